Background: an optimization exercise with open tools, aiming at small area. Do not read the settings as production practice. Where RTL was checked, it was by simulation tests only, not by an equivalence proof against the original. The runs stand in the order in which they began. Some may have run side by side, so a run need not build on the results above it, and the first need not be the original design. Not every run is shown, and edits may drop behaviour that the tests do not exercise. The RTL of runs 2 and 3 was laid out without a check of its function. The clock cells of runs 4 to 9 and 11 to 22 come from the design's own scripts or RTL, not from TritonCTS. No driver is modelled on the clock port, so clock power and skew are understated where the tree is cut down; a real chip needs a root buffer or a tree.

[design/flow/config.mk]
export PLATFORM = sky130hd
export DESIGN_NAME = APB
export DESIGN_NICKNAME = APB
export VERILOG_FILES = /design/flow/design.v
export SDC_FILE = /design/flow/constraint.sdc
export NUM_CORES = 4
export LEC_CHECK = 0
export CAP_MARGIN = 20
export CORE_MARGIN = 2
export CORE_UTILIZATION = 40
export PLACE_DENSITY = 0.6
export SLEW_MARGIN = 20
[design/flow/constraint.sdc]
create_clock -name core_clock -period 10.0 [get_ports {PCLK}]
set_input_delay 2.0000 -clock core_clock [delete_from_list [all_inputs] [get_ports {PCLK}]]
set_output_delay 2.0000 -clock core_clock [all_outputs]
set_load 0.01 [all_outputs]
[design/flow/design.v]
module transmitter
(
    input tx_en,
    input [7:0] data,
    input arst_n,
    input rst,
    input clk,
    output reg TX,
    output reg busy,
    output reg done
);
parameter IDLE = 2'b00;
parameter DATA = 2'b01;
parameter ERR = 2'b10;
parameter DONE = 2'b11;
reg [1:0] cs,ns;
reg [13:0] baud_counter;
reg load_baud_transmitter;
wire zero_flag;
reg [3:0] counter;
reg [9:0] frame_shift;
reg en_PISO;
always @(posedge clk or negedge arst_n) begin
    if(~arst_n)
        baud_counter <= 14'b0;
    else if(rst)
        baud_counter <= 14'b0;
    else if(load_baud_transmitter)
        baud_counter <= 14'd10416;  
    else if(baud_counter != 14'b0)
        baud_counter <= baud_counter - 1'b1;
end
assign zero_flag = (baud_counter == 14'b0)? 1:0;
always @(posedge clk or negedge arst_n) begin
    if(~arst_n) begin
        frame_shift <= 10'b0;
        counter <= 4'b0;
    end
    else if(rst) begin 
        frame_shift <= 10'b0;
        counter <= 4'b0;
    end
    else if(cs ==IDLE && tx_en) begin
            frame_shift <= {1'b1,data[7:0],1'b0};
            counter <= 4'b0;  
    end
    else if(en_PISO && zero_flag) begin
        frame_shift <= (frame_shift >> 1);
        counter <= counter + 1'b1;
    end
end
always @(posedge clk or negedge arst_n) begin
    if (~arst_n) begin
        done <= 1'b0;
    end
    else if (rst) begin
        done <= 1'b0;
    end
    else begin
        if (cs == DONE)
            done <= 1'b1;
    end
end
always @(posedge clk or negedge arst_n) begin
    if(~arst_n)
        cs <= IDLE;
    else if(rst)
        cs <= IDLE;
    else
        cs <= ns;
end
always @(*) begin
    ns = cs;
    load_baud_transmitter = 1'b0;
    en_PISO = 1'b0;
    busy = 1'b0;
    TX = 1'b1;
    case(cs)
    IDLE : begin
        if(tx_en) begin
            ns = DATA;
            load_baud_transmitter = 1'b1;
            busy = 1'b1;
        end
    end
    DATA : begin
        TX = frame_shift[0];
        en_PISO = 1'b1;
        busy = 1'b1;
        if(zero_flag) begin
            load_baud_transmitter = 1'b1;  
            if(counter == 4'd9) begin
                if(TX == 1'b1)
                    ns = DONE;
                else
                    ns = ERR;
            end
        end
    end
    DONE : ns = IDLE;
    ERR : ns = IDLE;
    default : ns = IDLE;
endcase
end
endmodule
module receiver
(
    input clk,
    input rst,
    input arst_n,
    input rx_en,
    input RX,
    output reg busy,
    output reg done,
    output reg err,
    output [7:0] data  
);
parameter IDLE = 3'b000;
parameter START = 3'b001;
parameter DATA = 3'b010;
parameter ERR = 3'b011;
parameter DONE = 3'b100;
reg [2:0] cs,ns;
reg [13:0] baud_counter;  
reg load_baud_start;  
reg load_baud_data;  
wire zero_flag;  
reg [3:0] bit_counter;   
reg en_SIPO;  
reg [9:0] SIPO_reg;  
wire edge_detect;
reg RX_reg;
reg RX_temp;
always @(posedge clk or negedge arst_n) begin
    if(~arst_n) begin 
        RX_reg <= 1'b1;
        RX_temp <= 1'b1;
    end
    else if(rst) begin 
        RX_reg <= 1'b1;
        RX_temp <= 1'b1;
    end
    else begin
        RX_temp <= RX_reg;
        RX_reg <= RX;
    end
end
assign edge_detect = (RX_temp == 1 && RX_reg == 0)? 1 : 0;
always @(posedge clk or negedge arst_n) begin
    if(~arst_n)
        baud_counter <= 14'b0;
    else if(rst)
        baud_counter <= 14'b0;
    else if(load_baud_start)
        baud_counter <= 14'd5207;  
    else if(load_baud_data)
        baud_counter <= 14'd10416;  
    else if(baud_counter != 14'b0)
        baud_counter <= baud_counter - 1'b1;  
end
assign zero_flag = (baud_counter == 0)? 1 : 0;
always @(posedge clk or negedge arst_n) begin
    if(~arst_n)
        bit_counter <= 4'b0;
    else if(rst)
        bit_counter <= 4'b0;
    else if(cs == IDLE)
        bit_counter <= 4'b0;
    else if(cs == DATA && zero_flag) 
        bit_counter <= bit_counter + 1'b1;
end
always @(posedge clk or negedge arst_n) begin
    if(~arst_n)
        SIPO_reg <= 10'b0;
    else if(rst)
        SIPO_reg <= 10'b0;    
    else if(en_SIPO && zero_flag) 
        SIPO_reg <= {RX,SIPO_reg[9:1]};
end
assign data = SIPO_reg [7:0];
always @(posedge clk or negedge arst_n) begin
    if (~arst_n) begin
        done <= 1'b0;
        err <= 1'b0;
    end
    else if (rst) begin
        done <= 1'b0;
        err <= 1'b0;
    end
    else begin
        if (cs == DONE)
            done <= 1'b1;
        if (cs == ERR)
            err <= 1'b1;
    end
end
always @(posedge clk or negedge arst_n) begin
    if(~arst_n)
        cs <= IDLE;
    else if(rst)
        cs <= IDLE;
    else
        cs <= ns;
end
always @(*) begin
        ns = cs;
        busy = 1'b0;
        load_baud_start = 1'b0;
        load_baud_data  = 1'b0;
        en_SIPO         = 1'b0;
    case(cs)
    IDLE : begin
        busy = 1'b0;
        load_baud_start = 1'b0;
        load_baud_data  = 1'b0;
        en_SIPO         = 1'b0;
        if(edge_detect && rx_en) begin
            ns = START;
            load_baud_start = 1;
            busy = 1'b1;
        end
        end
    START : begin
        busy = 1'b1;
        if(zero_flag) begin
            ns = DATA;
            load_baud_start = 1'b1;
        end
        end
    DATA : begin
        busy = 1'b1;
        en_SIPO = 1'b1;
        if(zero_flag) begin
            load_baud_data = 1'b1;
            if(bit_counter == 4'd9) begin
                if(RX == 1'b1)
                    ns = DONE;
                else
                    ns = ERR;
            end
        end
        end
    ERR : ns = IDLE;
    DONE : ns = IDLE;
    default : ns = IDLE;
    endcase
end
endmodule 
module APB
(
    input PCLK,
    input PRESETn,
    input [31:0] PADDR,
    input PSEL,
    input PENABLE,
    input PWRITE,
    input [31:0] PWDATA,
    output reg [31:0] PRDATA,
    output reg PREADY
);
reg [31:0] CTRL_REG;  
reg [31:0] TX_DATA;
wire [31:0] RX_DATA;
wire [31:0] STATS_REG;
parameter IDLE = 2'b00;
parameter WRITE = 2'b01;
parameter READ = 2'b10;
reg [1:0] cs,ns;
wire tx;
wire tx_busy,tx_done;
transmitter transmitter_UART
(
    .tx_en(CTRL_REG[0]),
    .data(TX_DATA[7:0]),
    .arst_n(PRESETn),
    .rst(CTRL_REG[1]),
    .clk(PCLK),
    .TX(tx),
    .busy(tx_busy),
    .done(tx_done)
);
wire rx_busy,rx_done,rx_err;
wire [7:0] rx_data_wire;
receiver receiver_UART
(
    .clk(PCLK),
    .rst(CTRL_REG[3]),
    .arst_n(PRESETn),
    .rx_en(CTRL_REG[2]),
    .RX(tx),
    .busy(rx_busy),
    .done(rx_done),
    .err(rx_err),
    .data(rx_data_wire)
);
assign STATS_REG = {27'b0,rx_err,rx_done,rx_busy,tx_done,tx_busy};
assign RX_DATA = {24'b0, rx_data_wire};
always @(posedge PCLK or negedge PRESETn) begin
    if(~PRESETn) begin
        CTRL_REG <= 32'b0;
        TX_DATA <= 32'b0;
    end
    else begin
        if(cs == WRITE) begin
            case(PADDR)
                32'd0 : CTRL_REG <= PWDATA;
                32'd2 : TX_DATA <= PWDATA;
                default : ;
            endcase
        end
    end
end
always @(posedge PCLK or negedge PRESETn) begin
    if(~PRESETn)
        cs <= IDLE;
    else
        cs <= ns;
end
always @(*) begin
    PREADY = 1'b0;
    PRDATA = 32'b0;
    ns = cs;
    case(cs)
        IDLE : begin
            PREADY = 1'b0;
            if(PENABLE && PSEL && PWRITE)
                ns = WRITE;
            else if(PENABLE && PSEL && ~PWRITE)
                ns = READ;
        end
        WRITE : begin
            PREADY = 1'b1;
            ns = IDLE;
        end
        READ : begin
            PREADY = 1'b1;
            case(PADDR) 
                32'd0 : PRDATA = CTRL_REG;
                32'd1 : PRDATA = STATS_REG;
                32'd2 : PRDATA = TX_DATA;
                32'd3 : PRDATA = RX_DATA;
                default : PRDATA = 32'b0;
            endcase
            ns = IDLE;
        end
        default : ns = IDLE;
    endcase
end
endmodule
[design/flow/run.sh]
#!/bin/bash
# synth_recipe.tcl (not shown) runs the flow's synth.tcl, then flattens the netlist and writes it again
# the make line also repeats each setting of config.mk as NAME=value (left out here)
make -C /OpenROAD-flow-scripts/flow DESIGN_CONFIG=/design/flow/config.mk WORK_HOME=/design/flow/orfs CLKGATE_MAP_FILE= SYNTH_SCRIPT=/design/flow/synth_recipe.tcl finish
==> impl_metrics.toml, run 1 <==
[run_status]
outcome = "finished clean"

[critical_path]
reg2reg_depth = 7
startpoint_type = "input port"
startpoint = "PADDR[16]"
r2r_end = "receiver_UART.baud_counter[1]"
crit_required_ns = 8.00
crit_type = "in2out"
crit_path_max_fanout = 24
cp.arrival_ns = 5.07
end_kind = "output pin"
reg2reg_setup_slack_ns = 7.27
crit_path_end = "PRDATA[16]"
r2r_start = "receiver_UART.baud_counter[0]"

[die]
initial_utilization = 0.4099
num_io_pins = 102
die_area_um2 = 17380
coreArea_um2 = 15940
dieHeight_um = 131.8
die_x_um = 131.8
rows = 46

[synthesis]
synth_area_leaders = "dfrtp_1, mux2_2, nor2_1"
synth_top_cell_area_share = 0.4978
synth.distinct_cells = 54
ys_seq_area_frac = 0.5058
synth_flop_cell = "dfrtp_1"
synth_cells = 605
avgSynthCellArea_um2 = 10.80
syn-num-nets = 683
syn_area_um2 = 6535
ys_ff_latch = 132
async_reset_ff_frac = 1.000
yosysWarnings = 3
synth.most_common_cell = "dfrtp_1"
yosys-top-cells-count = "dfrtp_1, nor2_1, mux2_2"
synth_top_area_cell = "dfrtp_1"
synth_edf_count = 0

[drt]
drt_wl_total_um = 15520
drc_errors = 0
drt-wirelength-per-cell_um = 16.72
vias = 4884
via_per_inst = 5.263
dr.pass1.iters = 5
dr.first_iter.drc_count = 334
ant_nets = 0

[grt]
grt_max_degree = 70
gr-usage-met1 = 0.2501
grt_pass1_wl_um = 26190
grt_use_total = 0.1879
top_usage_layer = "met2"
grtUsageMet3 = 0.05767
grt.overflow.total = 0
grt_pass1_vias = 5179
met2_usage = 0.2946
antenna_found_initial = 0

[placed_design]
io_buffer_count = 101
hpwl_um = 10430
globalplace.congestion = 0.8165

[clocking]
cts_tree = "built"
clk_latency_ns = 0.42
cts_buffers = 17
clkTransAtPathRegs_ns = 0.06
clockRootBuffer = "clkbuf_16"
cts_hold_buffers = 0
cts_resized = 0
cts_num_sinks = 132
postCtsSetupBuffers = 0
htreeDepth = 4
clockBufferDepth = 2

[layout]
reg.largest.list = "CTRL_REG (32), TX_DATA (32)"
syn2layout_area_growth_pct = 27.47
seqCellArea_um2 = 3306
layout.nets = 777
fillers = 1441
drive_gt1_frac = 0.1713
diodes = 0
multi_input_area_um2 = 3063

[timing]
finalMaxSlewViolations = 0
hold_viol_final = 0
timing.final.crit_share = 0.7067
finalSetupTns_ns = 0
maxSlewHeadroom = 0.3392
rsz0062_at_grt = "false"
setup_viol = 0
max_slew.worst_pin.slew_ns = 0.9882
min_period_ns = 7.067
fmax_mhz = 141.5
fin_worst_skew_ns = 0.006429

[hold_path]
min_path_type = "reg2reg"

[run]
maxCapViolations = 0
cell type report:
cell class | count | area share
repair buffers | 105 | 0.1241
multi-input cells | 431 | 0.3677
well taps | 216 | 0.03244
clock inverters | 14 | 0.02088
flip-flops and latches | 132 | 0.3968
inverters | 12 | 0.005407
clock buffers | 18 | 0.05272
stage by stage:
stage | hold slack [ns] | util | instances | area [um^2] | setup WS (ns)
6_report | 0.4906 | 0.5225 | 928 | 8330 | 2.933
4_1_cts | 0.4916 | 0.5225 | 928 | 8330 | 2.952
2_1_floorplan | 0.4502 | - | 605 | 6535 | 4.768
3_5_place_dp | 0.4781 | 0.4841 | 896 | 7717 | 2.960
3_3_place_gp | 0.4620 | 0.4841 | 896 | 7717 | 3.077
5_1_grt | 0.5067 | 0.5225 | 928 | 8330 | 2.707
cell families after synthesis:
kind of cell	synth area share
AO/OA/AOI/OAI	0.08750
adder cells (fa/ha/maj)	0.01723
flip-flops	0.5058
AND/OR/NAND/NOR	0.1618
buffers and inverters	0.02776
multiplexers	0.1691
XOR/XNOR	0.03082
cell usage in the layout (no fill, tap or decap), drive strengths merged, types with 5 or more instances in the layout:
cell type      instances
a211oi                 5
a21o                   5
a21oi                 31
a22oi                 12
a31oi                  7
buf                    6
clkbuf                18
clkdlybuf4s50         99
dfrtp                130
ha                     9
inv                   16
mux2                  67
mux2i                 26
nand2                 41
nand2b                 5
nand3                 14
nor2                  77
nor3                  15
nor4                  18
o21ai                 22
or4                    7
xnor2                 11
xor2                  12
per-layer routing:
layer	up-vias	wire [um]
li1	2352	-
met3	16	831
met1	2416	7324
met5	-	0
met4	0	203
met2	100	7161
worst min-delay path by stage:
stage                                    startpoint                              end  slack [ns]  depth (start not counted)
finish              transmitter_UART.frame_shift[9]  transmitter_UART.frame_shift[9]        0.49                          1
detailed placement  transmitter_UART.frame_shift[9]  transmitter_UART.frame_shift[9]        0.48                          1
global route        transmitter_UART.frame_shift[9]  transmitter_UART.frame_shift[9]        0.51                          1
CTS                 transmitter_UART.frame_shift[9]  transmitter_UART.frame_shift[9]        0.49                          1
global placement    transmitter_UART.frame_shift[9]  transmitter_UART.frame_shift[9]        0.46                          1
floorplan           transmitter_UART.frame_shift[9]  transmitter_UART.frame_shift[9]        0.45                          1
worst max-delay path, cell delays in order:
cell             delay (ns)
clkdlybuf4s50_1        0.41
nor4_1                 0.28
nand4_1                0.13
nor2_1                 0.50
nand3b_1               0.80
nor2_1                 0.36
clkdlybuf4s50_1        0.58
Power of run 1 is not shown: the default activity estimate is doubtful for this run.
==> run 2: changes to the inputs <==
==> design/flow/design.v (replaced) <==
module transmitter
(
    input tx_en,
    input [7:0] data,
    input arst_n,
    input rst,
    input clk,
    output TX,
    output busy,
    output reg done
);
localparam [13:0] BAUD_LOAD = 14'b10101010101010;
localparam [13:0] BAUD_LAST = 14'b10010011111001;
reg [13:0] baud;
wire tick = (baud == BAUD_LAST);
reg [9:0] frame;
reg fin;  
wire upper_zero = ~|frame[9:1];
wire sending = ~upper_zero | frame[0];
wire last = upper_zero & frame[0];
wire start = ~sending & ~fin & tx_en;
assign TX = frame[0] | upper_zero;
assign busy = sending | (~fin & tx_en);
always @(posedge clk) begin
    if (start | tick)
        baud <= BAUD_LOAD;
    else
        baud <= {~baud[12:0], baud[13] ^ baud[12]};
end
always @(posedge clk or negedge arst_n) begin
    if (~arst_n) begin
        frame <= 10'b0;
        fin <= 1'b0;
        done <= 1'b0;
    end else if (rst) begin
        frame <= 10'b0;
        fin <= 1'b0;
        done <= 1'b0;
    end else begin
        if (start)
            frame <= {1'b1, data, 1'b0};
        else if (tick)
            frame <= frame >> 1;
        fin <= tick & last;
        done <= done | fin;
    end
end
endmodule
module receiver
(
    input clk,
    input rst,
    input arst_n,
    input rx_en,
    input RX,
    output busy,
    output reg done,
    output reg err,
    output [7:0] data
);
localparam [13:0] BAUD_LOAD  = 14'b10101010101010;
localparam [13:0] BAUD_START = 14'b10101010101011;
localparam [13:0] BAUD_LAST  = 14'b10010011111001;
localparam [3:0] S_IDLE = 4'd0;
localparam [3:0] S_FIRST = 4'd5;
localparam [3:0] S_FIN = 4'd15;
reg [13:0] baud;
reg [3:0] st;
reg [9:0] sipo;
reg rx_s1, rx_s2;  
wire tick = (baud == BAUD_LAST);
wire idle = (st == S_IDLE);
wire fin = (st == S_FIN);
wire receiving = ~idle & ~fin;
wire start = idle & rx_s2 & ~rx_s1 & rx_en;
wire sample = receiving & tick;
assign busy = receiving | start;
assign data = sipo[7:0];
always @(posedge clk) begin
    if (rst) begin
        rx_s1 <= 1'b1;
        rx_s2 <= 1'b1;
    end else begin
        rx_s1 <= RX;
        rx_s2 <= rx_s1;
    end
end
always @(posedge clk) begin
    if (start)
        baud <= BAUD_START;
    else if (tick)
        baud <= BAUD_LOAD;
    else
        baud <= {~baud[12:0], baud[13] ^ baud[12]};
end
always @(posedge clk or negedge arst_n) begin
    if (~arst_n) begin
        st <= S_IDLE;
        sipo <= 10'b0;
        done <= 1'b0;
        err <= 1'b0;
    end else if (rst) begin
        st <= S_IDLE;
        sipo <= 10'b0;
        done <= 1'b0;
        err <= 1'b0;
    end else begin
        if (start)
            st <= S_FIRST;
        else if (sample | fin)
            st <= st + 4'd1;
        if (sample)
            sipo <= {RX, sipo[9:1]};
        if (fin) begin
            done <= done | sipo[9];
            err <= err | ~sipo[9];
        end
    end
end
endmodule
module APB
(
    input PCLK,
    input PRESETn,
    input [31:0] PADDR,
    input PSEL,
    input PENABLE,
    input PWRITE,
    input [31:0] PWDATA,
    output reg [31:0] PRDATA,
    output PREADY
);
reg [31:0] CTRL_REG;  
reg [31:0] TX_DATA;
reg acc;
assign PREADY = acc;
wire tx;
wire tx_busy, tx_done;
transmitter transmitter_UART
(
    .tx_en(CTRL_REG[0]),
    .data(TX_DATA[7:0]),
    .arst_n(PRESETn),
    .rst(CTRL_REG[1]),
    .clk(PCLK),
    .TX(tx),
    .busy(tx_busy),
    .done(tx_done)
);
wire rx_busy, rx_done, rx_err;
wire [7:0] rx_data_wire;
receiver receiver_UART
(
    .clk(PCLK),
    .rst(CTRL_REG[3]),
    .arst_n(PRESETn),
    .rx_en(CTRL_REG[2]),
    .RX(tx),
    .busy(rx_busy),
    .done(rx_done),
    .err(rx_err),
    .data(rx_data_wire)
);
wire hi_zero = ~|PADDR[31:2];
wire sel0 = hi_zero & (PADDR[1:0] == 2'd0);
wire sel1 = hi_zero & (PADDR[1:0] == 2'd1);
wire sel2 = hi_zero & (PADDR[1:0] == 2'd2);
wire sel3 = hi_zero & (PADDR[1:0] == 2'd3);
wire wr = acc & PWRITE;
always @(posedge PCLK or negedge PRESETn) begin
    if (~PRESETn)
        acc <= 1'b0;
    else
        acc <= ~acc & PSEL & PENABLE;
end
always @(posedge PCLK or negedge PRESETn) begin
    if (~PRESETn) begin
        CTRL_REG <= 32'b0;
        TX_DATA <= 32'b0;
    end else begin
        if (wr & sel0) CTRL_REG <= PWDATA;
        if (wr & sel2) TX_DATA <= PWDATA;
    end
end
always @(*) begin
    PRDATA = ({32{sel0}} & CTRL_REG)
           | ({32{sel2}} & TX_DATA)
           | ({32{sel1}} & {27'b0, rx_err, rx_done, rx_busy, tx_done, tx_busy})
           | ({32{sel3}} & {24'b0, rx_data_wire});
end
endmodule
==> run 2 against run 1 <==
Synthesized area decreased by 13%. Synthesized cell count fell by 24%. Design area fell by 12%. First-iteration DRC count is 22% lower. Register-to-register slack improved by 0.27 ns. Global-route usage decreased by 0.88 points.
==> impl_metrics.toml, run 2 <==
[run_status]
outcome = "finished clean"

[clocking]
clockRootBuffer = "clkbuf_16"
cts_num_sinks = 123
cts_tree = "built"
cts_buffers = 17
clk_latency_ns = 0.41
cts_hold_buffers = 0
cts_resized = 0
htreeDepth = 4
clockBufferDepth = 2
clkTransAtPathRegs_ns = 0.06
postCtsSetupBuffers = 0

[synthesis]
ys_ff_latch = 123
synth_cells = 460
synth_top_family_by_area = "multiplexers"
synth_edf_count = 0
syn-num-nets = 533
synth.most_common_cell = "dfrtp_1"
syn_area_um2 = 5700
async_reset_ff_frac = 0.7561
synth_top_area_cell = "dfrtp_1"
synth_flop_cell = "dfrtp_1"
synth_xor_area_frac = 0
ys_seq_area_frac = 0.5136
avgSynthCellArea_um2 = 12.39
synthAdderAreaFrac = 0.008780
synth_area_leaders = "dfrtp_1, mux2_4, dfxtp_1"
synth.distinct_cells = 45
yosys-top-cells-count = "dfrtp_1, mux2_4, nor2_1"
synth.area.mux_share = 0.2465
synth_top_cell_area_share = 0.4083
yosysWarnings = 3
synth_compound_area_frac = 0.04917
synthSimpleGateAreaFrac = 0.1409

[critical_path]
critPathMaxStageDelay_ns = 0.57
cp_common_cell = "clkdlybuf4s50_1"
r2r_end = "transmitter_UART.frame[1]"
startpoint_type = "input port"
timing.critical_path.cells = "clkdlybuf4s50_1 -> buf_4 -> nor3_1 -> nand4_2 -> or2_2 -> nor2_1 -> clkdlybuf4s50_1"
reg2reg_setup_slack_ns = 7.54
reg2reg_depth = 4
crit_required_ns = 8.00
crit_type = "in2out"
cp.arrival_ns = 4.42
end_kind = "output pin"
slowest_stage = "clkdlybuf4s50_1"
r2r_start = "transmitter_UART.frame[3]"
crit_path_max_fanout = 24

[timing]
timing.final.crit_share = 0.6419
timing.hold.ws_ns = 0.3716
fin_worst_skew_ns = 0.005315
max_slew.worst_pin.slew_ns = 0.9566
hold_viol_final = 0
maxSlewHeadroom = 0.3533
min_period_ns = 6.419
finalSetupTns_ns = 0
fmax_mhz = 155.8
setup_viol = 0
finalMaxSlewViolations = 0
rsz0062_at_grt = "false"

[layout]
final_common_cell = "clkdlybuf4s50_1"
drive_gt1_frac = 0.2154
fillers = 1191
syn2layout_area_growth_pct = 29.28
multi_input_area_um2 = 2539
final_cell_mix = "clkdlybuf4s50_1, dfrtp_1, mux2_4"
reg.largest.list = "CTRL_REG (32), TX_DATA (32)"
diodes = 0
fin_area_um2 = 7370
layout.nets = 631
seqCellArea_um2 = 2928

[hold_path]
hp-start = "transmitter_UART.baud[12]"
min_path_type = "reg2reg"
holdPathStages = 1
worstHoldEndpoint = "transmitter_UART.baud[13]"

[drt]
via_per_inst = 5.130
drt_wl_total_um = 12900
dr_wl_met2_um = 5929
wl_met3_um = 772
routed.top_layer = "met4"
dr.first_iter.drc_count = 261
drt-wirelength-per-cell_um = 17.18
dr.pass1.iters = 4
ant_nets = 0
vias = 3853
drt-met1-wl_um = 6064
drc_errors = 0

[die]
dieHeight_um = 123.4
die_area_um2 = 15220
coreArea_um2 = 13880
die_x_um = 123.4
initial_utilization = 0.4107
rows = 43
num_io_pins = 102

[grt]
grt_pass1_vias = 4068
grt_max_degree = 68
grt_use_total = 0.1791
grt_pass1_wl_um = 20820
grt.overflow.total = 0
antenna_found_initial = 0

[placed_design]
placedInstanceArea_um2 = 6785
hpwl_um = 8478
globalplace.congestion = 0.7552
io_buffer_count = 101

[run]
maxCapViolations = 0
run 2: changes by cell type after synthesis, sizes merged, moves of 11 or more:
cell   before  now
a22oi      12    0
nor2       77   57
mux2i      26   38
xor2       12    0
dfrtp     130   93
nand2      41   24
xnor2      11    0
a21oi      31   18
dfxtp       0   30
run 2: how the worst max path moves through the flow:
stage	from	end	slack, ns	depth (start not counted)
finish	PADDR[0]	PRDATA[22]	3.58	7
global route	PADDR[0]	PRDATA[23]	3.44	7
detailed placement	PADDR[0]	PRDATA[22]	3.59	7
floorplan	PADDR[5]	PRDATA[11]	4.64	6
CTS	PADDR[0]	PRDATA[22]	3.57	7
global placement	PADDR[0]	PRDATA[22]	3.58	7
run 2: kinds of logic after synthesis:
group / after synthesis
fa+ha+maj: 4
flops: 123
mux: 106
buf+inv: 41
simple gates: 141
compound gates: 45
run 2: per-layer routing:
layer / GRT usage / vias up
met5: 0 / -
met4: 0.04830 / 0
met3: 0.06089 / 15
met2: 0.2730 / 106
met1: 0.2438 / 1909
li1: - / 1823
run 2: cell type report:
type	instances	share of cell area
inverter	14	0.007131
multi-input combinational	296	0.3445
sequential	123	0.3973
tap	180	0.03056
timing repair buffer	106	0.1413
clock buffer	19	0.06010
clock inverter	13	0.01919
run 2: metrics by stage:
step / std cells / utilization / worst slack [ns]
5_1_grt: 751 / 0.5309 / 3.444
3_3_place_gp: 719 / 0.4888 / 3.576
2_1_floorplan: 460 / - / 4.635
4_1_cts: 751 / 0.5309 / 3.574
3_5_place_dp: 719 / 0.4888 / 3.593
6_report: 751 / 0.5309 / 3.581
run 2: critical path: cells and delay by family:
family	cells	cell delay, ns
simple gates	4	1.22
buf+inv	3	1.18
Power of run 2 is not shown: the default activity estimate is doubtful for this run.
==> run 3: changes to the inputs <==
--- a/design/flow/config.mk
+++ b/design/flow/config.mk
@@ -6,7 +6,9 @@
 export NUM_CORES = 4
 export LEC_CHECK = 0
+export ABC_AREA = 1
 export CAP_MARGIN = 20
 export CORE_MARGIN = 2
 export CORE_UTILIZATION = 40
+export CTS_BUF_LIST = sky130_fd_sc_hd__clkbuf_2 sky130_fd_sc_hd__clkbuf_4
 export PLACE_DENSITY = 0.6
 export SLEW_MARGIN = 20
==> run 3 against run 2 <==
Critical path depth rose by 5. Register-to-register slack improved by 0.18 ns. Synthesized cell count is 47% higher. Utilization decreased by 1.6 points. Global-route usage grew 1.7 points. Flip-flop and latch count unchanged. Worst hold slack gained 0.023 ns. Fmax shrank 4.9%. Design area shrank 7.4%. Still clean. Cell count up 28%. Clock-buffer cell count up 1. Clock skew increased by 0.015 ns.
==> impl_metrics.toml, run 3 <==
[die]
num_io_pins = 102
dieHeight_um = 120.7
die_area_um2 = 14560
die_x_um = 120.7
coreArea_um2 = 13240
initial_utilization = 0.4111
rows = 42

[clocking]
postCtsSetupBuffers = 0
clockBufferDepth = 2
cts_tree = "built"
clkTransAtPathRegs_ns = 0.10
cts_num_sinks = 123
htreeDepth = 4
cts_resized = 0
cts_buffers = 17
clk_latency_ns = 0.54
clockRootBuffer = "clkbuf_4"
cts_hold_buffers = 0

[layout]
final_common_cell = "nand2_1"
finish.utilization = 0.5152
drive_gt1_frac = 0.06513
reg.largest.list = "CTRL_REG (32), TX_DATA (32)"
multi_input_area_um2 = 2122
layout.nets = 843
final_cell_mix = "nand2_1, clkdlybuf4s50_1, dfrtp_1"
fillers = 1313
seqCellArea_um2 = 2928
syn2layout_area_growth_pct = 25.33

[synthesis]
ys_ff_latch = 123
synth_top_cell_area_share = 0.4275
synth_edf_count = 0
synth_top_area_cell = "dfrtp_1"
avgSynthCellArea_um2 = 8.053
yosys-top-cells-count = "nand2_1, dfrtp_1, nand3_1"
syn-num-nets = 749
synth_cells = 676
ys_seq_area_frac = 0.5378
yosysWarnings = 3
synth_area_leaders = "dfrtp_1, nand2_1, dfxtp_1"
synth.most_common_cell = "nand2_1"
async_reset_ff_frac = 0.7561
syn_area_um2 = 5444
synth_flop_cell = "dfrtp_1"
synth.distinct_cells = 34

[timing]
finalMaxSlewViolations = 0
fin_worst_skew_ns = 0.02010
rsz0062_at_grt = "false"
min_period_ns = 6.747
hold_viol_final = 0
fmax_mhz = 148.2
setup_ws_ns = 3.253
max_slew.worst_pin.slew_ns = 0.9457
setup_viol = 0
maxSlewHeadroom = 0.3680
timing.hold.ws_ns = 0.3948
timing.final.crit_share = 0.6747
finalSetupTns_ns = 0

[drt]
dr.first_iter.drc_count = 263
dr.pass1.iters = 4
drt_wl_total_um = 13110
via_per_inst = 4.845
drt-wirelength-per-cell_um = 13.65
vias = 4651
ant_nets = 0
drc_errors = 0

[critical_path]
crit_path_max_fanout = 58
crit_type = "in2out"
startpoint_type = "input port"
cp.arrival_ns = 4.75
crit_required_ns = 8.00
end_kind = "output pin"

[grt]
grt_max_degree = 66
antenna_found_initial = 1
grt_pass1_vias = 4669
grt.overflow.total = 0
grt_pass1_wl_um = 22540
grt_use_total = 0.1966

[placed_design]
hpwl_um = 9010
globalplace.congestion = 0.7764
io_buffer_count = 101
preCtsSetupSlack_ns = 3.267

[hold_path]
min_path_type = "reg2reg"

[run]
maxCapViolations = 0

[run_status]
outcome = "finished clean"
[run 3: worst paths after layout]
kind / from / end / slack (ns) / cells after the start
max: PADDR[3] / PRDATA[30] / 3.25 / 12
min: transmitter_UART.baud[12] / transmitter_UART.baud[13] / 0.39 / 1
max reg2reg: receiver_UART.st[0] / receiver_UART.sipo[6] / 7.72 / 9
min reg2reg: transmitter_UART.baud[12] / transmitter_UART.baud[13] / 0.39 / 1
max in group asynchronous: PRESETn / TX_DATA[1] / 7.48 / 2
min in group asynchronous: PRESETn / acc / 1.37 / 1
[run 3: kinds of logic after synthesis]
kind of cell,count (synthesis),share of synthesized area
and+or+nand+nor,387,0.3080
DFF,123,0.5378
buffers and inverters,89,0.07331
AOI/OAI and AO/OA,72,0.07010
adders and majority gates,4,0.009194
xor gates and xnor gates,1,0.001609
[run 3: cell type report]
class / count / share of cell area
clock buffer: 20 / 0.02201
multi-input combinational: 464 / 0.3110
tap: 176 / 0.03228
timing repair buffer: 106 / 0.1551
sequential: 123 / 0.4291
inverter: 58 / 0.03191
clock inverter: 12 / 0.01816
antenna: 1 / 0.0003668
[run 3: routing by layer]
layer	vias up	global-route usage	share of wire
met3	13	0.06887	0.054
met4	0	0.06323	0.012
met1	2189	0.2518	0.46
met2	102	0.3118	0.48
met5	-	0	0
li1	2347	-	-
[run 3: critical path, cell delays in order]
cell	delay (ns)
clkdlybuf4s50_1	0.39
or2_1	0.22
nor2_1	0.11
nand2_1	0.07
nor2_2	0.09
buf_4	0.29
nand2_1	0.14
nor2_4	0.10
buf_4	0.47
nand2_1	0.09
o21ai_0	0.12
clkdlybuf4s50_1	0.59
[run 3: stage by stage]
step / instance area, um^2 / cells
after floorplan: 5444 / 676
after global placement: 6526 / 926
after detailed placement: 6526 / 926
after CTS: 6800 / 958
after global routing: 6823 / 960
final: 6823 / 960
Power of run 3 is not shown: the default activity estimate is doubtful for this run.
==> run 4: changes to the inputs <==
--- a/design/flow/design.v
+++ b/design/flow/design.v
@@ -19,7 +19,11 @@
 wire sending = ~upper_zero | frame[0];
 wire last = upper_zero & frame[0];
-wire start = ~sending & ~fin & tx_en;
+wire start = ~sending & ~fin & tx_en;  
 assign TX = frame[0] | upper_zero;
 assign busy = sending | (~fin & tx_en);
+wire keep = arst_n & ~rst;
+wire f_load = start & keep;
+wire f_shift = tick & keep;
+wire f_hold = ~tick & keep;
 always @(posedge clk) begin
     if (start | tick)
@@ -28,21 +32,10 @@
         baud <= {~baud[12:0], baud[13] ^ baud[12]};
 end
-always @(posedge clk or negedge arst_n) begin
-    if (~arst_n) begin
-        frame <= 10'b0;
-        fin <= 1'b0;
-        done <= 1'b0;
-    end else if (rst) begin
-        frame <= 10'b0;
-        fin <= 1'b0;
-        done <= 1'b0;
-    end else begin
-        if (start)
-            frame <= {1'b1, data, 1'b0};
-        else if (tick)
-            frame <= frame >> 1;
-        fin <= tick & last;
-        done <= done | fin;
-    end
+always @(posedge clk) begin
+    frame <= ({10{f_load}} & {1'b1, data, 1'b0})
+           | ({10{f_shift}} & {1'b0, frame[9:1]})
+           | ({10{f_hold}} & frame);
+    fin <= f_shift & last;
+    done <= keep & (done | fin);
 end
 endmodule
@@ -77,12 +70,10 @@
 assign busy = receiving | start;
 assign data = sipo[7:0];
+wire keep = arst_n & ~rst;
+wire s_shift = sample & keep;
+wire s_hold = ~sample & keep;
 always @(posedge clk) begin
-    if (rst) begin
-        rx_s1 <= 1'b1;
-        rx_s2 <= 1'b1;
-    end else begin
-        rx_s1 <= RX;
-        rx_s2 <= rx_s1;
-    end
+    rx_s1 <= RX | rst;
+    rx_s2 <= rx_s1 | rst;
 end
 always @(posedge clk) begin
@@ -94,27 +85,14 @@
         baud <= {~baud[12:0], baud[13] ^ baud[12]};
 end
-always @(posedge clk or negedge arst_n) begin
-    if (~arst_n) begin
+always @(posedge clk) begin
+    if (~keep)
         st <= S_IDLE;
-        sipo <= 10'b0;
-        done <= 1'b0;
-        err <= 1'b0;
-    end else if (rst) begin
-        st <= S_IDLE;
-        sipo <= 10'b0;
-        done <= 1'b0;
-        err <= 1'b0;
-    end else begin
-        if (start)
-            st <= S_FIRST;
-        else if (sample | fin)
-            st <= st + 4'd1;
-        if (sample)
-            sipo <= {RX, sipo[9:1]};
-        if (fin) begin
-            done <= done | sipo[9];
-            err <= err | ~sipo[9];
-        end
-    end
+    else if (start)
+        st <= S_FIRST;
+    else if (sample | fin)
+        st <= st + 4'd1;
+    sipo <= ({10{s_shift}} & {RX, sipo[9:1]}) | ({10{s_hold}} & sipo);
+    done <= keep & (done | (fin & sipo[9]));
+    err <= keep & (err | (fin & ~sipo[9]));
 end
 endmodule
@@ -168,18 +146,12 @@
 wire sel3 = hi_zero & (PADDR[1:0] == 2'd3);
 wire wr = acc & PWRITE;
-always @(posedge PCLK or negedge PRESETn) begin
-    if (~PRESETn)
-        acc <= 1'b0;
-    else
-        acc <= ~acc & PSEL & PENABLE;
-end
-always @(posedge PCLK or negedge PRESETn) begin
-    if (~PRESETn) begin
-        CTRL_REG <= 32'b0;
-        TX_DATA <= 32'b0;
-    end else begin
-        if (wr & sel0) CTRL_REG <= PWDATA;
-        if (wr & sel2) TX_DATA <= PWDATA;
-    end
+wire ctrl_load = wr & sel0 & PRESETn;
+wire ctrl_hold = ~(wr & sel0) & PRESETn;
+wire txd_load = wr & sel2 & PRESETn;
+wire txd_hold = ~(wr & sel2) & PRESETn;
+always @(posedge PCLK) begin
+    acc <= PRESETn & ~acc & PSEL & PENABLE;
+    CTRL_REG <= ({32{ctrl_load}} & PWDATA) | ({32{ctrl_hold}} & CTRL_REG);
+    TX_DATA <= ({32{txd_load}} & PWDATA) | ({32{txd_hold}} & TX_DATA);
 end
 always @(*) begin
==> design/flow/flow/run.sh (new file) <==
#!/bin/bash
# Layout flow: the standard flow (standard.sh) with three changes.
#  1. After the standard synthesis, the combinational logic is mapped again
#     by ABC for area (flow/remap.ys, flow/remap.abc). The flip-flops of the
#     standard synthesis are kept: same cells, same names.
#  2. Port buffers use the smallest buffer cell.
#  3. The clock tree is built by flow/clock_tree.tcl: the clock port drives
#     one root buffer, which drives a few leaf buffers, each at the centre of
#     the flip-flops it clocks (no dummy loads).
set -euo pipefail
here=$(pwd)
plat=$FLOW_HOME/platforms/$FLOW_PLATFORM
res=$here/orfs/results/$FLOW_PLATFORM/APB/base
lib=$plat/lib/sky130_fd_sc_hd__tt_025C_1v80.lib
YOSYS=$(command -v yosys || echo $FLOW_HOME/../tools/install/yosys/bin/yosys)
OPENROAD=$(command -v openroad || echo $FLOW_HOME/../tools/install/OpenROAD/bin/openroad)
export BUFFER_PORTS_ARGS="-buffer_cell sky130_fd_sc_hd__buf_1"
source flow/settings.sh

bash standard.sh synth > synth.log 2>&1
cp $res/1_2_yosys.v $here/1_2_yosys.std.v
dontuse=$(sed -n '/DONT_USE_CELLS/,/^$/p' $plat/config.mk | grep -o 'sky130_fd_sc_hd__[a-z0-9_]*' | sed 's/^/-dont_use /' | tr '\n' ' ')
sed -e "s#@LIB@#$lib#g" -e "s#@IN@#$here/1_2_yosys.std.v#" -e "s#@OUT@#$res/1_2_yosys.v#" \
    -e "s#@ABC@#$here/flow/remap.abc#" -e "s#@DONTUSE@#$dontuse#" flow/remap.ys > remap_run.ys
$YOSYS -l remap.log -q remap_run.ys > /dev/null 2>&1
python3 flow/downsize.py $res/1_2_yosys.v $lib > downsize.log 2>&1
rm -f $res/1_synth.odb $res/1_synth.sdc
bash standard.sh synth > synth_odb.log 2>&1
bash standard.sh place > place.log 2>&1
RES=$res PLAT=$plat $OPENROAD -no_init -exit flow/clock_tree.tcl > cts.log 2>&1
bash standard.sh finish > finish.log 2>&1
==> design/flow/flow/clock_tree.tcl (new file) <==
# Clock tree: the clock port drives one root buffer; the root drives a few
# leaf buffers, each placed at the centre of a group of flip-flops it clocks.
# Reads 3_place.odb, writes 4_1_cts.odb and 4_cts.sdc.
# env: RES (results folder), PLAT (platform folder), LEAVES, ROOT_BUF, LEAF_BUF
set plat $::env(PLAT)
set res $::env(RES)
read_lef $plat/lef/sky130_fd_sc_hd.tlef
read_lef $plat/lef/sky130_fd_sc_hd_merged.lef
read_liberty $plat/lib/sky130_fd_sc_hd__tt_025C_1v80.lib
read_db $res/3_place.odb
read_sdc $res/3_place.sdc
source $plat/setRC.tcl

set db [ord::get_db]
set block [ord::get_db_block]
set clk [$block findNet PCLK]
set root_m [$db findMaster $::env(ROOT_BUF)]
set leaf_m [$db findMaster $::env(LEAF_BUF)]
set nleaf $::env(LEAVES)

# sinks: every instance pin on the clock net
set sinks {}
foreach it [$clk getITerms] {
  set inst [$it getInst]
  set bb [$inst getBBox]
  lappend sinks [list $it [expr ([$bb xMin] + [$bb xMax]) / 2] [expr ([$bb yMin] + [$bb yMax]) / 2]]
}
set n [llength $sinks]
puts "clock sinks: $n"

# k-means on sink positions, seeded along the x axis
set sorted [lsort -real -index 1 $sinks]
set cents {}
for {set k 0} {$k < $nleaf} {incr k} {
  set s [lindex $sorted [expr int(($k + 0.5) * $n / $nleaf)]]
  lappend cents [list [lindex $s 1] [lindex $s 2]]
}
for {set iter 0} {$iter < 30} {incr iter} {
  set groups {}
  for {set k 0} {$k < $nleaf} {incr k} { lappend groups {} }
  foreach s $sinks {
    set best 0; set bd 1e18
    for {set k 0} {$k < $nleaf} {incr k} {
      set c [lindex $cents $k]
      set d [expr abs([lindex $s 1] - [lindex $c 0]) + abs([lindex $s 2] - [lindex $c 1])]
      if {$d < $bd} { set bd $d; set best $k }
    }
    lset groups $best [concat [lindex $groups $best] [list $s]]
  }
  set cents {}
  foreach g $groups {
    set sx 0; set sy 0
    foreach s $g { set sx [expr $sx + [lindex $s 1]]; set sy [expr $sy + [lindex $s 2]] }
    set m [llength $g]
    if {$m == 0} { set m 1 }
    lappend cents [list [expr int($sx / $m)] [expr int($sy / $m)]]
  }
}

proc add_buf {block master name x y innet} {
  set inst [odb::dbInst_create $block $master $name]
  $inst setLocation [expr $x - [$master getWidth] / 2] [expr $y - [$master getHeight] / 2]
  $inst setPlacementStatus PLACED
  set out [odb::dbNet_create $block ${name}_net]
  $out setSigType CLOCK
  [$inst findITerm A] connect $innet
  [$inst findITerm X] connect $out
  return $out
}

# root at the centre of the leaves
set rx 0; set ry 0
foreach c $cents { set rx [expr $rx + [lindex $c 0]]; set ry [expr $ry + [lindex $c 1]] }
set rx [expr int($rx / $nleaf)]; set ry [expr int($ry / $nleaf)]
foreach s $sinks { [lindex $s 0] disconnect }
set rootnet [add_buf $block $root_m clkbuf_root $rx $ry $clk]
for {set k 0} {$k < $nleaf} {incr k} {
  set g [lindex $groups $k]
  if {[llength $g] == 0} { continue }
  set c [lindex $cents $k]
  if {$nleaf == 1} {
    set net $rootnet
  } else {
    set net [add_buf $block $leaf_m clkbuf_leaf_$k [lindex $c 0] [lindex $c 1] $rootnet]
  }
  puts "leaf $k: [llength $g] sinks"
  foreach s $g { [lindex $s 0] connect $net }
}

set_propagated_clock [all_clocks]
detailed_placement
check_placement -verbose
estimate_parasitics -placement
set m 0
foreach p [get_pins -hierarchical */CLK] {
  set sl [get_property $p slew_max]
  if {$sl > $m} { set m $sl }
}
puts "max flip-flop clock slew (placement estimate): $m"
report_clock_skew
report_checks -path_delay min -format end -group_path_count 3
report_checks -path_delay max -format end -group_path_count 3
write_db $res/4_1_cts.odb
write_sdc -no_timestamp $res/4_cts.sdc
==> design/flow/flow/downsize.py (new file) <==
#!/usr/bin/env python3
"""Swap every combinational cell of a mapped netlist for the smallest drive
strength of the same cell (same function and pins). Flip-flops are kept."""
import re, sys
netlist, lib = sys.argv[1], sys.argv[2]
text = open(lib).read()
area = {}
for m in re.finditer(r'cell\s*\(\s*"?sky130_fd_sc_hd__(\w+?)"?\s*\)\s*\{', text):
    a = re.search(r'\n\s*area\s*:\s*([\d.]+)', text[m.end():m.end() + 4000])
    if a:
        area[m.group(1)] = float(a.group(1))
dont = set(sys.argv[3].split()) if len(sys.argv) > 3 else set()
def smallest(cell):
    base = re.sub(r'_\d+$', '', cell)
    cands = [c for c in area if re.sub(r'_\d+$', '', c) == base
             and 'sky130_fd_sc_hd__' + c not in dont]
    return min(cands, key=lambda c: (area[c], c)) if cands else cell
seq = re.compile(r'^(df|edf|sdf|sedf|dl|ebuf|einv|conb|clkdly|dlygate|dlymetal)')
src = open(netlist).read()
n = 0
def sub(m):
    global n
    cell = m.group(1)
    if seq.match(cell):
        return m.group(0)
    s = smallest(cell)
    if s != cell:
        n += 1
    return 'sky130_fd_sc_hd__' + s + m.group(2)
src = re.sub(r'sky130_fd_sc_hd__(\w+)(\s+\S+\s*\()', sub, src)
open(netlist, 'w').write(src)
print(f"downsize: {n} cells swapped")
==> design/flow/flow/remap.abc (new file) <==
strash
balance -l
resub -K 6 -l
rewrite -l
resub -K 6 -N 2 -l
refactor -l
resub -K 8 -l
balance -l
resub -K 8 -N 2 -l
rewrite -l
resub -K 10 -l
rewrite -z -l
resub -K 10 -N 2 -l
balance -l
resub -K 12 -l
refactor -z -l
resub -K 12 -N 2 -l
rewrite -z -l
balance -l
balance -l
resub -K 6 -l
rewrite -l
resub -K 6 -N 2 -l
refactor -l
resub -K 8 -l
balance -l
resub -K 8 -N 2 -l
rewrite -l
resub -K 10 -l
rewrite -z -l
resub -K 10 -N 2 -l
balance -l
resub -K 12 -l
refactor -z -l
resub -K 12 -N 2 -l
rewrite -z -l
balance -l
dch -f
map -a
mfs2
strash
dch -f
map -a
mfs2
strash
dch -f
map -a
mfs2
strash
dch -f
map -a
topo
==> design/flow/flow/remap.ys (new file) <==
# Re-map the combinational logic of the standard synthesis for area. The
# flip-flop cells (and so their names, count and types) are kept as they are.
read_liberty -ignore_miss_func -ignore_miss_dir -ignore_miss_data_latch @LIB@
read_verilog @IN@
hierarchy -top APB
setattr -mod -set keep_hierarchy 1 sky130_fd_sc_hd__df*
flatten
delete t:$scopeinfo
opt_clean -purge
abc -liberty @LIB@ @DONTUSE@ -script @ABC@
opt_clean -purge
setundef -zero
hilomap -singleton -hicell sky130_fd_sc_hd__conb_1 HI -locell sky130_fd_sc_hd__conb_1 LO
splitnets
opt_clean -purge
stat -liberty @LIB@
select APB
write_verilog -noattr -nohex -nodec -selected @OUT@
==> design/flow/flow/settings.sh (new file) <==
# clock tree shape (flow/clock_tree.tcl)
export LEAVES=6
export ROOT_BUF=sky130_fd_sc_hd__clkbuf_16
export LEAF_BUF=sky130_fd_sc_hd__clkbuf_16
==> design/flow/standard.sh (new file) <==
#!/bin/bash
# synth_recipe.tcl (not shown) runs the flow's synth.tcl, then flattens the netlist and writes it again
# the make line also repeats each setting of config.mk as NAME=value (left out here)
make -C /OpenROAD-flow-scripts/flow DESIGN_CONFIG=/design/flow/config.mk WORK_HOME=/design/flow/orfs CLKGATE_MAP_FILE= SYNTH_SCRIPT=/design/flow/synth_recipe.tcl "${@:-finish}"
==> design/flow/config.mk (replaced) <==
export PLATFORM = sky130hd
export DESIGN_NAME = APB
export DESIGN_NICKNAME = APB
export VERILOG_FILES = /design/flow/design.v
export SDC_FILE = /design/flow/constraint.sdc
export NUM_CORES = 4
export LEC_CHECK = 0
export CAP_MARGIN = 20
export CORE_MARGIN = 2
export CORE_UTILIZATION = 40
export PLACE_DENSITY = 0.6
export SLEW_MARGIN = 20
removed: design/flow/run.sh
==> run 4 against run 3 <==
Synthesized area shrank 18%. Wire length shrank 14%. Global-route usage shrank 0.58 points. Die area shrank 17%. Utilization shrank 3.1 points. Clock skew grew 0.0023 ns. Register-to-register slack lost 0.39 ns. First-iteration DRC count shrank 17%. Sequential share of layout area grew 3.8 points. Synthesized cell count shrank 18%. Cell count shrank 16%. Design area shrank 23%. Largest cell class unchanged. Highest routed layer unchanged.
==> impl_metrics.toml, run 4 <==
[drt]
ant_nets = 0
dr.pass1.iters = 4
drt-wirelength-per-cell_um = 13.94
drc_errors = 0
vias = 4131
dr.first_iter.drc_count = 217
via_per_inst = 5.106
drt_wl_total_um = 11280

[layout]
layout.nets = 740
drive_gt1_frac = 0.02541
diodes = 0
final_common_cell = "nand2_1"
final_cell_mix = "nand2_1, dfxtp_1, buf_1"
syn2layout_area_growth_pct = 17.75
reg.largest.list = "CTRL_REG (32), TX_DATA (32)"

[timing]
maxSlewHeadroom = 0.3800
min_period_ns = 5.613
finalMaxSlewViolations = 0
max_slew.worst_pin.slew_ns = 0.9266
setup_viol = 0
timing.final.crit_share = 0.5613
fmax_mhz = 178.1
finalSetupTns_ns = 0
timing.hold.ws_ns = 0.3935
fin_worst_skew_ns = 0.02235
hold_viol_final = 0
rsz0062_at_grt = "false"

[critical_path]
crit_required_ns = 8.00
slowest_stage = "or4_1"
cp_top_family = "simple AND/OR/NAND/NOR gates"
r2r_start = "receiver_UART.st[0]"
critPathMaxStageDelay_ns = 0.51
startpoint_type = "input port"
startpoint = "PADDR[11]"
crit_type = "in2out"
path_buf_inv = 3
cp_common_cell = "buf_1"
end_kind = "output pin"
timing.critical_path.cells = "buf_1 -> or4_1 -> nor3_1 -> nand2_1 -> buf_4 -> a21oi_1 -> buf_1"
cp.arrival_ns = 3.61
crit_path_max_fanout = 32

[clocking]
clk_latency_ns = 0.35
clkTransAtPathRegs_ns = 0.08

[synthesis]
yosysWarnings = 3
avgSynthCellArea_um2 = 8.064
synth_cells = 555
syn-num-nets = 624
syn_area_um2 = 4476

[hold_path]
hp-start = "receiver_UART.baud[8]"
min_path_type = "reg2reg"

[die]
initial_utilization = 0.4111
num_io_pins = 102
dieHeight_um = 109.8
die_area_um2 = 12050
coreArea_um2 = 10890
rows = 38
die_x_um = 109.8

[grt]
grt_pass1_vias = 4100
grt_use_total = 0.1907
grt.overflow.total = 0
grt_max_degree = 52
antenna_found_initial = 0
grt_pass1_wl_um = 18940

[placed_design]
globalplace.congestion = 0.7759
io_buffer_count = 101
hpwl_um = 7563

[run_status]
outcome = "finished clean"

[run]
maxCapViolations = 0
## run 4: cell types whose count changed in the layout (fill, tap and decap cells not counted), sizes merged, moves of 58 or more
cell	change
buf	+101
clkdlybuf4s50	-100
dfrtp	-93
dfxtp	+93
inv	-58
nand2	-72
nand3	-65
## run 4: final cells by class
type / count / area, um^2
multi-input cells: 396 / 1898
flip-flops and latches: 123 / 2462
plain buffers: 7 / 175.2
fillers: 1133 / 5618
well taps: 140 / 175.2
inverters: 36 / 135.1
repair buffers: 107 / 424.2
## run 4: per-stage QoR
stage | area (um^2) | std cells | util | worst slack [ns]
after floorplan | 4476 | 555 | - | 4.289
after global placement | 5095 | 802 | 0.4679 | 4.436
after detailed placement | 5095 | 802 | 0.4679 | 4.372
after global routing | 5270 | 809 | 0.4840 | 4.270
final | 5270 | 809 | 0.4840 | 4.387
## run 4: path summary, 6_finish.rpt
check	cells past startpoint	slack [ns]	end
min	1	0.39	receiver_UART.baud[9]
max	7	4.39	PRDATA[5]
min reg2reg	1	0.39	receiver_UART.baud[9]
max reg2reg	12	7.33	receiver_UART.st[1]
## run 4: routing by layer
layer / GRT usage / vias up / part of all wire
li1: - / 2122 / -
met1: 0.2441 / 1903 / 0.45
met2: 0.3408 / 89 / 0.47
met3: 0.02905 / 17 / 0.056
met4: 0.03797 / 0 / 0.019
met5: 0 / - / 0
Power of run 4 is not shown: the default activity estimate is doubtful for this run.
==> run 5: changes to the inputs <==
==> design/flow/flow/run.sh (replaced) <==
#!/bin/bash
# Layout flow: the standard flow (standard.sh) with three changes.
#  1. Synthesis is the standard synthesis (synth_recipe.tcl) except that
#     ABC's final technology mapping runs an area script (flow/area.abc)
#     instead of ORFS's speed script (flow/my_synth.tcl); flip-flops, their
#     names and cells are those of the standard synthesis. Combinational
#     cells are then set to their smallest drive strength (flow/downsize.py);
#     later timing repair upsizes where needed.
#  2. Port buffers use the smallest buffer cell.
#  3. The clock tree is built by flow/clock_tree.tcl: the clock port drives
#     one root buffer, which drives a few leaf buffers, each at the centre of
#     the flip-flops it clocks (no dummy loads).
# Each tool's output goes to a log file of its own in this folder.
set -euo pipefail
here=$(pwd)
plat=$FLOW_HOME/platforms/$FLOW_PLATFORM
res=$here/orfs/results/$FLOW_PLATFORM/APB/base
lib=$plat/lib/sky130_fd_sc_hd__tt_025C_1v80.lib
OPENROAD=$(command -v openroad || echo $FLOW_HOME/../tools/install/OpenROAD/bin/openroad)
export BUFFER_PORTS_ARGS="-buffer_cell sky130_fd_sc_hd__buf_1"
source flow/settings.sh

sed -e "s#@AREA_ABC@#$here/flow/area.abc#" -e "s#@FLOW_SYNTH@#$here/synth_recipe.tcl#" \
    flow/my_synth.tcl > $here/my_synth.tcl
sed -e "s#SYNTH_SCRIPT=[^ ]*#SYNTH_SCRIPT=$here/my_synth.tcl#" standard.sh > $here/my_standard.sh
bash my_standard.sh $res/1_2_yosys.v > synth.log 2>&1
cp $res/1_2_yosys.v $here/1_2_yosys.abc.v
python3 flow/downsize.py $res/1_2_yosys.v $lib > downsize.log 2>&1
bash standard.sh synth > synth_odb.log 2>&1
bash standard.sh place > place.log 2>&1
RES=$res PLAT=$plat $OPENROAD -no_init -exit flow/clock_tree.tcl > cts.log 2>&1
bash standard.sh finish > finish.log 2>&1
==> design/flow/flow/area.abc (new file) <==
strash
&get -n
&st
&dch -f
&nf -a -R 1000
&put
topo
==> design/flow/flow/my_synth.tcl (new file) <==
# The standard synthesis (synth_recipe.tcl) with one change: the final
# ABC technology mapping runs the area script flow/area.abc instead of
# ORFS's speed script. Everything before it (and so every flip-flop, its
# name and its cell) is the standard synthesis's.
proc abc {args} {
  set i [lsearch -exact $args -script]
  if {$i >= 0} { lset args [expr {$i + 1}] {@AREA_ABC@} }
  yosys abc {*}$args
}
source {@FLOW_SYNTH@}
removed: design/flow/flow/remap.abc
removed: design/flow/flow/remap.ys
==> run 5 against run 4 <==
Synthesized area is 5.4% lower. Register-to-register slack better by 0.43 ns. Wire length down 12%. Synthesized cell count is 30% lower. Critical path depth did not move.
==> impl_metrics.toml, run 5 <==
[layout]
final_common_cell = "dfxtp_1"
reg.largest.list = "CTRL_REG (32), TX_DATA (32)"
drive_gt1_frac = 0.03953
diodes = 0
fillers = 1000
fin_area_um2 = 5037
layout.nets = 581
syn2layout_area_growth_pct = 18.97
final_cell_mix = "dfxtp_1, buf_1, a22o_1"

[hold_path]
min_path_type = "reg2reg"
holdPathStages = 1

[synthesis]
synth_flop_cell = "dfxtp_1"
avgSynthCellArea_um2 = 10.83
async_reset_ff_frac = 0
syn_area_um2 = 4234
synth.most_common_cell = "dfxtp_1"
synth_edf_count = 0
ys_seq_area_frac = 0.5816
synth_top_cell_area_share = 0.5816
synth_cells = 391
synth_area_leaders = "dfxtp_1, a22o_1, nand2_1"
synth_top_area_cell = "dfxtp_1"
yosys-top-cells-count = "dfxtp_1, a22o_1, nand2_1"
ys_ff_latch = 123
yosysWarnings = 3
syn-num-nets = 464
synth.distinct_cells = 31

[clocking]
clkTransAtPathRegs_ns = 0.07
clk_latency_ns = 0.36

[run_status]
outcome = "finished clean"

[timing]
fin_worst_skew_ns = 0.03842
finalMaxSlewViolations = 0
setup_ws_ns = 4.146
setup_viol = 0
hold_viol_final = 0
timing.hold.ws_ns = 0.3800
fmax_mhz = 170.8
finalSetupTns_ns = 0
rsz0062_at_grt = "false"
min_period_ns = 5.854
maxSlewHeadroom = 0.3960
max_slew.worst_pin.slew_ns = 0.8978
timing.final.crit_share = 0.5854

[drt]
dr.first_iter.drc_count = 179
ant_nets = 0
drt_wl_total_um = 9884
vias = 3457
drt-wirelength-per-cell_um = 15.40
dr.pass1.iters = 4
via_per_inst = 5.385
drc_errors = 0

[placed_design]
globalplace.congestion = 0.7801
hpwl_um = 6614
preCtsSetupSlack_ns = 4.186
placedInstanceArea_um2 = 4862
io_buffer_count = 101

[critical_path]
end_kind = "output pin"
crit_required_ns = 8.00
crit_path_max_fanout = 5
crit_type = "in2out"
cp.arrival_ns = 3.85
reg2reg_depth = 7
startpoint_type = "input port"

[die]
die_area_um2 = 11420
rows = 37
initial_utilization = 0.4101
die_x_um = 106.9
coreArea_um2 = 10320
dieHeight_um = 106.9
num_io_pins = 102

[grt]
grt.overflow.total = 0
grt_pass1_wl_um = 16810
antenna_found_initial = 0
grt_use_total = 0.1736
grt_max_degree = 35
grt_pass1_vias = 3446

[run]
maxCapViolations = 0
[run 5: cells by family (layout without fill, tap and decap cells)]
family,count (synthesis),count (layout),share of synthesized area
xor+xnor,2,2,0.004138
fa+ha+maj,4,4,0.01182
compound gates,126,126,0.2518
buf+inv,10,125,0.008866
simple gates,126,126,0.1418
flops,123,123,0.5816
[run 5: path summary, 6_finish.rpt]
kind	startpoint	end	slack [ns]
worst max register to register	receiver_UART.baud[1]	receiver_UART.sipo[9]	7.76
worst min register to register	transmitter_UART.baud[10]	transmitter_UART.baud[11]	0.38
worst max-delay path	PADDR[17]	PRDATA[3]	4.15
worst min-delay path	transmitter_UART.baud[10]	transmitter_UART.baud[11]	0.38
[run 5: stage by stage]
step | instances | util
floorplan | 391 | -
global placement | 635 | 0.4710
detailed placement | 635 | 0.4710
global route | 642 | 0.4879
finish | 642 | 0.4879
[run 5: critical path: stages]
cell and delay, ns:
buf_1 0.07, nor4_1 0.28, nand4_1 0.20, nor4_1 0.78, a222oi_1 0.21, nand2_1 0.15
buf_1 0.16
[run 5: final cells by class]
type | instances | area [um^2] | share of cell area
Sequential cell | 123 | 2462 | 0.4888
Multi-Input combinational cell | 258 | 1760 | 0.3495
Timing Repair Buffer | 108 | 431.7 | 0.08569
Buffer | 7 | 175.2 | 0.03477
Tap cell | 136 | 170.2 | 0.03378
Inverter | 10 | 37.54 | 0.007452
[run 5: per-layer routing]
metal  routed length (um)  up-vias  global-route usage  part of all wire
li1                     -     1730                   -                 -
met1                 4515     1653              0.2325              0.46
met2                 4666       69              0.2985              0.47
met3                  616        5             0.03587             0.062
met4                   86        0             0.02041            0.0087
met5                    0        -                   0                 0
Power of run 5 is not shown: the default activity estimate is doubtful for this run.
==> run 6: changes to the inputs <==
--- a/design/flow/design.v
+++ b/design/flow/design.v
@@ -15,15 +15,16 @@
 wire tick = (baud == BAUD_LAST);
 reg [9:0] frame;
-reg fin;  
 wire upper_zero = ~|frame[9:1];
-wire sending = ~upper_zero | frame[0];
+wire fin = frame[9] & frame[0];
+wire sending = (~upper_zero | frame[0]) & ~fin;
 wire last = upper_zero & frame[0];
-wire start = ~sending & ~fin & tx_en;  
+wire start = upper_zero & ~frame[0] & tx_en;
 assign TX = frame[0] | upper_zero;
 assign busy = sending | (~fin & tx_en);
 wire keep = arst_n & ~rst;
 wire f_load = start & keep;
-wire f_shift = tick & keep;
-wire f_hold = ~tick & keep;
+wire f_shift = tick & ~fin & keep;
+wire f_hold = ~tick & ~fin & keep;
+wire f_last = tick & last & keep;
 always @(posedge clk) begin
     if (start | tick)
@@ -35,6 +36,6 @@
     frame <= ({10{f_load}} & {1'b1, data, 1'b0})
            | ({10{f_shift}} & {1'b0, frame[9:1]})
-           | ({10{f_hold}} & frame);
-    fin <= f_shift & last;
+           | ({10{f_hold}} & frame)
+           | {f_last, 8'b0, f_last};
     done <= keep & (done | fin);
 end
@@ -56,6 +57,6 @@
 localparam [13:0] BAUD_LAST  = 14'b10010011111001;
 localparam [3:0] S_IDLE = 4'd0;
-localparam [3:0] S_FIRST = 4'd5;
-localparam [3:0] S_FIN = 4'd15;
+localparam [3:0] S_FIRST = 4'b0001;
+localparam [3:0] S_FIN = 4'b0111;
 reg [13:0] baud;
 reg [3:0] st;
@@ -90,6 +91,8 @@
     else if (start)
         st <= S_FIRST;
-    else if (sample | fin)
-        st <= st + 4'd1;
+    else if (fin)
+        st <= S_IDLE;
+    else if (sample)
+        st <= {st[2:0], st[3] ^ st[2]};
     sipo <= ({10{s_shift}} & {RX, sipo[9:1]}) | ({10{s_hold}} & sipo);
     done <= keep & (done | (fin & sipo[9]));
--- a/design/flow/flow/clock_tree.tcl
+++ b/design/flow/flow/clock_tree.tcl
@@ -36,23 +36,33 @@
   lappend cents [list [lindex $s 1] [lindex $s 2]]
 }
+set cap [expr {int(ceil(double($n) / $nleaf)) + 1}]
 for {set iter 0} {$iter < 30} {incr iter} {
-  set groups {}
-  for {set k 0} {$k < $nleaf} {incr k} { lappend groups {} }
-  foreach s $sinks {
-    set best 0; set bd 1e18
+  # capacity-limited assignment: closest (sink, centre) pairs first
+  set pairs {}
+  for {set i 0} {$i < $n} {incr i} {
+    set s [lindex $sinks $i]
     for {set k 0} {$k < $nleaf} {incr k} {
       set c [lindex $cents $k]
-      set d [expr abs([lindex $s 1] - [lindex $c 0]) + abs([lindex $s 2] - [lindex $c 1])]
-      if {$d < $bd} { set bd $d; set best $k }
+      lappend pairs [list [expr {abs([lindex $s 1] - [lindex $c 0]) + abs([lindex $s 2] - [lindex $c 1])}] $i $k]
     }
-    lset groups $best [concat [lindex $groups $best] [list $s]]
+  }
+  set pairs [lsort -real -index 0 $pairs]
+  set done [lrepeat $n 0]
+  set fill [lrepeat $nleaf 0]
+  set groups [lrepeat $nleaf {}]
+  foreach p $pairs {
+    lassign $p d i k
+    if {[lindex $done $i] || [lindex $fill $k] >= $cap} { continue }
+    lset done $i 1
+    lset fill $k [expr {[lindex $fill $k] + 1}]
+    lset groups $k [concat [lindex $groups $k] [list [lindex $sinks $i]]]
   }
   set cents {}
   foreach g $groups {
     set sx 0; set sy 0
-    foreach s $g { set sx [expr $sx + [lindex $s 1]]; set sy [expr $sy + [lindex $s 2]] }
+    foreach s $g { set sx [expr {$sx + [lindex $s 1]}]; set sy [expr {$sy + [lindex $s 2]}] }
     set m [llength $g]
     if {$m == 0} { set m 1 }
-    lappend cents [list [expr int($sx / $m)] [expr int($sy / $m)]]
+    lappend cents [list [expr {int($sx / $m)}] [expr {int($sy / $m)}]]
   }
 }
--- a/design/flow/config.mk
+++ b/design/flow/config.mk
@@ -8,5 +8,5 @@
 export CAP_MARGIN = 20
 export CORE_MARGIN = 2
-export CORE_UTILIZATION = 40
-export PLACE_DENSITY = 0.6
+export CORE_UTILIZATION = 60
+export PLACE_DENSITY = 0.75
 export SLEW_MARGIN = 20
==> run 6 against run 5 <==
Cell count decreased by 6.9%. Clock skew decreased by 0.019 ns. First-iteration DRC count increased by 10%. Die area decreased by 33%. Sequential share of layout area increased by 0.50 points. Still clean. Wire length increased by 0.97%.
==> impl_metrics.toml, run 6 <==
[run_status]
outcome = "finished clean"

[clocking]
clk_latency_ns = 0.34
clkTransAtPathRegs_ns = 0.08

[timing]
fmax_mhz = 173.5
hold_viol_final = 0
min_period_ns = 5.762
maxSlewHeadroom = 0.2610
rsz0062_at_grt = "false"
max_slew.worst_pin.slew_ns = 1.106
fin_worst_skew_ns = 0.01974
finalMaxSlewViolations = 0
timing.final.crit_share = 0.5762
finalSetupTns_ns = 0
setup_viol = 0

[die]
die_area_um2 = 7679
rows = 30
initial_utilization = 0.6177
num_io_pins = 102
coreArea_um2 = 6794
dieHeight_um = 87.63
die_x_um = 87.63

[run]
maxCapViolations = 0

[synthesis]
syn_area_um2 = 4197
synth_flop_cell = "dfxtp_1"
synth_edf_count = 0
synth.distinct_cells = 35
ys_seq_area_frac = 0.5820
ys_ff_latch = 122
yosys-top-cells-count = "dfxtp_1, a22o_1, nand2_1"
async_reset_ff_frac = 0
yosysWarnings = 3
synth_top_cell_area_share = 0.5820
avgSynthCellArea_um2 = 10.82
synth_area_leaders = "dfxtp_1, a22o_1, nand2_1"
synth_cells = 388
synth_top_area_cell = "dfxtp_1"
syn-num-nets = 459
synth.most_common_cell = "dfxtp_1"

[layout]
syn2layout_area_growth_pct = 17.86
fin_area_um2 = 4946
finish.utilization = 0.7280
layout.nets = 575
diodes = 0
fin_cells = 598
seqCellArea_um2 = 2442
final_cell_mix = "dfxtp_1, buf_1, a22o_1"
multi_input_area_um2 = 1758
final_common_cell = "dfxtp_1"
reg.largest.list = "CTRL_REG (32), TX_DATA (32)"
fillers = 533
drive_gt1_frac = 0.03785

[drt]
drt-wirelength-per-cell_um = 16.69
ant_nets = 0
dr.pass1.iters = 4
via_per_inst = 5.935
vias = 3549
drc_errors = 0
dr.first_iter.drc_count = 197
drt_wl_total_um = 9980

[critical_path]
crit_path_max_fanout = 34
r2r_end = "receiver_UART.sipo[5]"
cp.arrival_ns = 3.76
end_kind = "output pin"
crit_required_ns = 8.00
r2r_start = "receiver_UART.baud[8]"
reg2reg_setup_slack_ns = 7.57
crit_type = "in2out"
reg2reg_depth = 6
startpoint_type = "input port"

[hold_path]
worstHoldEndpoint = "transmitter_UART.baud[3]"
hp-start = "transmitter_UART.baud[2]"
holdPathStages = 1
min_path_type = "reg2reg"

[grt]
grt_max_degree = 35
grt.overflow.total = 0
grt_pass1_wl_um = 15990
grt_use_total = 0.2523
antenna_found_initial = 0
grt_pass1_vias = 3462

[placed_design]
io_buffer_count = 101
dp.cells = 591
globalplace.congestion = 0.8438
hpwl_um = 6716
placedInstanceArea_um2 = 4771
[run 6: changes by cell type in the layout (fill, tap and decap cells not counted), sizes merged, moves of 2 or more]
cell,delta
or4,+2
clkinv,-3
a22oi,+8
nor4,-3
xor2,-2
a222oi,-4
ha,-2
o21ai,-3
nor3,+5
[run 6: logic make-up after synthesis]
| family | share of synthesized area |
|---|---|
| AOI/OAI and AO/OA | 0.2579 |
| adders and majority gates | 0.005962 |
| and+or+nand+nor | 0.1458 |
| buffers and inverters | 0.006262 |
| xor gates and xnor gates | 0.002087 |
| DFF | 0.5820 |
[run 6: stage by stage]
stage          setup slack [ns]  hold slack [ns]
2_1_floorplan             2.116           0.3527
5_1_grt                   4.039           0.3969
3_5_place_dp              4.245           0.3616
3_3_place_gp              4.333           0.3571
6_report                  4.238           0.3831
[run 6: metal layers]
| metal | track usage | vias up | part of all wire |
|---|---|---|---|
| met1 | 0.3294 | 1699 | 0.43 |
| li1 | - | 1725 | - |
| met3 | 0.03582 | 16 | 0.060 |
| met2 | 0.4373 | 109 | 0.49 |
| met4 | 0.07133 | 0 | 0.015 |
| met5 | 0 | - | 0 |
[run 6: worst max-delay path, stage by stage]
cell and delay, ns:
buf_1 0.07, nor4_1 0.31, nand4_1 0.24, nor4b_2 0.31, buf_4 0.40, a222oi_1 0.18
nand2_1 0.10, buf_1 0.15
[run 6: how the worst max path moves through the flow]
stage                     end  slack [ns]  startpoint  cells after the start
global placement    PRDATA[0]        4.33   PADDR[17]                      8
detailed placement  PRDATA[0]        4.24   PADDR[17]                      8
finish              PRDATA[0]        4.24   PADDR[17]                      8
floorplan           PRDATA[0]        2.12   PADDR[17]                      5
global route        PRDATA[0]        4.04   PADDR[17]                      8
[run 6: final cells by class]
class	instances	area share
Tap cell	96	0.02429
Sequential cell	122	0.4938
Timing Repair Buffer	107	0.08576
Buffer	7	0.03542
Inverter	7	0.005312
Multi-Input combinational cell	259	0.3554
Power of run 6 is not shown: the default activity estimate is doubtful for this run.
==> run 7: changes to the inputs <==
==> design/flow/flow/settings.sh (replaced) <==
# clock tree shape (flow/clock_tree.tcl)
export LEAVES=5
export ROOT_BUF=sky130_fd_sc_hd__clkbuf_16
export LEAF_BUF=sky130_fd_sc_hd__clkbuf_16
--- a/design/flow/config.mk
+++ b/design/flow/config.mk
@@ -8,5 +8,5 @@
 export CAP_MARGIN = 20
 export CORE_MARGIN = 2
-export CORE_UTILIZATION = 60
-export PLACE_DENSITY = 0.75
+export CORE_UTILIZATION = 75
+export PLACE_DENSITY = 0.9
 export SLEW_MARGIN = 20
==> run 7 against run 6 <==
Synthesized cell count unchanged. Clock skew down 0.0028 ns. Die area down 19%. Largest cell class unchanged.
==> impl_metrics.toml, run 7 <==
[layout]
finish.utilization = 0.8992
final_common_cell = "dfxtp_1"
reg.largest.list = "CTRL_REG (32), TX_DATA (32)"
diodes = 0
final_cell_mix = "dfxtp_1, buf_1, a22o_1"
syn2layout_area_growth_pct = 16.55
fillers = 258
drive_gt1_frac = 0.03593
layout.nets = 574

[synthesis]
synth_top_cell_area_share = 0.5820
synth.distinct_cells = 35
synth_compound_area_frac = 0.2579
ys_seq_area_frac = 0.5820
avgSynthCellArea_um2 = 10.82
synth_cells = 388
yosysWarnings = 3
synth.most_common_cell = "dfxtp_1"
synth_xor_area_frac = 0.002087
syn_area_um2 = 4197
async_reset_ff_frac = 0
synth_top_area_cell = "dfxtp_1"
synth_top_family_by_area = "compound AO/OA/AOI/OAI gates"
synth_edf_count = 0
synthAdderAreaFrac = 0.005963
yosys-top-cells-count = "dfxtp_1, a22o_1, nand2_1"
ys_ff_latch = 122
synthSimpleGateAreaFrac = 0.1458
synth.area.mux_share = 0
syn-num-nets = 459
synth_flop_cell = "dfxtp_1"
synth_area_leaders = "dfxtp_1, a22o_1, nand2_1"

[run_status]
outcome = "finished clean"

[critical_path]
cp_common_cell = "buf_1"
critPathMaxStageDelay_ns = 0.40
crit_path_max_fanout = 34
crit_type = "in2out"
slowest_stage = "buf_4"
timing.critical_path.cells = "buf_1 -> nor4_1 -> nand4_1 -> nor4b_2 -> buf_4 -> a222oi_1 -> nand2_1 -> buf_1"
crit_required_ns = 8.00
end_kind = "output pin"
cp.arrival_ns = 3.80
reg2reg_depth = 7
startpoint_type = "input port"

[drt]
drt_wl_total_um = 11440
dr.first_iter.drc_count = 465
drc_errors = 0
ant_nets = 0
dr.pass1.iters = 10
drt-wirelength-per-cell_um = 19.97
via_per_inst = 6.714
vias = 3847

[die]
dieHeight_um = 78.80
initial_utilization = 0.7716
coreArea_um2 = 5439
die_x_um = 78.80
die_area_um2 = 6209
num_io_pins = 102
rows = 27

[timing]
fin_worst_skew_ns = 0.01696
hold_viol_final = 0
timing.final.crit_share = 0.5796
finalSetupTns_ns = 0
max_slew.worst_pin.slew_ns = 1.090
min_period_ns = 5.796
fmax_mhz = 172.5
timing.hold.ws_ns = 0.3865
finalMaxSlewViolations = 0
setup_viol = 0
maxSlewHeadroom = 0.2715
rsz0062_at_grt = "false"

[grt]
grt_pass1_wl_um = 18390
grt_pass1_vias = 3844
grt.overflow.total = 0
grt_max_degree = 35
grt_use_total = 0.3633
antenna_found_initial = 0

[hold_path]
min_path_type = "reg2reg"
holdPathStages = 1

[clocking]
clk_latency_ns = 0.33
clkTransAtPathRegs_ns = 0.09

[placed_design]
globalplace.congestion = 0.8620
io_buffer_count = 101
hpwl_um = 7204

[run]
maxCapViolations = 0
run 7: kinds of logic after synthesis:
group | Yosys count
buffers and inverters | 7
DFF | 122
xor gates and xnor gates | 1
AOI/OAI and AO/OA | 128
adders and majority gates | 2
and+or+nand+nor | 128
run 7: critical path, delay by kind of cell:
family                 cells  cell delay, ns
and+or+nand+nor            4            0.94
buffers and inverters      3            0.63
AOI/OAI and AO/OA          1            0.21
run 7: final cells by class:
type                       instances  area [um^2]  share of cell area
multi-input combinational        259         1758              0.3594
buffer                             6        150.1             0.03070
tap                               72        90.09             0.01842
timing repair buffer             107        424.2             0.08672
sequential                       122         2442              0.4994
inverter                           7        26.28            0.005372
run 7: per-layer routing:
layer,wire (um),up-vias,share of wire,track usage
li1,-,1729,-,-
met1,4477,1847,0.39,0.4573
met2,5895,233,0.52,0.6479
met3,789,38,0.069,0.04659
met4,278,0,0.024,0.1175
met5,0,-,0,0
run 7: worst paths after layout:
path / from / end / slack, ns
setup / recovery: PADDR[25] / PRDATA[0] / 4.20
hold / removal: transmitter_UART.baud[10] / transmitter_UART.baud[11] / 0.39
setup reg to reg: receiver_UART.baud[3] / receiver_UART.sipo[9] / 7.28
hold reg to reg: transmitter_UART.baud[10] / transmitter_UART.baud[11] / 0.39
run 7: stage by stage:
step	cell area (um^2)	std cells	worst slack, ns
global route	4891	573	3.957
global placement	4741	567	4.370
floorplan	4197	388	2.116
detailed placement	4741	567	4.280
finish	4891	573	4.204
Power of run 7 is not shown: the default activity estimate is doubtful for this run.
==> run 8: changes to the inputs <==
==> design/flow/flow/area.abc (replaced) <==
strash
&get -n
&st
&dch -f
&nf -a -R 1000
&put
mfs2
strash
&get -n
&st
&dch -f
&nf -a -R 1000
&put
topo
==> design/flow/flow/settings.sh (replaced) <==
# clock tree shape (flow/clock_tree.tcl)
export LEAVES=5
export ROOT_BUF=sky130_fd_sc_hd__clkbuf_4
export LEAF_BUF=sky130_fd_sc_hd__clkbuf_16
--- a/design/flow/config.mk
+++ b/design/flow/config.mk
@@ -8,5 +8,5 @@
 export CAP_MARGIN = 20
 export CORE_MARGIN = 2
-export CORE_UTILIZATION = 75
-export PLACE_DENSITY = 0.9
+export CORE_UTILIZATION = 65
+export PLACE_DENSITY = 0.8
 export SLEW_MARGIN = 20
==> run 8 against run 7 <==
Critical path depth stayed put. Global-route usage fell by 10 points. Synthesized area is 0.24% lower. Register-to-register slack better by 0.28 ns. Fmax is 6.6% lower. Cell count grew 1.7%. Synthesized cell count grew 1.3%. Via count fell by 6.5%. Utilization is 12 points lower. Critical endpoint unchanged. Largest cell class unchanged. Highest routed layer unchanged.
==> impl_metrics.toml, run 8 <==
[run_status]
outcome = "finished clean"

[critical_path]
end_kind = "output pin"
cp_common_cell = "buf_1"
crit_path_max_fanout = 5
cp.arrival_ns = 4.21
reg2reg_depth = 7
r2r_start = "receiver_UART.baud[8]"
cp_top_family = "simple AND/OR/NAND/NOR gates"
crit_type = "in2out"
startpoint = "PADDR[5]"
startpoint_type = "input port"
timing.critical_path.cells = "buf_1 -> or4_1 -> nor3_1 -> nand4_1 -> nor3b_1 -> a222oi_1 -> nand2_1 -> buf_1"
crit_required_ns = 8.00
path_buf_inv = 2
slowest_stage = "nor3b_1"
critPathMaxStageDelay_ns = 0.67
crit_cells = 8

[timing]
setup_viol = 0
fmax_mhz = 161.2
finalSetupTns_ns = 0
min_period_ns = 6.205
hold_viol_final = 0
rsz0062_at_grt = "false"
max_slew.worst_pin.slew_ns = 0.7093
finalMaxSlewViolations = 0
fin_worst_skew_ns = 0.007626
timing.final.crit_share = 0.6205
maxSlewHeadroom = 0.5261

[layout]
fillers = 452
reg.largest.list = "CTRL_REG (32), TX_DATA (32)"
layout.nets = 579
syn2layout_area_growth_pct = 16.26
drive_gt1_frac = 0.03557
multi_input_area_um2 = 1745
seqCellArea_um2 = 2442
final_cell_mix = "dfxtp_1, buf_1, a22o_1"
final_common_cell = "dfxtp_1"
finish.utilization = 0.7754
diodes = 0

[grt]
grt_pass1_wl_um = 15900
grt_pass1_vias = 3340
antenna_found_initial = 0
grt_use_total = 0.2628
grt_max_degree = 34
grt.overflow.total = 0

[drt]
drt_wl_total_um = 9507
via_per_inst = 6.172
dr.pass1.iters = 5
vias = 3598
drc_errors = 0
ant_nets = 0
drt-wirelength-per-cell_um = 16.31
dr.first_iter.drc_count = 270

[run]
maxCapViolations = 0

[clocking]
clkTransAtPathRegs_ns = 0.08
clk_latency_ns = 0.44

[synthesis]
synth_xor_area_frac = 0.002092
synth_cells = 393
synth.distinct_cells = 28
syn_area_um2 = 4187
synth_top_area_cell = "dfxtp_1"
avgSynthCellArea_um2 = 10.65
yosysWarnings = 3
synth.area.mux_share = 0
synthAdderAreaFrac = 0.005977
synth_top_family_by_area = "compound AO/OA/AOI/OAI gates"
ys_ff_latch = 122
ys_seq_area_frac = 0.5834
synth_flop_cell = "dfxtp_1"
syn-num-nets = 464
synth_area_leaders = "dfxtp_1, a22o_1, nand2_1"
synth_top_cell_area_share = 0.5834
yosys-top-cells-count = "dfxtp_1, a22o_1, nand2_1"
synth.most_common_cell = "dfxtp_1"
async_reset_ff_frac = 0
synth_edf_count = 0
synth_compound_area_frac = 0.2484
synthSimpleGateAreaFrac = 0.1539

[hold_path]
min_path_type = "reg2reg"
hp-start = "transmitter_UART.baud[8]"
holdPathStages = 1

[placed_design]
hpwl_um = 6322
io_buffer_count = 101
globalplace.congestion = 0.8277

[die]
dieHeight_um = 84.26
rows = 29
die_x_um = 84.26
num_io_pins = 102
die_area_um2 = 7099
initial_utilization = 0.6669
coreArea_um2 = 6277
run 8: path summary, 6_finish.rpt:
kind              slack, ns                  endpoint
setup / recovery       3.79                 PRDATA[0]
hold / removal         0.39  transmitter_UART.baud[9]
setup reg to reg       7.56     receiver_UART.sipo[9]
hold reg to reg        0.39  transmitter_UART.baud[9]
run 8: stage by stage:
stage | instances | hold WS (ns) | cell area (um^2) | worst slack (ns)
final | 583 | 0.3860 | 4867 | 3.795
after global routing | 583 | 0.4070 | 4867 | 3.642
after detailed placement | 577 | 0.3604 | 4735 | 3.907
after global placement | 577 | 0.3627 | 4735 | 3.988
after floorplan | 393 | 0.3527 | 4187 | 2.578
run 8: logic make-up (layout without fill, tap and decap cells):
family                   after synthesis  after routing
AO/OA/AOI/OAI                        122            122
AND/OR/NAND/NOR                      139            139
adder cells (fa/ha/maj)                2              2
buffers and inverters                  7            120
XOR/XNOR                               1              1
flip-flops                           122            122
run 8: area by class of cell:
| class | count | area share |
|---|---|---|
| sequential | 122 | 0.5018 |
| multi-input combinational | 264 | 0.3586 |
| timing repair buffer | 107 | 0.08715 |
| buffer | 6 | 0.02725 |
| tap | 77 | 0.01979 |
| inverter | 7 | 0.005398 |
run 8: per-layer routing:
metal	part of all wire	track usage
met5	0	0
met4	0.013	0.03666
met3	0.054	0.02262
met2	0.48	0.4452
met1	0.45	0.3796
Power of run 8 is not shown: the default activity estimate is doubtful for this run.
==> run 9: changes to the inputs <==
--- a/design/flow/design.v
+++ b/design/flow/design.v
@@ -57,6 +57,6 @@
 localparam [13:0] BAUD_LAST  = 14'b10010011111001;
 localparam [3:0] S_IDLE = 4'd0;
-localparam [3:0] S_FIRST = 4'b0001;
-localparam [3:0] S_FIN = 4'b0111;
+localparam [3:0] S_FIRST = 4'd13;
+localparam [3:0] S_FIN = 4'd2;
 reg [13:0] baud;
 reg [3:0] st;
--- a/design/flow/config.mk
+++ b/design/flow/config.mk
@@ -6,7 +6,7 @@
 export NUM_CORES = 4
 export LEC_CHECK = 0
-export CAP_MARGIN = 20
+export CAP_MARGIN = 0
 export CORE_MARGIN = 2
 export CORE_UTILIZATION = 65
 export PLACE_DENSITY = 0.8
-export SLEW_MARGIN = 20
+export SLEW_MARGIN = 0
==> run 9 against run 8 <==
Cell count shrank 1.7%. Synthesized area shrank 0.36%. Largest cell class unchanged. Flip-flop and latch count is the same. Register-to-register slack gained 0.43 ns. Wire length grew 6.7%. Still clean on timing, DRC and antenna.
==> impl_metrics.toml, run 9 <==
[run_status]
outcome = "finished clean"

[drt]
dr_wl_met2_um = 5048
vias = 3566
routed.top_layer = "met4"
wl_met3_um = 871
dr.pass1.iters = 6
dr.first_iter.drc_count = 325
via_per_inst = 6.223
ant_nets = 0
drt-met1-wl_um = 4151
drc_errors = 0
drt-wirelength-per-cell_um = 17.70
drt_wl_total_um = 10140

[synthesis]
synth.distinct_cells = 27
avgSynthCellArea_um2 = 10.89
async_reset_ff_frac = 0
synth_top_cell_area_share = 0.5855
yosys-top-cells-count = "dfxtp_1, a22o_1, nand2_1"
synth.most_common_cell = "dfxtp_1"
ys_seq_area_frac = 0.5855
syn-num-nets = 455
syn_area_um2 = 4172
synth_cells = 383
synth_edf_count = 0
synth_flop_cell = "dfxtp_1"
ys_ff_latch = 122
yosysWarnings = 3
synth_area_leaders = "dfxtp_1, a22o_1, a222oi_1"
synth_top_area_cell = "dfxtp_1"

[layout]
final_cell_mix = "dfxtp_1, buf_1, a22o_1"
drive_gt1_frac = 0.03629
diodes = 0
syn2layout_area_growth_pct = 16.32
layout.nets = 570
final_common_cell = "dfxtp_1"
reg.largest.list = "CTRL_REG (32), TX_DATA (32)"

[placed_design]
hpwl_um = 6792
globalplace.congestion = 0.8468
io_buffer_count = 101

[critical_path]
r2r_start = "transmitter_UART.frame[4]"
crit_cells = 8
timing.critical_path.cells = "buf_1 -> or4_1 -> nor3_1 -> nand4_1 -> nor3b_1 -> o311ai_0 -> nand3_1 -> buf_1"
cp_common_cell = "buf_1"
path_buf_inv = 2
slowest_stage = "nor3b_1"
crit_path_max_fanout = 5
cp_top_family = "simple AND/OR/NAND/NOR gates"
startpoint = "PADDR[5]"
reg2reg_depth = 7
cp.arrival_ns = 4.14
crit_required_ns = 8.00
end_kind = "output pin"
critPathMaxStageDelay_ns = 0.64
startpoint_type = "input port"
crit_type = "in2out"

[die]
dieHeight_um = 84.11
die_x_um = 84.11
die_area_um2 = 7074
initial_utilization = 0.6645
rows = 29
coreArea_um2 = 6277
num_io_pins = 102

[hold_path]
min_path_type = "reg2reg"
hp-start = "transmitter_UART.baud[6]"
holdPathStages = 1

[timing]
timing.final.crit_share = 0.6143
maxSlewHeadroom = 0.4806
finalSetupTns_ns = 0
rsz0062_at_grt = "false"
fmax_mhz = 162.8
fin_worst_skew_ns = 0.01423
setup_viol = 0
finalMaxSlewViolations = 0
min_period_ns = 6.143
max_slew.worst_pin.slew_ns = 0.7710
hold_viol_final = 0

[run]
maxCapViolations = 0

[clocking]
clk_latency_ns = 0.44
clkTransAtPathRegs_ns = 0.10

[grt]
grt_pass1_vias = 3537
grt_max_degree = 34
grt.overflow.total = 0
grt_pass1_wl_um = 16640
grt_use_total = 0.2780
antenna_found_initial = 0
[run 9: area by class of cell]
class | count | area (um^2)
Inverter | 17 | 63.81
Tap cell | 77 | 96.34
Sequential cell | 122 | 2442
Fill cell | 457 | 1425
Buffer | 6 | 132.6
Timing Repair Buffer | 107 | 424.2
Multi-Input combinational cell | 244 | 1693
[run 9: kinds of logic (layout without fill, tap and decap cells)]
kind of cell / count (synthesis) / in the layout / synth area share
adders and majority gates: 3 / 3 / 0.008999
AOI/OAI and AO/OA: 129 / 129 / 0.2651
DFF: 122 / 122 / 0.5855
buffers and inverters: 17 / 130 / 0.01530
and+or+nand+nor: 112 / 112 / 0.1251
[run 9: per-layer routing]
layer,global-route usage,vias up
li1,-,1718
met5,0,-
met4,0.03372,0
met1,0.3489,1686
met2,0.5152,155
met3,0.04748,7
[run 9: through the flow]
step,cell area [um^2],instances,util,hold WS [ns],setup slack [ns]
global placement,4720,567,0.7518,0.3621,4.018
finish,4852,573,0.7730,0.3927,3.857
global route,4852,573,0.7730,0.4130,3.712
detailed placement,4720,567,0.7518,0.3678,3.929
floorplan,4172,383,-,0.3580,2.574
[run 9: final timing paths]
check	slack (ns)	end
setup / recovery	3.86	PRDATA[0]
hold / removal	0.39	transmitter_UART.baud[7]
setup reg to reg	7.99	transmitter_UART.frame[8]
hold reg to reg	0.39	transmitter_UART.baud[7]
Power of run 9 is not shown: the default activity estimate is doubtful for this run.
==> run 10: changes to the inputs <==
--- a/design/flow/design.v
+++ b/design/flow/design.v
@@ -22,5 +22,5 @@
 assign TX = frame[0] | upper_zero;
 assign busy = sending | (~fin & tx_en);
-wire keep = arst_n & ~rst;
+wire keep = ~rst;
 wire f_load = start & keep;
 wire f_shift = tick & ~fin & keep;
@@ -33,5 +33,9 @@
         baud <= {~baud[12:0], baud[13] ^ baud[12]};
 end
-always @(posedge clk) begin
+always @(posedge clk or negedge arst_n) begin
+    if (~arst_n) begin
+        frame <= 10'b0;
+        done <= 1'b0;
+    end else begin
     frame <= ({10{f_load}} & {1'b1, data, 1'b0})
            | ({10{f_shift}} & {1'b0, frame[9:1]})
@@ -39,4 +43,5 @@
            | {f_last, 8'b0, f_last};
     done <= keep & (done | fin);
+    end
 end
 endmodule
@@ -71,5 +76,5 @@
 assign busy = receiving | start;
 assign data = sipo[7:0];
-wire keep = arst_n & ~rst;
+wire keep = ~rst;
 wire s_shift = sample & keep;
 wire s_hold = ~sample & keep;
@@ -86,5 +91,11 @@
         baud <= {~baud[12:0], baud[13] ^ baud[12]};
 end
-always @(posedge clk) begin
+always @(posedge clk or negedge arst_n) begin
+    if (~arst_n) begin
+        st <= S_IDLE;
+        sipo <= 10'b0;
+        done <= 1'b0;
+        err <= 1'b0;
+    end else begin
     if (~keep)
         st <= S_IDLE;
@@ -98,4 +109,5 @@
     done <= keep & (done | (fin & sipo[9]));
     err <= keep & (err | (fin & ~sipo[9]));
+    end
 end
 endmodule
@@ -149,12 +161,18 @@
 wire sel3 = hi_zero & (PADDR[1:0] == 2'd3);
 wire wr = acc & PWRITE;
-wire ctrl_load = wr & sel0 & PRESETn;
-wire ctrl_hold = ~(wr & sel0) & PRESETn;
-wire txd_load = wr & sel2 & PRESETn;
-wire txd_hold = ~(wr & sel2) & PRESETn;
-always @(posedge PCLK) begin
-    acc <= PRESETn & ~acc & PSEL & PENABLE;
-    CTRL_REG <= ({32{ctrl_load}} & PWDATA) | ({32{ctrl_hold}} & CTRL_REG);
-    TX_DATA <= ({32{txd_load}} & PWDATA) | ({32{txd_hold}} & TX_DATA);
+wire ctrl_load = wr & sel0;
+wire ctrl_hold = ~(wr & sel0);
+wire txd_load = wr & sel2;
+wire txd_hold = ~(wr & sel2);
+always @(posedge PCLK or negedge PRESETn) begin
+    if (~PRESETn) begin
+        acc <= 1'b0;
+        CTRL_REG <= 32'b0;
+        TX_DATA <= 32'b0;
+    end else begin
+        acc <= ~acc & PSEL & PENABLE;
+        CTRL_REG <= ({32{ctrl_load}} & PWDATA) | ({32{ctrl_hold}} & CTRL_REG);
+        TX_DATA <= ({32{txd_load}} & PWDATA) | ({32{txd_hold}} & TX_DATA);
+    end
 end
 always @(*) begin
==> design/flow/run.sh (new file) <==
#!/bin/bash
# synth_recipe.tcl (not shown) runs the flow's synth.tcl, then flattens the netlist and writes it again
# the make line also repeats each setting of config.mk as NAME=value (left out here)
make -C /OpenROAD-flow-scripts/flow DESIGN_CONFIG=/design/flow/config.mk WORK_HOME=/design/flow/orfs CLKGATE_MAP_FILE= SYNTH_SCRIPT=/design/flow/synth_recipe.tcl finish
==> design/flow/config.mk (replaced) <==
export PLATFORM = sky130hd
export DESIGN_NAME = APB
export DESIGN_NICKNAME = APB
export VERILOG_FILES = /design/flow/design.v
export SDC_FILE = /design/flow/constraint.sdc
export NUM_CORES = 4
export LEC_CHECK = 0
export CAP_MARGIN = 20
export CORE_MARGIN = 2
export CORE_UTILIZATION = 60
export CTS_BUF_LIST = sky130_fd_sc_hd__clkbuf_8
export PLACE_DENSITY = 0.75
export SLEW_MARGIN = 20
removed: design/flow/flow/run.sh
removed: design/flow/flow/area.abc
removed: design/flow/flow/clock_tree.tcl
removed: design/flow/flow/downsize.py
removed: design/flow/flow/my_synth.tcl
removed: design/flow/flow/settings.sh
removed: design/flow/standard.sh
==> run 10 against run 9 <==
First-iteration DRC count down 58%. Design area grew 41%. Critical endpoint is now PRDATA[8]. Via count rose by 6.5%. Global-route usage fell by 1.0 points. Worst hold slack got worse by 0.0087 ns.
==> impl_metrics.toml, run 10 <==
[synthesis]
yosys-top-cells-count = "dfrtp_1, mux2_2, nor2_1"
synthAdderAreaFrac = 0.007067
syn-num-nets = 522
synth_flop_cell = "dfrtp_1"
synth.distinct_cells = 41
synth_top_cell_area_share = 0.4335
synth_top_family_by_area = "multiplexers"
synth_edf_count = 0
synth_compound_area_frac = 0.06172
synth.most_common_cell = "dfrtp_1"
async_reset_ff_frac = 0.7541
synth_top_area_cell = "dfrtp_1"
synth_area_leaders = "dfrtp_1, mux2_2, dfxtp_1"
avgSynthCellArea_um2 = 11.80
ys_ff_latch = 122
yosysWarnings = 3
ys_seq_area_frac = 0.5465
synth.area.mux_share = 0.2221
synth_cells = 450
synthSimpleGateAreaFrac = 0.1336
syn_area_um2 = 5311
synth_xor_area_frac = 0

[grt]
antenna_found_initial = 0
grt_use_total = 0.2678
grt_max_degree = 58
grt_pass1_wl_um = 20420
grt_pass1_vias = 4106
grt.overflow.total = 0

[timing]
finalSetupTns_ns = 0
setup_viol = 0
hold_viol_final = 0
maxSlewHeadroom = 0.3162
rsz0062_at_grt = "false"
fmax_mhz = 149.0
min_period_ns = 6.711
finalMaxSlewViolations = 0
fin_worst_skew_ns = 0.01112
max_slew.worst_pin.slew_ns = 1.024
timing.final.crit_share = 0.6711

[critical_path]
cp_top_family = "buffers and inverters"
reg2reg_setup_slack_ns = 7.63
r2r_end = "transmitter_UART.baud[1]"
crit_type = "in2out"
startpoint_type = "input port"
reg2reg_depth = 4
cp_common_cell = "clkdlybuf4s50_1"
crit_path_max_fanout = 24
end_kind = "output pin"
slowest_stage = "clkdlybuf4s50_1"
critPathMaxStageDelay_ns = 0.81
path_buf_inv = 2
cp.arrival_ns = 4.71
timing.critical_path.cells = "clkdlybuf4s50_1 -> nor3_1 -> nand4_1 -> or2_2 -> nor2_1 -> clkdlybuf4s50_1"
crit_required_ns = 8.00
r2r_start = "transmitter_UART.frame[5]"

[placed_design]
hpwl_um = 8140
globalplace.congestion = 0.8565
io_buffer_count = 101
placedInstanceArea_um2 = 6377

[drt]
drt-wirelength-per-cell_um = 17.81
ant_nets = 0
drc_errors = 0
dr.first_iter.drc_count = 137
via_per_inst = 5.652
drt_wl_total_um = 11970
vias = 3798
dr.pass1.iters = 4

[die]
rows = 34
die_x_um = 98.09
num_io_pins = 102
coreArea_um2 = 8636
dieHeight_um = 98.09
initial_utilization = 0.6150
die_area_um2 = 9621

[clocking]
htreeDepth = 4
cts_resized = 0
cts_tree = "built"
clockRootBuffer = "clkbuf_8"
cts_num_sinks = 122
clkTransAtPathRegs_ns = 0.08
clockBufferDepth = 2
cts_buffers = 17
postCtsSetupBuffers = 0
cts_hold_buffers = 0
clk_latency_ns = 0.43

[hold_path]
worstHoldEndpoint = "receiver_UART.baud[1]"
hp-start = "receiver_UART.baud[0]"
min_path_type = "reg2reg"
holdPathStages = 1

[layout]
fillers = 555
fin_area_um2 = 6829
final_common_cell = "clkdlybuf4s50_1"
syn2layout_area_growth_pct = 28.57
final_cell_mix = "clkdlybuf4s50_1, dfrtp_1, mux2_2"
finish.utilization = 0.7908
diodes = 0
drive_gt1_frac = 0.2021
layout.nets = 623

[run]
maxCapViolations = 0

[run_status]
outcome = "finished clean"
[run 10: cell count changes in the layout (fill, tap and decap cells not counted), moves of 22 or more]
cell and delta:
clkdlybuf4s50_1 +99, a22o_1 -98, dfrtp_1 +92, mux2i_1 +38, dfxtp_1 -92, mux2_2 +60, nor2_1 +22, buf_1 -101
[run 10: through the flow]
step	setup slack [ns]	hold slack [ns]	std cells
after floorplan	4.543	0.3527	450
after global placement	3.408	0.3589	640
after detailed placement	3.282	0.3697	640
after CTS	3.263	0.3877	672
after global routing	3.028	0.3970	672
final	3.289	0.3840	672
[run 10: worst register-to-register path, cell delays in order, from the launching register on]
cell and delay [ns]:
dfrtp_1 0.41, or4_4 0.55, nor4_1 0.76, a31oi_1 0.40, nand2_1 0.18
[run 10: logic make-up (layout without fill, tap and decap cells)]
group / after synthesis / in the layout
and+or+nand+nor: 134 / 134
buffers and inverters: 34 / 148
muxes: 106 / 106
adders and majority gates: 3 / 3
AOI/OAI and AO/OA: 51 / 51
DFF: 122 / 122
[run 10: worst max path at each step]
stage | start | to | slack (ns) | cells after the start
4_1_cts | PADDR[0] | PRDATA[8] | 3.26 | 6
3_3_place_gp | PADDR[0] | PRDATA[21] | 3.41 | 6
5_1_grt | PADDR[0] | PRDATA[27] | 3.03 | 6
2_1_floorplan | PADDR[13] | PRDATA[11] | 4.54 | 6
3_5_place_dp | PADDR[0] | PRDATA[8] | 3.28 | 6
6_report | PADDR[0] | PRDATA[8] | 3.29 | 6
[run 10: layout make-up]
cell class                      count  area, um^2  share of cell area
Inverter                           10       37.54            0.005497
Sequential cell                   122        2903              0.4251
Tap cell                          108       135.1             0.01979
Clock inverter                     13       190.2             0.02785
Clock buffer                       19       261.5             0.03829
Multi-Input combinational cell    294        2261              0.3311
Timing Repair Buffer              106        1041              0.1524
[run 10: layer usage]
layer  track usage  share of wire  up-vias
li1              -              -     1814
met2        0.4457           0.50      103
met4       0.07692          0.016        0
met3       0.08304          0.054       15
met5             0              0        -
met1        0.3402           0.43     1866
Power of run 10 is not shown: the default activity estimate is doubtful for this run.
==> run 11: changes to the inputs <==
--- a/design/flow/design.v
+++ b/design/flow/design.v
@@ -22,5 +22,5 @@
 assign TX = frame[0] | upper_zero;
 assign busy = sending | (~fin & tx_en);
-wire keep = ~rst;
+wire keep = arst_n & ~rst;
 wire f_load = start & keep;
 wire f_shift = tick & ~fin & keep;
@@ -33,9 +33,5 @@
         baud <= {~baud[12:0], baud[13] ^ baud[12]};
 end
-always @(posedge clk or negedge arst_n) begin
-    if (~arst_n) begin
-        frame <= 10'b0;
-        done <= 1'b0;
-    end else begin
+always @(posedge clk) begin
     frame <= ({10{f_load}} & {1'b1, data, 1'b0})
            | ({10{f_shift}} & {1'b0, frame[9:1]})
@@ -43,5 +39,4 @@
            | {f_last, 8'b0, f_last};
     done <= keep & (done | fin);
-    end
 end
 endmodule
@@ -76,5 +71,5 @@
 assign busy = receiving | start;
 assign data = sipo[7:0];
-wire keep = ~rst;
+wire keep = arst_n & ~rst;
 wire s_shift = sample & keep;
 wire s_hold = ~sample & keep;
@@ -91,11 +86,5 @@
         baud <= {~baud[12:0], baud[13] ^ baud[12]};
 end
-always @(posedge clk or negedge arst_n) begin
-    if (~arst_n) begin
-        st <= S_IDLE;
-        sipo <= 10'b0;
-        done <= 1'b0;
-        err <= 1'b0;
-    end else begin
+always @(posedge clk) begin
     if (~keep)
         st <= S_IDLE;
@@ -109,5 +98,4 @@
     done <= keep & (done | (fin & sipo[9]));
     err <= keep & (err | (fin & ~sipo[9]));
-    end
 end
 endmodule
@@ -161,18 +149,12 @@
 wire sel3 = hi_zero & (PADDR[1:0] == 2'd3);
 wire wr = acc & PWRITE;
-wire ctrl_load = wr & sel0;
-wire ctrl_hold = ~(wr & sel0);
-wire txd_load = wr & sel2;
-wire txd_hold = ~(wr & sel2);
-always @(posedge PCLK or negedge PRESETn) begin
-    if (~PRESETn) begin
-        acc <= 1'b0;
-        CTRL_REG <= 32'b0;
-        TX_DATA <= 32'b0;
-    end else begin
-        acc <= ~acc & PSEL & PENABLE;
-        CTRL_REG <= ({32{ctrl_load}} & PWDATA) | ({32{ctrl_hold}} & CTRL_REG);
-        TX_DATA <= ({32{txd_load}} & PWDATA) | ({32{txd_hold}} & TX_DATA);
-    end
+wire ctrl_load = wr & sel0 & PRESETn;
+wire ctrl_hold = ~(wr & sel0) & PRESETn;
+wire txd_load = wr & sel2 & PRESETn;
+wire txd_hold = ~(wr & sel2) & PRESETn;
+always @(posedge PCLK) begin
+    acc <= PRESETn & ~acc & PSEL & PENABLE;
+    CTRL_REG <= ({32{ctrl_load}} & PWDATA) | ({32{ctrl_hold}} & CTRL_REG);
+    TX_DATA <= ({32{txd_load}} & PWDATA) | ({32{txd_hold}} & TX_DATA);
 end
 always @(*) begin
==> design/flow/flow/run.sh (new file) <==
#!/bin/bash
# Layout flow: the standard flow (standard.sh) with three changes.
#  1. Synthesis is the standard synthesis (synth_recipe.tcl) except that
#     ABC's final technology mapping runs an area script (flow/area.abc)
#     instead of ORFS's speed script (flow/my_synth.tcl); flip-flops, their
#     names and cells are those of the standard synthesis. Combinational
#     cells are then set to their smallest drive strength (flow/downsize.py);
#     later timing repair upsizes where needed.
#  2. Port buffers use the smallest buffer cell.
#  3. The clock tree is built by flow/clock_tree.tcl: the clock port drives
#     one root buffer, which drives a few leaf buffers, each at the centre of
#     the flip-flops it clocks (no dummy loads).
# Each tool's output goes to a log file of its own in this folder.
set -euo pipefail
here=$(pwd)
plat=$FLOW_HOME/platforms/$FLOW_PLATFORM
res=$here/orfs/results/$FLOW_PLATFORM/APB/base
lib=$plat/lib/sky130_fd_sc_hd__tt_025C_1v80.lib
OPENROAD=$(command -v openroad || echo $FLOW_HOME/../tools/install/OpenROAD/bin/openroad)
export BUFFER_PORTS_ARGS="-buffer_cell sky130_fd_sc_hd__buf_1"
source flow/settings.sh

sed -e "s#@AREA_ABC@#$here/flow/area.abc#" -e "s#@FLOW_SYNTH@#$here/synth_recipe.tcl#" \
    flow/my_synth.tcl > $here/my_synth.tcl
sed -e "s#SYNTH_SCRIPT=[^ ]*#SYNTH_SCRIPT=$here/my_synth.tcl#" standard.sh > $here/my_standard.sh
bash my_standard.sh $res/1_2_yosys.v > synth.log 2>&1
cp $res/1_2_yosys.v $here/1_2_yosys.abc.v
python3 flow/downsize.py $res/1_2_yosys.v $lib > downsize.log 2>&1
bash standard.sh synth > synth_odb.log 2>&1
bash standard.sh place > place.log 2>&1
RES=$res PLAT=$plat $OPENROAD -no_init -exit flow/clock_tree.tcl > cts.log 2>&1
bash standard.sh finish > finish.log 2>&1
==> design/flow/flow/area.abc (new file) <==
strash
&get -n
&st
&dch -f
&nf -a -R 1000
&put
mfs2
strash
&get -n
&st
&dch -f
&nf -a -R 1000
&put
topo
==> design/flow/flow/clock_tree.tcl: back to that of run 6 <==
==> design/flow/flow/downsize.py (new file) <==
#!/usr/bin/env python3
"""Swap every combinational cell of a mapped netlist for the smallest drive
strength of the same cell (same function and pins). Flip-flops are kept."""
import re, sys
netlist, lib = sys.argv[1], sys.argv[2]
text = open(lib).read()
area = {}
for m in re.finditer(r'cell\s*\(\s*"?sky130_fd_sc_hd__(\w+?)"?\s*\)\s*\{', text):
    a = re.search(r'\n\s*area\s*:\s*([\d.]+)', text[m.end():m.end() + 4000])
    if a:
        area[m.group(1)] = float(a.group(1))
dont = set(sys.argv[3].split()) if len(sys.argv) > 3 else set()
def smallest(cell):
    base = re.sub(r'_\d+$', '', cell)
    cands = [c for c in area if re.sub(r'_\d+$', '', c) == base
             and 'sky130_fd_sc_hd__' + c not in dont]
    return min(cands, key=lambda c: (area[c], c)) if cands else cell
seq = re.compile(r'^(df|edf|sdf|sedf|dl|ebuf|einv|conb|clkdly|dlygate|dlymetal)')
src = open(netlist).read()
n = 0
def sub(m):
    global n
    cell = m.group(1)
    if seq.match(cell):
        return m.group(0)
    s = smallest(cell)
    if s != cell:
        n += 1
    return 'sky130_fd_sc_hd__' + s + m.group(2)
src = re.sub(r'sky130_fd_sc_hd__(\w+)(\s+\S+\s*\()', sub, src)
open(netlist, 'w').write(src)
print(f"downsize: {n} cells swapped")
==> design/flow/flow/my_synth.tcl (new file) <==
# The standard synthesis (synth_recipe.tcl) with one change: the final
# ABC technology mapping runs the area script flow/area.abc instead of
# ORFS's speed script. Everything before it (and so every flip-flop, its
# name and its cell) is the standard synthesis's.
proc abc {args} {
  set i [lsearch -exact $args -script]
  if {$i >= 0} { lset args [expr {$i + 1}] {@AREA_ABC@} }
  yosys abc {*}$args
}
source {@FLOW_SYNTH@}
==> design/flow/flow/settings.sh (new file) <==
# clock tree shape (flow/clock_tree.tcl)
export LEAVES=4
export ROOT_BUF=sky130_fd_sc_hd__clkbuf_4
export LEAF_BUF=sky130_fd_sc_hd__clkbuf_16
==> design/flow/standard.sh (new file) <==
#!/bin/bash
# synth_recipe.tcl (not shown) runs the flow's synth.tcl, then flattens the netlist and writes it again
# the make line also repeats each setting of config.mk as NAME=value (left out here)
make -C /OpenROAD-flow-scripts/flow DESIGN_CONFIG=/design/flow/config.mk WORK_HOME=/design/flow/orfs CLKGATE_MAP_FILE= SYNTH_SCRIPT=/design/flow/synth_recipe.tcl "${@:-finish}"
==> design/flow/config.mk (replaced) <==
export PLATFORM = sky130hd
export DESIGN_NAME = APB
export DESIGN_NICKNAME = APB
export VERILOG_FILES = /design/flow/design.v
export SDC_FILE = /design/flow/constraint.sdc
export NUM_CORES = 4
export LEC_CHECK = 0
export CAP_MARGIN = 10
export CORE_MARGIN = 2
export CORE_UTILIZATION = 65
export PLACE_DENSITY = 0.8
export SLEW_MARGIN = 10
removed: design/flow/run.sh
==> run 11 against run 10 <==
Wire length fell by 16%. Sequential share of layout area rose by 8.1 points. Utilization fell by 2.2 points. Synthesized cell count fell by 15%. Synthesized area fell by 21%. Cell count fell by 15%. Fmax rose by 8.8%. Register-to-register slack improved by 0.39 ns. Design area fell by 29%. Die area fell by 26%. Via count fell by 6.0%. Critical endpoint is now PRDATA[0].
==> impl_metrics.toml, run 11 <==
[die]
rows = 29
die_area_um2 = 7074
num_io_pins = 102
dieHeight_um = 84.11
die_x_um = 84.11
coreArea_um2 = 6277
initial_utilization = 0.6645

[placed_design]
hpwl_um = 6792
io_buffer_count = 101
globalplace.congestion = 0.8468
dp.cells = 567
preCtsSetupSlack_ns = 3.929

[grt]
antenna_found_initial = 0
grt_max_degree = 34
grt.overflow.total = 0
grt_pass1_vias = 3523
grt_pass1_wl_um = 16510
grt_use_total = 0.2752

[layout]
final_common_cell = "dfxtp_1"
finish.utilization = 0.7690
reg.largest.list = "CTRL_REG (32), TX_DATA (32)"
drive_gt1_frac = 0.03434
layout.nets = 569
syn2layout_area_growth_pct = 15.72
final_cell_mix = "dfxtp_1, buf_1, a22o_1"
fin_cells = 572
diodes = 0
fillers = 470

[timing]
rsz0062_at_grt = "false"
setup_viol = 0
finalMaxSlewViolations = 0
fmax_mhz = 162.1
finalSetupTns_ns = 0
setup_ws_ns = 3.832
min_period_ns = 6.168
fin_worst_skew_ns = 0.01340
timing.final.crit_share = 0.6168
hold_viol_final = 0
max_slew.worst_pin.slew_ns = 0.7877
maxSlewHeadroom = 0.4693

[critical_path]
end_kind = "output pin"
startpoint_type = "input port"
crit_type = "in2out"
crit_path_max_fanout = 5
crit_required_ns = 8.00
cp.arrival_ns = 4.17

[synthesis]
syn_area_um2 = 4172
synth_area_leaders = "dfxtp_1, a22o_1, a222oi_1"
yosys-top-cells-count = "dfxtp_1, a22o_1, nand2_1"
synth_flop_cell = "dfxtp_1"
avgSynthCellArea_um2 = 10.89
syn-num-nets = 455
synth_edf_count = 0
synth_top_area_cell = "dfxtp_1"
synth.distinct_cells = 27
ys_ff_latch = 122
yosysWarnings = 3
synth_cells = 383
async_reset_ff_frac = 0
synth_top_cell_area_share = 0.5855
ys_seq_area_frac = 0.5855
synth.most_common_cell = "dfxtp_1"

[drt]
drt-wirelength-per-cell_um = 17.49
dr.pass1.iters = 6
dr.first_iter.drc_count = 302
drt_wl_total_um = 10010
via_per_inst = 6.241
ant_nets = 0
vias = 3570
drc_errors = 0

[clocking]
clkTransAtPathRegs_ns = 0.11
clk_latency_ns = 0.43

[run]
maxCapViolations = 0

[hold_path]
min_path_type = "reg2reg"

[run_status]
outcome = "finished clean"
==> run 11: cell count changes in the layout (fill, tap and decap cells not counted), moves of 38 or more <==
cell,before,now
mux2_2,60,0
a22o_1,0,98
mux2i_1,38,0
dfrtp_1,92,0
buf_1,0,101
clkdlybuf4s50_1,99,0
dfxtp_1,30,122
==> run 11: critical path, cell delays in order <==
cell      delay [ns]
buf_1           0.06
or4_1           0.51
nor3_1          0.14
nand4_1         0.22
nor3b_1         0.63
o311ai_0        0.28
nand3_1         0.16
buf_1           0.16
==> run 11: worst paths after layout <==
kind              slack, ns  cells past startpoint                 startpoint                         to
setup / recovery       3.83                      8                   PADDR[5]                  PRDATA[0]
hold / removal         0.39                      1   transmitter_UART.baud[4]   transmitter_UART.baud[5]
setup reg to reg       8.02                      7  transmitter_UART.frame[4]  transmitter_UART.frame[8]
hold reg to reg        0.39                      1   transmitter_UART.baud[4]   transmitter_UART.baud[5]
==> run 11: layer usage <==
| layer | part of all wire | up-vias | track usage |
|---|---|---|---|
| li1 | - | 1710 | - |
| met1 | 0.43 | 1727 | 0.3491 |
| met2 | 0.49 | 121 | 0.5029 |
| met3 | 0.076 | 12 | 0.04748 |
| met4 | 0.011 | 0 | 0.03812 |
| met5 | 0 | - | 0 |
==> run 11: cells by family (layout without fill, tap and decap cells) <==
kind of cell	after synthesis	in the layout	share of synthesized area
AOI/OAI and AO/OA	129	129	0.2651
adders and majority gates	3	3	0.008999
buffers and inverters	17	129	0.01530
DFF	122	122	0.5855
and+or+nand+nor	112	112	0.1251
==> run 11: through the flow <==
step	cell area [um^2]	hold WS [ns]
final	4827	0.3949
after global routing	4827	0.4167
after detailed placement	4720	0.3678
after global placement	4720	0.3621
after floorplan	4172	0.3580
==> run 11: final cells by class <==
type                    instances  area, um^2  share of cell area
flip-flops and latches        122        2442              0.5060
multi-input cells             244        1693              0.3507
repair buffers                107       424.2             0.08787
plain buffers                   5       107.6             0.02229
well taps                      77       96.34             0.01996
inverters                      17       63.81             0.01322
Power of run 11 is not shown: the default activity estimate is doubtful for this run.
==> run 12: changes to the inputs <==
--- a/design/flow/design.v
+++ b/design/flow/design.v
@@ -22,5 +22,5 @@
 assign TX = frame[0] | upper_zero;
 assign busy = sending | (~fin & tx_en);
-wire keep = arst_n & ~rst;
+wire keep = ~rst;
 wire f_load = start & keep;
 wire f_shift = tick & ~fin & keep;
@@ -33,5 +33,9 @@
         baud <= {~baud[12:0], baud[13] ^ baud[12]};
 end
-always @(posedge clk) begin
+always @(posedge clk or negedge arst_n) begin
+    if (~arst_n) begin
+        frame <= 10'b0;
+        done <= 1'b0;
+    end else begin
     frame <= ({10{f_load}} & {1'b1, data, 1'b0})
            | ({10{f_shift}} & {1'b0, frame[9:1]})
@@ -39,4 +43,5 @@
            | {f_last, 8'b0, f_last};
     done <= keep & (done | fin);
+    end
 end
 endmodule
@@ -71,5 +76,5 @@
 assign busy = receiving | start;
 assign data = sipo[7:0];
-wire keep = arst_n & ~rst;
+wire keep = ~rst;
 wire s_shift = sample & keep;
 wire s_hold = ~sample & keep;
@@ -86,5 +91,11 @@
         baud <= {~baud[12:0], baud[13] ^ baud[12]};
 end
-always @(posedge clk) begin
+always @(posedge clk or negedge arst_n) begin
+    if (~arst_n) begin
+        st <= S_IDLE;
+        sipo <= 10'b0;
+        done <= 1'b0;
+        err <= 1'b0;
+    end else begin
     if (~keep)
         st <= S_IDLE;
@@ -98,4 +109,5 @@
     done <= keep & (done | (fin & sipo[9]));
     err <= keep & (err | (fin & ~sipo[9]));
+    end
 end
 endmodule
@@ -149,12 +161,18 @@
 wire sel3 = hi_zero & (PADDR[1:0] == 2'd3);
 wire wr = acc & PWRITE;
-wire ctrl_load = wr & sel0 & PRESETn;
-wire ctrl_hold = ~(wr & sel0) & PRESETn;
-wire txd_load = wr & sel2 & PRESETn;
-wire txd_hold = ~(wr & sel2) & PRESETn;
-always @(posedge PCLK) begin
-    acc <= PRESETn & ~acc & PSEL & PENABLE;
-    CTRL_REG <= ({32{ctrl_load}} & PWDATA) | ({32{ctrl_hold}} & CTRL_REG);
-    TX_DATA <= ({32{txd_load}} & PWDATA) | ({32{txd_hold}} & TX_DATA);
+always @(posedge PCLK or negedge PRESETn) begin
+    if (~PRESETn)
+        acc <= 1'b0;
+    else
+        acc <= ~acc & PSEL & PENABLE;
+end
+always @(posedge PCLK or negedge PRESETn) begin
+    if (~PRESETn) begin
+        CTRL_REG <= 32'b0;
+        TX_DATA <= 32'b0;
+    end else begin
+        if (wr & sel0) CTRL_REG <= PWDATA;
+        if (wr & sel2) TX_DATA <= PWDATA;
+    end
 end
 always @(*) begin
==> design/flow/flow/settings.sh (replaced) <==
# clock tree shape (flow/clock_tree.tcl)
export LEAVES=5
export ROOT_BUF=sky130_fd_sc_hd__clkbuf_4
export LEAF_BUF=sky130_fd_sc_hd__clkbuf_16
--- a/design/flow/config.mk
+++ b/design/flow/config.mk
@@ -6,7 +6,7 @@
 export NUM_CORES = 4
 export LEC_CHECK = 0
-export CAP_MARGIN = 10
+export CAP_MARGIN = 20
 export CORE_MARGIN = 2
 export CORE_UTILIZATION = 65
 export PLACE_DENSITY = 0.8
-export SLEW_MARGIN = 10
+export SLEW_MARGIN = 20
==> run 12 against run 11 <==
Still clean. Design area grew 14%. Fmax shrank 1.9%. Via count shrank 2.7%. Wire length shrank 1.5%.
==> impl_metrics.toml, run 12 <==
[layout]
diodes = 0
reg.largest.list = "CTRL_REG (32), TX_DATA (32)"
layout.nets = 573
final_cell_mix = "buf_1, dfrtp_1, mux2_1"
finish.utilization = 0.7648
final_common_cell = "buf_1"
fillers = 507
drive_gt1_frac = 0.03006
syn2layout_area_growth_pct = 14.49

[die]
die_x_um = 90.11
die_area_um2 = 8120
rows = 31
dieHeight_um = 90.11
initial_utilization = 0.6681
coreArea_um2 = 7214
num_io_pins = 102

[timing]
fmax_mhz = 159.0
fin_worst_skew_ns = 0.006983
timing.final.crit_share = 0.6289
finalMaxSlewViolations = 0
hold_viol_final = 0
finalSetupTns_ns = 0
setup_ws_ns = 3.711
rsz0062_at_grt = "false"
maxSlewHeadroom = 0.4793
setup_viol = 0
max_slew.worst_pin.slew_ns = 0.7744
min_period_ns = 6.289

[synthesis]
async_reset_ff_frac = 0.7541
synth.most_common_cell = "dfrtp_1"
ys_seq_area_frac = 0.6023
synth.distinct_cells = 33
yosysWarnings = 3
synth_flop_cell = "dfrtp_1"
syn_area_um2 = 4820
ys_ff_latch = 122
yosys-top-cells-count = "dfrtp_1, mux2_1, nand2_1"
avgSynthCellArea_um2 = 12.49
synth_area_leaders = "dfrtp_1, mux2_1, dfxtp_1"
synth_top_cell_area_share = 0.4777
synth_edf_count = 0
synth_cells = 386
syn-num-nets = 458
synth_top_area_cell = "dfrtp_1"

[hold_path]
min_path_type = "reg2reg"
holdPathStages = 1

[critical_path]
crit_path_max_fanout = 5
crit_required_ns = 8.00
reg2reg_depth = 7
crit_type = "in2out"
reg2reg_setup_slack_ns = 7.66
cp.arrival_ns = 4.29
end_kind = "output pin"
startpoint_type = "input port"

[clocking]
clk_latency_ns = 0.45
clkTransAtPathRegs_ns = 0.09

[drt]
ant_nets = 0
via_per_inst = 5.806
drt-wirelength-per-cell_um = 16.48
dr.first_iter.drc_count = 197
vias = 3472
drc_errors = 0
drt_wl_total_um = 9857
dr.pass1.iters = 4

[grt]
grt_use_total = 0.2444
grt.overflow.total = 0
grt_pass1_wl_um = 16820
grt_pass1_vias = 3594
antenna_found_initial = 0
grt_max_degree = 86

[run]
maxCapViolations = 0

[placed_design]
io_buffer_count = 101
preCtsSetupSlack_ns = 3.704
hpwl_um = 6728
globalplace.congestion = 0.7813

[run_status]
outcome = "finished clean"
==> run 12: critical path: stages <==
cell and delay (ns):
buf_1 0.06, or4_1 0.51, nor4_1 0.23, nand4_1 0.25, nor3b_1 0.68, o311ai_0 0.26
nand2_1 0.14, buf_1 0.16
==> run 12: area by class of cell <==
class	count	area (um^2)	share of cell area
multi-input combinational	256	1897	0.3438
sequential	122	2903	0.5261
buffer	6	132.6	0.02404
inverter	8	30.03	0.005442
tap	99	123.9	0.02245
timing repair buffer	107	431.7	0.07823
==> run 12: stage by stage <==
stage	instance area, um^2	hold WS [ns]	std cells
global placement	5381	0.3606	592
finish	5518	0.3821	598
global route	5518	0.4032	598
floorplan	4820	0.3527	386
detailed placement	5381	0.3695	592
==> run 12: routing by layer <==
metal / vias to the layer above / global-route usage / part of all wire
met5: - / 0 / 0
met4: 0 / 0.03333 / 0.013
met3: 12 / 0.02850 / 0.044
met2: 75 / 0.4386 / 0.51
met1: 1732 / 0.3316 / 0.43
li1: 1653 / - / -
==> run 12: final timing paths <==
check	from	end
min in group asynchronous	PRESETn	TX_DATA[17]
hold reg to reg	receiver_UART.baud[8]	receiver_UART.baud[9]
hold / removal	receiver_UART.baud[8]	receiver_UART.baud[9]
setup reg to reg	receiver_UART.baud[5]	receiver_UART.sipo[3]
max in group asynchronous	PRESETn	transmitter_UART.frame[9]
setup / recovery	PADDR[5]	PRDATA[0]
==> run 12: logic make-up (layout without fill, tap and decap cells) <==
| family | Yosys count | after routing | share of synthesized area |
|---|---|---|---|
| flip-flops | 122 | 122 | 0.6023 |
| buffers and inverters | 8 | 121 | 0.006231 |
| adder cells (fa/ha/maj) | 3 | 3 | 0.007789 |
| AND/OR/NAND/NOR | 121 | 121 | 0.1207 |
| AO/OA/AOI/OAI | 68 | 68 | 0.1135 |
| multiplexers | 64 | 64 | 0.1495 |
Power of run 12 is not shown: the default activity estimate is doubtful for this run.
==> run 13: changes to the inputs <==
--- a/design/flow/design.v
+++ b/design/flow/design.v
@@ -22,5 +22,5 @@
 assign TX = frame[0] | upper_zero;
 assign busy = sending | (~fin & tx_en);
-wire keep = ~rst;
+wire keep = arst_n & ~rst;
 wire f_load = start & keep;
 wire f_shift = tick & ~fin & keep;
@@ -33,9 +33,5 @@
         baud <= {~baud[12:0], baud[13] ^ baud[12]};
 end
-always @(posedge clk or negedge arst_n) begin
-    if (~arst_n) begin
-        frame <= 10'b0;
-        done <= 1'b0;
-    end else begin
+always @(posedge clk) begin
     frame <= ({10{f_load}} & {1'b1, data, 1'b0})
            | ({10{f_shift}} & {1'b0, frame[9:1]})
@@ -43,5 +39,4 @@
            | {f_last, 8'b0, f_last};
     done <= keep & (done | fin);
-    end
 end
 endmodule
@@ -76,5 +71,5 @@
 assign busy = receiving | start;
 assign data = sipo[7:0];
-wire keep = ~rst;
+wire keep = arst_n & ~rst;
 wire s_shift = sample & keep;
 wire s_hold = ~sample & keep;
@@ -91,11 +86,5 @@
         baud <= {~baud[12:0], baud[13] ^ baud[12]};
 end
-always @(posedge clk or negedge arst_n) begin
-    if (~arst_n) begin
-        st <= S_IDLE;
-        sipo <= 10'b0;
-        done <= 1'b0;
-        err <= 1'b0;
-    end else begin
+always @(posedge clk) begin
     if (~keep)
         st <= S_IDLE;
@@ -109,5 +98,4 @@
     done <= keep & (done | (fin & sipo[9]));
     err <= keep & (err | (fin & ~sipo[9]));
-    end
 end
 endmodule
@@ -161,18 +149,12 @@
 wire sel3 = hi_zero & (PADDR[1:0] == 2'd3);
 wire wr = acc & PWRITE;
-always @(posedge PCLK or negedge PRESETn) begin
-    if (~PRESETn)
-        acc <= 1'b0;
-    else
-        acc <= ~acc & PSEL & PENABLE;
-end
-always @(posedge PCLK or negedge PRESETn) begin
-    if (~PRESETn) begin
-        CTRL_REG <= 32'b0;
-        TX_DATA <= 32'b0;
-    end else begin
-        if (wr & sel0) CTRL_REG <= PWDATA;
-        if (wr & sel2) TX_DATA <= PWDATA;
-    end
+wire ctrl_load = wr & sel0 & PRESETn;
+wire ctrl_hold = ~(wr & sel0) & PRESETn;
+wire txd_load = wr & sel2 & PRESETn;
+wire txd_hold = ~(wr & sel2) & PRESETn;
+always @(posedge PCLK) begin
+    acc <= PRESETn & ~acc & PSEL & PENABLE;
+    CTRL_REG <= ({32{ctrl_load}} & PWDATA) | ({32{ctrl_hold}} & CTRL_REG);
+    TX_DATA <= ({32{txd_load}} & PWDATA) | ({32{txd_hold}} & TX_DATA);
 end
 always @(*) begin
--- a/design/flow/flow/run.sh
+++ b/design/flow/flow/run.sh
@@ -3,6 +3,8 @@
 #  1. Synthesis is the standard synthesis (synth_recipe.tcl) except that
 #     ABC's final technology mapping runs an area script (flow/area.abc)
-#     instead of ORFS's speed script (flow/my_synth.tcl); flip-flops, their
-#     names and cells are those of the standard synthesis. Combinational
+#     instead of ORFS's speed script (flow/my_synth.tcl), and without ORFS's
+#     half/full adder extraction (ADDER_MAP_FILE empty), which left XOR gates
+#     as half-adder cells ABC cannot optimise; flip-flops, their names and
+#     cells are those of the standard synthesis. Combinational
 #     cells are then set to their smallest drive strength (flow/downsize.py);
 #     later timing repair upsizes where needed.
@@ -23,5 +25,5 @@
 sed -e "s#@AREA_ABC@#$here/flow/area.abc#" -e "s#@FLOW_SYNTH@#$here/synth_recipe.tcl#" \
     flow/my_synth.tcl > $here/my_synth.tcl
-sed -e "s#SYNTH_SCRIPT=[^ ]*#SYNTH_SCRIPT=$here/my_synth.tcl#" standard.sh > $here/my_standard.sh
+sed -e "s#SYNTH_SCRIPT=[^ ]*#SYNTH_SCRIPT=$here/my_synth.tcl ADDER_MAP_FILE=#" standard.sh > $here/my_standard.sh
 bash my_standard.sh $res/1_2_yosys.v > synth.log 2>&1
 cp $res/1_2_yosys.v $here/1_2_yosys.abc.v
==> design/flow/flow/settings.sh (replaced) <==
# clock tree shape (flow/clock_tree.tcl)
export LEAVES=4
export ROOT_BUF=sky130_fd_sc_hd__clkbuf_4
export LEAF_BUF=sky130_fd_sc_hd__clkbuf_16
--- a/design/flow/config.mk
+++ b/design/flow/config.mk
@@ -6,7 +6,7 @@
 export NUM_CORES = 4
 export LEC_CHECK = 0
-export CAP_MARGIN = 20
+export CAP_MARGIN = 10
 export CORE_MARGIN = 2
 export CORE_UTILIZATION = 65
 export PLACE_DENSITY = 0.8
-export SLEW_MARGIN = 20
+export SLEW_MARGIN = 10
==> run 13 against run 12 <==
Flip-flop and latch count unchanged. Cell count fell by 3.7%. Utilization rose by 0.12 points. Synthesized area down 14%. Fmax is 2.6% higher. First-iteration DRC count is 19% higher. Critical path type unchanged.
==> impl_metrics.toml, run 13 <==
[synthesis]
avgSynthCellArea_um2 = 10.73
synth.distinct_cells = 28
ys_seq_area_frac = 0.5881
ys_ff_latch = 122
synth_flop_cell = "dfxtp_1"
synth_cells = 387
yosys-top-cells-count = "dfxtp_1, a22o_1, nand2_1"
yosysWarnings = 3
synth_top_cell_area_share = 0.5881
synth_area_leaders = "dfxtp_1, a22o_1, nand2_1"
synth_edf_count = 0
syn-num-nets = 456
synth_top_area_cell = "dfxtp_1"
async_reset_ff_frac = 0
syn_area_um2 = 4153
synth.most_common_cell = "dfxtp_1"

[layout]
diodes = 0
reg.largest.list = "CTRL_REG (32), TX_DATA (32)"
fillers = 465
drive_gt1_frac = 0.03407
final_common_cell = "dfxtp_1"
layout.nets = 570
multi_input_area_um2 = 1708
seqCellArea_um2 = 2442
syn2layout_area_growth_pct = 15.79
final_cell_mix = "dfxtp_1, buf_1, a22o_1"

[run]
maxCapViolations = 0

[timing]
fin_worst_skew_ns = 0.01399
setup_viol = 0
finalSetupTns_ns = 0
min_period_ns = 6.132
maxSlewHeadroom = 0.3784
timing.final.crit_share = 0.6132
rsz0062_at_grt = "false"
fmax_mhz = 163.1
hold_viol_final = 0
max_slew.worst_pin.slew_ns = 0.9324
finalMaxSlewViolations = 0

[grt]
antenna_found_initial = 0
grt_pass1_vias = 3384
grt.overflow.total = 0
grt_use_total = 0.2676
grt_pass1_wl_um = 16060
grt_max_degree = 34

[critical_path]
reg2reg_setup_slack_ns = 7.62
startpoint_type = "input port"
crit_required_ns = 8.00
crit_path_max_fanout = 5
end_kind = "output pin"
crit_type = "in2out"
cp.arrival_ns = 4.13

[drt]
ant_nets = 0
dr.first_iter.drc_count = 234
via_per_inst = 6.094
drc_errors = 0
drt_wl_total_um = 9470
dr.pass1.iters = 5
drt-wirelength-per-cell_um = 16.44
vias = 3510

[die]
num_io_pins = 102
die_x_um = 83.93
die_area_um2 = 7044
dieHeight_um = 83.93
initial_utilization = 0.6616
coreArea_um2 = 6277
rows = 29

[clocking]
clkTransAtPathRegs_ns = 0.10
clk_latency_ns = 0.42

[placed_design]
hpwl_um = 6455
globalplace.congestion = 0.8420
io_buffer_count = 101

[hold_path]
min_path_type = "reg2reg"

[run_status]
outcome = "finished clean"
[run 13: cell types whose count changed in the layout (fill, tap and decap cells not counted), moves of 4 or more]
cell	previous run	this run
nor2_1	30	24
mux2_1	64	0
dfxtp_1	30	122
a222oi_1	4	8
a22oi_1	16	8
nor3_1	4	8
nand2_1	45	56
a22o_1	34	97
dfrtp_1	92	0
[run 13: layer usage]
metal | vias to the layer above | global-route usage | wire (um)
li1 | 1699 | - | -
met4 | 0 | 0.03519 | 86
met5 | - | 0 | 0
met3 | 13 | 0.03759 | 662
met2 | 113 | 0.4502 | 4510
met1 | 1685 | 0.3799 | 4210
[run 13: final cells by class]
cell class | instances | share of cell area
flip-flops and latches | 122 | 0.5079
inverters | 8 | 0.006245
well taps | 77 | 0.02004
multi-input cells | 257 | 0.3552
plain buffers | 5 | 0.02238
repair buffers | 107 | 0.08821
[run 13: critical path, stage by stage]
cell and delay (ns):
buf_1 0.09, or4_1 0.52, nor3_1 0.14, nand4_1 0.22, nor3b_1 0.66, a222oi_1 0.20
nand2_1 0.12, buf_1 0.18
[run 13: cells by family (layout without fill, tap and decap cells)]
logic type / Yosys count / after routing / synth area share
compound gates: 129 / 129 / 0.2603
xor+xnor: 2 / 2 / 0.004219
buf+inv: 8 / 120 / 0.007231
flops: 122 / 122 / 0.5881
simple gates: 126 / 126 / 0.1401
[run 13: final timing paths]
path                                  from  depth (start not counted)                   endpoint
setup / recovery                  PADDR[5]                          8                  PRDATA[4]
hold / removal    transmitter_UART.baud[2]                          1   transmitter_UART.baud[3]
setup reg to reg  transmitter_UART.baud[9]                          6  transmitter_UART.frame[4]
hold reg to reg   transmitter_UART.baud[2]                          1   transmitter_UART.baud[3]
[run 13: per-stage QoR]
stage                     std cells  setup slack [ns]  hold WS, ns  instance area, um^2    util
after floorplan                 387             2.576       0.3532                 4153       -
after global placement          571             3.895       0.3599                 4701  0.7489
after detailed placement        571             3.870       0.3631                 4701  0.7489
after global routing            576             3.641       0.4039                 4808  0.7660
final                           576             3.868       0.3851                 4808  0.7660
Power of run 13 is not shown: the default activity estimate is doubtful for this run.
==> run 14: changes to the inputs <==
--- a/design/flow/design.v
+++ b/design/flow/design.v
@@ -13,5 +13,6 @@
 localparam [13:0] BAUD_LAST = 14'b10010011111001;
 reg [13:0] baud;
-wire tick = (baud == BAUD_LAST);
+localparam [13:0] TICK_MASK = 14'b11110101111111;
+wire tick = ((baud & TICK_MASK) == (BAUD_LAST & TICK_MASK));
 reg [9:0] frame;
 wire upper_zero = ~|frame[9:1];
@@ -58,10 +59,11 @@
 localparam [3:0] S_IDLE = 4'd0;
 localparam [3:0] S_FIRST = 4'd13;
-localparam [3:0] S_FIN = 4'd2;
+localparam [3:0] S_FIN = 4'd1;
 reg [13:0] baud;
 reg [3:0] st;
 reg [9:0] sipo;
 reg rx_s1, rx_s2;  
-wire tick = (baud == BAUD_LAST);
+localparam [13:0] TICK_MASK = 14'b11110101111111;
+wire tick = ((baud & TICK_MASK) == (BAUD_LAST & TICK_MASK));
 wire idle = (st == S_IDLE);
 wire fin = (st == S_FIN);
@@ -94,5 +96,5 @@
         st <= S_IDLE;
     else if (sample)
-        st <= {st[2:0], st[3] ^ st[2]};
+        st <= {st[2:0], st[3] ^ st[0]};
     sipo <= ({10{s_shift}} & {RX, sipo[9:1]}) | ({10{s_hold}} & sipo);
     done <= keep & (done | (fin & sipo[9]));
==> run 14 against run 13 <==
Critical path depth is 1 higher. Flip-flop and latch count stayed put. Worst setup slack worse by 0.16 ns. Register-to-register slack worse by 0.12 ns. Wire length is 0.42% higher. Critical path type unchanged. Highest routed layer unchanged.
==> impl_metrics.toml, run 14 <==
[timing]
fin_worst_skew_ns = 0.01699
finalSetupTns_ns = 0
setup_viol = 0
max_slew.worst_pin.slew_ns = 1.010
min_period_ns = 6.287
hold_viol_final = 0
rsz0062_at_grt = "false"
fmax_mhz = 159.1
maxSlewHeadroom = 0.3207
timing.final.crit_share = 0.6287
finalMaxSlewViolations = 0

[run_status]
outcome = "finished clean"

[drt]
ant_nets = 0
dr.first_iter.drc_count = 244
via_per_inst = 6.102
dr.pass1.iters = 6
drt_wl_total_um = 9510
vias = 3515
drc_errors = 0
drt-wirelength-per-cell_um = 16.51

[hold_path]
min_path_type = "reg2reg"
hp-start = "transmitter_UART.baud[9]"
worstHoldEndpoint = "transmitter_UART.baud[10]"
holdPathStages = 1

[synthesis]
ys_seq_area_frac = 0.5901
synth_flop_cell = "dfxtp_1"
syn-num-nets = 455
avgSynthCellArea_um2 = 10.72
async_reset_ff_frac = 0
synth_top_area_cell = "dfxtp_1"
synth_cells = 386
yosysWarnings = 3
ys_ff_latch = 122
synth.distinct_cells = 27
syn_area_um2 = 4139
synth_edf_count = 0
synth_area_leaders = "dfxtp_1, a22o_1, nand2_1"
yosys-top-cells-count = "dfxtp_1, a22o_1, nand2_1"
synth_top_cell_area_share = 0.5901
synth.most_common_cell = "dfxtp_1"

[critical_path]
reg2reg_depth = 6
critPathMaxStageDelay_ns = 0.72
cp_common_cell = "buf_1"
end_kind = "output pin"
path_buf_inv = 2
reg2reg_setup_slack_ns = 7.50
startpoint_type = "input port"
crit_type = "in2out"
slowest_stage = "nor3b_1"
cp_top_family = "simple AND/OR/NAND/NOR gates"
r2r_start = "transmitter_UART.baud[11]"
r2r_end = "transmitter_UART.frame[6]"
cp.arrival_ns = 4.29
crit_required_ns = 8.00
timing.critical_path.cells = "buf_1 -> or4_1 -> nor3_1 -> nand4_1 -> nor3b_1 -> o21ai_0 -> nand2_1 -> a221o_1 -> buf_1"
crit_path_max_fanout = 5

[die]
dieHeight_um = 83.80
initial_utilization = 0.6632
die_area_um2 = 7022
num_io_pins = 102
die_x_um = 83.80
rows = 29
coreArea_um2 = 6241

[layout]
final_cell_mix = "dfxtp_1, buf_1, a22o_1"
layout.nets = 570
reg.largest.list = "CTRL_REG (32), TX_DATA (32)"
diodes = 0
final_common_cell = "dfxtp_1"
drive_gt1_frac = 0.03607
syn2layout_area_growth_pct = 16.02

[grt]
grt_max_degree = 34
grt_pass1_wl_um = 15940
grt.overflow.total = 0
grt_pass1_vias = 3419
antenna_found_initial = 0
grt_use_total = 0.2632

[clocking]
clkTransAtPathRegs_ns = 0.10
clk_latency_ns = 0.43

[placed_design]
hpwl_um = 6592
globalplace.congestion = 0.8401
io_buffer_count = 101

[run]
maxCapViolations = 0
## run 14: changes by cell type after synthesis, moves of 2 or more
cell / change
clkinv_1: -3
nand2_1: +5
nand2b_1: -2
nor2_1: +3
nor3_1: -2
nor4_1: +2
## run 14: stage by stage
stage	hold WS, ns	utilization	setup slack [ns]	area (um^2)	cells
6_report	0.3876	0.7694	3.713	4802	576
5_1_grt	0.3969	0.7694	3.501	4802	576
3_5_place_dp	0.3663	0.7522	3.765	4695	571
3_3_place_gp	0.3617	0.7522	3.804	4695	571
2_1_floorplan	0.3532	-	2.574	4139	386
## run 14: layout make-up
class,count,area (um^2)
inverter,5,18.77
multi-input combinational,259,1705
timing repair buffer,108,431.7
sequential,122,2442
tap,77,96.34
buffer,5,107.6
fill,462,1439
## run 14: how the worst max path moves through the flow
| stage | startpoint | end | cells past startpoint |
|---|---|---|---|
| finish | PADDR[5] | PRDATA[2] | 9 |
| global route | PADDR[5] | PRDATA[2] | 9 |
| detailed placement | PADDR[5] | PRDATA[2] | 9 |
| global placement | PADDR[5] | PRDATA[2] | 9 |
| floorplan | PADDR[5] | TX_DATA[0] | 7 |
## run 14: layer usage
layer,share of wire,wire length (um),global-route usage,vias up
li1,-,-,-,1716
met1,0.44,4165,0.3648,1686
met2,0.50,4726,0.4625,104
met3,0.055,520,0.02868,9
met4,0.010,97,0.02933,0
met5,0,0,0,-
## run 14: cells by family after synthesis
| group | after synthesis | share of synthesized area |
|---|---|---|
| AOI/OAI and AO/OA | 129 | 0.2618 |
| and+or+nand+nor | 129 | 0.1415 |
| DFF | 122 | 0.5901 |
| buffers and inverters | 5 | 0.004535 |
| xor gates and xnor gates | 1 | 0.002116 |
## run 14: worst register-to-register path, delay by kind of cell (launching register included)
family,cells,cell delay [ns]
DFF,1,0.32
and+or+nand+nor,4,1.71
buffers and inverters,1,0.23
AOI/OAI and AO/OA,1,0.19
Power of run 14 is not shown: the default activity estimate is doubtful for this run.
==> run 15: changes to the inputs <==
==> design/flow/flow/settings.sh (replaced) <==
# clock tree shape (flow/clock_tree.tcl)
export LEAVES=4
export ROOT_BUF=sky130_fd_sc_hd__clkbuf_4
export LEAF_BUF=sky130_fd_sc_hd__buf_12
==> run 15 against run 14 <==
Highest routed layer unchanged. Critical path depth unchanged. Clock skew decreased by 0.0029 ns. Worst hold slack improved by 0.00096 ns. Still clean on timing, DRC and antenna. Flip-flop and latch count unchanged. Fmax increased by 0.20%. Largest cell class unchanged. Design area decreased by 0.42%. Critical path type unchanged. Via count decreased by 0.48%. Die area unchanged.
==> impl_metrics.toml, run 15 <==
[run_status]
outcome = "finished clean"

[synthesis]
syn-num-nets = 455
avgSynthCellArea_um2 = 10.72
yosys-top-cells-count = "dfxtp_1, a22o_1, nand2_1"
synth_cells = 386
syn_area_um2 = 4139
synth_top_area_cell = "dfxtp_1"
synth_edf_count = 0
ys_ff_latch = 122
synth_top_cell_area_share = 0.5901
async_reset_ff_frac = 0
synth_flop_cell = "dfxtp_1"
ys_seq_area_frac = 0.5901
synth_area_leaders = "dfxtp_1, a22o_1, nand2_1"
synth.distinct_cells = 27
yosysWarnings = 3
synth.most_common_cell = "dfxtp_1"

[drt]
dr.first_iter.drc_count = 237
drt_wl_total_um = 9425
drc_errors = 0
via_per_inst = 6.073
drt-wirelength-per-cell_um = 16.36
dr.pass1.iters = 5
vias = 3498
ant_nets = 0

[die]
dieHeight_um = 83.80
die_x_um = 83.80
coreArea_um2 = 6241
initial_utilization = 0.6632
rows = 29
num_io_pins = 102
die_area_um2 = 7022

[timing]
setup_viol = 0
fmax_mhz = 159.4
fin_worst_skew_ns = 0.01408
max_slew.worst_pin.slew_ns = 0.9942
rsz0062_at_grt = "false"
hold_viol_final = 0
maxSlewHeadroom = 0.3311
finalMaxSlewViolations = 0
timing.final.crit_share = 0.6274
finalSetupTns_ns = 0
min_period_ns = 6.274

[critical_path]
startpoint_type = "input port"
cp.arrival_ns = 4.27
critPathMaxStageDelay_ns = 0.70
cp_common_cell = "buf_1"
timing.critical_path.cells = "buf_1 -> or4_1 -> nor3_1 -> nand4_1 -> nor3b_1 -> o21ai_0 -> nand2_1 -> a221o_1 -> buf_1"
slowest_stage = "nor3b_1"
crit_required_ns = 8.00
crit_path_max_fanout = 5
end_kind = "output pin"
crit_type = "in2out"
reg2reg_depth = 6

[grt]
grt.overflow.total = 0
grt_use_total = 0.2609
grt_pass1_vias = 3381
grt_max_degree = 34
antenna_found_initial = 0
grt_pass1_wl_um = 15800

[run]
maxCapViolations = 0

[layout]
fin_cells = 576
drive_gt1_frac = 0.03607
layout.nets = 570
final_cell_mix = "dfxtp_1, buf_1, a22o_1"
diodes = 0
syn2layout_area_growth_pct = 15.54
final_common_cell = "dfxtp_1"
reg.largest.list = "CTRL_REG (32), TX_DATA (32)"

[placed_design]
globalplace.congestion = 0.8401
hpwl_um = 6592
dp.cells = 571
io_buffer_count = 101

[hold_path]
min_path_type = "reg2reg"
holdPathStages = 1

[clocking]
clk_latency_ns = 0.42
clkTransAtPathRegs_ns = 0.11
==> run 15: changes by cell type in the layout (fill, tap and decap cells not counted) <==
cell,previous run,this run
buf_12,0,4
clkbuf_16,4,0
==> run 15: stage by stage <==
stage | setup WS [ns] | util | hold WS, ns | cell area [um^2]
after floorplan | 2.574 | - | 0.3532 | 4139
after global placement | 3.804 | 0.7522 | 0.3617 | 4695
after detailed placement | 3.765 | 0.7522 | 0.3663 | 4695
after global routing | 3.513 | 0.7662 | 0.3977 | 4782
final | 3.726 | 0.7662 | 0.3885 | 4782
==> run 15: path summary, 6_finish.rpt <==
kind                                                   to  slack, ns                 startpoint
worst max register to register  transmitter_UART.frame[6]       7.51  transmitter_UART.baud[11]
worst max-delay path                            PRDATA[2]       3.73                   PADDR[5]
worst min-delay path            transmitter_UART.baud[10]       0.39   transmitter_UART.baud[9]
worst min register to register  transmitter_UART.baud[10]       0.39   transmitter_UART.baud[9]
==> run 15: routing by layer <==
layer  track usage  vias to the layer above  wire length (um)
met5             0                        -                 0
met4       0.02199                        0                90
met3       0.02671                        7               537
met2        0.4575                       98              4640
met1        0.3670                     1682              4156
li1              -                     1711                 -
==> run 15: critical path, delay by kind of cell <==
kind | cells | cell delay, ns
AOI/OAI and AO/OA | 2 | 0.34
buffers and inverters | 2 | 0.23
and+or+nand+nor | 5 | 1.71
==> run 15: cell type report <==
| cell class | instances | area [um^2] |
|---|---|---|
| sequential | 122 | 2442 |
| multi-input combinational | 259 | 1705 |
| tap | 77 | 96.34 |
| buffer | 5 | 87.58 |
| inverter | 5 | 18.77 |
| timing repair buffer | 108 | 431.7 |
| fill | 461 | 1459 |
==> run 15: cell families after synthesis <==
| group | count (synthesis) | share of synthesized area |
|---|---|---|
| AOI/OAI and AO/OA | 129 | 0.2618 |
| xor gates and xnor gates | 1 | 0.002116 |
| buffers and inverters | 5 | 0.004535 |
| DFF | 122 | 0.5901 |
| and+or+nand+nor | 129 | 0.1415 |
Power of run 15 is not shown: the default activity estimate is doubtful for this run.
==> run 16: changes to the inputs <==
==> design/flow/flow/settings.sh (replaced) <==
# clock tree shape (flow/clock_tree.tcl)
export LEAVES=4
export ROOT_BUF=sky130_fd_sc_hd__clkbuf_4
export LEAF_BUF=sky130_fd_sc_hd__buf_12
# keep timing repair to small buffers (added to the platform's list)
export DONT_USE_CELLS="sky130_fd_sc_hd__buf_4 sky130_fd_sc_hd__buf_6 sky130_fd_sc_hd__buf_8 sky130_fd_sc_hd__buf_12 sky130_fd_sc_hd__buf_16"
==> run 16 against run 15 <==
Critical path depth did not move. Register-to-register slack about the same. Flip-flop and latch count did not move. Wire length unchanged. Largest cell class unchanged. Cell count stayed put. Worst hold slack did not move. Synthesized area stayed put.
==> impl_metrics.toml, run 16 <==
[run_status]
outcome = "finished clean"

[grt]
grt_use_total = 0.2609
grt_max_degree = 34
grt_pass1_vias = 3381
antenna_found_initial = 0
grt.overflow.total = 0
grt_pass1_wl_um = 15800

[die]
num_io_pins = 102
coreArea_um2 = 6241
die_area_um2 = 7022
rows = 29
die_x_um = 83.80
dieHeight_um = 83.80
initial_utilization = 0.6632

[timing]
fmax_mhz = 159.4
maxSlewHeadroom = 0.3311
setup_viol = 0
min_period_ns = 6.274
finalSetupTns_ns = 0
max_slew.worst_pin.slew_ns = 0.9942
finalMaxSlewViolations = 0
hold_viol_final = 0
rsz0062_at_grt = "false"
timing.final.crit_share = 0.6274
fin_worst_skew_ns = 0.01408

[layout]
reg.largest.list = "CTRL_REG (32), TX_DATA (32)"
final_common_cell = "dfxtp_1"
drive_gt1_frac = 0.03607
fin_area_um2 = 4782
diodes = 0
syn2layout_area_growth_pct = 15.54
final_cell_mix = "dfxtp_1, buf_1, a22o_1"
layout.nets = 570

[placed_design]
hpwl_um = 6592
globalplace.congestion = 0.8401
placedInstanceArea_um2 = 4695
io_buffer_count = 101

[critical_path]
end_kind = "output pin"
crit_path_max_fanout = 5
crit_type = "in2out"
crit_required_ns = 8.00
cp.arrival_ns = 4.27
startpoint_type = "input port"

[synthesis]
async_reset_ff_frac = 0
synth.distinct_cells = 27
synth_top_area_cell = "dfxtp_1"
synth_flop_cell = "dfxtp_1"
synth_cells = 386
synth_edf_count = 0
yosys-top-cells-count = "dfxtp_1, a22o_1, nand2_1"
synth_area_leaders = "dfxtp_1, a22o_1, nand2_1"
ys_ff_latch = 122
avgSynthCellArea_um2 = 10.72
yosysWarnings = 3
synth.most_common_cell = "dfxtp_1"
synth_top_cell_area_share = 0.5901
syn-num-nets = 455
ys_seq_area_frac = 0.5901
syn_area_um2 = 4139

[drt]
ant_nets = 0
via_per_inst = 6.073
vias = 3498
dr.first_iter.drc_count = 237
drt-wirelength-per-cell_um = 16.36
drc_errors = 0
drt_wl_total_um = 9425
dr.pass1.iters = 5

[clocking]
clkTransAtPathRegs_ns = 0.11
clk_latency_ns = 0.42

[hold_path]
min_path_type = "reg2reg"

[run]
maxCapViolations = 0
==> run 16: cell type report <==
type | count | area (um^2)
Fill cell | 461 | 1459
Inverter | 5 | 18.77
Multi-Input combinational cell | 259 | 1705
Sequential cell | 122 | 2442
Tap cell | 77 | 96.34
Buffer | 5 | 87.58
Timing Repair Buffer | 108 | 431.7
==> run 16: kinds of logic (layout without fill, tap and decap cells) <==
group	count (synthesis)	in the layout	synth area share
simple gates	129	129	0.1415
buf+inv	5	118	0.004535
compound gates	129	129	0.2618
flops	122	122	0.5901
xor+xnor	1	1	0.002116
==> run 16: routing by layer <==
layer	vias to the layer above	routed length, um	part of all wire	GRT usage
met1	1682	4156	0.44	0.3670
met4	0	90	0.0095	0.02199
met2	98	4640	0.49	0.4575
met3	7	537	0.057	0.02671
met5	-	0	0	0
li1	1711	-	-	-
==> run 16: worst paths after layout <==
check / start / end / slack, ns / depth (start not counted)
setup / recovery: PADDR[5] / PRDATA[2] / 3.73 / 9
hold / removal: transmitter_UART.baud[9] / transmitter_UART.baud[10] / 0.39 / 1
setup reg to reg: transmitter_UART.baud[11] / transmitter_UART.frame[6] / 7.51 / 6
hold reg to reg: transmitter_UART.baud[9] / transmitter_UART.baud[10] / 0.39 / 1
==> run 16: critical path, stage by stage <==
cell	delay, ns
buf_1	0.08
or4_1	0.52
nor3_1	0.15
nand4_1	0.21
nor3b_1	0.70
o21ai_0	0.21
nand2_1	0.13
a221o_1	0.13
buf_1	0.15
==> run 16: stage by stage <==
stage               hold WS [ns]    util  instances  worst slack (ns)
floorplan                 0.3532       -        386             2.574
global placement          0.3617  0.7522        571             3.804
detailed placement        0.3663  0.7522        571             3.765
global route              0.3977  0.7662        576             3.513
finish                    0.3885  0.7662        576             3.726
Power of run 16 is not shown: the default activity estimate is doubtful for this run.
==> run 17: changes to the inputs <==
--- a/design/flow/design.v
+++ b/design/flow/design.v
@@ -23,5 +23,5 @@
 assign TX = frame[0] | upper_zero;
 assign busy = sending | (~fin & tx_en);
-wire keep = arst_n & ~rst;
+wire keep = ~rst;
 wire f_load = start & keep;
 wire f_shift = tick & ~fin & keep;
@@ -34,5 +34,9 @@
         baud <= {~baud[12:0], baud[13] ^ baud[12]};
 end
-always @(posedge clk) begin
+always @(posedge clk or negedge arst_n) begin
+    if (~arst_n) begin
+        frame <= 10'b0;
+        done <= 1'b0;
+    end else begin
     frame <= ({10{f_load}} & {1'b1, data, 1'b0})
            | ({10{f_shift}} & {1'b0, frame[9:1]})
@@ -40,4 +44,5 @@
            | {f_last, 8'b0, f_last};
     done <= keep & (done | fin);
+    end
 end
 endmodule
@@ -73,5 +78,5 @@
 assign busy = receiving | start;
 assign data = sipo[7:0];
-wire keep = arst_n & ~rst;
+wire keep = ~rst;
 wire s_shift = sample & keep;
 wire s_hold = ~sample & keep;
@@ -88,5 +93,11 @@
         baud <= {~baud[12:0], baud[13] ^ baud[12]};
 end
-always @(posedge clk) begin
+always @(posedge clk or negedge arst_n) begin
+    if (~arst_n) begin
+        st <= S_IDLE;
+        sipo <= 10'b0;
+        done <= 1'b0;
+        err <= 1'b0;
+    end else begin
     if (~keep)
         st <= S_IDLE;
@@ -100,4 +111,5 @@
     done <= keep & (done | (fin & sipo[9]));
     err <= keep & (err | (fin & ~sipo[9]));
+    end
 end
 endmodule
@@ -151,12 +163,18 @@
 wire sel3 = hi_zero & (PADDR[1:0] == 2'd3);
 wire wr = acc & PWRITE;
-wire ctrl_load = wr & sel0 & PRESETn;
-wire ctrl_hold = ~(wr & sel0) & PRESETn;
-wire txd_load = wr & sel2 & PRESETn;
-wire txd_hold = ~(wr & sel2) & PRESETn;
-always @(posedge PCLK) begin
-    acc <= PRESETn & ~acc & PSEL & PENABLE;
-    CTRL_REG <= ({32{ctrl_load}} & PWDATA) | ({32{ctrl_hold}} & CTRL_REG);
-    TX_DATA <= ({32{txd_load}} & PWDATA) | ({32{txd_hold}} & TX_DATA);
+always @(posedge PCLK or negedge PRESETn) begin
+    if (~PRESETn)
+        acc <= 1'b0;
+    else
+        acc <= ~acc & PSEL & PENABLE;
+end
+always @(posedge PCLK or negedge PRESETn) begin
+    if (~PRESETn) begin
+        CTRL_REG <= 32'b0;
+        TX_DATA <= 32'b0;
+    end else begin
+        if (wr & sel0) CTRL_REG <= PWDATA;
+        if (wr & sel2) TX_DATA <= PWDATA;
+    end
 end
 always @(*) begin
==> design/flow/flow/settings.sh (replaced) <==
# clock tree shape (flow/clock_tree.tcl)
export LEAVES=4
export ROOT_BUF=sky130_fd_sc_hd__clkbuf_4
export LEAF_BUF=sky130_fd_sc_hd__buf_12
==> run 17 against run 16 <==
Still clean on timing, DRC and antenna. Worst hold slack improved by 0.0017 ns. Synthesized cell count fell by 0.52%. Synthesized area grew 15%. First-iteration DRC count down 14%. Critical path type unchanged. Highest routed layer unchanged.
==> impl_metrics.toml, run 17 <==
[synthesis]
yosys-top-cells-count = "dfrtp_1, mux2_1, nand2_1"
ys_ff_latch = 122
synth_flop_cell = "dfrtp_1"
avgSynthCellArea_um2 = 12.40
synth_top_cell_area_share = 0.4833
yosysWarnings = 3
synth_top_area_cell = "dfrtp_1"
synth_edf_count = 0
ys_seq_area_frac = 0.6094
synth_cells = 384
synth_area_leaders = "dfrtp_1, mux2_1, dfxtp_1"
syn-num-nets = 453
synth.distinct_cells = 31
syn_area_um2 = 4763
synth.most_common_cell = "dfrtp_1"
async_reset_ff_frac = 0.7541

[timing]
hold_viol_final = 0
finalMaxSlewViolations = 0
max_slew.worst_pin.slew_ns = 0.7562
finalSetupTns_ns = 0
min_period_ns = 6.296
maxSlewHeadroom = 0.4948
timing.final.crit_share = 0.6296
fmax_mhz = 158.8
setup_viol = 0
rsz0062_at_grt = "false"
fin_worst_skew_ns = 0.01687

[hold_path]
holdPathStages = 1
min_path_type = "reg2reg"

[grt]
gr-usage-met1 = 0.3199
grt_pass1_wl_um = 15260
top_usage_layer = "met2"
grt_max_degree = 91
grtUsageMet3 = 0.03382
grt_pass1_vias = 3285
met2_usage = 0.4251
antenna_found_initial = 0
grt.overflow.total = 0
grt_use_total = 0.2380

[critical_path]
crit_required_ns = 8.00
timing.critical_path.cells = "buf_1 -> or4_1 -> nor4_1 -> nand4_1 -> nor3b_1 -> o311ai_0 -> nand2_1 -> buf_1"
crit_path_end = "PRDATA[0]"
end_kind = "output pin"
r2r_start = "transmitter_UART.baud[11]"
cp.arrival_ns = 4.30
r2r_end = "transmitter_UART.frame[6]"
reg2reg_setup_slack_ns = 7.46
cp_common_cell = "buf_1"
startpoint = "PADDR[5]"
slowest_stage = "nor3b_1"
crit_type = "in2out"
startpoint_type = "input port"
reg2reg_depth = 6
critPathMaxStageDelay_ns = 0.70
crit_path_max_fanout = 5

[die]
coreArea_um2 = 7176
rows = 31
die_area_um2 = 8029
dieHeight_um = 89.61
num_io_pins = 102
die_x_um = 89.61
initial_utilization = 0.6638

[layout]
drive_gt1_frac = 0.03018
diodes = 0
reg.largest.list = "CTRL_REG (32), TX_DATA (32)"
seqCellArea_um2 = 2903
final_common_cell = "buf_1"
multi_input_area_um2 = 1848
fin_cells = 596
final_cell_mix = "buf_1, dfrtp_1, mux2_1"
syn2layout_area_growth_pct = 14.05
fillers = 478
layout.nets = 568

[clocking]
clkTransAtPathRegs_ns = 0.10
clk_latency_ns = 0.43

[run]
maxCapViolations = 0

[drt]
drt_wl_total_um = 9847
dr.first_iter.drc_count = 204
drt-wirelength-per-cell_um = 16.52
vias = 3459
dr.pass1.iters = 5
ant_nets = 0
via_per_inst = 5.804
drc_errors = 0

[placed_design]
io_buffer_count = 101
dp.cells = 590
hpwl_um = 6856
globalplace.congestion = 0.8401

[run_status]
outcome = "finished clean"
run 17: how the worst min path moves through the flow:
stage	startpoint	end	slack (ns)
final	receiver_UART.baud[7]	receiver_UART.baud[8]	0.39
after global routing	transmitter_UART.baud[2]	transmitter_UART.baud[3]	0.40
after detailed placement	transmitter_UART.baud[2]	transmitter_UART.baud[3]	0.37
after global placement	receiver_UART.baud[4]	receiver_UART.baud[5]	0.36
after floorplan	receiver_UART.baud[6]	receiver_UART.baud[7]	0.35
run 17: logic make-up after synthesis:
family	Yosys count	share of synthesized area
simple gates	123	0.1195
flops	122	0.6094
compound gates	68	0.1132
mux	64	0.1513
buf+inv	6	0.004728
xor+xnor	1	0.001839
run 17: layer usage:
layer | vias up | share of wire
li1 | 1646 | -
met1 | 1726 | 0.42
met2 | 77 | 0.52
met3 | 10 | 0.047
met4 | 0 | 0.013
met5 | - | 0
run 17: critical path, delay by kind of cell:
kind | cells | cell delay, ns
and+or+nand+nor | 5 | 1.78
AOI/OAI and AO/OA | 1 | 0.29
buffers and inverters | 2 | 0.22
run 17: cell type report:
class	instances	share of cell area
Tap cell	99	0.02280
Inverter	6	0.004146
Buffer	5	0.01612
Multi-Input combinational cell	256	0.3402
Sequential cell	122	0.5343
Timing Repair Buffer	108	0.08245
run 17: metrics by stage:
stage	util	instance area (um^2)	hold WS, ns	worst slack [ns]
after floorplan	-	4763	0.3528	2.749
after global placement	0.7421	5325	0.3630	3.827
after detailed placement	0.7421	5325	0.3664	3.738
after global routing	0.7571	5433	0.4010	3.422
final	0.7571	5433	0.3903	3.704
Power of run 17 is not shown: the default activity estimate is doubtful for this run.
==> run 18: changes to the inputs <==
--- a/design/flow/design.v
+++ b/design/flow/design.v
@@ -23,5 +23,5 @@
 assign TX = frame[0] | upper_zero;
 assign busy = sending | (~fin & tx_en);
-wire keep = ~rst;
+wire keep = arst_n & ~rst;
 wire f_load = start & keep;
 wire f_shift = tick & ~fin & keep;
@@ -34,9 +34,5 @@
         baud <= {~baud[12:0], baud[13] ^ baud[12]};
 end
-always @(posedge clk or negedge arst_n) begin
-    if (~arst_n) begin
-        frame <= 10'b0;
-        done <= 1'b0;
-    end else begin
+always @(posedge clk) begin
     frame <= ({10{f_load}} & {1'b1, data, 1'b0})
            | ({10{f_shift}} & {1'b0, frame[9:1]})
@@ -44,5 +40,4 @@
            | {f_last, 8'b0, f_last};
     done <= keep & (done | fin);
-    end
 end
 endmodule
@@ -78,5 +73,5 @@
 assign busy = receiving | start;
 assign data = sipo[7:0];
-wire keep = ~rst;
+wire keep = arst_n & ~rst;
 wire s_shift = sample & keep;
 wire s_hold = ~sample & keep;
@@ -93,11 +88,5 @@
         baud <= {~baud[12:0], baud[13] ^ baud[12]};
 end
-always @(posedge clk or negedge arst_n) begin
-    if (~arst_n) begin
-        st <= S_IDLE;
-        sipo <= 10'b0;
-        done <= 1'b0;
-        err <= 1'b0;
-    end else begin
+always @(posedge clk) begin
     if (~keep)
         st <= S_IDLE;
@@ -111,5 +100,4 @@
     done <= keep & (done | (fin & sipo[9]));
     err <= keep & (err | (fin & ~sipo[9]));
-    end
 end
 endmodule
@@ -163,18 +151,12 @@
 wire sel3 = hi_zero & (PADDR[1:0] == 2'd3);
 wire wr = acc & PWRITE;
-always @(posedge PCLK or negedge PRESETn) begin
-    if (~PRESETn)
-        acc <= 1'b0;
-    else
-        acc <= ~acc & PSEL & PENABLE;
-end
-always @(posedge PCLK or negedge PRESETn) begin
-    if (~PRESETn) begin
-        CTRL_REG <= 32'b0;
-        TX_DATA <= 32'b0;
-    end else begin
-        if (wr & sel0) CTRL_REG <= PWDATA;
-        if (wr & sel2) TX_DATA <= PWDATA;
-    end
+wire ctrl_load = wr & sel0 & PRESETn;
+wire ctrl_hold = ~(wr & sel0) & PRESETn;
+wire txd_load = wr & sel2 & PRESETn;
+wire txd_hold = ~(wr & sel2) & PRESETn;
+always @(posedge PCLK) begin
+    acc <= PRESETn & ~acc & PSEL & PENABLE;
+    CTRL_REG <= ({32{ctrl_load}} & PWDATA) | ({32{ctrl_hold}} & CTRL_REG);
+    TX_DATA <= ({32{txd_load}} & PWDATA) | ({32{txd_hold}} & TX_DATA);
 end
 always @(*) begin
--- a/design/flow/config.mk
+++ b/design/flow/config.mk
@@ -9,4 +9,5 @@
 export CORE_MARGIN = 2
 export CORE_UTILIZATION = 65
+export GPL_TIMING_DRIVEN = 0
 export PLACE_DENSITY = 0.8
 export SLEW_MARGIN = 10
==> run 18 against run 17 <==
Still clean. Wire length fell by 0.27%. Clock skew is 0.0018 ns lower. Fmax fell by 2.1%. Flip-flop and latch count unchanged. Die area shrank 13%. Cell count decreased by 3.5%. Critical endpoint is now PRDATA[6].
==> impl_metrics.toml, run 18 <==
[die]
coreArea_um2 = 6241
die_area_um2 = 7022
dieHeight_um = 83.80
initial_utilization = 0.6632
num_io_pins = 102
die_x_um = 83.80
rows = 29

[synthesis]
ys_seq_area_frac = 0.5901
yosys-top-cells-count = "dfxtp_1, a22o_1, nand2_1"
async_reset_ff_frac = 0
syn_area_um2 = 4139
synth_cells = 386
synth_top_area_cell = "dfxtp_1"
synth_flop_cell = "dfxtp_1"
synth_area_leaders = "dfxtp_1, a22o_1, nand2_1"
syn-num-nets = 455
ys_ff_latch = 122
synth_edf_count = 0
synth.distinct_cells = 27
synth.most_common_cell = "dfxtp_1"
yosysWarnings = 3
synth_top_cell_area_share = 0.5901
avgSynthCellArea_um2 = 10.72

[placed_design]
hpwl_um = 6953
io_buffer_count = 101
placedInstanceArea_um2 = 4766
globalplace.congestion = 0.8479

[timing]
timing.hold.ws_ns = 0.3909
setup_viol = 0
maxSlewHeadroom = 0.2917
finalMaxSlewViolations = 0
finalSetupTns_ns = 0
hold_viol_final = 0
max_slew.worst_pin.slew_ns = 1.053
fin_worst_skew_ns = 0.01503
rsz0062_at_grt = "false"
fmax_mhz = 155.4
min_period_ns = 6.434
timing.final.crit_share = 0.6434

[drt]
ant_nets = 0
via_per_inst = 6.184
drt-wirelength-per-cell_um = 17.08
drt_wl_total_um = 9820
dr.first_iter.drc_count = 316
dr.pass1.iters = 5
drc_errors = 0
vias = 3556

[grt]
grt_pass1_wl_um = 16450
antenna_found_initial = 0
grt_pass1_vias = 3477
grt.overflow.total = 0
grt_max_degree = 33
grt_use_total = 0.2727

[layout]
drive_gt1_frac = 0.03414
fin_area_um2 = 4853
diodes = 0
layout.nets = 569
final_cell_mix = "dfxtp_1, buf_1, a22o_1"
reg.largest.list = "CTRL_REG (32), TX_DATA (32)"
finish.utilization = 0.7777
syn2layout_area_growth_pct = 17.26
final_common_cell = "dfxtp_1"

[hold_path]
min_path_type = "reg2reg"
hp-start = "receiver_UART.baud[10]"

[critical_path]
crit_type = "in2out"
critPathMaxStageDelay_ns = 0.79
r2r_start = "receiver_UART.baud[1]"
cp.arrival_ns = 4.43
cp_common_cell = "buf_1"
crit_required_ns = 8.00
timing.critical_path.cells = "buf_1 -> or4_1 -> nor3_1 -> nand4_1 -> nor3b_2 -> buf_4 -> a222oi_1 -> clkinv_1 -> buf_1"
end_kind = "output pin"
slowest_stage = "nor3b_2"
crit_path_max_fanout = 11
startpoint_type = "input port"
startpoint = "PADDR[5]"
path_buf_inv = 4
cp_top_family = "simple AND/OR/NAND/NOR gates"

[run]
maxCapViolations = 0

[run_status]
outcome = "finished clean"

[clocking]
clkTransAtPathRegs_ns = 0.10
clk_latency_ns = 0.43
run 18: cell families after synthesis:
logic type | Yosys count | share of synthesized area
AO/OA/AOI/OAI | 129 | 0.2618
XOR/XNOR | 1 | 0.002116
AND/OR/NAND/NOR | 129 | 0.1415
buffers and inverters | 5 | 0.004535
flip-flops | 122 | 0.5901
run 18: final timing paths:
kind | endpoint | slack, ns | cells after the start
worst max-delay path | PRDATA[6] | 3.57 | 9
worst min-delay path | receiver_UART.baud[11] | 0.39 | 1
worst max register to register | receiver_UART.sipo[9] | 7.43 | 7
worst min register to register | receiver_UART.baud[11] | 0.39 | 1
run 18: metal layers:
metal / vias up / wire [um] / track usage
met5: - / 0 / 0
met3: 13 / 550 / 0.03066
met2: 114 / 4845 / 0.4691
li1: 1711 / - / -
met4: 0 / 148 / 0.04545
met1: 1718 / 4275 / 0.3795
run 18: stage by stage:
stage	worst slack [ns]	instances
floorplan	2.574	386
finish	3.566	575
global placement	-1.114	564
global route	3.417	575
detailed placement	3.606	570
run 18: final cells by class:
| class | instances | area [um^2] |
|---|---|---|
| sequential | 122 | 2442 |
| multi-input combinational | 259 | 1733 |
| fill | 445 | 1388 |
| timing repair buffer | 107 | 475.5 |
| tap | 77 | 96.34 |
| buffer | 5 | 87.58 |
| inverter | 5 | 18.77 |
run 18: worst reg2reg max path: stages (launching register included):
cell	delay (ns)
dfxtp_1	0.33
and4b_1	0.23
nand4_1	0.09
nor4_1	0.73
nand2_1	0.20
nor2_1	0.66
o21ai_0	0.19
nand2_1	0.10
Power of run 18 is not shown: the default activity estimate is doubtful for this run.
==> run 19: changes to the inputs <==
--- a/design/flow/config.mk
+++ b/design/flow/config.mk
@@ -8,6 +8,5 @@
 export CAP_MARGIN = 10
 export CORE_MARGIN = 2
-export CORE_UTILIZATION = 65
-export GPL_TIMING_DRIVEN = 0
-export PLACE_DENSITY = 0.8
+export CORE_UTILIZATION = 50
+export PLACE_DENSITY = 0.65
 export SLEW_MARGIN = 10
==> run 19 against run 18 <==
Global-route usage decreased by 6.0 points. Worst hold slack got worse by 0.0033 ns. Clock skew increased by 0.00082 ns. Worst setup slack improved by 0.074 ns. Cell count increased by 5.0%. Synthesized area unchanged. Via count decreased by 2.8%. Synthesized cell count unchanged.
==> impl_metrics.toml, run 19 <==
[run_status]
outcome = "finished clean"

[critical_path]
end_kind = "output pin"
crit_cells = 9
critPathMaxStageDelay_ns = 0.61
path_buf_inv = 4
reg2reg_setup_slack_ns = 7.54
startpoint_type = "input port"
crit_path_max_fanout = 26
crit_type = "in2out"
cp_top_family = "simple AND/OR/NAND/NOR gates"
crit_required_ns = 8.00
cp_common_cell = "buf_1"
cp.arrival_ns = 4.36
r2r_end = "transmitter_UART.frame[3]"
startpoint = "PADDR[5]"
crit_path_end = "PRDATA[7]"
r2r_start = "transmitter_UART.baud[11]"
slowest_stage = "nor3b_2"
reg2reg_depth = 6
timing.critical_path.cells = "buf_1 -> or4_1 -> nor3_1 -> nand4_1 -> nor3b_2 -> buf_4 -> a222oi_1 -> clkinv_1 -> buf_1"

[placed_design]
preCtsSetupSlack_ns = 3.623
globalplace.congestion = 0.7824
io_buffer_count = 101
placedInstanceArea_um2 = 4730
hpwl_um = 6653

[run]
maxCapViolations = 0

[die]
rows = 33
initial_utilization = 0.5088
num_io_pins = 102
die_x_um = 94.99
dieHeight_um = 94.99
die_area_um2 = 9022
coreArea_um2 = 8134

[timing]
timing.final.crit_share = 0.6360
hold_viol_final = 0
fin_worst_skew_ns = 0.01585
setup_ws_ns = 3.640
rsz0062_at_grt = "false"
fmax_mhz = 157.2
maxSlewHeadroom = 0.2878
setup_viol = 0
finalSetupTns_ns = 0
max_slew.worst_pin.slew_ns = 1.059
min_period_ns = 6.360
finalMaxSlewViolations = 0

[synthesis]
synth_flop_cell = "dfxtp_1"
yosysWarnings = 3
synth_cells = 386
synth_top_area_cell = "dfxtp_1"
synth.most_common_cell = "dfxtp_1"
ys_seq_area_frac = 0.5901
yosys-top-cells-count = "dfxtp_1, a22o_1, nand2_1"
synth_edf_count = 0
syn_area_um2 = 4139
synth_area_leaders = "dfxtp_1, a22o_1, nand2_1"
synth_top_cell_area_share = 0.5901
syn-num-nets = 455
avgSynthCellArea_um2 = 10.72
async_reset_ff_frac = 0
ys_ff_latch = 122
synth.distinct_cells = 27

[hold_path]
min_path_type = "reg2reg"

[layout]
diodes = 0
syn2layout_area_growth_pct = 16.38
layout.nets = 570
fin_area_um2 = 4817
drive_gt1_frac = 0.03607
reg.largest.list = "CTRL_REG (32), TX_DATA (32)"
final_cell_mix = "dfxtp_1, buf_1, a22o_1"
final_common_cell = "dfxtp_1"

[grt]
antenna_found_initial = 0
grt.overflow.total = 0
grt_max_degree = 34
grt_pass1_wl_um = 15820
grt_use_total = 0.2127
grt_pass1_vias = 3268

[drt]
drc_errors = 0
dr.first_iter.drc_count = 206
vias = 3456
drt-wirelength-per-cell_um = 16.16
ant_nets = 0
via_per_inst = 5.722
drt_wl_total_um = 9758
dr.pass1.iters = 4

[clocking]
clkTransAtPathRegs_ns = 0.10
clk_latency_ns = 0.43
==> run 19: logic make-up after synthesis <==
group                     synth area share
buffers and inverters             0.004535
xor gates and xnor gates          0.002116
AOI/OAI and AO/OA                   0.2618
and+or+nand+nor                     0.1415
DFF                                 0.5901
==> run 19: layout make-up <==
type / instances / area [um^2]
Sequential cell: 122 / 2442
Timing Repair Buffer: 108 / 431.7
Inverter: 5 / 18.77
Multi-Input combinational cell: 259 / 1705
Fill cell: 716 / 3317
Buffer: 5 / 87.58
Tap cell: 105 / 131.4
==> run 19: per-stage QoR <==
stage | hold slack, ns | cells | util
after floorplan | 0.3532 | 386 | -
after global placement | 0.3599 | 599 | 0.5814
after detailed placement | 0.3626 | 599 | 0.5814
after global routing | 0.4039 | 604 | 0.5922
final | 0.3876 | 604 | 0.5922
==> run 19: worst min path at each step <==
| stage | slack, ns | endpoint | depth (start not counted) | start |
|---|---|---|---|---|
| 5_1_grt | 0.40 | receiver_UART.baud[10] | 1 | receiver_UART.baud[9] |
| 2_1_floorplan | 0.35 | transmitter_UART.baud[3] | 1 | transmitter_UART.baud[2] |
| 3_5_place_dp | 0.36 | transmitter_UART.baud[3] | 1 | transmitter_UART.baud[2] |
| 3_3_place_gp | 0.36 | transmitter_UART.baud[3] | 1 | transmitter_UART.baud[2] |
| 6_report | 0.39 | transmitter_UART.baud[10] | 1 | transmitter_UART.baud[9] |
==> run 19: per-layer routing <==
layer  GRT usage  part of all wire  vias to the layer above
met3     0.02554             0.044                        7
met1      0.2929              0.47                     1677
met5           0                 0                        -
met2      0.3717              0.48                       69
met4     0.02174             0.012                        0
li1            -                 -                     1703
Power of run 19 is not shown: the default activity estimate is doubtful for this run.
==> run 20: changes to the inputs <==
--- a/design/flow/config.mk
+++ b/design/flow/config.mk
@@ -8,5 +8,5 @@
 export CAP_MARGIN = 10
 export CORE_MARGIN = 2
-export CORE_UTILIZATION = 50
-export PLACE_DENSITY = 0.65
+export CORE_UTILIZATION = 70
+export PLACE_DENSITY = 0.9
 export SLEW_MARGIN = 10
==> run 20 against run 19 <==
Still clean on timing, DRC and antenna. Via count increased by 3.4%. Synthesized cell count unchanged. Utilization increased by 23 points. Design area decreased by 0.78%. Sequential share of layout area increased by 0.40 points. Cell count decreased by 5.0%. Global-route usage increased by 8.2 points. Clock skew about the same. Flip-flop and latch count unchanged. Largest cell class unchanged.
==> impl_metrics.toml, run 20 <==
[critical_path]
r2r_start = "transmitter_UART.baud[11]"
reg2reg_setup_slack_ns = 7.48
r2r_end = "transmitter_UART.frame[6]"
reg2reg_depth = 6
startpoint_type = "input port"
crit_required_ns = 8.00
crit_path_max_fanout = 5
cp.arrival_ns = 4.20
end_kind = "output pin"
crit_type = "in2out"

[timing]
fmax_mhz = 161.4
maxSlewHeadroom = 0.2443
rsz0062_at_grt = "false"
max_slew.worst_pin.slew_ns = 1.123
finalMaxSlewViolations = 0
setup_ws_ns = 3.803
finalSetupTns_ns = 0
fin_worst_skew_ns = 0.01591
hold_viol_final = 0
min_period_ns = 6.197
timing.final.crit_share = 0.6197
setup_viol = 0

[synthesis]
syn-num-nets = 455
yosys-top-cells-count = "dfxtp_1, a22o_1, nand2_1"
ys_seq_area_frac = 0.5901
synth.distinct_cells = 27
async_reset_ff_frac = 0
synth_area_leaders = "dfxtp_1, a22o_1, nand2_1"
yosysWarnings = 3
synth_cells = 386
synth_edf_count = 0
ys_ff_latch = 122
syn_area_um2 = 4139
synth.most_common_cell = "dfxtp_1"
synth_top_area_cell = "dfxtp_1"
avgSynthCellArea_um2 = 10.72
synth_top_cell_area_share = 0.5901
synth_flop_cell = "dfxtp_1"

[grt]
antenna_found_initial = 0
grt_pass1_vias = 3378
grt.overflow.total = 0
grt_max_degree = 33
grt_pass1_wl_um = 15750
grt_use_total = 0.2945

[hold_path]
hp-start = "receiver_UART.baud[7]"
holdPathStages = 1
min_path_type = "reg2reg"
worstHoldEndpoint = "receiver_UART.baud[8]"

[die]
dieHeight_um = 80.90
die_x_um = 80.90
rows = 28
num_io_pins = 102
die_area_um2 = 6544
initial_utilization = 0.7117
coreArea_um2 = 5816

[placed_design]
globalplace.congestion = 0.7935
hpwl_um = 6923
io_buffer_count = 101
preCtsSetupSlack_ns = 3.874

[layout]
layout.nets = 570
final_common_cell = "dfxtp_1"
syn2layout_area_growth_pct = 15.48
finish.utilization = 0.8219
final_cell_mix = "dfxtp_1, buf_1, a22o_1"
reg.largest.list = "CTRL_REG (32), TX_DATA (32)"
diodes = 0
drive_gt1_frac = 0.03607

[drt]
drt-wirelength-per-cell_um = 17.43
vias = 3572
dr.first_iter.drc_count = 240
ant_nets = 0
dr.pass1.iters = 7
via_per_inst = 6.223
drc_errors = 0
drt_wl_total_um = 10010

[run_status]
outcome = "finished clean"

[clocking]
clk_latency_ns = 0.43
clkTransAtPathRegs_ns = 0.11

[run]
maxCapViolations = 0
==> run 20: cell counts after synthesis <==
Identical to the previous run, type by type.
==> run 20: metal layers <==
layer / wire length [um] / global-route usage / vias to the layer above
met5: 0 / 0 / -
met4: 199 / 0.06949 / 0
met3: 604 / 0.02667 / 22
met2: 4963 / 0.5215 / 149
met1: 4237 / 0.3911 / 1693
li1: - / - / 1708
==> run 20: logic make-up (layout without fill, tap and decap cells) <==
| family | count (synthesis) | in the layout | share of synthesized area |
|---|---|---|---|
| AOI/OAI and AO/OA | 129 | 129 | 0.2618 |
| and+or+nand+nor | 129 | 129 | 0.1415 |
| DFF | 122 | 122 | 0.5901 |
| buffers and inverters | 5 | 118 | 0.004535 |
| xor gates and xnor gates | 1 | 1 | 0.002116 |
==> run 20: per-stage QoR <==
step / instance area, um^2 / cells / hold WS [ns]
2_1_floorplan: 4139 / 386 / 0.3532
6_report: 4780 / 574 / 0.3933
3_3_place_gp: 4692 / 569 / 0.3623
3_5_place_dp: 4692 / 569 / 0.3654
5_1_grt: 4780 / 574 / 0.4040
==> run 20: cell type report <==
class / count / area (um^2)
sequential: 122 / 2442
multi-input combinational: 259 / 1705
fill: 374 / 1036
timing repair buffer: 108 / 431.7
tap: 75 / 93.84
buffer: 5 / 87.58
inverter: 5 / 18.77
==> run 20: worst max-delay path, stage by stage <==
cell and delay [ns]:
buf_1 0.06, or4_1 0.51, nor3_1 0.15, nand4_1 0.26, nor3b_1 0.61, o21ai_0 0.19
nand2_1 0.12, a221o_1 0.14, buf_1 0.15
==> run 20: how the worst max path moves through the flow <==
stage               startpoint          to  slack [ns]  cells past startpoint
finish                PADDR[5]   PRDATA[2]        3.80                      9
global route          PADDR[5]   PRDATA[2]        3.63                      9
detailed placement    PADDR[5]   PRDATA[2]        3.87                      9
global placement      PADDR[5]   PRDATA[2]        3.94                      9
floorplan             PADDR[5]  TX_DATA[0]        2.57                      7
Power of run 20 is not shown: the default activity estimate is doubtful for this run.
==> run 21: changes to the inputs <==
--- a/design/flow/flow/run.sh
+++ b/design/flow/flow/run.sh
@@ -8,5 +8,7 @@
 #     cells are those of the standard synthesis. Combinational
 #     cells are then set to their smallest drive strength (flow/downsize.py);
-#     later timing repair upsizes where needed.
+#     later timing repair upsizes where needed. The driver of each net
+#     with 24 or more loads is duplicated, each copy driving half of the
+#     loads (flow/split_fanout.py), so such nets need no buffers.
 #  2. Port buffers use the smallest buffer cell.
 #  3. The clock tree is built by flow/clock_tree.tcl: the clock port drives
@@ -29,4 +31,5 @@
 cp $res/1_2_yosys.v $here/1_2_yosys.abc.v
 python3 flow/downsize.py $res/1_2_yosys.v $lib > downsize.log 2>&1
+python3 flow/split_fanout.py $res/1_2_yosys.v 24 > split_fanout.log 2>&1
 bash standard.sh synth > synth_odb.log 2>&1
 bash standard.sh place > place.log 2>&1
==> design/flow/flow/split_fanout.py (new file) <==
#!/usr/bin/env python3
"""Duplicate the combinational driver of every net with at least MIN loads:
the copy drives half of the loads (same cell, same inputs), so that no
buffer tree is needed there. Flip-flops and ports are not touched."""
import re, sys, collections
netlist, limit = sys.argv[1], int(sys.argv[2])
src = open(netlist).read()
cell_re = re.compile(r'(\s*)sky130_fd_sc_hd__(\w+)\s+(\S+)\s*\((.*?)\);', re.S)
pin_re = re.compile(r'\.(\w+)\(([^()]*?)\s*\)')
outs = ('X', 'Y', 'Q', 'Q_N', 'HI', 'LO', 'COUT', 'SUM')
insts = []
for m in cell_re.finditer(src):
    pins = [(p, v.strip()) for p, v in pin_re.findall(m.group(4))]
    insts.append((m, m.group(2), m.group(3), pins))
driver = {}
loads = collections.defaultdict(list)
for k, (m, c, n, pins) in enumerate(insts):
    for p, v in pins:
        if p in outs:
            driver[v] = k
        else:
            loads[v].append((k, p))
ports = set(re.findall(r'^\s*(?:input|output)\s+(?:\[[^\]]*\]\s*)?(\S+?)\s*;', src, re.M))
seq = re.compile(r'^(df|edf|sdf|sedf|dl|conb)')
moves = {}   # (inst index, pin) -> new net
extra = []   # (after inst index, text)
wires = []
n = 0
for net, ls in loads.items():
    if len(ls) < limit or net not in driver or net in ports:
        continue
    k = driver[net]
    m, c, name, pins = insts[k]
    if seq.match(c) or sum(p in outs for p, _ in pins) != 1:
        continue
    new = f'_split{n}_'
    wires.append(new)
    half = sorted(ls)[len(ls) // 2:]
    for key in half:
        moves[key] = new
    body = ',\n    '.join(f'.{p}({new if p in outs else v})' for p, v in pins)
    extra.append((k, f'\n  sky130_fd_sc_hd__{c} {name.rstrip()}_split{n} (\n    {body}\n  );'))
    n += 1
out = []
last = 0
add = collections.defaultdict(list)
for k, t in extra:
    add[k].append(t)
for k, (m, c, name, pins) in enumerate(insts):
    out.append(src[last:m.start()])
    text = m.group(0)
    if any((k, p) in moves for p, _ in pins):
        def rep(pm):
            p, v = pm.group(1), pm.group(2)
            return f'.{p}({moves[(k, p)]})' if (k, p) in moves else pm.group(0)
        text = pin_re.sub(rep, text)
    out.append(text)
    out.extend(add[k])
    last = m.end()
out.append(src[last:])
res = ''.join(out)
decl = ''.join(f'  wire {w};\n' for w in wires)
res = re.sub(r'(module\s+\w+\s*\([^;]*\);\n)', lambda mm: mm.group(1) + decl, res, count=1)
open(netlist, 'w').write(res)
print(f"split_fanout: {n} drivers duplicated")
--- a/design/flow/config.mk
+++ b/design/flow/config.mk
@@ -8,5 +8,5 @@
 export CAP_MARGIN = 10
 export CORE_MARGIN = 2
-export CORE_UTILIZATION = 70
-export PLACE_DENSITY = 0.9
+export CORE_UTILIZATION = 65
+export PLACE_DENSITY = 0.8
 export SLEW_MARGIN = 10
==> run 21 against run 20 <==
Wire length is 2.1% lower. Synthesized cell count up 1.6%. Flip-flop and latch count unchanged. Die area is 8.1% higher. Critical endpoint is now PRDATA[7].
==> impl_metrics.toml, run 21 <==
[run_status]
outcome = "finished clean"

[die]
coreArea_um2 = 6277
num_io_pins = 102
initial_utilization = 0.6645
dieHeight_um = 84.11
die_area_um2 = 7074
rows = 29
die_x_um = 84.11

[drt]
vias = 3539
drt_wl_total_um = 9799
dr.pass1.iters = 5
via_per_inst = 6.091
drc_errors = 0
routed.top_layer = "met4"
drt-met1-wl_um = 4256
drt-wirelength-per-cell_um = 16.87
dr.first_iter.drc_count = 210
ant_nets = 0
dr_wl_met2_um = 4761
wl_met3_um = 627

[timing]
min_period_ns = 6.565
timing.final.crit_share = 0.6565
setup_ws_ns = 3.435
hold_viol_final = 0
finalMaxSlewViolations = 0
fin_worst_skew_ns = 0.01021
setup_viol = 0
maxSlewHeadroom = 0.2091
max_slew.worst_pin.slew_ns = 1.182
timing.hold.ws_ns = 0.3901
fmax_mhz = 152.3
rsz0062_at_grt = "false"
finalSetupTns_ns = 0

[placed_design]
io_buffer_count = 101
hpwl_um = 6858
globalplace.congestion = 0.8315
preCtsSetupSlack_ns = 3.438

[layout]
final_common_cell = "dfxtp_1"
reg.largest.list = "CTRL_REG (32), TX_DATA (32)"
layout.nets = 575
syn2layout_area_growth_pct = 15.21
drive_gt1_frac = 0.03175
diodes = 0
final_cell_mix = "dfxtp_1, buf_1, a22o_1"

[grt]
grt_pass1_vias = 3378
antenna_found_initial = 0
grt_use_total = 0.2659
grt_pass1_wl_um = 15960
grt.overflow.total = 0
grt_max_degree = 33

[critical_path]
cp.arrival_ns = 4.56
end_kind = "output pin"
startpoint_type = "input port"
crit_path_max_fanout = 17
crit_type = "in2out"
crit_required_ns = 8.00

[run]
maxCapViolations = 0

[hold_path]
min_path_type = "reg2reg"

[clocking]
clk_latency_ns = 0.43
clkTransAtPathRegs_ns = 0.11

[synthesis]
syn_area_um2 = 4172
avgSynthCellArea_um2 = 10.64
yosysWarnings = 3
synth_cells = 392
syn-num-nets = 461
[run 21: routing by layer]
metal,vias up,track usage
met4,0,0.04692
met1,1679,0.3684
li1,1726,-
met5,-,0
met2,119,0.4538
met3,15,0.03561
[run 21: area by class of cell]
cell class | instances | area (um^2)
Inverter | 5 | 18.77
Buffer | 5 | 87.58
Tap cell | 77 | 96.34
Multi-Input combinational cell | 265 | 1737
Fill cell | 471 | 1471
Sequential cell | 122 | 2442
Timing Repair Buffer | 107 | 424.2
[run 21: worst max-delay path: stages]
cell	delay (ns)
buf_1	0.08
or4_1	0.50
nor3_1	0.15
nand4_1	0.31
nor3b_2	1.01
a222oi_1	0.25
clkinv_1	0.09
buf_1	0.15
[run 21: final timing paths]
path                                          startpoint                         to  slack [ns]  depth (start not counted)
worst min-delay path            transmitter_UART.baud[9]  transmitter_UART.baud[10]        0.39                          1
worst min register to register  transmitter_UART.baud[9]  transmitter_UART.baud[10]        0.39                          1
worst max-delay path                            PADDR[4]                  PRDATA[7]        3.44                          8
worst max register to register     receiver_UART.baud[1]      receiver_UART.sipo[9]        7.44                          7
[run 21: per-stage QoR]
stage,utilization,cell area [um^2],cells
after detailed placement,0.7516,4718,576
after global placement,0.7516,4718,576
after floorplan,-,4172,392
after global routing,0.7656,4806,581
final,0.7656,4806,581
Power of run 21 is not shown: the default activity estimate is doubtful for this run.
==> run 22: changes to the inputs <==
--- a/design/flow/flow/run.sh
+++ b/design/flow/flow/run.sh
@@ -8,7 +8,5 @@
 #     cells are those of the standard synthesis. Combinational
 #     cells are then set to their smallest drive strength (flow/downsize.py);
-#     later timing repair upsizes where needed. The driver of each net
-#     with 24 or more loads is duplicated, each copy driving half of the
-#     loads (flow/split_fanout.py), so such nets need no buffers.
+#     later timing repair upsizes where needed.
 #  2. Port buffers use the smallest buffer cell.
 #  3. The clock tree is built by flow/clock_tree.tcl: the clock port drives
@@ -31,5 +29,5 @@
 cp $res/1_2_yosys.v $here/1_2_yosys.abc.v
 python3 flow/downsize.py $res/1_2_yosys.v $lib > downsize.log 2>&1
-python3 flow/split_fanout.py $res/1_2_yosys.v 24 > split_fanout.log 2>&1
+python3 flow/prebuffer.py $res/1_2_yosys.v 24 > prebuffer.log 2>&1
 bash standard.sh synth > synth_odb.log 2>&1
 bash standard.sh place > place.log 2>&1
==> design/flow/flow/prebuffer.py (new file) <==
#!/usr/bin/env python3
"""Put a buf_4 after the combinational driver of every net with at least MIN
loads; the buffer drives all the loads, the driver only the buffer."""
import re, sys, collections
netlist, limit = sys.argv[1], int(sys.argv[2])
src = open(netlist).read()
cell_re = re.compile(r'sky130_fd_sc_hd__(\w+)\s+(\S+)\s*\((.*?)\);', re.S)
pin_re = re.compile(r'\.(\w+)\(([^()]*?)\s*\)')
outs = ('X', 'Y', 'Q', 'Q_N', 'HI', 'LO', 'COUT', 'SUM')
insts = []
for m in cell_re.finditer(src):
    insts.append((m, m.group(1), m.group(2), [(p, v.strip()) for p, v in pin_re.findall(m.group(3))]))
driver = {}
loads = collections.Counter()
for k, (m, c, n, pins) in enumerate(insts):
    for p, v in pins:
        if p in outs:
            driver[v] = k
        else:
            loads[v] += 1
ports = set(re.findall(r'^\s*(?:input|output)\s+(?:\[[^\]]*\]\s*)?(\S+?)\s*;', src, re.M))
seq = re.compile(r'^(df|edf|sdf|sedf|dl|conb)')
n = 0
repl = {}
wires = []
for net, cnt in loads.items():
    if cnt < limit or net not in driver or net in ports:
        continue
    k = driver[net]
    m, c, name, pins = insts[k]
    if seq.match(c):
        continue
    new = f'_prebuf{n}_'
    wires.append(new)
    body = m.group(0)
    body = pin_re.sub(lambda pm: f'.{pm.group(1)}({new})' if pm.group(1) in outs and pm.group(2).strip() == net else pm.group(0), body)
    body += f'\n  sky130_fd_sc_hd__buf_4 prebuf{n} (\n    .A({new}),\n    .X({net})\n  );'
    repl[m.start()] = (m.end(), body)
    n += 1
out = []
last = 0
for s in sorted(repl):
    e, body = repl[s]
    out.append(src[last:s]); out.append(body); last = e
out.append(src[last:])
res = ''.join(out)
decl = ''.join(f'  wire {w};\n' for w in wires)
res = re.sub(r'(module\s+\w+\s*\([^;]*\);\n)', lambda mm: mm.group(1) + decl, res, count=1)
open(netlist, 'w').write(res)
print(f"prebuffer: {n} nets buffered")
removed: design/flow/flow/split_fanout.py
==> run 22 against run 21 <==
Global-route usage down 0.90 points. Register-to-register slack worse by 0.03 ns. Design area down 0.49%. Utilization down 0.38 points. Die area up 0.29%. Fmax up 7.2%. Via count down 1.1%. First-iteration DRC count down 12%. Worst setup slack better by 0.44 ns. Synthesized cell count unchanged. Clock skew about the same. Wire length down 2.8%.
==> impl_metrics.toml, run 22 <==
[synthesis]
avgSynthCellArea_um2 = 10.67
synth_cells = 392
syn-num-nets = 461
syn_area_um2 = 4184
yosysWarnings = 3

[grt]
grt_pass1_wl_um = 15620
grt_pass1_vias = 3302
grt_max_degree = 34
grt.overflow.total = 0
grt_use_total = 0.2570
antenna_found_initial = 0

[layout]
fillers = 455
multi_input_area_um2 = 1705
reg.largest.list = "CTRL_REG (32), TX_DATA (32)"
layout.nets = 570
diodes = 0
seqCellArea_um2 = 2442
syn2layout_area_growth_pct = 14.29
fin_area_um2 = 4782
final_cell_mix = "dfxtp_1, buf_1, a22o_1"
final_common_cell = "dfxtp_1"
drive_gt1_frac = 0.03607

[drt]
ant_nets = 0
dr.first_iter.drc_count = 184
dr_wl_met2_um = 4578
vias = 3499
via_per_inst = 6.075
routed.top_layer = "met4"
drc_errors = 0
drt_wl_total_um = 9527
wl_met3_um = 468
dr.pass1.iters = 5
drt-met1-wl_um = 4325
drt-wirelength-per-cell_um = 16.54

[critical_path]
crit_type = "in2out"
cp_common_cell = "buf_1"
r2r_start = "transmitter_UART.baud[11]"
startpoint = "PADDR[5]"
reg2reg_setup_slack_ns = 7.41
r2r_end = "transmitter_UART.frame[7]"
path_buf_inv = 2
startpoint_type = "input port"
critPathMaxStageDelay_ns = 0.62
timing.critical_path.cells = "buf_1 -> or4_1 -> nor3_1 -> nand4_1 -> nor3b_1 -> o21ai_0 -> nand2_1 -> a221o_1 -> buf_1"
cp.arrival_ns = 4.13
slowest_stage = "nor3b_1"
reg2reg_depth = 6
cp_top_family = "simple AND/OR/NAND/NOR gates"
crit_cells = 9
crit_path_max_fanout = 5
end_kind = "output pin"
crit_path_end = "PRDATA[2]"
crit_required_ns = 8.00

[timing]
rsz0062_at_grt = "false"
min_period_ns = 6.126
finalSetupTns_ns = 0
hold_viol_final = 0
fmax_mhz = 163.2
timing.final.crit_share = 0.6126
fin_worst_skew_ns = 0.01047
setup_viol = 0
finalMaxSlewViolations = 0
max_slew.worst_pin.slew_ns = 0.9946
maxSlewHeadroom = 0.3308

[run]
maxCapViolations = 0

[clocking]
clk_latency_ns = 0.42
clkTransAtPathRegs_ns = 0.10

[die]
initial_utilization = 0.6665
die_area_um2 = 7095
num_io_pins = 102
rows = 29
dieHeight_um = 84.23
coreArea_um2 = 6277
die_x_um = 84.23

[placed_design]
globalplace.congestion = 0.8256
io_buffer_count = 101
placedInstanceArea_um2 = 4695
hpwl_um = 6403

[run_status]
outcome = "finished clean"

[hold_path]
min_path_type = "reg2reg"
[run 22: per-layer routing]
layer	vias up	global-route usage
met1	1677	0.3678
met4	0	0.04545
met3	14	0.02655
met5	-	0
met2	102	0.4315
li1	1706	-
[run 22: worst min-delay path by stage]
stage	startpoint	endpoint	slack, ns	cells after the start
finish	receiver_UART.baud[9]	receiver_UART.baud[10]	0.39	1
floorplan	transmitter_UART.baud[2]	transmitter_UART.baud[3]	0.35	1
global route	receiver_UART.baud[7]	receiver_UART.baud[8]	0.41	1
detailed placement	transmitter_UART.baud[10]	transmitter_UART.baud[11]	0.37	1
global placement	transmitter_UART.baud[10]	transmitter_UART.baud[11]	0.37	1
[run 22: layout make-up]
| cell class | instances | area share |
|---|---|---|
| tap | 77 | 0.02015 |
| buffer | 5 | 0.01832 |
| sequential | 122 | 0.5107 |
| timing repair buffer | 108 | 0.09027 |
| multi-input combinational | 259 | 0.3566 |
| inverter | 5 | 0.003925 |
[run 22: stage by stage]
step / hold WS, ns / std cells / setup slack (ns) / utilization
finish: 0.3928 / 576 / 3.874 / 0.7618
global route: 0.4102 / 576 / 3.578 / 0.7618
detailed placement: 0.3678 / 571 / 3.888 / 0.7479
global placement: 0.3662 / 571 / 3.924 / 0.7479
floorplan: 0.3532 / 392 / 4.442 / -
Power of run 22 is not shown: the default activity estimate is doubtful for this run.

==> separate check: timing with driven ports <==
The flow's constraints put no driver on any port. The routed layouts listed below were extracted and timed again, unchanged, in two steps.
Step 1, drivers: a clkbuf_16 drives PCLK and a buf_2 each remaining input, both assumed.
Step 2 adds t to the input delays and takes it off the output delays; t is the mean of the earliest and latest rising clock arrival at the registers after step 1. Input paths then give back, and output paths get back, about the clock's delay inside the block.
Three values: ideal, step 1, step 2; two values: the first two.
run | shift t [ns] | setup WS [ns] | worst setup path after step 2 | worst register clock-pin slew, ns
run 1 | 0.457 | 2.933 / 2.911 / 2.911 | input to output | 0.06 / 0.06
run 2 | 0.447 | 3.581 / 3.552 / 3.552 | input to output | 0.06 / 0.06
run 3 | 0.573 | 3.253 / 3.233 / 3.233 | input to output | 0.12 / 0.12
run 4 | 0.380 | 4.387 / 4.363 / 4.363 | input to output | 0.10 / 0.10
run 5 | 0.378 | 4.146 / 4.125 / 4.125 | input to output | 0.11 / 0.11
run 6 | 0.368 | 4.238 / 4.218 / 4.218 | input to output | 0.09 / 0.09
run 7 | 0.357 | 4.204 / 4.183 / 4.183 | input to output | 0.10 / 0.10
run 8 | 0.467 | 3.795 / 3.771 / 3.771 | input to output | 0.09 / 0.09
run 9 | 0.465 | 3.857 / 3.831 / 3.831 | input to output | 0.10 / 0.10
run 10 | 0.452 | 3.289 / 3.254 / 3.254 | input to output | 0.08 / 0.08
run 11 | 0.457 | 3.832 / 3.806 / 3.806 | input to output | 0.11 / 0.11
run 12 | 0.477 | 3.711 / 3.685 / 3.685 | input to output | 0.09 / 0.09
run 13 | 0.440 | 3.868 / 3.847 / 3.847 | input to output | 0.11 / 0.11
run 14 | 0.453 | 3.713 / 3.690 / 3.690 | input to output | 0.11 / 0.11
run 15 | 0.441 | 3.726 / 3.703 / 3.703 | input to output | 0.11 / 0.11
run 16 | 0.441 | 3.726 / 3.703 / 3.703 | input to output | 0.11 / 0.11
run 17 | 0.449 | 3.704 / 3.684 / 3.684 | input to output | 0.12 / 0.12
run 18 | 0.447 | 3.566 / 3.538 / 3.538 | input to output | 0.12 / 0.12
run 19 | 0.450 | 3.640 / 3.616 / 3.616 | input to output | 0.12 / 0.12
run 20 | 0.445 | 3.803 / 3.781 / 3.781 | input to output | 0.12 / 0.12
run 21 | 0.456 | 3.435 / 3.408 / 3.408 | input to output | 0.12 / 0.12
run 22 | 0.442 | 3.874 / 3.853 / 3.853 | input to output | 0.12 / 0.12
After both steps setup and hold are still met in every run listed. For run 10, which loses most, drivers alone change the setup slack by -0.035 ns; drivers and shift together by -0.035 ns.
